This is an optimization exercise on Yosys and OpenROAD, whose aim is small area, not a production implementation. RTL that was checked went through simulation tests only; none was proved equivalent to the original. The runs stand in the order in which they began. Some may have run side by side, so a run need not build on the results above it, and the first need not be the original design. Not every run is shown, and edits may drop behaviour that the tests do not exercise. For runs 1 to 3, 6, 15 and 25, only the layout was checked, not whether the RTL still works. No driver is modelled on the clock port, so clocking that relies on it looks cheaper here than on a real chip. Power and IR drop assume default switching activity.

[design/flow/run.sh]
#!/bin/bash
# synth_recipe.tcl (not shown) runs the flow's synth.tcl, then flattens the netlist and writes it again
# the make line also repeats each setting of config.mk as NAME=value (left out here)
make -C /OpenROAD-flow-scripts/flow DESIGN_CONFIG=/design/flow/config.mk WORK_HOME=/design/flow/orfs CLKGATE_MAP_FILE= SYNTH_SCRIPT=/design/flow/synth_recipe.tcl finish
[design/flow/config.mk]
export PLATFORM = sky130hd
export DESIGN_NAME = sync_shfifo
export DESIGN_NICKNAME = sync_shfifo
export VERILOG_FILES = /design/flow/design.v
export SDC_FILE = /design/flow/constraint.sdc
export NUM_CORES = 4
export LEC_CHECK = 0
export CAP_MARGIN = 20
export CORE_MARGIN = 2
export CORE_UTILIZATION = 40
export SLEW_MARGIN = 20
[design/flow/constraint.sdc]
create_clock -name core_clock -period 7.0 [get_ports {clk}]
set_input_delay 1.4000 -clock core_clock [delete_from_list [all_inputs] [get_ports {clk}]]
set_output_delay 1.4000 -clock core_clock [all_outputs]
set_load 0.01 [all_outputs]
[design/flow/design.v]
module sync_shfifo #(
    parameter FIFO_WIDTH = 32,
    parameter FIFO_ADDR  = 5,
    parameter FIFO_DEPTH = 1 << FIFO_ADDR,
    parameter FIFO_AE_THRESHOLD = 1,
    parameter FIFO_AF_THRESHOLD = FIFO_DEPTH -1) 
(
    input                           clk,
    input                           rst_n,
    input                           fifo_wen,
    input      [FIFO_WIDTH-1 :0]    fifo_wdat,
    input                           fifo_ren,
    output     [FIFO_WIDTH-1 :0]    fifo_rdat,
    output                          fifo_empty,
    output                          fifo_full,
    output                          fifo_aempty,
    output                          fifo_afull,
    output reg [FIFO_ADDR :0]       fifo_wcnt,
    output reg [FIFO_ADDR :0]       fifo_rcnt,
    output reg                      fifo_wr_full_err,
    output reg                      fifo_rd_empty_err
);
reg  [FIFO_WIDTH-1 :0]   fifo_data[FIFO_DEPTH-1 :0];
reg  [FIFO_ADDR-1 :0]    fifo_wr_ptr;
reg  [FIFO_ADDR-1 :0]    fifo_rd_ptr;
always @(posedge clk or negedge rst_n)
begin
    if(~rst_n) begin
        fifo_wr_ptr <= 'b0;
    end
    else if(fifo_wen & ~fifo_full) begin
        fifo_wr_ptr <= fifo_wr_ptr + 'b1;
    end
    else;
end
always @(posedge clk or negedge rst_n)
begin
    if(~rst_n) begin
        for(integer i = 0; i <= FIFO_DEPTH-1; i=i+1) begin
            fifo_data[i] <= 'b0;
        end
    end
    else if(fifo_wen & ~fifo_full) begin
        fifo_data[fifo_wr_ptr] <= fifo_wdat;
    end
    else;
end
always @(posedge clk or negedge rst_n)
begin
    if(~rst_n) begin
        fifo_rd_ptr <= 'b0;
    end
    else if(fifo_ren & ~fifo_empty) begin
        fifo_rd_ptr <= fifo_rd_ptr + 'b1;
    end
    else;
end
assign fifo_rdat = fifo_data[fifo_rd_ptr];
always@(posedge clk or negedge rst_n)
begin
    if(~rst_n) begin
        fifo_rcnt <= 'b0;
    end
    else if((fifo_wen & ~fifo_full) & ~(fifo_ren & ~fifo_empty)) begin
        fifo_rcnt <= fifo_rcnt + 'b1;
    end
    else if((fifo_ren & ~fifo_empty) & ~(fifo_wen & ~fifo_full)) begin
        fifo_rcnt <= fifo_rcnt - 'b1;
    end
    else;
end
always @(posedge clk or negedge rst_n)
begin
    if(~rst_n) begin
        fifo_wcnt <= FIFO_DEPTH;
    end
    else if((fifo_wen & ~fifo_full) & ~(fifo_ren & ~fifo_empty)) begin
        fifo_wcnt <= fifo_wcnt - 'b1;
    end
    else if((fifo_ren & ~fifo_empty) & ~(fifo_wen & ~fifo_full)) begin
        fifo_wcnt <= fifo_wcnt + 'b1;
    end
    else;
end
assign fifo_full = fifo_rcnt == FIFO_DEPTH;
assign fifo_empty = fifo_rcnt == 'b0;
assign fifo_aempty = fifo_rcnt <= FIFO_AE_THRESHOLD;
assign fifo_afull = fifo_rcnt >= FIFO_AF_THRESHOLD;
always @(posedge clk or negedge rst_n) begin
    if(~rst_n) begin
        fifo_wr_full_err <= 'b0;
    end
    else if(fifo_full & fifo_wen) begin
        fifo_wr_full_err <= 'b1;
    end
    else;
end
always @(posedge clk or negedge rst_n) begin
    if(~rst_n) begin
        fifo_rd_empty_err <= 'b0;
    end
    else if(fifo_empty & fifo_ren) begin
        fifo_rd_empty_err <= 'b1;
    end
    else;
end
endmodule
==> impl_metrics.yaml, run 1 <==
status:
  status: "no timing/DRC/antenna violations"
clock_network:
  postCtsResizedCells: 0
  cts_hold_buf: 0
  clockRootBuffer: "clkbuf_16"
  cts_setup_buffers: 0
  clock-sinks: 1048
  clock_path_buffers: 3
  htreeDepth: 3
  cts_buffers: 114
  clk_pin_slew_worst_paths_ns: 0.07
  cts_tree: "built"
  insertion_delay_ns: 0.73
sta:
  fin_crit_ns: 6.698
  drv_slew: 0
  hold_ws_ns: 0.4611
  max_freq_mhz: 149.3
  finalHoldViolCount: 0
  setup_violations: 0
  fin_skew_ns: 0.02311
  max_slew_margin: 0.1891
  tns_ns: 0
  rsz0062_at_grt: "no"
  period_share: 0.9569
  worstMarginPinSlew_ns: 1.211
final_layout:
  syn2layout_area_growth_pct: 13.85
  final_util: 0.4574
  finalNetCount: 3542
  final_cell_area_mm2: 0.05386
  drive_gt1_frac: 0.4022
  layout_common_cells: "1044 x dfrtp_1, 1031 x mux2_2, 190 x a22oi_1, 114 x clkbuf_16, 114 x buf_4"
  nFillCells: 10413
  final_common_cell: "dfrtp_1"
setup_path:
  crit_start: "fifo_rd_ptr[4]"
  r2r-start: "fifo_rcnt[0]"
  crit_path_end_kind: "output port"
  worstPathArrival_ns: 5.30
  cp_slowest_stage_delay_ns: 0.99
  crit_path_start_kind: "flip-flop"
  path_class: "reg2out"
  crit_buf_inv: 3
  slowest_stage: "dfrtp_4"
  crit_family: "buffers and inverters"
  worstPathCellList: "clkinv_1 -> ha_2 -> buf_4 -> a22oi_1 -> o21ai_0 -> nor4_1 -> a21oi_1 -> clkdlybuf4s50_1"
  worst_ep_required_time_ns: 5.60
  worstPathMaxFanout: 45
logic_synthesis:
  synth-edff-count: 0
  yosysSeqAreaShare: 0.5543
  ys.flop_type: "dfrtp_1"
  synth_warnings: 2
  synthCells: 3499
  synth_nets: 3553
  async_flop_share: 1.000
  syn_avg_cell_area_um2: 13.52
  synth_cell_types: 71
  ys_ff_latch: 1048
  syn-cell-area_mm2: 0.04731
place:
  dpl_cell_area_mm2: 0.05007
  place.gp.congestion: 0.8877
  hpwl_um: 106900
  port_buffers: 85
power:
  intPower_mw: 16.35
  vdd_drop_max_v: 0.0002457
  pwr-share-seq: 0.400
  p_clk_frac: 0.246
  p_per_area_mw_per_mm2: 472.9
  power.leakage_nw: 24.17
  p_sw_mw: 9.121
  swShare: 0.3581
  p_comb_frac: 0.354
global_routing:
  first_global_vias: 32284
  globalRouteOverflowTotal: 0
  grt_pass1_wl_um: 250200
  antenna_found_initial: 3
  grt_max_degree: 176
  grt_usage: 0.2891
routing:
  post_drt_wl_per_cell_um: 34.44
  drt_wl_total_um: 176300
  drt-initial-drc-count: 3721
  postRouteAntennaNets: 0
  dr.pass1.iters: 6
  vias_per_cell: 6.324
  drc: 0
  vias: 32374
flow_run:
  maxCapViolations: 0
min_path:
  hold_path.class: "reg2reg"
  hp-start: "fifo_rd_empty_err"
floorplan:
  die_w_um: 347.9
  core_mm2: 0.1178
  placementRows: 126
  die-area_mm2: 0.1210
  start_util: 0.4018
  ios: 86
  fp.dieH_um: 347.9
[Yosys cell counts, types with 28 or more instances]
cell type / count / area share
clkbuf_1: 174 / 0.014
mux2i_1: 110 / 0.023
nand2_1: 99 / 0.0079
a222oi_1: 28 / 0.0059
o21ai_0: 35 / 0.0037
o22ai_1: 32 / 0.0042
mux2_2: 1031 / 0.25
dfrtp_1: 1047 / 0.55
a22oi_1: 190 / 0.030
nor2_1: 75 / 0.0060
mux2_1: 37 / 0.0088
buf_2: 134 / 0.014
nand3_1: 38 / 0.0040
a21oi_1: 30 / 0.0032
[kinds of logic after synthesis]
logic type / count (synthesis) / synth area share
flops: 1048 / 0.5543
mux: 1183 / 0.2798
compound gates: 518 / 0.08378
fa+ha+maj: 18 / 0.004760
simple gates: 362 / 0.04059
buf+inv: 352 / 0.03337
xor+xnor: 18 / 0.003332
[routing by layer]
metal	vias to the layer above	GRT usage	routed length (um)	part of all wire
met1	17270	0.3970	73650	0.42
met2	1643	0.4377	77970	0.44
met5	-	0	35	0.00020
li1	13035	-	-	-
met3	420	0.06428	15830	0.090
met4	6	0.1298	8804	0.050
[flip-flops by register name, indices dropped and copies added, names as in the netlist]
name and cells:
fifo_wr_ptr 5, fifo_rd_ptr 5, fifo_wcnt 6, fifo_data 1024, fifo_wr_full_err 1, fifo_rd_empty_err 1, fifo_rcnt 6
[worst paths after layout]
path | end | slack (ns) | depth (start not counted)
setup / recovery | fifo_rdat[15] | 0.30 | 8
max in group asynchronous | fifo_data[25][27] | 4.84 | 2
setup reg to reg | fifo_data[21][29] | 2.92 | 7
hold reg to reg | fifo_rd_empty_err | 0.46 | 1
hold / removal | fifo_rd_empty_err | 0.46 | 1
min in group asynchronous | fifo_data[24][28] | 0.71 | 1
[power by group through the flow]
stage	combinational [mW]	sequential [mW]	clock [mW]
floorplan	5.44	9.62	0
global placement	8.74	10.2	0
detailed placement	8.88	10.2	0
CTS	8.91	10.2	6.32
global route	9.36	10.5	6.57
finish	9.01	10.2	6.26
[stage by stage]
stage | power (mW) | cells | setup slack (ns)
final | 25.47 | 5119 | 0.3017
after global routing | 26.42 | 5116 | 0.3127
after CTS | 25.38 | 5115 | 0.4047
after detailed placement | 19.13 | 4907 | 1.176
after global placement | 18.93 | 4907 | 1.185
after floorplan | 15.06 | 3499 | 2.658
[final cells by class]
type / instances / area (um2) / share of cell area
multi-input combinational: 2099 / 19930 / 0.3701
antenna: 3 / 7.507 / 0.0001394
inverter: 14 / 52.55 / 0.0009756
timing repair buffer: 211 / 1852 / 0.03438
tap: 1536 / 1922 / 0.03568
sequential: 1048 / 26240 / 0.4871
clock buffer: 160 / 3246 / 0.06026
clock inverter: 48 / 614.3 / 0.01141
==> run 2: changes to the inputs <==
==> design/flow/design.v (replaced) <==
module sync_shfifo #(
    parameter FIFO_WIDTH = 32,
    parameter FIFO_ADDR  = 5,
    parameter FIFO_DEPTH = 1 << FIFO_ADDR,
    parameter FIFO_AE_THRESHOLD = 1,
    parameter FIFO_AF_THRESHOLD = FIFO_DEPTH -1)
(
    input                           clk,
    input                           rst_n,
    input                           fifo_wen,
    input      [FIFO_WIDTH-1 :0]    fifo_wdat,
    input                           fifo_ren,
    output     [FIFO_WIDTH-1 :0]    fifo_rdat,
    output                          fifo_empty,
    output                          fifo_full,
    output                          fifo_aempty,
    output                          fifo_afull,
    output     [FIFO_ADDR :0]       fifo_wcnt,
    output reg [FIFO_ADDR :0]       fifo_rcnt,
    output reg                      fifo_wr_full_err,
    output reg                      fifo_rd_empty_err
);
reg  [FIFO_WIDTH-1 :0]   fifo_data[FIFO_DEPTH-1 :0];
reg  [FIFO_ADDR-1 :0]    fifo_wr_ptr;
reg  [FIFO_ADDR-1 :0]    fifo_rd_ptr;
wire wr_acc = fifo_wen & ~fifo_full;
wire rd_acc = fifo_ren & ~fifo_empty;
always @(posedge clk or negedge rst_n)
begin
    if(~rst_n)
        fifo_wr_ptr <= 'b0;
    else if(wr_acc)
        fifo_wr_ptr <= fifo_wr_ptr + 'b1;
end
always @(posedge clk)
begin
    if(wr_acc)
        fifo_data[fifo_wr_ptr] <= fifo_wdat;
end
always @(posedge clk or negedge rst_n)
begin
    if(~rst_n)
        fifo_rd_ptr <= 'b0;
    else if(rd_acc)
        fifo_rd_ptr <= fifo_rd_ptr + 'b1;
end
wire [FIFO_DEPTH-1 :0]   rd_sel_n;
genvar gk, gb;
generate
    for (gk = 0; gk < FIFO_DEPTH; gk = gk + 1) begin : g_sel
        assign rd_sel_n[gk] = fifo_rd_ptr != gk;
    end
    for (gb = 0; gb < FIFO_WIDTH; gb = gb + 1) begin : g_rd
        wire [FIFO_DEPTH-1 :0] col;
        for (gk = 0; gk < FIFO_DEPTH; gk = gk + 1) begin : g_col
            assign col[gk] = fifo_data[gk][gb];
        end
        sync_shfifo_rdbit #(.N(FIFO_DEPTH)) u_rd (.d(col), .sel_n(rd_sel_n), .q(fifo_rdat[gb]));
    end
endgenerate
always @(posedge clk or negedge rst_n)
begin
    if(~rst_n)
        fifo_rcnt <= 'b0;
    else if(wr_acc & ~rd_acc)
        fifo_rcnt <= fifo_rcnt + 'b1;
    else if(rd_acc & ~wr_acc)
        fifo_rcnt <= fifo_rcnt - 'b1;
end
assign fifo_wcnt   = FIFO_DEPTH - fifo_rcnt;
assign fifo_full   = fifo_rcnt[FIFO_ADDR];
assign fifo_empty  = fifo_rcnt == 'b0;
assign fifo_aempty = fifo_rcnt <= FIFO_AE_THRESHOLD;
assign fifo_afull  = fifo_rcnt >= FIFO_AF_THRESHOLD;
always @(posedge clk or negedge rst_n) begin
    if(~rst_n)
        fifo_wr_full_err <= 'b0;
    else if(fifo_full & fifo_wen)
        fifo_wr_full_err <= 'b1;
end
always @(posedge clk or negedge rst_n) begin
    if(~rst_n)
        fifo_rd_empty_err <= 'b0;
    else if(fifo_empty & fifo_ren)
        fifo_rd_empty_err <= 'b1;
end
endmodule
module sync_shfifo_rdbit #(parameter N = 32) (
    input  [N-1:0] d,
    input  [N-1:0] sel_n,
    output         q
);
assign q = &(d | sel_n);
endmodule
==> design/flow/config.mk (replaced) <==
export PLATFORM = sky130hd
export DESIGN_NAME = sync_shfifo
export DESIGN_NICKNAME = sync_shfifo
export VERILOG_FILES = /design/flow/design.v
export SDC_FILE = /design/flow/constraint.sdc
export NUM_CORES = 4
export LEC_CHECK = 0
export CAP_MARGIN = 0
export CORE_MARGIN = 2
export CORE_UTILIZATION = 60
export CTS_BUF_LIST = sky130_fd_sc_hd__clkbuf_4 sky130_fd_sc_hd__clkbuf_8
export SLEW_MARGIN = 0
export SYNTH_HIERARCHICAL = 1
==> run 2 against run 1 <==
Net effect:
- count of clock-buffer cells in the layout increased by 66
- non-clock buffer count decreased by 68
- via count decreased by 33%
- largest cell class unchanged
- cell count decreased by 36%
==> impl_metrics.yaml, run 2 <==
sta:
  finalHoldViolCount: 0
  drv_slew: 0
  tns_ns: 0
  setup_violations: 0
  worstMarginPinSlew_ns: 1.325
  max_slew_margin: 0.1139
  period_share: 0.8674
  rsz0062_at_grt: "no"
  fin_skew_ns: 0.03335
  worst_slack_ns: 0.9281
  hold_ws_ns: 0.4517
  max_freq_mhz: 164.7
  fin_crit_ns: 6.072
setup_path:
  crit_path_start_kind: "flip-flop"
  path_class: "reg2out"
  crit_path_end_kind: "output port"
  worstPathArrival_ns: 4.67
  worstPathMaxFanout: 23
  worst_ep_required_time_ns: 5.60
final_layout:
  reg_top3: "fifo_data (1024), fifo_rcnt (6)"
  finalNetCount: 2429
  final_common_cell: "edfxtp_1"
  regMostFlops: "fifo_data"
  layout_common_cells: "1024 x edfxtp_1, 512 x o22ai_1, 295 x nor2_1, 168 x clkbuf_8, 85 x clkdlybuf4s50_1"
  drive_gt1_frac: 0.1474
  syn2layout_area_growth_pct: 15.07
  largest_reg_flops: 1024
  fin_cells: 3291
logic_synthesis:
  synth_top_area_frac: 0.8311
  ys.flop_type: "edfxtp_1"
  syn_avg_cell_area_um2: 17.73
  yosysSeqAreaShare: 0.8432
  synth-edff-count: 1024
  synth_top_area_cell: "edfxtp_1"
  synth_commonest_cells: "1024 x edfxtp_1, 512 x o22ai_1, 327 x nor2_1"
  synthCells: 2087
  synth_nets: 2138
  syn-cell-area_mm2: 0.03700
  async_flop_share: 0.01727
  post-synth-top-count-cell: "edfxtp_1"
  ys_ff_latch: 1042
  synth_warnings: 7
  synth_cell_types: 40
  yosys-top-cells-area: "edfxtp_1 83%, o22ai_1 8.7%, nor2_1 3.3%, dfrtp_1 1.2%, nand4_1 1.2%"
clock_network:
  cts_setup_buffers: 0
  clockRootBuffer: "clkbuf_8"
  clock_path_buffers: 3
  clk_pin_slew_worst_paths_ns: 0.06
  htreeDepth: 4
  insertion_delay_ns: 0.81
  cts_tree: "built"
  cts_hold_buf: 0
  cts_buffers: 161
  postCtsResizedCells: 0
  clock-sinks: 1042
global_routing:
  grt_max_degree: 33
  first_global_vias: 21253
  globalRouteOverflowTotal: 0
  grt_usage: 0.3159
  antenna_found_initial: 3
  grt_pass1_wl_um: 141100
flow_run:
  maxCapViolations: 0
routing:
  drt_wl_total_um: 99090
  dr.pass1.iters: 5
  post_drt_wl_per_cell_um: 30.11
  vias: 21590
  drc: 0
  vias_per_cell: 6.560
  postRouteAntennaNets: 0
  drt-initial-drc-count: 2647
floorplan:
  die-area_mm2: 0.06367
  placementRows: 91
  ios: 86
  core_mm2: 0.06137
  fp.dieH_um: 252.3
  start_util: 0.6029
  die_w_um: 252.3
power:
  power.leakage_nw: 13.49
  vdd_drop_max_v: 0.0002864
  total_power_mw: 15.68
  p_per_area_mw_per_mm2: 368.3
place:
  place.gp.congestion: 0.7953
  port_buffers: 85
  hpwl_um: 53380
  place_ws_ns: 1.852
  dp_cells: 3005
status:
  status: "no timing/DRC/antenna violations"
min_path:
  hold_path.class: "reg2reg"
[run 2: cell count changes after synthesis, moves of 75 or more]
cell      delta
mux2_2    -1031
dfrtp_1   -1029
edfxtp_1  +1024
o22ai_1    +480
nor2_1     +252
a22oi_1    -190
clkbuf_1   -167
buf_2      -131
mux2i_1    -108
nand2_1     -75
[run 2: layout make-up]
cell class	instances	area, um2
well taps	790	988.4
fillers	4076	18790
diodes	4	10.01
repair buffers	143	1286
clock inverters	56	300.3
flip-flops and latches	1042	31200
multi-input cells	1020	6008
inverters	10	37.54
clock buffers	226	2748
[run 2: stage by stage]
stage,util,cell area [um2]
after CTS,0.6936,42570
after detailed placement,0.6440,39520
after global routing,0.6937,42570
final,0.6938,42580
after global placement,0.6440,39520
after floorplan,-,37000
[run 2: kinds of logic (layout without fill, tap and decap cells)]
family,after synthesis,after routing,synth area share
AOI/OAI and AO/OA,526,526,0.08941
adders and majority gates,15,15,0.005072
xor gates and xnor gates,16,16,0.003788
buffers and inverters,25,435,0.003246
other,0,4,0
DFF,1042,1042,0.8432
muxes,3,3,0.0008454
and+or+nand+nor,460,460,0.05441
[run 2: where the power goes]
| group | internal (mW) | switching [mW] | total, mW | leakage [nW] |
|---|---|---|---|---|
| Combinational | 1.27 | 2.26 | 3.53 | 2.45 |
| Sequential | 7.17 | 0.171 | 7.34 | 9.43 |
| Clock | 2.56 | 2.25 | 4.81 | 1.61 |
| Total | 11.0 | 4.68 | 15.7 | 13.5 |
[run 2: worst paths after layout]
kind                                endpoint  cells past startpoint  slack (ns)        startpoint
max                            fifo_rdat[15]                     10        0.93    fifo_rd_ptr[0]
min                         fifo_wr_full_err                      1        0.45  fifo_wr_full_err
max reg2reg                fifo_data[13][22]                      4        3.38      fifo_rcnt[5]
min reg2reg                 fifo_wr_full_err                      1        0.45  fifo_wr_full_err
max in group asynchronous     fifo_wr_ptr[2]                      1        5.22             rst_n
min in group asynchronous       fifo_rcnt[0]                      1        1.15             rst_n
[run 2: critical path: stages (launching register included)]
cell             delay, ns
dfrtp_1               0.41
ha_1                  0.31
and3_1                0.24
ha_1                  0.19
inv_1                 0.90
buf_4                 0.39
o22ai_1               0.12
nor2_1                0.15
nand4_1               0.28
nor2_1                0.29
clkdlybuf4s50_1       0.58
[run 2: metal layers]
metal,vias to the layer above,GRT usage,wire length (um)
met5,-,0,23
met4,4,0.1041,2503
met3,189,0.08177,10440
met2,1185,0.4886,46490
met1,10963,0.4462,39630
li1,9249,-,-
==> run 3: changes to the inputs <==
==> design/flow/config.mk (replaced) <==
export PLATFORM = sky130hd
export DESIGN_NAME = sync_shfifo
export DESIGN_NICKNAME = sync_shfifo
export VERILOG_FILES = /design/flow/design.v
export SDC_FILE = /design/flow/constraint.sdc
export NUM_CORES = 4
export LEC_CHECK = 0
export CAP_MARGIN = 20
export CORE_MARGIN = 2
export CORE_UTILIZATION = 40
export SLEW_MARGIN = 20
export SYNTH_HIERARCHICAL = 1
==> run 3 against run 2 <==
Net effect:
- critical path depth is 3 lower
- total power increased by 4.0%
- design area increased by 1.8%
- routed wire length increased by 7.3%
- global-route usage is 9.3 points lower
- count of clock-buffer cells in the layout fell by 105
- non-clock buffer count grew 14
- core utilization down 22 points
- clock skew about the same
- cell count grew 9.6%
- combinational power is 3% higher
- register-to-register slack improved by 0.04 ns
- critical endpoint is now fifo_rdat[16]
- highest routed layer is now met4
==> impl_metrics.yaml, run 3 <==
setup_path:
  reg2reg_slack_ns: 3.42
  crit_path_start_kind: "flip-flop"
  rr_endpoint: "fifo_data[8][24]"
  path_class: "reg2out"
  slowest_stage: "dfrtp_1"
  cp_slowest_stage_delay_ns: 0.96
  worst_ep_required_time_ns: 5.60
  worstPathMaxFanout: 21
  crit_path_end_kind: "output port"
  crit_top_cell: "nor2_1"
  worstPathArrival_ns: 4.55
  worstPathCellList: "nor2b_1 -> nand2_2 -> o22ai_1 -> nor2_1 -> nand4_1 -> nor2_1 -> clkdlybuf4s50_1"
  reg2reg_depth: 4
  r2r-start: "fifo_rcnt[5]"
final_layout:
  finalNetCount: 2384
  fin_cells: 3606
  layout_common_cells: "1024 x edfxtp_1, 512 x o22ai_1, 295 x nor2_1, 103 x clkbuf_16, 69 x nand4_1"
  drive_gt1_frac: 0.1306
  final_common_cell: "edfxtp_1"
  syn2layout_area_growth_pct: 17.16
  regMostFlops: "fifo_data"
  reg_top3: "fifo_data (1024), fifo_rcnt (6)"
  largest_reg_flops: 1024
floorplan:
  die-area_mm2: 0.09495
  core_mm2: 0.09166
  die_w_um: 308.1
  start_util: 0.4037
  fp.dieH_um: 308.1
  ios: 86
  placementRows: 111
logic_synthesis:
  synthCells: 2087
  yosys-top-cells-area: "edfxtp_1 83%, o22ai_1 8.7%, nor2_1 3.3%, dfrtp_1 1.2%, nand4_1 1.2%"
  ys_ff_latch: 1042
  synth_top_area_frac: 0.8311
  synth-edff-count: 1024
  synth_top_area_cell: "edfxtp_1"
  ys.flop_type: "edfxtp_1"
  syn-cell-area_mm2: 0.03700
  synth-simple-area-share: 0.05441
  async_flop_share: 0.01727
  synth-compound-area-share: 0.08941
  synth_commonest_cells: "1024 x edfxtp_1, 512 x o22ai_1, 327 x nor2_1"
  synth_cell_types: 40
  synth_top_family_by_area: "compound AO/OA/AOI/OAI gates"
  yosysSeqAreaShare: 0.8432
  synth_mux_area_frac: 0.0008454
  synthXorXnorAreaFrac: 0.003787
  syn_avg_cell_area_um2: 17.73
  synthAdderAreaFrac: 0.005072
  synth_nets: 2138
  synth_warnings: 7
  post-synth-top-count-cell: "edfxtp_1"
power:
  total_power_mw: 16.31
  p_comb_frac: 0.222
  p_sw_mw: 4.829
  power.leakage_nw: 13.57
  p_per_area_mw_per_mm2: 376.3
  pwr-share-seq: 0.450
  intPower_mw: 11.48
  vdd_drop_max_v: 0.0002456
  p_clk_frac: 0.328
  swShare: 0.2961
global_routing:
  grt_usage: 0.2231
  first_global_vias: 21638
  grt_pass1_wl_um: 151600
  antenna_found_initial: 1
  grt_max_degree: 33
  globalRouteOverflowTotal: 0
place:
  place_ws_ns: 1.857
  dp_cells: 3415
  place.gp.congestion: 0.8512
  hpwl_um: 62880
  port_buffers: 85
clock_network:
  cts_setup_buffers: 0
  postCtsResizedCells: 0
  cts_buffers: 102
  clk_pin_slew_worst_paths_ns: 0.06
  cts_tree: "built"
  clock-sinks: 1042
  clockRootBuffer: "clkbuf_16"
  insertion_delay_ns: 0.68
  cts_hold_buf: 0
  htreeDepth: 3
  clock_path_buffers: 3
sta:
  worst_slack_ns: 1.048
  max_slew_margin: 0.2389
  fin_crit_ns: 5.952
  hold_ws_ns: 0.4579
  drv_slew: 0
  worstMarginPinSlew_ns: 1.139
  tns_ns: 0
  period_share: 0.8502
  max_freq_mhz: 168.0
  finalHoldViolCount: 0
  fin_skew_ns: 0.03307
  rsz0062_at_grt: "no"
  setup_violations: 0
routing:
  vias: 21663
  drt_wl_total_um: 106300
  postRouteAntennaNets: 0
  dr.pass1.iters: 6
  post_drt_wl_per_cell_um: 29.48
  vias_per_cell: 6.007
  drt-initial-drc-count: 2516
  drc: 0
status:
  status: "no timing/DRC/antenna violations"
flow_run:
  maxCapViolations: 0
min_path:
  whs_path_depth: 1
  hold_path_end: "fifo_wr_full_err"
  hold_path.class: "reg2reg"
  hp-start: "fifo_wr_full_err"
[run 3: cell counts after synthesis]
No cell type changed its count.
[run 3: critical path: cells and delay by family, from the launching register on]
family / cells / cell delay (ns)
and+or+nand+nor: 5 / 2.04
DFF: 1 / 0.96
buffers and inverters: 1 / 0.61
AOI/OAI and AO/OA: 1 / 0.23
[run 3: kinds of logic (layout without fill, tap and decap cells)]
group | after synthesis | count (layout)
other | 0 | 1
DFF | 1042 | 1042
adders and majority gates | 15 | 15
buffers and inverters | 25 | 357
and+or+nand+nor | 460 | 460
AOI/OAI and AO/OA | 526 | 526
muxes | 3 | 3
xor gates and xnor gates | 16 | 16
[run 3: layout make-up]
cell class / instances / area, um2
clock inverters: 69 / 619.3
multi-input cells: 1020 / 6036
flip-flops and latches: 1042 / 31200
diodes: 1 / 2.502
clock buffers: 121 / 2645
repair buffers: 157 / 1326
inverters: 10 / 37.54
well taps: 1186 / 1484
fillers: 7748 / 48310
[run 3: how the worst max path moves through the flow]
stage                         from                to  slack (ns)  cells past startpoint
finish              fifo_rd_ptr[4]     fifo_rdat[16]        1.05                      7
global route        fifo_rd_ptr[4]     fifo_rdat[28]        0.92                      8
CTS                 fifo_rd_ptr[4]      fifo_rdat[9]        1.13                      8
detailed placement  fifo_rd_ptr[4]      fifo_rdat[1]        1.86                      8
global placement    fifo_rd_ptr[4]      fifo_rdat[9]        1.98                      8
floorplan                 fifo_wen  fifo_data[31][0]        3.30                      4
[run 3: power groups by stage]
| stage | clock network (mW) | registers (mW) | logic [mW] |
|---|---|---|---|
| 3_5_place_dp | 0 | 7.47 | 3.63 |
| 5_1_grt | 5.64 | 7.36 | 3.85 |
| 4_1_cts | 5.41 | 7.34 | 3.64 |
| 2_1_floorplan | 0 | 7.40 | 1.60 |
| 3_3_place_gp | 0 | 7.46 | 3.58 |
| 6_report | 5.35 | 7.34 | 3.62 |
[run 3: per-stage QoR]
stage | utilization | area [um2]
after floorplan | - | 37000
after global placement | 0.4374 | 40100
after detailed placement | 0.4384 | 40190
after CTS | 0.4741 | 43450
after global routing | 0.4729 | 43350
final | 0.4729 | 43350
[run 3: per-layer routing]
| layer | wire length [um] | share of wire | global-route usage | up-vias |
|---|---|---|---|---|
| met4 | 3395 | 0.032 | 0.07533 | 0 |
| met3 | 9953 | 0.094 | 0.04508 | 222 |
| met5 | 0 | 0 | 0 | - |
| li1 | - | - | - | 9164 |
| met1 | 42230 | 0.40 | 0.3014 | 11137 |
| met2 | 50720 | 0.48 | 0.3618 | 1140 |
==> run 4: changes to the inputs <==
--- a/design/flow/design.v
+++ b/design/flow/design.v
@@ -44,18 +44,18 @@
     else if(rd_acc)
         fifo_rd_ptr <= fifo_rd_ptr + 'b1;
 end
-wire [FIFO_DEPTH-1 :0]   rd_sel_n;
+wire [FIFO_DEPTH-1 :0]   rd_sel;
 genvar gk, gb;
 generate
     for (gk = 0; gk < FIFO_DEPTH; gk = gk + 1) begin : g_sel
-        assign rd_sel_n[gk] = fifo_rd_ptr != gk;
+        assign rd_sel[gk] = fifo_rd_ptr == gk;
     end
     for (gb = 0; gb < FIFO_WIDTH; gb = gb + 1) begin : g_rd
         wire [FIFO_DEPTH-1 :0] col;
         for (gk = 0; gk < FIFO_DEPTH; gk = gk + 1) begin : g_col
             assign col[gk] = fifo_data[gk][gb];
         end
-        sync_shfifo_rdbit #(.N(FIFO_DEPTH)) u_rd (.d(col), .sel_n(rd_sel_n), .q(fifo_rdat[gb]));
+        sync_shfifo_rdbit u_rd (.d(col), .sel(rd_sel), .q(fifo_rdat[gb]));
     end
 endgenerate
 always @(posedge clk or negedge rst_n)
@@ -85,10 +85,31 @@
         fifo_rd_empty_err <= 'b1;
 end
 endmodule
-module sync_shfifo_rdbit #(parameter N = 32) (
-    input  [N-1:0] d,
-    input  [N-1:0] sel_n,
-    output         q
+module sync_shfifo_rdbit (
+    input  [31:0] d,
+    input  [31:0] sel,
+    output        q
 );
-assign q = &(d | sel_n);
+wire [10:0] g;
+wire [2:0]  h;
+genvar i;
+generate
+    for (i = 0; i < 10; i = i + 1) begin : g_aoi
+        sync_shfifo_aoi222 u_aoi (.d(d[3*i+2:3*i]), .s(sel[3*i+2:3*i]), .y(g[i]));
+    end
+endgenerate
+sync_shfifo_aoi222 u_aoi10 (.d({d[31:30], d[30]}), .s({sel[31:30], sel[30]}), .y(g[10]));
+sync_shfifo_nand4  u_nd0 (.a(g[3:0]),  .y(h[0]));
+sync_shfifo_nand4  u_nd1 (.a(g[7:4]),  .y(h[1]));
+sync_shfifo_nand3  u_nd2 (.a(g[10:8]), .y(h[2]));
+assign q = |h;
 endmodule
+module sync_shfifo_aoi222 (input [2:0] d, input [2:0] s, output y);
+assign y = ~|(d & s);
+endmodule
+module sync_shfifo_nand4 (input [3:0] a, output y);
+assign y = ~&a;
+endmodule
+module sync_shfifo_nand3 (input [2:0] a, output y);
+assign y = ~&a;
+endmodule
==> design/flow/config.mk (replaced) <==
export PLATFORM = sky130hd
export DESIGN_NAME = sync_shfifo
export DESIGN_NICKNAME = sync_shfifo
export VERILOG_FILES = /design/flow/design.v
export SDC_FILE = /design/flow/constraint.sdc
export NUM_CORES = 4
export LEC_CHECK = 0
export CAP_MARGIN = 10
export CORE_MARGIN = 2
export CORE_UTILIZATION = 55
export CTS_BUF_LIST = sky130_fd_sc_hd__clkbuf_16
export CTS_CLUSTER_DIAMETER = 100
export CTS_CLUSTER_SIZE = 30
export SLEW_MARGIN = 10
export SYNTH_HIERARCHICAL = 1
==> run 4 against run 3 <==
Net effect:
- worst hold slack better by 0.013 ns
- critical endpoint is now fifo_rdat[26]
- critical path type unchanged
- highest routed layer is now met5
- routed wire length down 2.3%
- global-route usage rose by 8.3 points
- non-clock buffer count down 13
- sequential cell count stayed put
==> impl_metrics.yaml, run 4 <==
clock_network:
  cts_buffers: 40
  clk_pin_slew_worst_paths_ns: 0.12
  clockRootBuffer: "clkbuf_16"
  postCtsResizedCells: 0
  htreeDepth: 2
  clock-sinks: 1042
  cts_hold_buf: 0
  cts_setup_buffers: 0
  clock_path_buffers: 3
  insertion_delay_ns: 0.63
  cts_tree: "built"
routing:
  postRouteAntennaNets: 0
  drc: 0
  post_drt_wl_per_cell_um: 37.68
  vias_per_cell: 7.304
  dr.pass1.iters: 12
  drt-initial-drc-count: 4405
  vias: 20138
  drt_wl_total_um: 103900
power:
  swShare: 0.3002
  p_comb_frac: 0.255
  pwr-share-seq: 0.531
  p_sw_mw: 4.146
  p_per_area_mw_per_mm2: 341.1
  intPower_mw: 9.664
  power.leakage_nw: 12.32
  vdd_drop_max_v: 0.0002647
  p_clk_frac: 0.214
final_layout:
  reg_top3: "fifo_data (1024), fifo_rcnt (6)"
  drive_gt1_frac: 0.09456
  finalNetCount: 1928
  layout_common_cells: "1024 x edfxtp_1, 352 x a222oi_1, 83 x clkdlybuf4s50_1, 66 x nand4_1, 62 x nor2_4"
  final_util: 0.6157
  syn2layout_area_growth_pct: 10.88
  regMostFlops: "fifo_data"
  final_common_cell: "edfxtp_1"
  antenna-diode-count: 0
  largest_reg_flops: 1024
  nFillCells: 4564
logic_synthesis:
  synth_commonest_cells: "1024 x edfxtp_1, 352 x a222oi_1, 73 x nor2_1"
  synth_nets: 1754
  synth_cell_types: 31
  yosys-top-cells-area: "edfxtp_1 84%, a222oi_1 9.7%, dfrtp_1 1.2%, nand4_1 1.1%, nor2_1 0.75%"
  synth_warnings: 7
  synthCells: 1703
  synth_top_area_cell: "edfxtp_1"
  ys_ff_latch: 1042
  yosysSeqAreaShare: 0.8546
  synth-edff-count: 1024
  synth_top_area_frac: 0.8422
  post-synth-top-count-cell: "edfxtp_1"
  syn-cell-area_mm2: 0.03651
  syn_avg_cell_area_um2: 21.44
  ys.flop_type: "edfxtp_1"
  async_flop_share: 0.01727
setup_path:
  worst_ep_required_time_ns: 5.60
  path_class: "reg2out"
  worstPathArrival_ns: 4.21
  worstPathMaxFanout: 17
  reg2reg_depth: 4
  crit_path_end_kind: "output port"
  crit_path_start_kind: "flip-flop"
floorplan:
  core_mm2: 0.06575
  fp.dieH_um: 261.6
  ios: 86
  placementRows: 94
  start_util: 0.5553
  die-area_mm2: 0.06846
  die_w_um: 261.6
global_routing:
  first_global_vias: 19337
  antenna_found_initial: 4
  globalRouteOverflowTotal: 0
  grt_usage: 0.3057
  grt_pass1_wl_um: 145300
  grt_max_degree: 37
flow_run:
  maxCapViolations: 0
sta:
  max_slew_margin: 0.07852
  fin_crit_ns: 5.608
  rsz0062_at_grt: "no"
  finalHoldViolCount: 0
  tns_ns: 0
  max_freq_mhz: 178.3
  fin_skew_ns: 0.02198
  setup_violations: 0
  period_share: 0.8011
  worstMarginPinSlew_ns: 1.379
  drv_slew: 0
min_path:
  hold_path.class: "reg2reg"
  whs_path_depth: 1
place:
  hpwl_um: 59950
  place.gp.congestion: 0.8048
  port_buffers: 85
status:
  status: "no timing/DRC/antenna violations"
## run 4: cell count changes in the layout (fill, tap and decap cells not counted), sizes merged, moves of 6 or more
cell / before / now
o22ai: 512 / 1
a222oi: 0 / 352
nor2: 327 / 73
clkbuf: 121 / 42
clkinv: 52 / 1
buf: 103 / 61
or3: 2 / 34
clkdlybuf4s50: 54 / 83
nand3: 18 / 35
inv: 14 / 22
bufinv: 9 / 2
nor2b: 7 / 1
## run 4: critical path: stages, from the launching register on
cell             delay [ns]
dfrtp_1                0.45
nand2b_1               0.56
nor2_4                 0.89
buf_4                  0.44
a222oi_1               0.17
nand3_1                0.19
or3_1                  0.27
clkdlybuf4s50_1        0.60
## run 4: power groups by stage
stage               clock network (mW)  registers, mW  logic [mW]
floorplan                            0           7.42        1.49
global placement                     0           7.46        3.51
detailed placement                   0           7.47        3.51
CTS                               2.99           7.33        3.53
global route                      3.17           7.36        3.70
finish                            2.95           7.33        3.52
## run 4: area by class of cell
type	count	area, um2	area share
Clock buffer	42	1051	0.02596
Clock inverter	16	125.1	0.003091
Inverter	9	33.78	0.0008345
Multi-Input combinational cell	640	5680	0.1403
Sequential cell	1042	31200	0.7707
Tap cell	864	1081	0.02671
Timing Repair Buffer	144	1309	0.03233
## run 4: worst paths after layout
kind / startpoint / end / slack (ns)
hold / removal: fifo_wr_full_err / fifo_wr_full_err / 0.47
hold reg to reg: fifo_wr_full_err / fifo_wr_full_err / 0.47
max in group asynchronous: rst_n / fifo_wr_ptr[4] / 5.02
setup / recovery: fifo_rd_ptr[2] / fifo_rdat[26] / 1.39
setup reg to reg: fifo_rcnt[5] / fifo_data[8][8] / 3.43
min in group asynchronous: rst_n / fifo_rd_ptr[4] / 1.35
## run 4: logic make-up (layout without fill, tap and decap cells)
family          after synthesis  in the layout  share of synthesized area
mux                           2              2                  0.0006853
simple gates                244            244                    0.03437
fa+ha+maj                    15             15                   0.005141
flops                      1042           1042                     0.8546
compound gates              363            363                    0.09867
buf+inv                      21            211                   0.002707
xor+xnor                     16             16                   0.003839
## run 4: routing by layer
metal	wire length, um	track usage	up-vias	share of wire
met5	13	0	-	0.00013
met4	3043	0.08081	2	0.029
met3	11610	0.05093	163	0.11
met2	49660	0.4908	1357	0.48
met1	39560	0.4425	10450	0.38
li1	-	-	8166	-
## run 4: Yosys stat by module (local to each module, per instance)
module | cell area, um2 | flops+latches
sync_shfifo | 32220 | 1042
sync_shfifo_aoi222 | 10.01 | 0
sync_shfifo_nand4 | 6.256 | 0
sync_shfifo_rdbit | 6.256 | 0
sync_shfifo_nand3 | 5.005 | 0
## run 4: through the flow
step                worst slack [ns]  area (um2)  std cells  hold slack (ns)  power, mW
floorplan                      2.303       36510       1703           0.4882      8.917
global placement               2.075       39270       2697           0.4476      10.97
detailed placement             1.999       39270       2697           0.4472      10.98
CTS                            1.392       40450       2755           0.4753      13.86
global route                   1.292       40480       2757           0.4997      14.23
finish                         1.392       40480       2757           0.4707      13.81
==> run 5: changes to the inputs <==
--- a/design/flow/config.mk
+++ b/design/flow/config.mk
@@ -8,8 +8,8 @@
 export CAP_MARGIN = 10
 export CORE_MARGIN = 2
 export CORE_UTILIZATION = 55
-export CTS_BUF_LIST = sky130_fd_sc_hd__clkbuf_16
-export CTS_CLUSTER_DIAMETER = 100
-export CTS_CLUSTER_SIZE = 30
+export CTS_BUF_LIST = sky130_fd_sc_hd__clkbuf_8
+export CTS_CLUSTER_DIAMETER = 60
+export CTS_CLUSTER_SIZE = 16
 export SLEW_MARGIN = 10
 export SYNTH_HIERARCHICAL = 1
==> run 5 against run 4 <==
Net effect:
- still clean on timing, DRC and antenna
- critical path depth unchanged
- synthesized area unchanged
- cell count up 1.3%
- core utilization about the same
- routed wire length up 1.1%
- first-iteration DRC count down 1.4%
- critical endpoint unchanged
- highest routed layer is now met4
==> impl_metrics.yaml, run 5 <==
status:
  status: "no timing/DRC/antenna violations"
setup_path:
  reg2reg_depth: 4
  worstPathArrival_ns: 4.28
  path_class: "reg2out"
  crit_path_end: "fifo_rdat[26]"
  rr_endpoint: "fifo_data[8][26]"
  r2r-start: "fifo_rcnt[5]"
  crit_path_end_kind: "output port"
  worstPathMaxFanout: 17
  reg2reg_slack_ns: 3.49
  crit_start: "fifo_rd_ptr[2]"
  crit_path_start_kind: "flip-flop"
  worst_ep_required_time_ns: 5.60
flow_run:
  maxCapViolations: 0
floorplan:
  die_w_um: 261.6
  start_util: 0.5553
  core_mm2: 0.06575
  placementRows: 94
  ios: 86
  fp.dieH_um: 261.6
  die-area_mm2: 0.06846
place:
  dpl_cell_area_mm2: 0.03927
  dp_cells: 2697
  port_buffers: 85
  place.gp.congestion: 0.8048
  hpwl_um: 59950
final_layout:
  regMostFlops: "fifo_data"
  layout_common_cells: "1024 x edfxtp_1, 352 x a222oi_1, 82 x clkdlybuf4s50_1, 77 x clkbuf_8, 66 x nand4_1"
  reg_top3: "fifo_data (1024), fifo_rcnt (6)"
  final_common_cell: "edfxtp_1"
  syn2layout_area_growth_pct: 10.79
  finalNetCount: 1964
  final_cell_area_mm2: 0.04045
  final_util: 0.6152
  drive_gt1_frac: 0.1131
  largest_reg_flops: 1024
  fin_cells: 2792
logic_synthesis:
  synth_top_area_cell: "edfxtp_1"
  post-synth-top-count-cell: "edfxtp_1"
  synth-edff-count: 1024
  synth_cell_types: 31
  ys_ff_latch: 1042
  synth_warnings: 7
  syn_avg_cell_area_um2: 21.44
  yosys-top-cells-area: "edfxtp_1 84%, a222oi_1 9.7%, dfrtp_1 1.2%, nand4_1 1.1%, nor2_1 0.75%"
  ys.flop_type: "edfxtp_1"
  synth_top_area_frac: 0.8422
  syn-cell-area_mm2: 0.03651
  async_flop_share: 0.01727
  synthCells: 1703
  synth_nets: 1754
  synth_commonest_cells: "1024 x edfxtp_1, 352 x a222oi_1, 73 x nor2_1"
  yosysSeqAreaShare: 0.8546
sta:
  max_freq_mhz: 175.9
  drv_slew: 0
  setup_violations: 0
  max_slew_margin: 0.07705
  fin_crit_ns: 5.685
  tns_ns: 0
  finalHoldViolCount: 0
  fin_skew_ns: 0.04108
  worstMarginPinSlew_ns: 1.381
  rsz0062_at_grt: "no"
  period_share: 0.8121
power:
  p_per_area_mw_per_mm2: 339.6
  swShare: 0.3084
  p_comb_frac: 0.257
  intPower_mw: 9.499
  p_sw_mw: 4.236
  power.leakage_nw: 12.31
  pwr-share-seq: 0.534
  vdd_drop_max_v: 0.0002896
  p_clk_frac: 0.209
global_routing:
  grt_pass1_wl_um: 146800
  grt_max_degree: 37
  grt_usage: 0.3103
  first_global_vias: 19663
  globalRouteOverflowTotal: 0
  antenna_found_initial: 5
routing:
  post_drt_wl_per_cell_um: 37.63
  dr.pass1.iters: 15
  drt-initial-drc-count: 4345
  drt_wl_total_um: 105100
  vias: 20213
  vias_per_cell: 7.240
  postRouteAntennaNets: 0
  drc: 0
clock_network:
  clockRootBuffer: "clkbuf_8"
  insertion_delay_ns: 0.71
  cts_setup_buffers: 0
  clock-sinks: 1042
  postCtsResizedCells: 0
  cts_hold_buf: 0
  htreeDepth: 3
  cts_tree: "built"
  cts_buffers: 76
  clock_path_buffers: 3
  clk_pin_slew_worst_paths_ns: 0.08
min_path:
  hold_path.class: "reg2reg"
==> run 5: how the worst min path moves through the flow <==
stage / slack (ns) / startpoint / endpoint / cells past startpoint
after floorplan: 0.49 / fifo_rd_ptr[3] / fifo_rd_ptr[3] / 1
after global placement: 0.45 / fifo_wr_full_err / fifo_wr_full_err / 1
after detailed placement: 0.45 / fifo_rd_empty_err / fifo_rd_empty_err / 1
after CTS: 0.47 / fifo_wr_full_err / fifo_wr_full_err / 1
after global routing: 0.49 / fifo_wr_full_err / fifo_wr_full_err / 1
final: 0.46 / fifo_wr_full_err / fifo_wr_full_err / 1
==> run 5: stage by stage <==
step	hold slack [ns]	setup WS (ns)	power, mW
after global routing	0.4897	1.260	14.17
after CTS	0.4703	1.340	13.77
after floorplan	0.4882	2.303	8.917
after global placement	0.4476	2.075	10.97
final	0.4623	1.315	13.74
after detailed placement	0.4472	1.999	10.98
==> run 5: critical path: stages (launching register included) <==
cell and delay, ns:
dfrtp_1 0.44, nand2b_1 0.58, nor2_4 0.90, buf_4 0.45
a222oi_1 0.17, nand3_1 0.19, or3_1 0.27, clkdlybuf4s50_1 0.60
==> run 5: modules after synthesis (local to each module, per instance) <==
module              times used  cells inside  area [um2]
sync_shfifo                  1          1223       32220
sync_shfifo_aoi222         352             1       10.01
sync_shfifo_nand3           32             1       5.005
sync_shfifo_rdbit           32             1       6.256
sync_shfifo_nand4           64             1       6.256
==> run 5: routing by layer <==
metal	wire, um	track usage
met5	0	0
met4	2988	0.09422
met3	11850	0.05517
met2	50110	0.4938
met1	40110	0.4455
==> run 5: kinds of logic after synthesis <==
kind of cell / share of synthesized area
AO/OA/AOI/OAI: 0.09867
XOR/XNOR: 0.003839
adder cells (fa/ha/maj): 0.005141
buffers and inverters: 0.002707
flip-flops: 0.8546
multiplexers: 0.0006853
AND/OR/NAND/NOR: 0.03437
==> run 5: final cells by class <==
cell class / count / area, um2
multi-input combinational: 640 / 5680
inverter: 9 / 33.78
antenna: 1 / 2.502
fill: 4568 / 25300
tap: 864 / 1081
timing repair buffer: 144 / 1304
clock buffer: 77 / 1060
clock inverter: 15 / 86.33
sequential: 1042 / 31200
==> run 5: power by group through the flow <==
stage,clock (mW),combinational [mW],sequential (mW)
2_1_floorplan,0,1.49,7.42
4_1_cts,2.90,3.53,7.33
6_report,2.87,3.53,7.33
3_5_place_dp,0,3.51,7.47
3_3_place_gp,0,3.51,7.46
5_1_grt,3.11,3.70,7.36
==> run 6: changes to the inputs <==
--- a/design/flow/design.v
+++ b/design/flow/design.v
@@ -21,35 +21,36 @@
     output reg                      fifo_rd_empty_err
 );
 reg  [FIFO_WIDTH-1 :0]   fifo_data[FIFO_DEPTH-1 :0];
-reg  [FIFO_ADDR-1 :0]    fifo_wr_ptr;
 reg  [FIFO_ADDR-1 :0]    fifo_rd_ptr;
+wire [FIFO_ADDR-1 :0]    fifo_wr_ptr = fifo_rd_ptr + fifo_rcnt[FIFO_ADDR-1:0];
 wire wr_acc = fifo_wen & ~fifo_full;
 wire rd_acc = fifo_ren & ~fifo_empty;
-always @(posedge clk or negedge rst_n)
-begin
-    if(~rst_n)
-        fifo_wr_ptr <= 'b0;
-    else if(wr_acc)
-        fifo_wr_ptr <= fifo_wr_ptr + 'b1;
-end
+wire [3:0]              wr_lo, rd_lo;
+wire [7:0]              wr_hi, rd_hi;
+wire [FIFO_DEPTH-1 :0]  wr_en, rd_sel;
+genvar gk, gb;
+generate
+    for (gk = 0; gk < 4; gk = gk + 1) begin : g_lo
+        assign wr_lo[gk] = wr_acc & (fifo_wr_ptr[1:0] == gk);
+        assign rd_lo[gk] = fifo_rd_ptr[1:0] == gk;
+    end
+    for (gk = 0; gk < 8; gk = gk + 1) begin : g_hi
+        assign wr_hi[gk] = fifo_wr_ptr[4:2] == gk;
+        assign rd_hi[gk] = fifo_rd_ptr[4:2] == gk;
+    end
+    for (gk = 0; gk < FIFO_DEPTH; gk = gk + 1) begin : g_dec
+        sync_shfifo_and2 u_wr (.a(wr_hi[gk/4]), .b(wr_lo[gk%4]), .y(wr_en[gk]));
+        sync_shfifo_and2 u_rd (.a(rd_hi[gk/4]), .b(rd_lo[gk%4]), .y(rd_sel[gk]));
+    end
+endgenerate
+integer i;
 always @(posedge clk)
 begin
-    if(wr_acc)
-        fifo_data[fifo_wr_ptr] <= fifo_wdat;
+    for (i = 0; i < FIFO_DEPTH; i = i + 1)
+        if (wr_en[i])
+            fifo_data[i] <= fifo_wdat;
 end
-always @(posedge clk or negedge rst_n)
-begin
-    if(~rst_n)
-        fifo_rd_ptr <= 'b0;
-    else if(rd_acc)
-        fifo_rd_ptr <= fifo_rd_ptr + 'b1;
-end
-wire [FIFO_DEPTH-1 :0]   rd_sel;
-genvar gk, gb;
 generate
-    for (gk = 0; gk < FIFO_DEPTH; gk = gk + 1) begin : g_sel
-        assign rd_sel[gk] = fifo_rd_ptr == gk;
-    end
     for (gb = 0; gb < FIFO_WIDTH; gb = gb + 1) begin : g_rd
         wire [FIFO_DEPTH-1 :0] col;
         for (gk = 0; gk < FIFO_DEPTH; gk = gk + 1) begin : g_col
@@ -58,6 +59,13 @@
         sync_shfifo_rdbit u_rd (.d(col), .sel(rd_sel), .q(fifo_rdat[gb]));
     end
 endgenerate
+always @(posedge clk or negedge rst_n)
+begin
+    if(~rst_n)
+        fifo_rd_ptr <= 'b0;
+    else if(rd_acc)
+        fifo_rd_ptr <= fifo_rd_ptr + 'b1;
+end
 always @(posedge clk or negedge rst_n)
 begin
     if(~rst_n)
@@ -84,6 +92,9 @@
     else if(fifo_empty & fifo_ren)
         fifo_rd_empty_err <= 'b1;
 end
+endmodule
+module sync_shfifo_and2 (input a, input b, output y);
+assign y = a & b;
 endmodule
 module sync_shfifo_rdbit (
     input  [31:0] d,
==> design/flow/flow/run.sh (new file) <==
#!/bin/bash
# Standard ORFS layout (standard.sh, standard synthesis unchanged) with
# two changes to how the layout is made:
#  - port buffers are sky130_fd_sc_hd__buf_2 instead of the default pick;
#  - power recovery after global routing downsizes cells off the critical path.
set -uo pipefail
export BUFFER_PORTS_ARGS="-buffer_cell sky130_fd_sc_hd__buf_2"
export RECOVER_POWER=100
bash standard.sh > standard.log 2>&1
rc=$?
# keep every tool's log beside this run
mkdir -p orfs_logs
cp -r orfs/logs/. orfs_logs/ 2>/dev/null || true
exit $rc
==> design/flow/standard.sh (new file) <==
#!/bin/bash
# synth_recipe.tcl (not shown) runs the flow's synth.tcl, then flattens the netlist and writes it again
# the make line also repeats each setting of config.mk as NAME=value (left out here)
make -C /OpenROAD-flow-scripts/flow DESIGN_CONFIG=/design/flow/config.mk WORK_HOME=/design/flow/orfs CLKGATE_MAP_FILE= SYNTH_SCRIPT=/design/flow/synth_recipe.tcl "${@:-finish}"
removed: design/flow/run.sh
==> run 6 against run 5 <==
Net effect:
- total power rose by 5.4%
- highest routed layer is now met5
- now fails the layout checks on capacitance limit, slew limit
- global-route usage fell by 0.37 points
- clock skew fell by 0.010 ns
- register-to-register slack got worse by 2.3 ns
- routed wire length rose by 2.0%
- non-clock buffer count fell by 8
- cell count rose by 0.61%
- setup slack got worse by 0.17 ns
==> impl_metrics.yaml, run 6 <==
setup_path:
  worst_ep_required_time_ns: 7.29
  reg2reg_slack_ns: 1.14
  reg2reg_depth: 8
  worstPathArrival_ns: 6.15
  crit_path_end_kind: "flip-flop"
  crit_path_start_kind: "flip-flop"
  path_class: "reg2reg"
  worstPathMaxFanout: 18
final_layout:
  seqCellArea_mm2: 0.03107
  multi_input_area_mm2: 0.005554
  syn2layout_area_growth_pct: 7.951
  layout_common_cells: "1024 x edfxtp_1, 352 x a222oi_1, 113 x clkbuf_1, 79 x clkbuf_8, 68 x nand4_1"
  reg_top3: "fifo_data (1024), fifo_rcnt (6), fifo_rd_ptr (5)"
  drive_gt1_frac: 0.08436
  finalNetCount: 1963
  largest_reg_flops: 1024
  regMostFlops: "fifo_data"
  final_common_cell: "edfxtp_1"
  nFillCells: 4821
logic_synthesis:
  synth_commonest_cells: "1024 x edfxtp_1, 352 x a222oi_1, 68 x nand4_1"
  ys_ff_latch: 1037
  yosys-top-cells-area: "edfxtp_1 84%, a222oi_1 9.6%, nand4_1 1.2%, and2_1 1.1%, dfrtp_1 0.89%"
  async_flop_share: 0.01254
  synth_top_area_frac: 0.8383
  synthCells: 1713
  synth_warnings: 8
  syn_avg_cell_area_um2: 21.41
  yosysSeqAreaShare: 0.8472
  post-synth-top-count-cell: "edfxtp_1"
  synth_nets: 1762
  synth_cell_types: 40
  syn-cell-area_mm2: 0.03668
  synth_top_area_cell: "edfxtp_1"
  synth-edff-count: 1024
  ys.flop_type: "edfxtp_1"
sta:
  fin_crit_ns: 5.860
  max_slew_margin: -1.165
  setup_violations: 0
  finalHoldViolCount: 0
  worst_slack_ns: 1.140
  fin_skew_ns: 0.03061
  max_freq_mhz: 170.7
  rsz0062_at_grt: "no"
  period_share: 0.8371
  tns_ns: 0
  worstMarginPinSlew_ns: 3.248
  drv_slew: 1049
place:
  place.gp.congestion: 0.8180
  hpwl_um: 58080
  port_buffers: 85
  place_ws_ns: 2.654
global_routing:
  antenna_found_initial: 3
  first_global_vias: 20031
  grt_usage: 0.3066
  grt_max_degree: 35
  grt_pass1_wl_um: 148500
  globalRouteOverflowTotal: 0
clock_network:
  clock-sinks: 1037
  clk_pin_slew_worst_paths_ns: 0.09
  cts_tree: "built"
  clockRootBuffer: "clkbuf_8"
  cts_hold_buf: 0
  htreeDepth: 3
  postCtsResizedCells: 0
  insertion_delay_ns: 0.71
  cts_buffers: 77
  clock_path_buffers: 3
  cts_setup_buffers: 0
routing:
  drc: 0
  postRouteAntennaNets: 0
  drt_wl_total_um: 107100
  dr.pass1.iters: 14
  drt-initial-drc-count: 4097
  post_drt_wl_per_cell_um: 38.14
  vias_per_cell: 7.356
  vias: 20663
min_path:
  whs_path_depth: 1
  hold_path.class: "reg2reg"
power:
  p_per_area_mw_per_mm2: 365.8
  vdd_drop_max_v: 0.0002002
  power.leakage_nw: 12.10
floorplan:
  start_util: 0.5569
  die_w_um: 262.2
  core_mm2: 0.06586
  ios: 86
  fp.dieH_um: 262.2
  placementRows: 94
  die-area_mm2: 0.06877
status:
  violations: "capacitance limit, slew limit"
  status: "finished with violations"
flow_run:
  maxCapViolations: 42
## run 6: final timing paths
path | start | endpoint
worst max-delay path | fifo_rcnt[0] | fifo_data[28][1]
worst min-delay path | fifo_wr_full_err | fifo_wr_full_err
worst max register to register | fifo_rcnt[0] | fifo_data[28][1]
worst min register to register | fifo_wr_full_err | fifo_wr_full_err
max in group asynchronous | rst_n | fifo_rd_ptr[0]
min in group asynchronous | rst_n | fifo_rd_ptr[3]
## run 6: cell families (layout without fill, tap and decap cells)
group,count (synthesis),count (layout),synth area share
buf+inv,20,251,0.002695
mux,1,1,0.0002729
flops,1037,1037,0.8472
other cells,0,1,0
compound gates,370,370,0.09943
xor+xnor,18,18,0.004298
fa+ha+maj,13,13,0.004639
simple gates,254,254,0.04148
## run 6: where the power goes
part | internal [mW] | total, mW | switching [mW]
clock | 1.09 | 2.96 | 1.87
sequential | 7.60 | 7.85 | 0.254
combinational | 0.988 | 3.67 | 2.68
## run 6: layout make-up
type,count,share of cell area
Antenna cell,1,0.00006320
Clock buffer,79,0.02746
Tap cell,864,0.02730
Inverter,6,0.0005688
Multi-Input combinational cell,656,0.1403
Clock inverter,30,0.004740
Sequential cell,1037,0.7848
Timing Repair Buffer,136,0.01482
## run 6: modules after synthesis, one instance, submodules excluded
module	area [um2]	flops+latches
sync_shfifo	32000	1037
sync_shfifo_and2	6.256	0
sync_shfifo_aoi222	10.01	0
sync_shfifo_nand3	5.005	0
sync_shfifo_nand4	6.256	0
sync_shfifo_rdbit	6.256	0
## run 6: layer usage
| layer | track usage | vias up | part of all wire |
|---|---|---|---|
| met1 | 0.4214 | 10642 | 0.36 |
| li1 | - | 8288 | - |
| met4 | 0.1189 | 2 | 0.038 |
| met5 | 0 | - | 0.00010 |
| met3 | 0.06392 | 210 | 0.12 |
| met2 | 0.4873 | 1521 | 0.47 |
## run 6: per-stage QoR
stage,cell area [um2],power [mW],hold slack [ns],instances,utilization
floorplan,36680,9.751,0.4932,1713,-
CTS,39850,14.55,0.4666,2808,0.6050
global placement,38570,11.64,0.4371,2699,0.5857
detailed placement,38570,11.68,0.4415,2699,0.5857
finish,39600,14.48,0.4709,2809,0.6012
global route,39600,14.93,0.4766,2809,0.6012
## run 6: worst max-delay path, stage by stage, from the launching register on
cell,delay (ns)
dfrtp_1,0.59
ha_1,0.35
fa_1,0.55
a21o_1,0.24
a21oi_1,0.26
xnor2_1,0.21
a211oi_1,0.36
and2_0,1.35
clkbuf_1,1.47
==> run 7: changes to the inputs <==
--- a/design/flow/design.v
+++ b/design/flow/design.v
@@ -101,7 +101,7 @@
     input  [31:0] sel,
     output        q
 );
-wire [10:0] g;
+wire [9:0]  g;
 wire [2:0]  h;
 genvar i;
 generate
@@ -109,10 +109,9 @@
         sync_shfifo_aoi222 u_aoi (.d(d[3*i+2:3*i]), .s(sel[3*i+2:3*i]), .y(g[i]));
     end
 endgenerate
-sync_shfifo_aoi222 u_aoi10 (.d({d[31:30], d[30]}), .s({sel[31:30], sel[30]}), .y(g[10]));
 sync_shfifo_nand4  u_nd0 (.a(g[3:0]),  .y(h[0]));
 sync_shfifo_nand4  u_nd1 (.a(g[7:4]),  .y(h[1]));
-sync_shfifo_nand3  u_nd2 (.a(g[10:8]), .y(h[2]));
+sync_shfifo_aoi22_nand3 u_nd2 (.g(g[9:8]), .d(d[31:30]), .s(sel[31:30]), .y(h[2]));
 assign q = |h;
 endmodule
 module sync_shfifo_aoi222 (input [2:0] d, input [2:0] s, output y);
@@ -121,6 +120,6 @@
 module sync_shfifo_nand4 (input [3:0] a, output y);
 assign y = ~&a;
 endmodule
-module sync_shfifo_nand3 (input [2:0] a, output y);
-assign y = ~&a;
+module sync_shfifo_aoi22_nand3 (input [1:0] g, input [1:0] d, input [1:0] s, output y);
+assign y = ~(g[0] & g[1] & ~|(d & s));
 endmodule
==> design/flow/flow/run.sh (replaced) <==
#!/bin/bash
# Standard ORFS layout (standard.sh, standard synthesis unchanged) with:
#  - port buffers sky130_fd_sc_hd__buf_1;
#  - power recovery after global routing (downsizes cells off the critical
#    path), followed by a repair_design pass to restore slew/cap limits.
set -uo pipefail
export BUFFER_PORTS_ARGS="-buffer_cell sky130_fd_sc_hd__buf_1"
export RECOVER_POWER=100
export POST_GLOBAL_ROUTE_TCL=$PWD/flow/post_grt.tcl
bash standard.sh > standard.log 2>&1
rc=$?
mkdir -p orfs_logs
cp -r orfs/logs/. orfs_logs/ 2>/dev/null || true
exit $rc
==> design/flow/flow/post_grt.tcl (new file) <==
# after power recovery: fix any slew/cap violation it introduced
global_route -start_incremental
repair_design -verbose -cap_margin $::env(CAP_MARGIN) -slew_margin $::env(SLEW_MARGIN)
detailed_placement
global_route -end_incremental
estimate_parasitics -global_routing
report_check_types -max_slew -max_capacitance -violators
==> run 7 against run 6 <==
Net effect:
- the run now finishes clean
- count of clock-buffer cells in the layout shrank 3
- routed wire length shrank 2.8%
- non-clock buffer count grew 22
- total power shrank 1.2%
- setup slack gained 0.66 ns
- clock power shrank 5%
- sequential share of layout area shrank 0.67 points
- worst hold slack lost 0.0049 ns
- highest routed layer unchanged
==> impl_metrics.yaml, run 7 <==
status:
  status: "no timing/DRC/antenna violations"
routing:
  met1Wirelength_um: 39690
  drt_wl_total_um: 104100
  met3_length_um: 13170
  drt-initial-drc-count: 4057
  postRouteAntennaNets: 0
  dr.pass1.iters: 10
  wl_met2_um: 47150
  post_drt_wl_per_cell_um: 37.04
  vias_per_cell: 7.332
  vias: 20611
  highest_layer: "met5"
  drc: 0
final_layout:
  final_common_cell: "edfxtp_1"
  drive_gt1_frac: 0.1125
  final_util: 0.6064
  fin_cells: 2811
  regMostFlops: "fifo_data"
  syn2layout_area_growth_pct: 9.121
  largest_reg_flops: 1024
  nFillCells: 4732
  layout_common_cells: "1024 x edfxtp_1, 320 x a222oi_1, 76 x clkbuf_8, 68 x nand4_1, 66 x buf_1"
  finalNetCount: 1983
  reg_top3: "fifo_data (1024), fifo_rcnt (6), fifo_rd_ptr (5)"
  final_cell_area_mm2: 0.03994
logic_synthesis:
  async_flop_share: 0.01254
  synth_mux_area_frac: 0.0002735
  synth-edff-count: 1024
  synthXorXnorAreaFrac: 0.004307
  post-synth-top-count-cell: "edfxtp_1"
  synth_commonest_cells: "1024 x edfxtp_1, 320 x a222oi_1, 68 x nand4_1"
  ys.flop_type: "edfxtp_1"
  synth_top_area_frac: 0.8401
  synth_nets: 1762
  yosysSeqAreaShare: 0.8490
  synth_cell_types: 41
  syn_avg_cell_area_um2: 21.37
  syn-cell-area_mm2: 0.03660
  synthCells: 1713
  synth-simple-area-share: 0.04157
  synthAdderAreaFrac: 0.004649
  ys_ff_latch: 1037
  yosys-top-cells-area: "edfxtp_1 84%, a222oi_1 8.8%, nand4_1 1.2%, and2_1 1.1%, dfrtp_1 0.89%"
  synth_top_family_by_area: "compound AO/OA/AOI/OAI gates"
  synth-compound-area-share: 0.09746
  synth_top_area_cell: "edfxtp_1"
  synth_warnings: 8
setup_path:
  slowest_stage: "and2_1"
  worstPathCellList: "inv_1 -> ha_1 -> and2_1 -> buf_4 -> a222oi_1 -> nand4_1 -> or3_1 -> buf_1"
  crit_family: "simple AND/OR/NAND/NOR gates"
  cp_slowest_stage_delay_ns: 0.53
  worstPathMaxFanout: 17
  path_class: "reg2out"
  cp.depth: 8
  crit_path_end_kind: "output port"
  crit_path_start_kind: "flip-flop"
  worstPathArrival_ns: 3.80
  worst_ep_required_time_ns: 5.60
  reg2reg_depth: 8
  crit_buf_inv: 3
sta:
  max_slew_margin: 0.1331
  fin_skew_ns: 0.02462
  period_share: 0.7429
  drv_slew: 0
  max_freq_mhz: 192.3
  finalHoldViolCount: 0
  setup_violations: 0
  worstMarginPinSlew_ns: 1.300
  tns_ns: 0
  fin_crit_ns: 5.200
clock_network:
  cts_setup_buffers: 0
  clockRootBuffer: "clkbuf_8"
  postCtsResizedCells: 0
  clock_path_buffers: 3
  cts_buffers: 75
  clk_pin_slew_worst_paths_ns: 0.10
  cts_hold_buf: 0
  htreeDepth: 3
  insertion_delay_ns: 0.69
  clock-sinks: 1037
  cts_tree: "built"
global_routing:
  first_global_vias: 20080
  grt_max_degree: 33
  globalRouteOverflowTotal: 0
  antenna_found_initial: 8
  grt_usage: 0.3057
  grt_pass1_wl_um: 144800
floorplan:
  start_util: 0.5557
  die_w_um: 262.0
  fp.dieH_um: 262.0
  core_mm2: 0.06586
  placementRows: 94
  ios: 86
  die-area_mm2: 0.06863
power:
  p_per_area_mw_per_mm2: 358.1
  intPower_mw: 9.598
  p_comb_frac: 0.260
  p_clk_frac: 0.197
  power.leakage_nw: 12.32
  pwr-share-seq: 0.543
  vdd_drop_max_v: 0.0003492
  swShare: 0.3290
  p_sw_mw: 4.706
place:
  dpl_cell_area_mm2: 0.03836
  hpwl_um: 53350
  dp_cells: 2696
  place.gp.congestion: 0.8093
  port_buffers: 85
flow_run:
  maxCapViolations: 0
min_path:
  whs_path_depth: 1
  hold_path.class: "reg2reg"
==> run 7: changes by cell type in the layout (fill, tap and decap cells not counted), sizes merged <==
cell	before	now
bufinv	1	0
a22oi	0	32
buf	23	110
inv	28	17
clkinvlp	2	1
a222oi	352	320
clkbuf	192	124
clkinv	5	1
==> run 7: metal layers <==
layer  vias to the layer above  GRT usage
li1                       8246          -
met1                     10683     0.4409
met2                      1461     0.4540
met3                       213    0.07108
met4                         8     0.1315
met5                         -          0
==> run 7: logic make-up (layout without fill, tap and decap cells) <==
logic type / count (synthesis) / in the layout
xor+xnor: 18 / 18
buf+inv: 20 / 253
mux: 1 / 1
fa+ha+maj: 13 / 13
simple gates: 254 / 254
other cells: 0 / 1
compound gates: 370 / 370
flops: 1037 / 1037
==> run 7: final timing paths <==
| check | startpoint | endpoint | slack (ns) |
|---|---|---|---|
| max reg2reg | fifo_rcnt[0] | fifo_data[29][8] | 2.66 |
| max | fifo_rd_ptr[0] | fifo_rdat[22] | 1.80 |
| max in group asynchronous | rst_n | fifo_rcnt[3] | 5.74 |
| min in group asynchronous | rst_n | fifo_rd_ptr[1] | 0.77 |
| min reg2reg | fifo_rd_empty_err | fifo_rd_empty_err | 0.47 |
| min | fifo_rd_empty_err | fifo_rd_empty_err | 0.47 |
==> run 7: layout make-up <==
cell class	count	area (um2)	share of cell area
Tap cell	864	1081	0.02707
Clock buffer	76	1046	0.02619
Sequential cell	1037	31070	0.7781
Clock inverter	13	67.56	0.001692
Antenna cell	1	2.502	0.00006266
Inverter	6	22.52	0.0005639
Multi-Input combinational cell	656	5479	0.1372
Timing Repair Buffer	158	1165	0.02917
==> run 7: power groups by stage <==
stage               clock, mW  sequential [mW]  combinational, mW
finish                   2.82             7.77               3.72
detailed placement          0             7.92               3.59
floorplan                   0             7.82               1.90
CTS                      2.87             7.78               3.60
global placement            0             7.89               3.55
==> run 7: stage by stage <==
stage / worst slack (ns) / hold WS [ns] / power [mW]
final: 1.800 / 0.4660 / 14.30
after CTS: 1.786 / 0.4692 / 14.24
after detailed placement: 2.556 / 0.4476 / 11.51
after global placement: 2.675 / 0.4375 / 11.44
after floorplan: 3.493 / 0.4932 / 9.728
==> run 7: modules after synthesis (local to each module, per instance) <==
module | flops+latches | copies in the design
sync_shfifo_rdbit | 0 | 32
sync_shfifo_nand4 | 0 | 64
sync_shfifo_and2 | 0 | 64
sync_shfifo_aoi22_nand3 | 0 | 32
sync_shfifo | 1037 | 1
sync_shfifo_aoi222 | 0 | 320
==> run 8: changes to the inputs <==
==> design/flow/flow/run.sh (replaced) <==
#!/bin/bash
# Standard ORFS layout (standard.sh, standard synthesis unchanged);
# the only change: port buffers are sky130_fd_sc_hd__buf_1 (repair_design
# then sizes up or buffers the ones with large loads).
set -uo pipefail
export BUFFER_PORTS_ARGS="-buffer_cell sky130_fd_sc_hd__buf_1"
bash standard.sh > standard.log 2>&1
rc=$?
mkdir -p orfs_logs
cp -r orfs/logs/. orfs_logs/ 2>/dev/null || true
exit $rc
removed: design/flow/flow/post_grt.tcl
==> run 8 against run 7 <==
Net effect:
- synthesized area is the same
- via count shrank 0.96%
- critical path depth shrank 1
- clock power is essentially flat
- worst hold slack gained 0.0015 ns
- cell count shrank 0.89%
- die area is the same
- total power shrank 0.60%
- global-route usage is the same
- sequential cell count is the same
- critical path type unchanged
==> impl_metrics.yaml, run 8 <==
power:
  power.leakage_nw: 12.12
  total_power_mw: 14.22
  p_per_area_mw_per_mm2: 360.0
  vdd_drop_max_v: 0.0003501
setup_path:
  slowest_stage: "and2_1"
  crit_path_end: "fifo_rdat[19]"
  worstPathCellList: "nor3b_1 -> and2_1 -> buf_4 -> a222oi_1 -> nand4_1 -> or3_1 -> buf_1"
  rr_endpoint: "fifo_data[28][21]"
  crit_start: "fifo_rd_ptr[2]"
  crit_path_start_kind: "flip-flop"
  crit_path_end_kind: "output port"
  r2r-start: "fifo_rcnt[0]"
  path_class: "reg2out"
  reg2reg_slack_ns: 3.01
  cp_slowest_stage_delay_ns: 0.92
  worstPathArrival_ns: 3.83
  worst_ep_required_time_ns: 5.60
  worstPathMaxFanout: 17
  reg2reg_depth: 8
logic_synthesis:
  synth_nets: 1762
  syn-cell-area_mm2: 0.03660
  yosysSeqAreaShare: 0.8490
  syn_avg_cell_area_um2: 21.37
  ys_ff_latch: 1037
  synth-edff-count: 1024
  synth_top_area_cell: "edfxtp_1"
  async_flop_share: 0.01254
  post-synth-top-count-cell: "edfxtp_1"
  yosys-top-cells-area: "edfxtp_1 84%, a222oi_1 8.8%, nand4_1 1.2%, and2_1 1.1%, dfrtp_1 0.89%"
  ys.flop_type: "edfxtp_1"
  synth_cell_types: 41
  synth_warnings: 8
  synth_top_area_frac: 0.8401
  synth_commonest_cells: "1024 x edfxtp_1, 320 x a222oi_1, 68 x nand4_1"
  synthCells: 1713
floorplan:
  start_util: 0.5557
  core_mm2: 0.06586
  fp.dieH_um: 262.0
  ios: 86
  placementRows: 94
  die_w_um: 262.0
  die-area_mm2: 0.06863
clock_network:
  clock-sinks: 1037
  clockRootBuffer: "clkbuf_8"
  postCtsResizedCells: 0
  htreeDepth: 3
  cts_hold_buf: 0
  cts_setup_buffers: 0
  insertion_delay_ns: 0.69
  clock_path_buffers: 3
  cts_tree: "built"
  cts_buffers: 75
  clk_pin_slew_worst_paths_ns: 0.10
routing:
  drt_wl_total_um: 104100
  vias_per_cell: 7.327
  drt-initial-drc-count: 4252
  postRouteAntennaNets: 0
  post_drt_wl_per_cell_um: 37.37
  vias: 20414
  drc: 0
  dr.pass1.iters: 13
final_layout:
  fin_cells: 2786
  final_common_cell: "edfxtp_1"
  final_util: 0.5996
  syn2layout_area_growth_pct: 7.900
  regMostFlops: "fifo_data"
  finalNetCount: 1958
  drive_gt1_frac: 0.1067
  reg_top3: "fifo_data (1024), fifo_rcnt (6), fifo_rd_ptr (5)"
  layout_common_cells: "1024 x edfxtp_1, 320 x a222oi_1, 76 x clkbuf_8, 72 x buf_1, 68 x nand4_1"
  largest_reg_flops: 1024
  final_cell_area_mm2: 0.03949
sta:
  setup_violations: 0
  max_freq_mhz: 191.2
  fin_crit_ns: 5.230
  tns_ns: 0
  fin_skew_ns: 0.02982
  drv_slew: 0
  max_slew_margin: 0.1264
  rsz0062_at_grt: "no"
  period_share: 0.7472
  worstMarginPinSlew_ns: 1.310
  finalHoldViolCount: 0
global_routing:
  antenna_found_initial: 8
  grt_usage: 0.3057
  first_global_vias: 20080
  grt_max_degree: 33
  grt_pass1_wl_um: 144800
  globalRouteOverflowTotal: 0
place:
  place.gp.congestion: 0.8093
  dp_cells: 2696
  dpl_cell_area_mm2: 0.03836
  port_buffers: 85
  hpwl_um: 53350
min_path:
  hp-start: "fifo_rd_empty_err"
  hold_path.class: "reg2reg"
flow_run:
  maxCapViolations: 0
status:
  status: "no timing/DRC/antenna violations"
==> run 8: where the power goes <==
group	switching (mW)	internal, mW
Combinational	2.64	0.987
Clock	1.82	0.995
Sequential	0.229	7.55
==> run 8: area by class of cell <==
type / count / area, um2
Antenna cell: 1 / 2.502
Clock buffer: 76 / 1046
Clock inverter: 13 / 67.56
Fill cell: 4761 / 26370
Inverter: 6 / 22.52
Multi-Input combinational cell: 656 / 5502
Sequential cell: 1037 / 31070
Tap cell: 864 / 1081
Timing Repair Buffer: 133 / 695.7
==> run 8: Yosys stat by module (local to each module, per instance) <==
module / copies in the design / cells inside / area (um2)
sync_shfifo_nand4: 64 / 1 / 6.256
sync_shfifo_rdbit: 32 / 1 / 6.256
sync_shfifo_aoi22_nand3: 32 / 2 / 12.51
sync_shfifo_aoi222: 320 / 1 / 10.01
sync_shfifo_and2: 64 / 1 / 6.256
sync_shfifo: 1 / 1169 / 32000
==> run 8: kinds of logic (layout without fill, tap and decap cells) <==
family                     count (synthesis)  after routing  share of synthesized area
AOI/OAI and AO/OA                        370            370                    0.09746
xor gates and xnor gates                  18             18                   0.004308
adders and majority gates                 13             13                   0.004649
muxes                                      1              1                  0.0002735
other                                      0              1                          0
buffers and inverters                     20            228                   0.002701
and+or+nand+nor                          254            254                    0.04157
DFF                                     1037           1037                     0.8490
==> run 8: critical path, delay by kind of cell, from the launching register on <==
family / cells / cell delay, ns
buffers and inverters: 2 / 0.66
AO/OA/AOI/OAI: 1 / 0.19
AND/OR/NAND/NOR: 4 / 1.70
flip-flops: 1 / 0.57
==> run 8: per-stage QoR <==
stage | hold slack (ns) | setup WS (ns)
after floorplan | 0.4932 | 3.493
after global placement | 0.4375 | 2.675
after detailed placement | 0.4476 | 2.556
after CTS | 0.4692 | 1.786
after global routing | 0.4847 | 1.660
final | 0.4675 | 1.770
==> run 8: how the worst min path moves through the flow <==
| stage | slack [ns] | cells past startpoint | end |
|---|---|---|---|
| 6_report | 0.47 | 1 | fifo_rd_empty_err |
| 5_1_grt | 0.48 | 1 | fifo_rd_empty_err |
| 4_1_cts | 0.47 | 1 | fifo_rd_empty_err |
| 3_5_place_dp | 0.45 | 1 | fifo_rd_empty_err |
| 3_3_place_gp | 0.44 | 1 | fifo_rd_empty_err |
| 2_1_floorplan | 0.49 | 1 | fifo_rd_empty_err |
==> run 8: layer usage <==
metal  track usage  part of all wire  vias to the layer above
met4        0.1315             0.043                        8
met1        0.4409              0.38                    10539
li1              -                 -                     8189
met2        0.4540              0.45                     1446
met3       0.07108              0.13                      232
met5             0           0.00044                        -
==> run 9: changes to the inputs <==
==> design/flow/config.mk (replaced) <==
export PLATFORM = sky130hd
export DESIGN_NAME = sync_shfifo
export DESIGN_NICKNAME = sync_shfifo
export VERILOG_FILES = /design/flow/design.v
export SDC_FILE = /design/flow/constraint.sdc
export NUM_CORES = 4
export LEC_CHECK = 0
export CAP_MARGIN = 10
export CORE_MARGIN = 2
export CORE_UTILIZATION = 65
export CTS_BUF_LIST = sky130_fd_sc_hd__clkbuf_4
export CTS_CLUSTER_DIAMETER = 40
export CTS_CLUSTER_SIZE = 10
export SLEW_MARGIN = 10
export SYNTH_HIERARCHICAL = 1
==> run 9 against run 8 <==
Net effect:
- still clean
- register-to-register slack gained 0.04 ns
- critical path depth increased by 1
- first-iteration DRC count shrank 3.2%
- sequential share of layout area fell by 0.88 points
- clock power grew 22%
- via count grew 2.1%
- total power increased by 4.3%
- sequential power about the same
- combinational power hardly changed
- largest power group unchanged
==> impl_metrics.yaml, run 9 <==
status:
  status: "no timing/DRC/antenna violations"
floorplan:
  placementRows: 86
  die-area_mm2: 0.05822
  die_w_um: 241.3
  fp.dieH_um: 241.3
  ios: 86
  start_util: 0.6605
  core_mm2: 0.05542
logic_synthesis:
  async_flop_share: 0.01254
  synth_cell_types: 41
  yosysSeqAreaShare: 0.8490
  yosys-top-cells-area: "edfxtp_1 84%, a222oi_1 8.8%, nand4_1 1.2%, and2_1 1.1%, dfrtp_1 0.89%"
  syn_avg_cell_area_um2: 21.37
  ys.flop_type: "edfxtp_1"
  synth_top_area_cell: "edfxtp_1"
  synth_commonest_cells: "1024 x edfxtp_1, 320 x a222oi_1, 68 x nand4_1"
  post-synth-top-count-cell: "edfxtp_1"
  synth_nets: 1762
  synth_top_area_frac: 0.8401
  ys_ff_latch: 1037
  synth-edff-count: 1024
  syn-cell-area_mm2: 0.03660
  synth_warnings: 8
  synthCells: 1713
place:
  hpwl_um: 54770
  place_ws_ns: 2.624
  dpl_cell_area_mm2: 0.03821
  place.gp.congestion: 0.8228
  port_buffers: 85
  dp_cells: 2581
routing:
  drt_wl_total_um: 102900
  drt-initial-drc-count: 4115
  post_drt_wl_per_cell_um: 36.77
  wl_met2_um: 48100
  dr.pass1.iters: 11
  postRouteAntennaNets: 0
  met3_length_um: 13580
  vias_per_cell: 7.449
  highest_layer: "met5"
  drc: 0
  met1Wirelength_um: 36100
  vias: 20850
clock_network:
  cts_buffers: 134
  htreeDepth: 4
  clk_pin_slew_worst_paths_ns: 0.11
  insertion_delay_ns: 1.05
  cts_hold_buf: 0
  clockRootBuffer: "clkbuf_4"
  cts_setup_buffers: 0
  clock_path_buffers: 3
  postCtsResizedCells: 0
  clock-sinks: 1037
  cts_tree: "built"
sta:
  max_freq_mhz: 181.7
  tns_ns: 0
  worstMarginPinSlew_ns: 1.322
  fin_skew_ns: 0.03531
  finalHoldViolCount: 0
  worst_slack_ns: 1.497
  hold_ws_ns: 0.4024
  setup_violations: 0
  drv_slew: 0
  rsz0062_at_grt: "no"
  fin_crit_ns: 5.503
  period_share: 0.7862
  max_slew_margin: 0.1186
setup_path:
  crit_path_end_kind: "output port"
  crit_family: "simple AND/OR/NAND/NOR gates"
  reg2reg_depth: 8
  crit_path_start_kind: "flip-flop"
  worstPathCellList: "inv_1 -> ha_1 -> and2_1 -> buf_4 -> a222oi_1 -> nand4_1 -> or3_1 -> buf_1"
  slowest_stage: "dfrtp_1"
  reg2reg_slack_ns: 3.05
  cp.depth: 8
  cp_slowest_stage_delay_ns: 0.47
  worstPathArrival_ns: 4.10
  worst_ep_required_time_ns: 5.60
  crit_buf_inv: 3
  worstPathMaxFanout: 19
  path_class: "reg2out"
power:
  vdd_drop_max_v: 0.0002276
  p_sw_mw: 4.823
  power.leakage_nw: 12.53
  p_per_area_mw_per_mm2: 371.4
  total_power_mw: 14.83
  swShare: 0.3252
  intPower_mw: 10.01
  p_comb_frac: 0.244
  pwr-share-seq: 0.524
  p_clk_frac: 0.231
min_path:
  hold_path.class: "in2async"
final_layout:
  syn2layout_area_growth_pct: 9.128
  layout_common_cells: "1024 x edfxtp_1, 320 x a222oi_1, 162 x clkbuf_4, 68 x nand4_1, 65 x buf_1"
  largest_reg_flops: 1024
  final_cell_area_mm2: 0.03994
  nFillCells: 3452
  final_util: 0.7208
  drive_gt1_frac: 0.1569
  fin_cells: 2799
  regMostFlops: "fifo_data"
  finalNetCount: 2018
  reg_top3: "fifo_data (1024), fifo_rcnt (6), fifo_rd_ptr (5)"
  final_common_cell: "edfxtp_1"
global_routing:
  globalRouteOverflowTotal: 0
  grt_usage: 0.3634
  antenna_found_initial: 7
  grt_max_degree: 33
  first_global_vias: 20359
  grt_pass1_wl_um: 143900
flow_run:
  maxCapViolations: 0
==> run 9: cell type report <==
| type | count | area [um2] | share of cell area |
|---|---|---|---|
| diodes | 12 | 30.03 | 0.0007518 |
| multi-input cells | 656 | 5492 | 0.1375 |
| repair buffers | 134 | 711.9 | 0.01782 |
| well taps | 748 | 935.9 | 0.02343 |
| inverters | 6 | 22.52 | 0.0005639 |
| clock buffers | 162 | 1216 | 0.03045 |
| flip-flops and latches | 1037 | 31070 | 0.7780 |
| clock inverters | 44 | 457.9 | 0.01147 |
==> run 9: Yosys stat by module (local to each module, per instance) <==
module	copies in the design	flip-flops and latches	cells	cell area (um2)
sync_shfifo_aoi222	320	0	1	10.01
sync_shfifo	1	1037	1169	32000
sync_shfifo_aoi22_nand3	32	0	2	12.51
sync_shfifo_and2	64	0	1	6.256
sync_shfifo_rdbit	32	0	1	6.256
sync_shfifo_nand4	64	0	1	6.256
==> run 9: worst reg2reg max path: stages (launching register included) <==
cell and delay [ns]:
dfrtp_1 0.55, ha_1 0.32, fa_1 0.53, a21o_1 0.24, a21oi_2 0.18, xnor2_1 0.17
a211oi_1 0.40, and2_2 0.56, buf_4 0.60
==> run 9: kinds of logic (layout without fill, tap and decap cells) <==
kind of cell / after synthesis / after routing / share of synthesized area
buffers and inverters: 20 / 346 / 0.002701
AOI/OAI and AO/OA: 370 / 370 / 0.09746
other: 0 / 12 / 0
adders and majority gates: 13 / 13 / 0.004649
muxes: 1 / 1 / 0.0002735
and+or+nand+nor: 254 / 254 / 0.04157
xor gates and xnor gates: 18 / 18 / 0.004308
DFF: 1037 / 1037 / 0.8490
==> run 9: path summary, 6_finish.rpt <==
check	start	to
setup reg to reg	fifo_rcnt[0]	fifo_data[30][23]
hold / removal	rst_n	fifo_rd_empty_err
max in group asynchronous	rst_n	fifo_rcnt[0]
hold reg to reg	fifo_wr_full_err	fifo_wr_full_err
min in group core_clock	fifo_wr_full_err	fifo_wr_full_err
setup / recovery	fifo_rd_ptr[1]	fifo_rdat[20]
==> run 9: routing by layer <==
| metal | vias to the layer above | track usage |
|---|---|---|
| met5 | - | 0 |
| met1 | 10551 | 0.4856 |
| met4 | 4 | 0.1887 |
| met2 | 1591 | 0.5563 |
| li1 | 8438 | - |
| met3 | 266 | 0.1019 |
==> run 9: power groups by stage <==
stage	sequential, mW	combinational [mW]	clock (mW)
after floorplan	7.82	1.90	0
after CTS	7.78	3.56	3.47
final	7.78	3.62	3.43
after detailed placement	7.92	3.55	0
after global placement	7.89	3.50	0
after global routing	7.83	3.77	3.72
==> run 10: changes to the inputs <==
--- a/design/flow/config.mk
+++ b/design/flow/config.mk
@@ -8,8 +8,8 @@
 export CAP_MARGIN = 10
 export CORE_MARGIN = 2
 export CORE_UTILIZATION = 65
-export CTS_BUF_LIST = sky130_fd_sc_hd__clkbuf_4
-export CTS_CLUSTER_DIAMETER = 40
-export CTS_CLUSTER_SIZE = 10
+export CTS_BUF_LIST = sky130_fd_sc_hd__clkbuf_16
+export CTS_CLUSTER_DIAMETER = 60
+export CTS_CLUSTER_SIZE = 32
 export SLEW_MARGIN = 10
 export SYNTH_HIERARCHICAL = 1
==> run 10 against run 9 <==
Net effect:
- still clean
- first-iteration DRC count down 2.7%
- via count is 2.2% lower
- worst hold slack improved by 0.067 ns
- total power hardly changed
- clock skew increased by 0.012 ns
- global-route usage decreased by 0.95 points
- critical endpoint is now fifo_rdat[5]
- highest routed layer unchanged
==> impl_metrics.yaml, run 10 <==
clock_network:
  clock_path_buffers: 3
  cts_tree: "built"
  clk_pin_slew_worst_paths_ns: 0.10
  clock-sinks: 1037
  htreeDepth: 2
  cts_setup_buffers: 0
  cts_buffers: 48
  postCtsResizedCells: 0
  clockRootBuffer: "clkbuf_16"
  cts_hold_buf: 0
  insertion_delay_ns: 0.66
logic_synthesis:
  ys_ff_latch: 1037
  synth_top_area_cell: "edfxtp_1"
  synthCells: 1713
  synth_nets: 1762
  synth_warnings: 8
  syn_avg_cell_area_um2: 21.37
  ys.flop_type: "edfxtp_1"
  async_flop_share: 0.01254
  syn-cell-area_mm2: 0.03660
  synth_top_area_frac: 0.8401
  synth-edff-count: 1024
  yosysSeqAreaShare: 0.8490
  yosys-top-cells-area: "edfxtp_1 84%, a222oi_1 8.8%, nand4_1 1.2%, and2_1 1.1%, dfrtp_1 0.89%"
  synth_commonest_cells: "1024 x edfxtp_1, 320 x a222oi_1, 68 x nand4_1"
  synth_cell_types: 41
  post-synth-top-count-cell: "edfxtp_1"
floorplan:
  placementRows: 86
  start_util: 0.6605
  core_mm2: 0.05542
  ios: 86
  die-area_mm2: 0.05822
  fp.dieH_um: 241.3
  die_w_um: 241.3
power:
  p_per_area_mw_per_mm2: 371.7
  vdd_drop_max_v: 0.0003389
  power.leakage_nw: 12.36
global_routing:
  globalRouteOverflowTotal: 0
  antenna_found_initial: 4
  grt_pass1_wl_um: 141000
  grt_usage: 0.3539
  first_global_vias: 19420
  grt_max_degree: 33
setup_path:
  rr_endpoint: "fifo_data[30][8]"
  crit_path_end_kind: "output port"
  slowest_stage: "and2_1"
  reg2reg_depth: 8
  worstPathCellList: "inv_1 -> ha_1 -> and2_1 -> buf_4 -> a222oi_1 -> nand4_1 -> or3_1 -> buf_1"
  worstPathMaxFanout: 18
  cp_slowest_stage_delay_ns: 0.50
  worstPathArrival_ns: 3.69
  r2r-start: "fifo_rcnt[0]"
  worst_ep_required_time_ns: 5.60
  reg2reg_slack_ns: 3.02
  path_class: "reg2out"
  crit_path_start_kind: "flip-flop"
min_path:
  hold_path.class: "reg2reg"
  hp-start: "fifo_wr_full_err"
  whs_path_depth: 1
  hold_path_end: "fifo_wr_full_err"
routing:
  dr.pass1.iters: 10
  drc: 0
  drt_wl_total_um: 101200
  post_drt_wl_per_cell_um: 37.86
  vias: 20396
  drt-initial-drc-count: 4003
  vias_per_cell: 7.633
  postRouteAntennaNets: 0
sta:
  period_share: 0.7268
  drv_slew: 0
  worst_slack_ns: 1.913
  max_slew_margin: 0.1350
  finalHoldViolCount: 0
  rsz0062_at_grt: "no"
  setup_violations: 0
  fin_crit_ns: 5.087
  fin_skew_ns: 0.04691
  worstMarginPinSlew_ns: 1.297
  max_freq_mhz: 196.6
  tns_ns: 0
final_layout:
  final_common_cell: "edfxtp_1"
  drive_gt1_frac: 0.1068
  syn2layout_area_growth_pct: 9.076
  fin_cells: 2672
  finalNetCount: 1932
  regMostFlops: "fifo_data"
  reg_top3: "fifo_data (1024), fifo_rcnt (6), fifo_rd_ptr (5)"
  largest_reg_flops: 1024
  layout_common_cells: "1024 x edfxtp_1, 320 x a222oi_1, 68 x nand4_1, 66 x buf_1, 52 x and2_2"
  final_util: 0.7204
  final_cell_area_mm2: 0.03992
place:
  place.gp.congestion: 0.8228
  hpwl_um: 54770
  dpl_cell_area_mm2: 0.03821
  dp_cells: 2581
  place_ws_ns: 2.624
  port_buffers: 85
status:
  status: "no timing/DRC/antenna violations"
flow_run:
  maxCapViolations: 0
run 10: cell counts after synthesis:
Identical to the previous run, type by type.
run 10: how the worst max path moves through the flow:
stage | slack [ns] | endpoint | startpoint
2_1_floorplan | 3.49 | fifo_rdat[0] | fifo_rd_ptr[3]
3_3_place_gp | 2.69 | fifo_rdat[5] | fifo_rd_ptr[1]
3_5_place_dp | 2.62 | fifo_rdat[20] | fifo_rd_ptr[1]
4_1_cts | 1.94 | fifo_rdat[20] | fifo_rd_ptr[1]
5_1_grt | 1.78 | fifo_rdat[20] | fifo_rd_ptr[1]
6_report | 1.91 | fifo_rdat[5] | fifo_rd_ptr[1]
run 10: kinds of logic after synthesis:
kind of cell               Yosys count  synth area share
adders and majority gates           13          0.004649
DFF                               1037            0.8490
buffers and inverters               20          0.002701
and+or+nand+nor                    254           0.04157
xor gates and xnor gates            18          0.004308
muxes                                1         0.0002735
AOI/OAI and AO/OA                  370           0.09746
run 10: power by group:
| group | leakage, nW | internal [mW] | switching, mW |
|---|---|---|---|
| sequential | 9.37 | 7.55 | 0.229 |
| clock | 0.822 | 1.42 | 2.03 |
| combinational | 2.17 | 0.990 | 2.62 |
run 10: Yosys stat by module (local to each module, per instance):
| module | cell area [um2] | cells |
|---|---|---|
| sync_shfifo | 32000 | 1169 |
| sync_shfifo_and2 | 6.256 | 1 |
| sync_shfifo_aoi222 | 10.01 | 1 |
| sync_shfifo_rdbit | 6.256 | 1 |
| sync_shfifo_aoi22_nand3 | 12.51 | 2 |
| sync_shfifo_nand4 | 6.256 | 1 |
run 10: area by class of cell:
cell class | instances | area, um2
Antenna cell | 5 | 12.51
Clock buffer | 50 | 1251
Clock inverter | 36 | 422.9
Fill cell | 3356 | 15490
Inverter | 6 | 22.52
Multi-Input combinational cell | 656 | 5492
Sequential cell | 1037 | 31070
Tap cell | 748 | 935.9
Timing Repair Buffer | 134 | 710.7
run 10: per-stage QoR:
step                      hold WS, ns  power [mW]
after floorplan                0.4932       9.728
after global placement         0.4385       11.39
after detailed placement       0.4516       11.47
after CTS                      0.4747       14.82
after global routing           0.4993       15.28
final                          0.4694       14.84
run 10: metal layers:
metal	GRT usage	vias to the layer above	share of wire
li1	-	8204	-
met1	0.4843	10496	0.35
met2	0.5523	1459	0.47
met3	0.08352	235	0.13
met4	0.1618	2	0.049
met5	0	-	0.00012
run 10: worst max-delay path: cells and delay by family (launching register included):
kind	cells	cell delay, ns
AOI/OAI and AO/OA	1	0.36
adders and majority gates	1	0.26
buffers and inverters	3	0.67
DFF	1	0.47
and+or+nand+nor	3	1.30
==> run 11: changes to the inputs <==
--- a/design/flow/config.mk
+++ b/design/flow/config.mk
@@ -7,9 +7,10 @@
 export LEC_CHECK = 0
 export CAP_MARGIN = 10
 export CORE_MARGIN = 2
-export CORE_UTILIZATION = 65
-export CTS_BUF_LIST = sky130_fd_sc_hd__clkbuf_16
+export CORE_UTILIZATION = 55
+export CTS_BUF_LIST = sky130_fd_sc_hd__clkbuf_8
 export CTS_CLUSTER_DIAMETER = 60
-export CTS_CLUSTER_SIZE = 32
+export CTS_CLUSTER_SIZE = 16
+export GPL_TIMING_DRIVEN = 0
 export SLEW_MARGIN = 10
 export SYNTH_HIERARCHICAL = 1
==> run 11 against run 10 <==
Net effect:
- still clean
- maximum frequency up 2.2%
- cell count is 5.4% higher
- clock power shrank 19%
- sequential share of layout area is 1.5 points lower
- die area is 18% higher
- critical path depth is the same
- non-clock buffer count is 33 higher
- sequential power down 0.8%
- core utilization decreased by 10 points
- worst hold slack lost 0.0048 ns
- total power is 2.9% lower
- via count decreased by 0.98%
- critical path type unchanged
- largest cell class unchanged
- largest power group unchanged
==> impl_metrics.yaml, run 11 <==
routing:
  drc: 0
  dr.pass1.iters: 10
  post_drt_wl_per_cell_um: 35.47
  drt_wl_total_um: 99840
  vias_per_cell: 7.175
  drt-initial-drc-count: 3571
  postRouteAntennaNets: 0
  vias: 20197
setup_path:
  cp_slowest_stage_delay_ns: 0.45
  crit_path_start_kind: "flip-flop"
  r2r-start: "fifo_rcnt[0]"
  crit_buf_inv: 3
  path_class: "reg2out"
  slowest_stage: "or3_1"
  reg2reg_depth: 9
  worst_ep_required_time_ns: 5.60
  crit_family: "simple AND/OR/NAND/NOR gates"
  crit_path_end_kind: "output port"
  worstPathCellList: "clkbuf_1 -> and3b_1 -> and2_2 -> buf_16 -> a222oi_1 -> nand3_1 -> or3_1 -> buf_1"
  cp.depth: 8
  rr_endpoint: "fifo_data[30][16]"
  worstPathMaxFanout: 17
  crit_start: "fifo_rd_ptr[2]"
  reg2reg_slack_ns: 3.27
  worstPathArrival_ns: 3.58
final_layout:
  nFillCells: 4668
  final_common_cell: "edfxtp_1"
  reg_top3: "fifo_data (1024), fifo_rcnt (6), fifo_rd_ptr (5)"
  regMostFlops: "fifo_data"
  drive_gt1_frac: 0.1241
  syn2layout_area_growth_pct: 11.22
  seqCellArea_mm2: 0.03107
  largest_reg_flops: 1024
  layout_common_cells: "1024 x edfxtp_1, 320 x a222oi_1, 77 x clkbuf_8, 68 x nand4_1, 68 x buf_1"
  multi_input_area_mm2: 0.005507
  finalNetCount: 1992
  final_cell_area_mm2: 0.04071
sta:
  tns_ns: 0
  max_slew_margin: 0.1741
  fin_crit_ns: 4.977
  drv_slew: 0
  finalHoldViolCount: 0
  period_share: 0.7109
  rsz0062_at_grt: "no"
  max_freq_mhz: 200.9
  worstMarginPinSlew_ns: 1.239
  fin_skew_ns: 0.02678
  setup_violations: 0
clock_network:
  cts_hold_buf: 0
  cts_buffers: 75
  clock-sinks: 1037
  cts_tree: "built"
  clockRootBuffer: "clkbuf_8"
  clock_path_buffers: 3
  cts_setup_buffers: 0
  clk_pin_slew_worst_paths_ns: 0.10
  insertion_delay_ns: 0.69
  htreeDepth: 3
  postCtsResizedCells: 0
logic_synthesis:
  synth_cell_types: 41
  ys_ff_latch: 1037
  synthCells: 1713
  yosys-top-cells-area: "edfxtp_1 84%, a222oi_1 8.8%, nand4_1 1.2%, and2_1 1.1%, dfrtp_1 0.89%"
  synth_commonest_cells: "1024 x edfxtp_1, 320 x a222oi_1, 68 x nand4_1"
  synth_top_area_cell: "edfxtp_1"
  syn_avg_cell_area_um2: 21.37
  async_flop_share: 0.01254
  synth_warnings: 8
  syn-cell-area_mm2: 0.03660
  synth-edff-count: 1024
  ys.flop_type: "edfxtp_1"
  yosysSeqAreaShare: 0.8490
  synth_top_area_frac: 0.8401
  post-synth-top-count-cell: "edfxtp_1"
  synth_nets: 1762
global_routing:
  first_global_vias: 19984
  grt_max_degree: 33
  grt_pass1_wl_um: 139700
  grt_usage: 0.2929
  globalRouteOverflowTotal: 0
  antenna_found_initial: 4
min_path:
  hold_path.class: "reg2reg"
  hold_path_end: "fifo_wr_full_err"
  whs_path_depth: 1
  hp-start: "fifo_wr_full_err"
power:
  total_power_mw: 14.41
  power.leakage_nw: 12.53
  vdd_drop_max_v: 0.0002655
  p_per_area_mw_per_mm2: 354.1
floorplan:
  die-area_mm2: 0.06863
  fp.dieH_um: 262.0
  start_util: 0.5557
  core_mm2: 0.06586
  ios: 86
  die_w_um: 262.0
  placementRows: 94
place:
  dpl_cell_area_mm2: 0.03954
  hpwl_um: 63100
  place.gp.congestion: 0.7675
  port_buffers: 85
flow_run:
  maxCapViolations: 0
status:
  status: "no timing/DRC/antenna violations"
-- run 11: power breakdown --
part	switching [mW]	internal, mW
clock	1.78	0.999
sequential	0.177	7.54
combinational	2.69	1.23
-- run 11: stage by stage --
step | hold slack (ns) | worst slack, ns | utilization | instances
floorplan | 0.4932 | 3.493 | - | 1713
global placement | 0.4409 | 1.827 | 0.5770 | 2662
detailed placement | 0.4461 | 2.789 | 0.6004 | 2727
CTS | 0.4706 | 1.995 | 0.6172 | 2811
global route | 0.4849 | 1.844 | 0.6180 | 2815
finish | 0.4645 | 2.023 | 0.6180 | 2815
-- run 11: cells by family (layout without fill, tap and decap cells) --
| kind of cell | count (synthesis) | after routing | share of synthesized area |
|---|---|---|---|
| flops | 1037 | 1037 | 0.8490 |
| compound gates | 370 | 370 | 0.09746 |
| simple gates | 254 | 254 | 0.04157 |
| buf+inv | 20 | 257 | 0.002701 |
| xor+xnor | 18 | 18 | 0.004308 |
| fa+ha+maj | 13 | 13 | 0.004649 |
| mux | 1 | 1 | 0.0002735 |
| other cells | 0 | 1 | 0 |
-- run 11: worst max-delay path by stage --
| stage | to | slack, ns |
|---|---|---|
| floorplan | fifo_rdat[0] | 3.49 |
| global placement | fifo_rdat[28] | 1.83 |
| detailed placement | fifo_rdat[1] | 2.79 |
| CTS | fifo_rdat[1] | 1.99 |
| global route | fifo_rdat[1] | 1.84 |
| finish | fifo_rdat[18] | 2.02 |
-- run 11: layout make-up --
class                           count  area share
Inverter                            6   0.0005533
Sequential cell                  1037      0.7634
Timing Repair Buffer              153     0.04509
Buffer                             14    0.001875
Multi-Input combinational cell    656      0.1353
Tap cell                          864     0.02656
Antenna cell                        1  0.00006147
Clock buffer                       77     0.02603
Clock inverter                      7    0.001168
-- run 11: modules after synthesis, one instance, submodules excluded --
module / copies in the design / cells / flops+latches
sync_shfifo_nand4: 64 / 1 / 0
sync_shfifo_and2: 64 / 1 / 0
sync_shfifo: 1 / 1169 / 1037
sync_shfifo_aoi22_nand3: 32 / 2 / 0
sync_shfifo_aoi222: 320 / 1 / 0
sync_shfifo_rdbit: 32 / 1 / 0
-- run 11: worst register-to-register path, stage by stage (launching register included) --
cell      delay [ns]
dfrtp_1         0.55
ha_1            0.32
fa_1            0.35
buf_2           0.18
a21o_1          0.20
a21oi_2         0.18
xnor2_1         0.16
a211oi_1        0.47
and2_2          0.69
buf_12          0.27
-- run 11: routing by layer --
layer | track usage | part of all wire | vias up
met1 | 0.4145 | 0.38 | 10488
met4 | 0.09887 | 0.031 | 6
li1 | - | - | 8261
met5 | 0 | 0.00039 | -
met3 | 0.04861 | 0.11 | 201
met2 | 0.4704 | 0.48 | 1241
==> run 12: changes to the inputs <==
--- a/design/flow/config.mk
+++ b/design/flow/config.mk
@@ -7,10 +7,9 @@
 export LEC_CHECK = 0
 export CAP_MARGIN = 10
 export CORE_MARGIN = 2
-export CORE_UTILIZATION = 55
+export CORE_UTILIZATION = 70
 export CTS_BUF_LIST = sky130_fd_sc_hd__clkbuf_8
 export CTS_CLUSTER_DIAMETER = 60
 export CTS_CLUSTER_SIZE = 16
-export GPL_TIMING_DRIVEN = 0
 export SLEW_MARGIN = 10
 export SYNTH_HIERARCHICAL = 1
==> run 12 against run 11 <==
Net effect:
- sequential share of layout area increased by 2.5 points
- via count increased by 2.6%
- clock skew decreased by 0.0042 ns
- total power decreased by 1.1%
- synthesized area unchanged
- worst hold slack improved by 0.0066 ns
- largest power group unchanged
- highest routed layer unchanged
==> impl_metrics.yaml, run 12 <==
status:
  status: "no timing/DRC/antenna violations"
routing:
  drt-initial-drc-count: 4476
  postRouteAntennaNets: 0
  drc: 0
  vias: 20729
  post_drt_wl_per_cell_um: 38.03
  vias_per_cell: 7.924
  dr.pass1.iters: 10
  drt_wl_total_um: 99480
final_layout:
  finalNetCount: 1966
  layout_common_cells: "1024 x edfxtp_1, 320 x a222oi_1, 79 x clkbuf_8, 68 x nand4_1, 68 x buf_1"
  multi_input_area_mm2: 0.005473
  largest_reg_flops: 1024
  drive_gt1_frac: 0.1024
  regMostFlops: "fifo_data"
  seqCellArea_mm2: 0.03107
  reg_top3: "fifo_data (1024), fifo_rcnt (6), fifo_rd_ptr (5)"
  final_common_cell: "edfxtp_1"
  nFillCells: 2859
  syn2layout_area_growth_pct: 7.651
sta:
  fin_crit_ns: 5.127
  max_freq_mhz: 195.1
  max_slew_margin: 0.1441
  period_share: 0.7324
  fin_skew_ns: 0.02257
  worst_slack_ns: 1.873
  worstMarginPinSlew_ns: 1.284
  drv_slew: 0
  tns_ns: 0
  setup_violations: 0
  finalHoldViolCount: 0
  rsz0062_at_grt: "no"
logic_synthesis:
  yosysSeqAreaShare: 0.8490
  yosys-top-cells-area: "edfxtp_1 84%, a222oi_1 8.8%, nand4_1 1.2%, and2_1 1.1%, dfrtp_1 0.89%"
  synth_nets: 1762
  synth_top_area_frac: 0.8401
  synth_cell_types: 41
  ys_ff_latch: 1037
  synth_top_area_cell: "edfxtp_1"
  synth_warnings: 8
  ys.flop_type: "edfxtp_1"
  synthCells: 1713
  synth_commonest_cells: "1024 x edfxtp_1, 320 x a222oi_1, 68 x nand4_1"
  post-synth-top-count-cell: "edfxtp_1"
  syn_avg_cell_area_um2: 21.37
  async_flop_share: 0.01254
  synth-edff-count: 1024
  syn-cell-area_mm2: 0.03660
setup_path:
  crit_path_end: "fifo_rdat[9]"
  path_class: "reg2out"
  crit_start: "fifo_rd_ptr[1]"
  rr_endpoint: "fifo_data[19][4]"
  slowest_stage: "and2_1"
  reg2reg_slack_ns: 3.32
  worst_ep_required_time_ns: 5.60
  crit_path_start_kind: "flip-flop"
  crit_path_end_kind: "output port"
  worstPathCellList: "inv_1 -> ha_1 -> and2_1 -> buf_4 -> a222oi_1 -> nand4_1 -> or3_1 -> buf_1"
  worstPathMaxFanout: 20
  cp_slowest_stage_delay_ns: 0.50
  worstPathArrival_ns: 3.73
  crit_buf_inv: 3
  crit_family: "simple AND/OR/NAND/NOR gates"
  reg2reg_depth: 8
  r2r-start: "fifo_rcnt[0]"
  cp.depth: 8
floorplan:
  ios: 86
  die_w_um: 232.7
  fp.dieH_um: 232.7
  die-area_mm2: 0.05413
  placementRows: 83
  core_mm2: 0.05151
  start_util: 0.7106
place:
  port_buffers: 85
  place.gp.congestion: 0.8003
  hpwl_um: 51350
  place_ws_ns: 2.689
global_routing:
  first_global_vias: 20359
  antenna_found_initial: 4
  globalRouteOverflowTotal: 0
  grt_max_degree: 33
  grt_pass1_wl_um: 140100
  grt_usage: 0.3763
clock_network:
  cts_buffers: 75
  postCtsResizedCells: 0
  clock-sinks: 1037
  cts_hold_buf: 0
  clock_path_buffers: 3
  insertion_delay_ns: 0.69
  clockRootBuffer: "clkbuf_8"
  clk_pin_slew_worst_paths_ns: 0.10
  cts_tree: "built"
  htreeDepth: 3
  cts_setup_buffers: 0
power:
  p_per_area_mw_per_mm2: 361.7
  power.leakage_nw: 12.22
  vdd_drop_max_v: 0.0004002
flow_run:
  maxCapViolations: 0
min_path:
  hold_path.class: "reg2reg"
## run 12: cell counts after synthesis
No cell type changed its count.
## run 12: logic make-up (layout without fill, tap and decap cells)
logic type,count (synthesis),count (layout),share of synthesized area
AND/OR/NAND/NOR,254,254,0.04157
flip-flops,1037,1037,0.8490
multiplexers,1,1,0.0002735
other,0,2,0
buffers and inverters,20,241,0.002701
adder cells (fa/ha/maj),13,13,0.004649
AO/OA/AOI/OAI,370,370,0.09746
XOR/XNOR,18,18,0.004308
## run 12: Yosys stat by module (local to each module, per instance)
module,flip-flops and latches,times used
sync_shfifo_nand4,0,64
sync_shfifo_rdbit,0,32
sync_shfifo_and2,0,64
sync_shfifo_aoi22_nand3,0,32
sync_shfifo,1037,1
sync_shfifo_aoi222,0,320
## run 12: worst min path at each step
stage          cells past startpoint         startpoint           endpoint  slack, ns
2_1_floorplan                      1  fifo_rd_empty_err  fifo_rd_empty_err       0.49
3_3_place_gp                       1   fifo_wr_full_err   fifo_wr_full_err       0.44
3_5_place_dp                       1  fifo_rd_empty_err  fifo_rd_empty_err       0.45
4_1_cts                            1   fifo_wr_full_err   fifo_wr_full_err       0.47
5_1_grt                            1  fifo_rd_empty_err  fifo_rd_empty_err       0.49
6_report                           1   fifo_wr_full_err   fifo_wr_full_err       0.47
## run 12: layer usage
layer,vias to the layer above,part of all wire,GRT usage
met3,274,0.15,0.1013
met2,1913,0.47,0.5830
li1,8216,-,-
met1,10322,0.33,0.5090
met4,4,0.047,0.1756
met5,-,0.00023,0
## run 12: layout make-up
| class | count | share of cell area |
|---|---|---|
| flip-flops and latches | 1037 | 0.7887 |
| multi-input cells | 656 | 0.1389 |
| clock buffers | 79 | 0.02760 |
| well taps | 680 | 0.02159 |
| repair buffers | 141 | 0.01950 |
| clock inverters | 15 | 0.003017 |
| inverters | 6 | 0.0005716 |
| diodes | 2 | 0.0001270 |
## run 12: power breakdown
group | total (mW) | switching, mW | internal, mW | leakage [nW]
clock | 2.88 | 1.78 | 1.10 | 0.658
combinational | 3.58 | 2.58 | 0.999 | 2.20
sequential | 7.79 | 0.245 | 7.55 | 9.37
## run 12: through the flow
step / cell area [um2] / total power, mW / util / hold slack (ns) / instances
after detailed placement: 38150 / 11.39 / 0.7407 / 0.4468 / 2519
after floorplan: 36600 / 9.728 / - / 0.4932 / 1713
final: 39400 / 14.25 / 0.7649 / 0.4712 / 2616
after CTS: 39360 / 14.17 / 0.7641 / 0.4696 / 2613
after global routing: 39400 / 14.66 / 0.7649 / 0.4862 / 2616
after global placement: 38150 / 11.31 / 0.7407 / 0.4422 / 2519
## run 12: worst register-to-register path, cell delays in order, from the launching register on
cell,delay (ns)
dfrtp_1,0.53
ha_1,0.31
fa_1,0.54
or4_1,0.44
o21ai_0,0.09
a211oi_1,0.08
nor2_1,0.20
and2_2,0.68
buf_4,0.46
==> run 13: changes to the inputs <==
--- a/design/flow/design.v
+++ b/design/flow/design.v
@@ -21,35 +21,32 @@
     output reg                      fifo_rd_empty_err
 );
 reg  [FIFO_WIDTH-1 :0]   fifo_data[FIFO_DEPTH-1 :0];
-reg  [FIFO_ADDR-1 :0]    fifo_rd_ptr;
-wire [FIFO_ADDR-1 :0]    fifo_wr_ptr = fifo_rd_ptr + fifo_rcnt[FIFO_ADDR-1:0];
 wire wr_acc = fifo_wen & ~fifo_full;
 wire rd_acc = fifo_ren & ~fifo_empty;
-wire [3:0]              wr_lo, rd_lo;
-wire [7:0]              wr_hi, rd_hi;
-wire [FIFO_DEPTH-1 :0]  wr_en, rd_sel;
+integer i;
+always @(posedge clk)
+begin
+    if (wr_acc) begin
+        fifo_data[0] <= fifo_wdat;
+        for (i = 1; i < FIFO_DEPTH; i = i + 1)
+            fifo_data[i] <= fifo_data[i-1];
+    end
+end
+wire [3:0]              rd_lo;
+wire [8:0]              rd_hi;
+wire [FIFO_DEPTH-1 :0]  rd_sel;
 genvar gk, gb;
 generate
     for (gk = 0; gk < 4; gk = gk + 1) begin : g_lo
-        assign wr_lo[gk] = wr_acc & (fifo_wr_ptr[1:0] == gk);
-        assign rd_lo[gk] = fifo_rd_ptr[1:0] == gk;
+        assign rd_lo[gk] = fifo_rcnt[1:0] == gk;
     end
-    for (gk = 0; gk < 8; gk = gk + 1) begin : g_hi
-        assign wr_hi[gk] = fifo_wr_ptr[4:2] == gk;
-        assign rd_hi[gk] = fifo_rd_ptr[4:2] == gk;
+    for (gk = 0; gk < 9; gk = gk + 1) begin : g_hi
+        assign rd_hi[gk] = fifo_rcnt[FIFO_ADDR:2] == gk;
     end
     for (gk = 0; gk < FIFO_DEPTH; gk = gk + 1) begin : g_dec
-        sync_shfifo_and2 u_wr (.a(wr_hi[gk/4]), .b(wr_lo[gk%4]), .y(wr_en[gk]));
-        sync_shfifo_and2 u_rd (.a(rd_hi[gk/4]), .b(rd_lo[gk%4]), .y(rd_sel[gk]));
+        sync_shfifo_and2 u_rd (.a(rd_hi[(gk+1)/4]), .b(rd_lo[(gk+1)%4]), .y(rd_sel[gk]));
     end
 endgenerate
-integer i;
-always @(posedge clk)
-begin
-    for (i = 0; i < FIFO_DEPTH; i = i + 1)
-        if (wr_en[i])
-            fifo_data[i] <= fifo_wdat;
-end
 generate
     for (gb = 0; gb < FIFO_WIDTH; gb = gb + 1) begin : g_rd
         wire [FIFO_DEPTH-1 :0] col;
@@ -59,13 +56,6 @@
         sync_shfifo_rdbit u_rd (.d(col), .sel(rd_sel), .q(fifo_rdat[gb]));
     end
 endgenerate
-always @(posedge clk or negedge rst_n)
-begin
-    if(~rst_n)
-        fifo_rd_ptr <= 'b0;
-    else if(rd_acc)
-        fifo_rd_ptr <= fifo_rd_ptr + 'b1;
-end
 always @(posedge clk or negedge rst_n)
 begin
     if(~rst_n)
--- a/design/flow/config.mk
+++ b/design/flow/config.mk
@@ -7,7 +7,7 @@
 export LEC_CHECK = 0
 export CAP_MARGIN = 10
 export CORE_MARGIN = 2
-export CORE_UTILIZATION = 70
+export CORE_UTILIZATION = 55
 export CTS_BUF_LIST = sky130_fd_sc_hd__clkbuf_8
 export CTS_CLUSTER_DIAMETER = 60
 export CTS_CLUSTER_SIZE = 16
==> run 13 against run 12 <==
Net effect:
- count of clock-buffer cells in the layout down 2
- cell count increased by 2.3%
- non-clock buffer count decreased by 8
- largest power group unchanged
- largest cell class unchanged
- synthesized cell count decreased by 6.2%
- critical endpoint is now fifo_rdat[10]
- clock skew grew 0.0073 ns
- still clean
==> impl_metrics.yaml, run 13 <==
logic_synthesis:
  synthCells: 1607
  post-synth-top-count-cell: "edfxtp_1"
  syn_avg_cell_area_um2: 22.27
  synth_top_area_cell: "edfxtp_1"
  yosysSeqAreaShare: 0.8646
  ys.flop_type: "edfxtp_1"
  syn-cell-area_mm2: 0.03580
  async_flop_share: 0.007752
  synth_nets: 1649
  ys_ff_latch: 1032
  synth_top_area_frac: 0.8590
  yosys-top-cells-area: "edfxtp_1 86%, a222oi_1 8.9%, nand4_1 1.2%, a22oi_1 0.67%, and2_1 0.59%"
  synth-edff-count: 1024
  synth_warnings: 8
  synth_cell_types: 32
  synth_commonest_cells: "1024 x edfxtp_1, 320 x a222oi_1, 66 x nand4_1"
final_layout:
  nFillCells: 4581
  finalNetCount: 1852
  layout_common_cells: "1024 x edfxtp_1, 320 x a222oi_1, 85 x buf_1, 77 x clkbuf_8, 66 x nand4_1"
  largest_reg_flops: 1024
  final_util: 0.6018
  drive_gt1_frac: 0.07752
  final_common_cell: "edfxtp_1"
  regMostFlops: "fifo_data"
  final_cell_area_mm2: 0.03873
  syn2layout_area_growth_pct: 8.190
  reg_top3: "fifo_data (1024), fifo_rcnt (6)"
sta:
  max_freq_mhz: 183.4
  finalHoldViolCount: 0
  setup_violations: 0
  rsz0062_at_grt: "no"
  fin_crit_ns: 5.453
  period_share: 0.7790
  max_slew_margin: 0.2143
  fin_skew_ns: 0.02983
  tns_ns: 0
  worstMarginPinSlew_ns: 1.179
  drv_slew: 0
flow_run:
  maxCapViolations: 0
routing:
  post_drt_wl_per_cell_um: 31.92
  vias_per_cell: 7.078
  drt-initial-drc-count: 4130
  vias: 18934
  dr.pass1.iters: 8
  postRouteAntennaNets: 0
  drc: 0
  drt_wl_total_um: 85400
setup_path:
  worstPathMaxFanout: 22
  rr_endpoint: "fifo_data[10][4]"
  reg2reg_depth: 3
  worstPathArrival_ns: 4.05
  r2r-start: "fifo_rcnt[5]"
  worst_ep_required_time_ns: 5.60
  crit_path_start_kind: "flip-flop"
  crit_start: "fifo_rcnt[2]"
  path_class: "reg2out"
  crit_path_end_kind: "output port"
  reg2reg_slack_ns: 3.77
min_path:
  hold_path_end: "fifo_data[2][31]"
  whs_path_depth: 0
  hold_path.class: "reg2reg"
  hp-start: "fifo_data[1][31]"
floorplan:
  core_mm2: 0.06435
  ios: 86
  placementRows: 93
  fp.dieH_um: 259.1
  die_w_um: 259.1
  start_util: 0.5563
  die-area_mm2: 0.06714
clock_network:
  insertion_delay_ns: 0.70
  cts_tree: "built"
  clk_pin_slew_worst_paths_ns: 0.10
  clockRootBuffer: "clkbuf_8"
  clock_path_buffers: 3
  cts_setup_buffers: 0
  cts_hold_buf: 0
  cts_buffers: 75
  htreeDepth: 3
  postCtsResizedCells: 0
  clock-sinks: 1032
status:
  status: "no timing/DRC/antenna violations"
global_routing:
  antenna_found_initial: 1
  grt_usage: 0.2533
  first_global_vias: 18185
  grt_max_degree: 212
  grt_pass1_wl_um: 123800
  globalRouteOverflowTotal: 0
place:
  hpwl_um: 46120
  dpl_cell_area_mm2: 0.03759
  port_buffers: 85
  place.gp.congestion: 0.7848
power:
  vdd_drop_max_v: 0.0002579
  power.leakage_nw: 12.22
  total_power_mw: 14.88
  p_per_area_mw_per_mm2: 384.1
[run 13: cell count changes in the layout (fill, tap and decap cells not counted), sizes merged, moves of 7 or more]
cell | before | now
and2 | 64 | 34
buf | 124 | 133
nor3b | 7 | 0
clkbuf | 96 | 77
nor2 | 14 | 5
inv | 16 | 5
[run 13: final cells by class]
| cell class | instances | area [um2] | area share |
|---|---|---|---|
| Timing Repair Buffer | 133 | 742.0 | 0.01916 |
| Clock buffer | 77 | 1060 | 0.02737 |
| Inverter | 2 | 7.507 | 0.0001938 |
| Tap cell | 855 | 1070 | 0.02762 |
| Sequential cell | 1032 | 30950 | 0.7992 |
| Multi-Input combinational cell | 566 | 4818 | 0.1244 |
| Clock inverter | 9 | 77.57 | 0.002003 |
| Antenna cell | 1 | 2.502 | 0.00006462 |
[run 13: critical path, cell delays in order (launching register included)]
cell	delay, ns
dfrtp_1	0.58
nand2b_1	0.25
nor3_1	0.38
and2_1	0.68
buf_4	0.58
a222oi_1	0.16
nand4_1	0.25
or3_1	0.16
buf_1	0.27
[run 13: stage by stage]
stage,instances,hold WS (ns),worst slack [ns]
2_1_floorplan,1607,0.4260,-11.79
3_3_place_gp,2588,0.4289,2.458
3_5_place_dp,2588,0.4320,2.318
4_1_cts,2674,0.4443,1.548
5_1_grt,2675,0.4622,1.399
6_report,2675,0.4382,1.547
[run 13: logic make-up after synthesis]
logic type               count (synthesis)  share of synthesized area
multiplexers                             1                  0.0002796
adder cells (fa/ha/maj)                  6                   0.002097
buffers and inverters                    9                   0.001188
AO/OA/AOI/OAI                          360                    0.09808
XOR/XNOR                                10                   0.002447
flip-flops                            1032                     0.8646
AND/OR/NAND/NOR                        189                    0.03128
[run 13: how the worst max path moves through the flow]
stage	end
floorplan	fifo_rcnt[5]
global placement	fifo_rdat[10]
detailed placement	fifo_rdat[10]
CTS	fifo_rdat[10]
global route	fifo_rdat[10]
finish	fifo_rdat[10]
[run 13: modules after synthesis, one instance, submodules excluded]
module	cells inside	flip-flops and latches	cell area, um2	times used
sync_shfifo_aoi22_nand3	2	0	12.51	32
sync_shfifo_and2	1	0	6.256	32
sync_shfifo_rdbit	1	0	6.256	32
sync_shfifo	1095	1032	31390	1
sync_shfifo_aoi222	1	0	10.01	320
sync_shfifo_nand4	1	0	6.256	64
[run 13: power breakdown]
| group | total [mW] | internal [mW] | switching [mW] |
|---|---|---|---|
| sequential | 9.48 | 8.75 | 0.736 |
| combinational | 2.53 | 0.679 | 1.85 |
| clock | 2.86 | 1.04 | 1.82 |
| total | 14.9 | 10.5 | 4.41 |
[run 13: routing by layer]
| metal | global-route usage | wire [um] | vias to the layer above |
|---|---|---|---|
| li1 | - | - | 7851 |
| met1 | 0.3775 | 34150 | 9769 |
| met2 | 0.3784 | 39280 | 1181 |
| met3 | 0.06444 | 9917 | 133 |
| met4 | 0.06535 | 2052 | 0 |
| met5 | 0 | 0 | - |
==> run 14: changes to the inputs <==
--- a/design/flow/config.mk
+++ b/design/flow/config.mk
@@ -9,7 +9,7 @@
 export CORE_MARGIN = 2
 export CORE_UTILIZATION = 55
 export CTS_BUF_LIST = sky130_fd_sc_hd__clkbuf_8
-export CTS_CLUSTER_DIAMETER = 60
-export CTS_CLUSTER_SIZE = 16
+export CTS_CLUSTER_DIAMETER = 50
+export CTS_CLUSTER_SIZE = 18
 export SLEW_MARGIN = 10
 export SYNTH_HIERARCHICAL = 1
==> run 14 against run 13 <==
Net effect:
- register-to-register slack improved by 0.04 ns
- design area grew 2.5%
- via count is 1.3% higher
- sequential share of layout area is 2.0 points lower
- cell count up 3.0%
- synthesized area stayed put
- largest power group unchanged
==> impl_metrics.yaml, run 14 <==
power:
  p_comb_frac: 0.158
  intPower_mw: 11.14
  p_sw_mw: 4.783
  p_per_area_mw_per_mm2: 401.1
  vdd_drop_max_v: 0.0003087
  pwr-share-seq: 0.596
  power.leakage_nw: 12.69
  p_clk_frac: 0.246
  total_power_mw: 15.92
  swShare: 0.3004
global_routing:
  grt_pass1_wl_um: 125200
  globalRouteOverflowTotal: 0
  grt_max_degree: 212
  first_global_vias: 18470
  antenna_found_initial: 1
  grt_usage: 0.2549
floorplan:
  fp.dieH_um: 259.1
  core_mm2: 0.06435
  start_util: 0.5563
  placementRows: 93
  die_w_um: 259.1
  ios: 86
  die-area_mm2: 0.06714
setup_path:
  reg2reg_depth: 3
  r2r-start: "fifo_rcnt[5]"
  worst_ep_required_time_ns: 5.60
  reg2reg_slack_ns: 3.81
  worstPathMaxFanout: 16
  crit_path_start_kind: "flip-flop"
  crit_path_end_kind: "output port"
  path_class: "reg2out"
  rr_endpoint: "fifo_data[15][4]"
  worstPathArrival_ns: 4.06
clock_network:
  cts_buffers: 91
  cts_hold_buf: 0
  clock_path_buffers: 3
  cts_setup_buffers: 0
  htreeDepth: 3
  cts_tree: "built"
  postCtsResizedCells: 0
  clock-sinks: 1032
  insertion_delay_ns: 0.73
  clk_pin_slew_worst_paths_ns: 0.11
  clockRootBuffer: "clkbuf_8"
sta:
  period_share: 0.7800
  rsz0062_at_grt: "no"
  tns_ns: 0
  fin_crit_ns: 5.460
  finalHoldViolCount: 0
  setup_violations: 0
  drv_slew: 0
  max_slew_margin: 0.2398
  worstMarginPinSlew_ns: 1.140
  fin_skew_ns: 0.03357
  max_freq_mhz: 183.1
final_layout:
  layout_common_cells: "1024 x edfxtp_1, 320 x a222oi_1, 95 x clkbuf_8, 85 x buf_1, 66 x nand4_1"
  seqCellArea_mm2: 0.03095
  multi_input_area_mm2: 0.004818
  drive_gt1_frac: 0.1121
  regMostFlops: "fifo_data"
  finalNetCount: 1868
  fin_cells: 2756
  reg_top3: "fifo_data (1024), fifo_rcnt (6)"
  final_common_cell: "edfxtp_1"
  largest_reg_flops: 1024
  nFillCells: 4546
  syn2layout_area_growth_pct: 10.90
logic_synthesis:
  post-synth-top-count-cell: "edfxtp_1"
  syn-cell-area_mm2: 0.03580
  synth-edff-count: 1024
  synth_top_area_cell: "edfxtp_1"
  yosys-top-cells-area: "edfxtp_1 86%, a222oi_1 8.9%, nand4_1 1.2%, a22oi_1 0.67%, and2_1 0.59%"
  syn_avg_cell_area_um2: 22.27
  yosysSeqAreaShare: 0.8646
  synth_nets: 1649
  async_flop_share: 0.007752
  synthCells: 1607
  synth_commonest_cells: "1024 x edfxtp_1, 320 x a222oi_1, 66 x nand4_1"
  ys.flop_type: "edfxtp_1"
  synth_cell_types: 32
  ys_ff_latch: 1032
  synth_top_area_frac: 0.8590
  synth_warnings: 8
place:
  place.gp.congestion: 0.7848
  port_buffers: 85
  hpwl_um: 46120
  dp_cells: 2588
routing:
  vias_per_cell: 6.962
  drt_wl_total_um: 85690
  dr.pass1.iters: 10
  post_drt_wl_per_cell_um: 31.09
  drt-initial-drc-count: 4059
  drc: 0
  postRouteAntennaNets: 0
  vias: 19187
flow_run:
  maxCapViolations: 0
min_path:
  hp-start: "fifo_data[19][12]"
  hold_path.class: "reg2reg"
  hold_path_end: "fifo_data[20][12]"
  whs_path_depth: 0
status:
  status: "no timing/DRC/antenna violations"
run 14: cell count changes in the layout (fill, tap and decap cells not counted), sizes merged:
cell      previous run  this run
clkinv               2        25
inv                  5        29
bufinv               1         9
clkbuf              77        95
clkinvlp             3        11
run 14: logic make-up after synthesis:
logic type / Yosys count / share of synthesized area
AOI/OAI and AO/OA: 360 / 0.09808
DFF: 1032 / 0.8646
buffers and inverters: 9 / 0.001188
muxes: 1 / 0.0002796
xor gates and xnor gates: 10 / 0.002447
and+or+nand+nor: 189 / 0.03128
adders and majority gates: 6 / 0.002097
run 14: final cells by class:
| class | count | area share |
|---|---|---|
| diodes | 1 | 0.00006304 |
| clock buffers | 95 | 0.03294 |
| clock inverters | 72 | 0.02014 |
| inverters | 2 | 0.0001891 |
| multi-input cells | 566 | 0.1214 |
| flip-flops and latches | 1032 | 0.7797 |
| well taps | 855 | 0.02695 |
| repair buffers | 133 | 0.01869 |
run 14: power groups by stage:
stage          clock network, mW  registers (mW)  logic (mW)
2_1_floorplan                  0            10.0        1.47
3_3_place_gp                   0            9.53        2.50
3_5_place_dp                   0            9.59        2.55
4_1_cts                     4.02            9.48        2.54
5_1_grt                     4.24            9.64        2.71
6_report                    3.92            9.49        2.52
run 14: layer usage:
metal / global-route usage / share of wire / vias to the layer above / routed length, um
li1: - / - / 7963 / -
met2: 0.3850 / 0.47 / 1135 / 40160
met3: 0.05165 / 0.11 / 112 / 9038
met1: 0.3882 / 0.41 / 9977 / 34930
met5: 0 / 0 / - / 0
met4: 0.05909 / 0.018 / 0 / 1565
run 14: metrics by stage:
stage               worst slack [ns]    util  hold WS [ns]  area [um2]
global route                   1.412  0.6169        0.4499       39700
detailed placement             2.318  0.5841        0.4320       37590
global placement               2.458  0.5841        0.4289       37590
CTS                            1.537  0.6169        0.4360       39690
floorplan                     -11.79       -        0.4260       35810
finish                         1.540  0.6169        0.4371       39700
run 14: Yosys stat by module (local to each module, per instance):
module | area (um2) | copies in the design | flops+latches | cells inside
sync_shfifo_aoi222 | 10.01 | 320 | 0 | 1
sync_shfifo_nand4 | 6.256 | 64 | 0 | 1
sync_shfifo_aoi22_nand3 | 12.51 | 32 | 0 | 2
sync_shfifo_and2 | 6.256 | 32 | 0 | 1
sync_shfifo_rdbit | 6.256 | 32 | 0 | 1
sync_shfifo | 31390 | 1 | 1032 | 1095
run 14: worst max path at each step:
stage	startpoint	to	slack, ns	depth (start not counted)
final	fifo_rcnt[2]	fifo_rdat[23]	1.54	8
after global routing	fifo_rcnt[2]	fifo_rdat[10]	1.41	8
after CTS	fifo_rcnt[2]	fifo_rdat[10]	1.54	8
after detailed placement	fifo_rcnt[2]	fifo_rdat[10]	2.32	8
after global placement	fifo_rcnt[2]	fifo_rdat[10]	2.46	8
after floorplan	fifo_wen	fifo_rcnt[5]	-11.79	6
run 14: worst max-delay path: stages (launching register included):
cell,delay [ns]
dfrtp_1,0.57
nor4_1,0.66
and2_1,0.84
buf_4,0.38
buf_4,0.27
a222oi_1,0.14
nand4_1,0.18
or3_1,0.13
buf_1,0.17
==> run 15: changes to the inputs <==
--- a/design/flow/design.v
+++ b/design/flow/design.v
@@ -23,19 +23,26 @@
 reg  [FIFO_WIDTH-1 :0]   fifo_data[FIFO_DEPTH-1 :0];
 wire wr_acc = fifo_wen & ~fifo_full;
 wire rd_acc = fifo_ren & ~fifo_empty;
+wire                    wr_ok = ~fifo_full;
+wire [FIFO_WIDTH-1 :0]  wr_col;
 integer i;
-always @(posedge clk)
-begin
-    if (wr_acc) begin
-        fifo_data[0] <= fifo_wdat;
-        for (i = 1; i < FIFO_DEPTH; i = i + 1)
-            fifo_data[i] <= fifo_data[i-1];
+genvar gk, gb;
+generate
+    for (gb = 0; gb < FIFO_WIDTH; gb = gb + 1) begin : g_wr
+        sync_shfifo_and2 u_we (.a(fifo_wen), .b(wr_ok), .y(wr_col[gb]));
+        always @(posedge clk)
+        begin
+            if (wr_col[gb]) begin
+                fifo_data[0][gb] <= fifo_wdat[gb];
+                for (i = 1; i < FIFO_DEPTH; i = i + 1)
+                    fifo_data[i][gb] <= fifo_data[i-1][gb];
+            end
+        end
     end
-end
+endgenerate
 wire [3:0]              rd_lo;
 wire [8:0]              rd_hi;
 wire [FIFO_DEPTH-1 :0]  rd_sel;
-genvar gk, gb;
 generate
     for (gk = 0; gk < 4; gk = gk + 1) begin : g_lo
         assign rd_lo[gk] = fifo_rcnt[1:0] == gk;
--- a/design/flow/config.mk
+++ b/design/flow/config.mk
@@ -9,7 +9,7 @@
 export CORE_MARGIN = 2
 export CORE_UTILIZATION = 55
 export CTS_BUF_LIST = sky130_fd_sc_hd__clkbuf_8
-export CTS_CLUSTER_DIAMETER = 50
-export CTS_CLUSTER_SIZE = 18
+export CTS_CLUSTER_DIAMETER = 60
+export CTS_CLUSTER_SIZE = 16
 export SLEW_MARGIN = 10
 export SYNTH_HIERARCHICAL = 1
==> run 15 against run 14 <==
Net effect:
- worst hold slack barely moved
- still clean
- register-to-register slack improved by 0.33 ns
- maximum frequency rose by 4.9%
- clock skew fell by 0.0084 ns
- critical endpoint is now fifo_rdat[21]
- combinational power fell by 9.5%
- first-iteration DRC count rose by 3.5%
- count of clock-buffer cells in the layout fell by 18
- sequential share of layout area rose by 1.3 points
- routed wire length rose by 1.5%
- clock power fell by 25%
- global-route usage rose by 0.072 points
==> impl_metrics.yaml, run 15 <==
status:
  status: "no timing/DRC/antenna violations"
clock_network:
  clockRootBuffer: "clkbuf_8"
  clock_path_buffers: 3
  cts_setup_buffers: 0
  cts_buffers: 76
  clk_pin_slew_worst_paths_ns: 0.10
  htreeDepth: 3
  cts_tree: "built"
  postCtsResizedCells: 0
  cts_hold_buf: 0
  clock-sinks: 1032
  insertion_delay_ns: 0.70
routing:
  post_drt_wl_per_cell_um: 31.82
  vias: 19563
  postRouteAntennaNets: 0
  vias_per_cell: 7.161
  drt-initial-drc-count: 4201
  dr.pass1.iters: 14
  drc: 0
  drt_wl_total_um: 86940
setup_path:
  worst_ep_required_time_ns: 5.60
  cp_slowest_stage_delay_ns: 1.08
  crit_path_start_kind: "flip-flop"
  worstPathArrival_ns: 3.80
  worstPathCellList: "nand2_1 -> nor3_1 -> and2_2 -> a222oi_1 -> nand4_1 -> or3_1 -> buf_1"
  crit_family: "simple AND/OR/NAND/NOR gates"
  slowest_stage: "and2_2"
  worstPathMaxFanout: 32
  crit_buf_inv: 1
  path_class: "reg2out"
  crit_path_end_kind: "output port"
logic_synthesis:
  async_flop_share: 0.007752
  synth_cell_types: 34
  syn_avg_cell_area_um2: 21.91
  synth_top_area_cell: "edfxtp_1"
  synth_top_area_frac: 0.8540
  ys.flop_type: "edfxtp_1"
  synthCells: 1643
  yosys-top-cells-area: "edfxtp_1 85%, a222oi_1 8.9%, nand4_1 1.1%, and2_1 1.1%, a22oi_1 0.67%"
  yosysSeqAreaShare: 0.8596
  ys_ff_latch: 1032
  syn-cell-area_mm2: 0.03600
  synth_commonest_cells: "1024 x edfxtp_1, 320 x a222oi_1, 66 x nand4_1"
  synth_nets: 1685
  post-synth-top-count-cell: "edfxtp_1"
  synth-edff-count: 1024
  synth_warnings: 8
sta:
  period_share: 0.7432
  hold_ws_ns: 0.4369
  setup_violations: 0
  finalHoldViolCount: 0
  fin_crit_ns: 5.203
  drv_slew: 0
  max_slew_margin: 0.1129
  tns_ns: 0
  rsz0062_at_grt: "no"
  fin_skew_ns: 0.02516
  worstMarginPinSlew_ns: 1.331
  max_freq_mhz: 192.2
global_routing:
  globalRouteOverflowTotal: 0
  grt_usage: 0.2556
  antenna_found_initial: 3
  grt_pass1_wl_um: 125900
  first_global_vias: 18874
  grt_max_degree: 37
flow_run:
  maxCapViolations: 0
final_layout:
  largest_reg_flops: 1024
  regMostFlops: "fifo_data"
  drive_gt1_frac: 0.09701
  syn2layout_area_growth_pct: 8.444
  reg_top3: "fifo_data (1024), fifo_rcnt (6)"
  final_common_cell: "edfxtp_1"
  fin_cells: 2732
  final_util: 0.6046
  layout_common_cells: "1024 x edfxtp_1, 320 x a222oi_1, 85 x buf_1, 77 x clkbuf_8, 66 x nand4_1"
  finalNetCount: 1896
min_path:
  hold_path.class: "reg2reg"
floorplan:
  start_util: 0.5575
  core_mm2: 0.06458
  fp.dieH_um: 259.9
  die_w_um: 259.9
  die-area_mm2: 0.06752
  placementRows: 93
  ios: 86
place:
  dp_cells: 2631
  place.gp.congestion: 0.7975
  hpwl_um: 45640
  port_buffers: 85
power:
  vdd_drop_max_v: 0.0002140
  total_power_mw: 14.41
  p_per_area_mw_per_mm2: 369.0
  power.leakage_nw: 12.28
run 15: cell count changes after synthesis, moves of 2 or more:
cell and delta:
buf_2 +2, nand2_1 +2, nor2_1 +2, and2_1 +30, nand2b_1 -2
run 15: area by class of cell:
cell class                 instances  area, um2
antenna                            1      2.502
clock buffer                      77       1060
clock inverter                    23      177.7
fill                            4627      25540
inverter                           3      11.26
multi-input combinational        600       5035
sequential                      1032      30950
tap                              855       1070
timing repair buffer             141      739.5
run 15: kinds of logic after synthesis:
kind of cell,after synthesis,share of synthesized area
flops,1032,0.8596
compound gates,360,0.09706
simple gates,223,0.03687
buf+inv,11,0.001668
xor+xnor,10,0.002432
fa+ha+maj,6,0.002085
mux,1,0.0002780
run 15: power breakdown:
part	switching, mW	internal [mW]
logic	1.65	0.627
clock network	1.85	1.09
registers	0.650	8.53
run 15: routing by layer:
metal / vias to the layer above / GRT usage / wire length, um
met5: - / 0 / 13
met4: 2 / 0.06897 / 2055
met3: 136 / 0.05741 / 11290
met2: 1331 / 0.3668 / 38610
met1: 10103 / 0.3988 / 34960
li1: 7991 / - / -
run 15: worst reg2reg max path, stage by stage (launching register included):
cell	delay, ns
dfrtp_1	0.52
inv_1	0.17
ha_1	0.39
nand2_1	0.20
nor3_1	0.27
nand2b_1	0.18
ha_1	0.32
nand4_1	0.15
or2_2	0.33
a21oi_2	0.13
xnor2_1	0.07
run 15: final timing paths:
kind | start | to | cells past startpoint | slack [ns]
worst max-delay path | fifo_rcnt[2] | fifo_rdat[21] | 7 | 1.80
worst min-delay path | fifo_data[22][18] | fifo_data[23][18] | 0 | 0.44
worst max register to register | fifo_rcnt[0] | fifo_rcnt[5] | 10 | 4.14
worst min register to register | fifo_data[22][18] | fifo_data[23][18] | 0 | 0.44
max in group asynchronous | rst_n | fifo_rcnt[4] | 1 | 6.05
min in group asynchronous | rst_n | fifo_rd_empty_err | 1 | 0.63
run 15: per-module statistics from Yosys (local to each module, per instance):
module / cell area (um2) / flops+latches
sync_shfifo: 31400 / 1032
sync_shfifo_aoi222: 10.01 / 0
sync_shfifo_rdbit: 6.256 / 0
sync_shfifo_and2: 6.256 / 0
sync_shfifo_nand4: 6.256 / 0
sync_shfifo_aoi22_nand3: 12.51 / 0
run 15: through the flow:
step                      cell area, um2  setup WS (ns)
after floorplan                    36000          2.836
after global placement             37810          2.655
after detailed placement           37810          2.590
after CTS                          39040          1.792
after global routing               39040          1.578
final                              39040          1.797
==> run 16: changes to the inputs <==
--- a/design/flow/design.v
+++ b/design/flow/design.v
@@ -23,26 +23,19 @@
 reg  [FIFO_WIDTH-1 :0]   fifo_data[FIFO_DEPTH-1 :0];
 wire wr_acc = fifo_wen & ~fifo_full;
 wire rd_acc = fifo_ren & ~fifo_empty;
-wire                    wr_ok = ~fifo_full;
-wire [FIFO_WIDTH-1 :0]  wr_col;
 integer i;
-genvar gk, gb;
-generate
-    for (gb = 0; gb < FIFO_WIDTH; gb = gb + 1) begin : g_wr
-        sync_shfifo_and2 u_we (.a(fifo_wen), .b(wr_ok), .y(wr_col[gb]));
-        always @(posedge clk)
-        begin
-            if (wr_col[gb]) begin
-                fifo_data[0][gb] <= fifo_wdat[gb];
-                for (i = 1; i < FIFO_DEPTH; i = i + 1)
-                    fifo_data[i][gb] <= fifo_data[i-1][gb];
-            end
-        end
+always @(posedge clk)
+begin
+    if (wr_acc) begin
+        fifo_data[0] <= fifo_wdat;
+        for (i = 1; i < FIFO_DEPTH; i = i + 1)
+            fifo_data[i] <= fifo_data[i-1];
     end
-endgenerate
+end
 wire [3:0]              rd_lo;
 wire [8:0]              rd_hi;
 wire [FIFO_DEPTH-1 :0]  rd_sel;
+genvar gk, gb;
 generate
     for (gk = 0; gk < 4; gk = gk + 1) begin : g_lo
         assign rd_lo[gk] = fifo_rcnt[1:0] == gk;
--- a/design/flow/config.mk
+++ b/design/flow/config.mk
@@ -9,7 +9,7 @@
 export CORE_MARGIN = 2
 export CORE_UTILIZATION = 55
 export CTS_BUF_LIST = sky130_fd_sc_hd__clkbuf_8
-export CTS_CLUSTER_DIAMETER = 60
+export CTS_CLUSTER_DIAMETER = 80
 export CTS_CLUSTER_SIZE = 16
 export SLEW_MARGIN = 10
 export SYNTH_HIERARCHICAL = 1
==> run 16 against run 15 <==
Net effect:
- sequential power grew 3.3%
- cell count down 2.2%
- combinational power is 11% higher
- total power increased by 2.8%
- register-to-register slack lost 0.32 ns
- global-route usage is 0.28 points lower
- critical path type unchanged
==> impl_metrics.yaml, run 16 <==
clock_network:
  postCtsResizedCells: 0
  cts_setup_buffers: 0
  clk_pin_slew_worst_paths_ns: 0.10
  clock-sinks: 1032
  clockRootBuffer: "clkbuf_8"
  clock_path_buffers: 3
  htreeDepth: 3
  cts_buffers: 74
  cts_hold_buf: 0
  insertion_delay_ns: 0.69
  cts_tree: "built"
logic_synthesis:
  synth_top_area_cell: "edfxtp_1"
  post-synth-top-count-cell: "edfxtp_1"
  synth_top_area_frac: 0.8590
  synth_nets: 1649
  synth_cell_types: 32
  syn-cell-area_mm2: 0.03580
  syn_avg_cell_area_um2: 22.27
  synthCells: 1607
  async_flop_share: 0.007752
  synth-edff-count: 1024
  yosysSeqAreaShare: 0.8646
  ys.flop_type: "edfxtp_1"
  yosys-top-cells-area: "edfxtp_1 86%, a222oi_1 8.9%, nand4_1 1.2%, a22oi_1 0.67%, and2_1 0.59%"
  ys_ff_latch: 1032
  synth_warnings: 8
  synth_commonest_cells: "1024 x edfxtp_1, 320 x a222oi_1, 66 x nand4_1"
final_layout:
  regMostFlops: "fifo_data"
  layout_common_cells: "1024 x edfxtp_1, 320 x a222oi_1, 85 x buf_1, 77 x clkbuf_8, 66 x nand4_1"
  final_common_cell: "edfxtp_1"
  largest_reg_flops: 1024
  syn2layout_area_growth_pct: 8.057
  finalNetCount: 1851
  drive_gt1_frac: 0.07603
  reg_top3: "fifo_data (1024), fifo_rcnt (6)"
routing:
  vias_per_cell: 7.070
  dr.pass1.iters: 8
  drt-initial-drc-count: 4009
  drt_wl_total_um: 85230
  postRouteAntennaNets: 0
  post_drt_wl_per_cell_um: 31.91
  drc: 0
  vias: 18883
power:
  power.leakage_nw: 12.20
  p_per_area_mw_per_mm2: 383.0
  vdd_drop_max_v: 0.0002576
floorplan:
  ios: 86
  placementRows: 93
  start_util: 0.5563
  fp.dieH_um: 259.1
  die_w_um: 259.1
  core_mm2: 0.06435
  die-area_mm2: 0.06714
setup_path:
  crit_start: "fifo_rcnt[2]"
  crit_buf_inv: 3
  crit_family: "simple AND/OR/NAND/NOR gates"
  crit_path_start_kind: "flip-flop"
  worstPathArrival_ns: 4.00
  worstPathMaxFanout: 16
  worst_ep_required_time_ns: 5.60
  crit_path_end_kind: "output port"
  worstPathCellList: "nor4_1 -> and2_1 -> buf_4 -> buf_4 -> a222oi_1 -> nand4_1 -> or3_1 -> buf_1"
  cp_slowest_stage_delay_ns: 0.83
  crit_top_cell: "buf_4"
  path_class: "reg2out"
  slowest_stage: "and2_1"
  r2r-start: "fifo_rcnt[5]"
sta:
  rsz0062_at_grt: "no"
  hold_ws_ns: 0.4437
  finalHoldViolCount: 0
  worstMarginPinSlew_ns: 1.126
  period_share: 0.7713
  setup_violations: 0
  fin_crit_ns: 5.399
  max_freq_mhz: 185.2
  fin_skew_ns: 0.02493
  max_slew_margin: 0.2494
  drv_slew: 0
  tns_ns: 0
min_path:
  hold_path.class: "reg2reg"
  hp-start: "fifo_data[19][19]"
global_routing:
  grt_max_degree: 212
  grt_pass1_wl_um: 123800
  antenna_found_initial: 1
  first_global_vias: 18179
  grt_usage: 0.2527
  globalRouteOverflowTotal: 0
place:
  place.gp.congestion: 0.7848
  port_buffers: 85
  hpwl_um: 46120
flow_run:
  maxCapViolations: 0
status:
  status: "no timing/DRC/antenna violations"
run 16: cell types whose count changed after synthesis, sizes merged, moves of 2 or more:
cell	delta
nand2	-2
buf	-2
nand2b	+2
nor2	-2
and2	-30
run 16: metrics by stage:
stage	worst slack [ns]	cells	cell area [um2]	total power, mW	utilization
detailed placement	2.318	2588	37590	12.14	0.5841
global placement	2.458	2588	37590	12.03	0.5841
global route	1.403	2671	38680	15.44	0.6011
finish	1.601	2671	38680	14.82	0.6011
CTS	1.555	2670	38680	14.91	0.6011
floorplan	-11.79	1607	35810	11.48	-
run 16: final cells by class:
class,count,area (um2)
Clock inverter,5,30.03
Inverter,2,7.507
Tap cell,855,1070
Clock buffer,77,1060
Antenna cell,1,2.502
Fill cell,4583,25670
Sequential cell,1032,30950
Timing Repair Buffer,133,742.0
Multi-Input combinational cell,566,4818
run 16: cells by family (layout without fill, tap and decap cells):
| group | after synthesis | count (layout) | share of synthesized area |
|---|---|---|---|
| mux | 1 | 1 | 0.0002796 |
| flops | 1032 | 1032 | 0.8646 |
| xor+xnor | 10 | 10 | 0.002447 |
| simple gates | 189 | 189 | 0.03128 |
| compound gates | 360 | 360 | 0.09808 |
| other cells | 0 | 1 | 0 |
| buf+inv | 9 | 217 | 0.001188 |
| fa+ha+maj | 6 | 6 | 0.002097 |
run 16: Yosys stat by module (local to each module, per instance):
module	cells inside	copies in the design	area, um2	flops+latches
sync_shfifo	1095	1	31390	1032
sync_shfifo_and2	1	32	6.256	0
sync_shfifo_aoi222	1	320	10.01	0
sync_shfifo_aoi22_nand3	2	32	12.51	0
sync_shfifo_nand4	1	64	6.256	0
sync_shfifo_rdbit	1	32	6.256	0
run 16: metal layers:
layer  global-route usage  vias to the layer above  wire length, um  part of all wire
met2               0.3790                     1119            39600              0.46
met1               0.3789                     9796            34080              0.40
li1                     -                     7843                -                 -
met3              0.06132                      125             9695              0.11
met4              0.06182                        0             1862             0.022
met5                    0                        -                0                 0
run 16: where the power goes:
group,switching [mW],leakage [nW],internal (mW)
logic,1.85,1.87,0.679
registers,0.737,9.77,8.75
clock network,1.81,0.561,0.995
run 16: path summary, 6_finish.rpt:
kind | depth (start not counted) | slack [ns] | to
worst min-delay path | 0 | 0.44 | fifo_data[20][19]
max in group asynchronous | 1 | 6.05 | fifo_rcnt[5]
min in group asynchronous | 1 | 0.63 | fifo_rd_empty_err
worst max register to register | 3 | 3.82 | fifo_data[16][4]
worst max-delay path | 8 | 1.60 | fifo_rdat[20]
worst min register to register | 0 | 0.44 | fifo_data[20][19]
==> run 17: changes to the inputs <==
==> design/flow/flow/run.sh (replaced) <==
#!/bin/bash
# Standard ORFS layout (standard.sh, standard synthesis unchanged) with
# two changes to how the layout is made:
#  - port buffers are sky130_fd_sc_hd__buf_1 (repair_design then sizes up or
#    buffers the ones with large loads);
#  - clock tree synthesis without dummy loads (same clustering and buffer as
#    config.mk's CTS settings).
set -uo pipefail
export BUFFER_PORTS_ARGS="-buffer_cell sky130_fd_sc_hd__buf_1"
export CTS_ARGS="-sink_clustering_enable -repair_clock_nets -sink_clustering_size 16 -sink_clustering_max_diameter 60 -buf_list sky130_fd_sc_hd__clkbuf_8 -dont_use_dummy_load"
bash standard.sh > standard.log 2>&1
rc=$?
mkdir -p orfs_logs
cp -r orfs/logs/. orfs_logs/ 2>/dev/null || true
exit $rc
--- a/design/flow/config.mk
+++ b/design/flow/config.mk
@@ -9,7 +9,7 @@
 export CORE_MARGIN = 2
 export CORE_UTILIZATION = 55
 export CTS_BUF_LIST = sky130_fd_sc_hd__clkbuf_8
-export CTS_CLUSTER_DIAMETER = 80
+export CTS_CLUSTER_DIAMETER = 60
 export CTS_CLUSTER_SIZE = 16
 export SLEW_MARGIN = 10
 export SYNTH_HIERARCHICAL = 1
==> run 17 against run 16 <==
Net effect:
- critical endpoint is now fifo_rdat[10]
- worst hold slack lost 0.015 ns
- design area shrank 0.15%
- still clean
- sequential cell count is the same
- highest routed layer unchanged
- synthesized area is the same
- first-iteration DRC count grew 6.0%
- total power shrank 0.34%
==> impl_metrics.yaml, run 17 <==
routing:
  post_drt_wl_per_cell_um: 32.03
  drc: 0
  drt-initial-drc-count: 4249
  postRouteAntennaNets: 0
  vias: 18876
  drt_wl_total_um: 85330
  dr.pass1.iters: 8
  vias_per_cell: 7.086
place:
  place.gp.congestion: 0.7848
  hpwl_um: 46120
  place_ws_ns: 2.318
  port_buffers: 85
logic_synthesis:
  async_flop_share: 0.007752
  syn_avg_cell_area_um2: 22.27
  ys_ff_latch: 1032
  synth-edff-count: 1024
  synth_top_area_cell: "edfxtp_1"
  syn-cell-area_mm2: 0.03580
  ys.flop_type: "edfxtp_1"
  yosys-top-cells-area: "edfxtp_1 86%, a222oi_1 8.9%, nand4_1 1.2%, a22oi_1 0.67%, and2_1 0.59%"
  synth_commonest_cells: "1024 x edfxtp_1, 320 x a222oi_1, 66 x nand4_1"
  synth_nets: 1649
  yosysSeqAreaShare: 0.8646
  synth_cell_types: 32
  synth_top_area_frac: 0.8590
  synthCells: 1607
  post-synth-top-count-cell: "edfxtp_1"
  synth_warnings: 8
final_layout:
  drive_gt1_frac: 0.07356
  finalNetCount: 1852
  syn2layout_area_growth_pct: 7.896
  largest_reg_flops: 1024
  seqCellArea_mm2: 0.03095
  nFillCells: 4586
  reg_top3: "fifo_data (1024), fifo_rcnt (6)"
  final_util: 0.6002
  regMostFlops: "fifo_data"
  multi_input_area_mm2: 0.004818
  layout_common_cells: "1024 x edfxtp_1, 320 x a222oi_1, 85 x buf_1, 75 x clkbuf_8, 66 x nand4_1"
  final_common_cell: "edfxtp_1"
setup_path:
  r2r-start: "fifo_rcnt[5]"
  worst_ep_required_time_ns: 5.60
  rr_endpoint: "fifo_data[10][4]"
  crit_start: "fifo_rcnt[2]"
  worstPathMaxFanout: 22
  crit_path_start_kind: "flip-flop"
  reg2reg_slack_ns: 3.84
  worstPathArrival_ns: 4.00
  slowest_stage: "and2_1"
  worstPathCellList: "nand2b_1 -> nor3_1 -> and2_1 -> buf_4 -> a222oi_1 -> nand4_1 -> or3_1 -> buf_1"
  crit_path_end_kind: "output port"
  reg2reg_depth: 3
  path_class: "reg2out"
  crit_path_end: "fifo_rdat[10]"
  cp_slowest_stage_delay_ns: 0.69
floorplan:
  fp.dieH_um: 259.1
  die_w_um: 259.1
  start_util: 0.5563
  core_mm2: 0.06435
  die-area_mm2: 0.06714
  ios: 86
  placementRows: 93
clock_network:
  cts_buffers: 75
  cts_tree: "built"
  insertion_delay_ns: 0.71
  cts_hold_buf: 0
  clock-sinks: 1032
  postCtsResizedCells: 0
  cts_setup_buffers: 0
  clockRootBuffer: "clkbuf_8"
  clock_path_buffers: 3
  htreeDepth: 3
  clk_pin_slew_worst_paths_ns: 0.09
global_routing:
  antenna_found_initial: 1
  globalRouteOverflowTotal: 0
  grt_usage: 0.2531
  grt_pass1_wl_um: 123700
  grt_max_degree: 212
  first_global_vias: 18162
power:
  total_power_mw: 14.77
  vdd_drop_max_v: 0.0002574
  swShare: 0.2961
  p_sw_mw: 4.372
  p_clk_frac: 0.187
  p_per_area_mw_per_mm2: 382.3
  power.leakage_nw: 12.17
  intPower_mw: 10.39
  p_comb_frac: 0.171
  pwr-share-seq: 0.642
flow_run:
  maxCapViolations: 0
sta:
  period_share: 0.7714
  worst_slack_ns: 1.600
  hold_ws_ns: 0.4285
  max_freq_mhz: 185.2
  max_slew_margin: 0.2292
  tns_ns: 0
  fin_crit_ns: 5.400
  setup_violations: 0
  finalHoldViolCount: 0
  worstMarginPinSlew_ns: 1.156
  drv_slew: 0
  fin_skew_ns: 0.04774
  rsz0062_at_grt: "no"
status:
  status: "no timing/DRC/antenna violations"
min_path:
  hold_path.class: "reg2reg"
-- run 17: cell counts after synthesis --
Identical to the previous run, type by type.
-- run 17: Yosys stat by module, one instance, submodules excluded --
module	flip-flops and latches	area, um2	copies in the design
sync_shfifo_and2	0	6.256	32
sync_shfifo_aoi222	0	10.01	320
sync_shfifo_aoi22_nand3	0	12.51	32
sync_shfifo	1032	31390	1
sync_shfifo_rdbit	0	6.256	32
sync_shfifo_nand4	0	6.256	64
-- run 17: worst min-delay path by stage --
stage,to,depth (start not counted),from
2_1_floorplan,fifo_data[10][0],0,fifo_data[9][0]
3_3_place_gp,fifo_data[3][1],0,fifo_data[2][1]
3_5_place_dp,fifo_data[28][19],0,fifo_data[27][19]
4_1_cts,fifo_data[21][5],0,fifo_data[20][5]
5_1_grt,fifo_data[20][19],0,fifo_data[19][19]
6_report,fifo_data[21][5],0,fifo_data[20][5]
-- run 17: cell type report --
type / count / area share
flip-flops and latches: 1032 / 0.8013
multi-input cells: 566 / 0.1248
well taps: 855 / 0.02770
clock buffers: 75 / 0.02673
repair buffers: 133 / 0.01921
inverters: 2 / 0.0001944
diodes: 1 / 0.00006479
-- run 17: power groups by stage --
| stage | Clock, mW | Combinational, mW | Sequential (mW) |
|---|---|---|---|
| after floorplan | 0 | 1.47 | 10.0 |
| after global placement | 0 | 2.50 | 9.53 |
| after detailed placement | 0 | 2.55 | 9.59 |
| after CTS | 2.84 | 2.54 | 9.48 |
| after global routing | 3.04 | 2.71 | 9.64 |
| final | 2.75 | 2.53 | 9.49 |
-- run 17: routing by layer --
layer | wire length (um) | vias up | GRT usage
li1 | - | 7838 | -
met4 | 1896 | 0 | 0.06535
met1 | 34050 | 9775 | 0.3775
met3 | 9921 | 121 | 0.06366
met5 | 0 | - | 0
met2 | 39470 | 1142 | 0.3783
-- run 17: metrics by stage --
step / cell area [um2] / cells
CTS: 38620 / 2663
finish: 38620 / 2664
global placement: 37590 / 2588
global route: 38620 / 2664
floorplan: 35810 / 1607
detailed placement: 37590 / 2588
-- run 17: cell families (layout without fill, tap and decap cells) --
kind of cell               after synthesis  count (layout)  synth area share
and+or+nand+nor                        189             189           0.03128
adders and majority gates                6               6          0.002097
xor gates and xnor gates                10              10          0.002447
DFF                                   1032            1032            0.8646
AOI/OAI and AO/OA                      360             360           0.09808
muxes                                    1               1         0.0002796
other                                    0               1                 0
buffers and inverters                    9             210          0.001188
-- run 17: critical path: cells and delay by family (launching register included) --
kind,cells,cell delay [ns]
DFF,1,0.58
and+or+nand+nor,5,1.72
buffers and inverters,2,0.84
AOI/OAI and AO/OA,1,0.16
==> run 18: changes to the inputs <==
--- a/design/flow/flow/run.sh
+++ b/design/flow/flow/run.sh
@@ -7,7 +7,7 @@
 #    config.mk's CTS settings).
 set -uo pipefail
 export BUFFER_PORTS_ARGS="-buffer_cell sky130_fd_sc_hd__buf_1"
-export CTS_ARGS="-sink_clustering_enable -repair_clock_nets -sink_clustering_size 16 -sink_clustering_max_diameter 60 -buf_list sky130_fd_sc_hd__clkbuf_8 -dont_use_dummy_load"
+export CTS_ARGS="-sink_clustering_enable -repair_clock_nets -sink_clustering_size 18 -sink_clustering_max_diameter 100 -buf_list sky130_fd_sc_hd__clkbuf_8 -dont_use_dummy_load"
 bash standard.sh > standard.log 2>&1
 rc=$?
 mkdir -p orfs_logs
==> run 18 against run 17 <==
Net effect:
- still clean
- first-iteration DRC count fell by 5.4%
- core utilization decreased by 0.17 points
- critical path depth unchanged
- maximum frequency is 0.25% lower
- routed wire length down 0.11%
- sequential power barely moved
- synthesized area unchanged
- critical path type unchanged
==> impl_metrics.yaml, run 18 <==
global_routing:
  met1_usage: 0.3809
  grt_max_degree: 212
  grt_usage: 0.2524
  globalRouteOverflowTotal: 0
  grt_use_met2: 0.3795
  met3_usage: 0.05438
  antenna_found_initial: 1
  first_global_vias: 18084
  busiest_layer: "met1"
  grt_pass1_wl_um: 123400
routing:
  dr.pass1.iters: 10
  drt-initial-drc-count: 4020
  drc: 0
  post_drt_wl_per_cell_um: 32.09
  postRouteAntennaNets: 0
  vias_per_cell: 7.060
  vias: 18752
  drt_wl_total_um: 85240
logic_synthesis:
  synthCells: 1607
  synthXorXnorAreaFrac: 0.002447
  ys_ff_latch: 1032
  syn_avg_cell_area_um2: 22.27
  synth-compound-area-share: 0.09808
  yosysSeqAreaShare: 0.8646
  synth_top_area_frac: 0.8590
  synth_warnings: 8
  synth_nets: 1649
  synth_mux_area_frac: 0.0002796
  ys.flop_type: "edfxtp_1"
  synth-simple-area-share: 0.03128
  synthAdderAreaFrac: 0.002097
  syn-cell-area_mm2: 0.03580
  async_flop_share: 0.007752
  synth_cell_types: 32
  post-synth-top-count-cell: "edfxtp_1"
  synth_top_area_cell: "edfxtp_1"
  yosys-top-cells-area: "edfxtp_1 86%, a222oi_1 8.9%, nand4_1 1.2%, a22oi_1 0.67%, and2_1 0.59%"
  synth_commonest_cells: "1024 x edfxtp_1, 320 x a222oi_1, 66 x nand4_1"
  synth-edff-count: 1024
  synth_top_family_by_area: "compound AO/OA/AOI/OAI gates"
sta:
  tns_ns: 0
  fin_crit_ns: 5.413
  worst_slack_ns: 1.587
  period_share: 0.7733
  setup_violations: 0
  fin_skew_ns: 0.05414
  max_freq_mhz: 184.7
  finalHoldViolCount: 0
  rsz0062_at_grt: "no"
  max_slew_margin: 0.2495
  worstMarginPinSlew_ns: 1.126
  drv_slew: 0
power:
  power.leakage_nw: 12.12
  total_power_mw: 14.64
  vdd_drop_max_v: 0.0003202
  p_per_area_mw_per_mm2: 380.2
floorplan:
  core_mm2: 0.06435
  die_w_um: 259.1
  start_util: 0.5563
  placementRows: 93
  fp.dieH_um: 259.1
  die-area_mm2: 0.06714
  ios: 86
min_path:
  hold_path_end: "fifo_data[4][5]"
  hp-start: "fifo_data[3][5]"
  hold_path.class: "reg2reg"
  whs_path_depth: 0
setup_path:
  crit_path_start_kind: "flip-flop"
  reg2reg_slack_ns: 3.83
  crit_path_end_kind: "output port"
  worst_ep_required_time_ns: 5.60
  worstPathMaxFanout: 16
  reg2reg_depth: 3
  rr_endpoint: "fifo_data[4][4]"
  path_class: "reg2out"
  r2r-start: "fifo_rcnt[5]"
  worstPathArrival_ns: 4.01
final_layout:
  layout_common_cells: "1024 x edfxtp_1, 320 x a222oi_1, 85 x buf_1, 67 x clkbuf_8, 66 x nand4_1"
  seqCellArea_mm2: 0.03095
  final_util: 0.5985
  syn2layout_area_growth_pct: 7.588
  multi_input_area_mm2: 0.004818
  largest_reg_flops: 1024
  drive_gt1_frac: 0.06944
  final_cell_area_mm2: 0.03851
  reg_top3: "fifo_data (1024), fifo_rcnt (6)"
  final_common_cell: "edfxtp_1"
  regMostFlops: "fifo_data"
  nFillCells: 4585
  finalNetCount: 1844
clock_network:
  clk_pin_slew_worst_paths_ns: 0.12
  postCtsResizedCells: 0
  cts_hold_buf: 0
  insertion_delay_ns: 0.68
  clock-sinks: 1032
  clock_path_buffers: 3
  cts_buffers: 67
  cts_setup_buffers: 0
  cts_tree: "built"
  htreeDepth: 3
  clockRootBuffer: "clkbuf_8"
place:
  hpwl_um: 46120
  port_buffers: 85
  place_ws_ns: 2.318
  dpl_cell_area_mm2: 0.03759
  place.gp.congestion: 0.7848
flow_run:
  maxCapViolations: 0
status:
  status: "no timing/DRC/antenna violations"
-- run 18: critical path: stages (launching register included) --
cell,delay (ns)
dfrtp_1,0.58
nor4_1,0.64
and2_1,0.84
buf_4,0.38
buf_4,0.27
a222oi_1,0.13
nand4_1,0.19
or3_1,0.14
buf_1,0.15
-- run 18: Yosys stat by module (local to each module, per instance) --
module	cells	flops+latches	copies in the design	area, um2
sync_shfifo_and2	1	0	32	6.256
sync_shfifo_rdbit	1	0	32	6.256
sync_shfifo_aoi22_nand3	2	0	32	12.51
sync_shfifo_aoi222	1	0	320	10.01
sync_shfifo_nand4	1	0	64	6.256
sync_shfifo	1095	1032	1	31390
-- run 18: worst max-delay path by stage --
stage / slack [ns] / from / cells past startpoint / endpoint
after global placement: 2.46 / fifo_rcnt[2] / 8 / fifo_rdat[10]
final: 1.59 / fifo_rcnt[2] / 8 / fifo_rdat[20]
after CTS: 1.55 / fifo_rcnt[2] / 8 / fifo_rdat[10]
after detailed placement: 2.32 / fifo_rcnt[2] / 8 / fifo_rdat[10]
after floorplan: -11.79 / fifo_wen / 6 / fifo_rcnt[5]
after global routing: 1.41 / fifo_rcnt[2] / 8 / fifo_rdat[10]
-- run 18: final cells by class --
cell class / count / area share
multi-input combinational: 566 / 0.1251
sequential: 1032 / 0.8036
tap: 855 / 0.02778
antenna: 1 / 0.00006498
clock buffer: 67 / 0.02394
inverter: 2 / 0.0001949
timing repair buffer: 133 / 0.01927
-- run 18: cell families (layout without fill, tap and decap cells) --
group | Yosys count | count (layout)
mux | 1 | 1
simple gates | 189 | 189
compound gates | 360 | 360
xor+xnor | 10 | 10
other cells | 0 | 1
flops | 1032 | 1032
fa+ha+maj | 6 | 6
buf+inv | 9 | 202
-- run 18: routing by layer --
metal | vias up | routed length (um)
met5 | - | 0
met4 | 0 | 1696
met3 | 114 | 9517
met2 | 1071 | 39500
met1 | 9745 | 34520
li1 | 7822 | -
-- run 18: power breakdown --
part	internal (mW)	switching, mW	total, mW	leakage [nW]
logic	0.679	1.85	2.53	1.87
registers	8.75	0.736	9.48	9.77
clock network	0.869	1.76	2.62	0.482
-- run 18: metrics by stage --
stage	instances	hold slack (ns)
CTS	2655	0.4199
global placement	2588	0.4289
detailed placement	2588	0.4320
finish	2656	0.4204
floorplan	1607	0.4260
global route	2656	0.4213
==> run 19: changes to the inputs <==
==> design/flow/flow/run.sh (replaced) <==
#!/bin/bash
# Standard ORFS layout (standard.sh, standard synthesis unchanged) with
# these changes to how the layout is made:
#  - port buffers are sky130_fd_sc_hd__buf_1 (repair_design then sizes up or
#    buffers the ones with large loads);
#  - clock tree synthesis without dummy loads (same clustering and buffer as
#    config.mk's CTS settings);
#  - after CTS, an area-recovery pass (flow/downsize.tcl) downsizes
#    combinational cells while slew, capacitance and timing stay met.
set -uo pipefail
export BUFFER_PORTS_ARGS="-buffer_cell sky130_fd_sc_hd__buf_1"
export CTS_ARGS="-sink_clustering_enable -repair_clock_nets -sink_clustering_size 16 -sink_clustering_max_diameter 60 -buf_list sky130_fd_sc_hd__clkbuf_8 -dont_use_dummy_load"
export POST_CTS_TCL=$PWD/flow/post_cts.tcl
bash standard.sh > standard.log 2>&1
rc=$?
mkdir -p orfs_logs
cp -r orfs/logs/. orfs_logs/ 2>/dev/null || true
exit $rc
==> design/flow/flow/downsize.tcl (new file) <==
# Area recovery: try each upsized combinational cell at smaller drive
# strengths of the same function; keep a change only if no max-slew (with
# a 10% margin) or max-capacitance violation appears and setup/hold slack
# stay comfortable. Clock-tree cells and registers are left alone.
proc my_downsize {} {
  set_max_transition 1.35 [current_design]
  set lib_cells {}
  foreach lc [get_lib_cells sky130_fd_sc_hd__*] {
    dict set lib_cells [get_name $lc] 1
  }
  set dont_use [expr {[info exists ::env(DONT_USE_CELLS)] ? $::env(DONT_USE_CELLS) : {}}]
  set base_slew [sta::max_slew_violation_count]
  set base_cap [sta::max_capacitance_violation_count]
  set base_setup [sta::worst_slack_cmd max]
  puts "downsize: start slew_viol=$base_slew cap_viol=$base_cap setup_ws=$base_setup"
  set saved 0.0
  set n 0
  foreach inst [get_cells *] {
    set ref [get_property $inst ref_name]
    if {![regexp {^(sky130_fd_sc_hd__[a-z0-9]+)_([0-9]+)$} $ref -> base drive]} { continue }
    if {[regexp {df|dl|edf|sdf|clkbuf|clkinv|clkdly|tap|fill|decap|conb|probe} $base]} { continue }
    set orig $ref
    set best $ref
    foreach d {0 1 2 4 6 8 12} {
      if {$d >= $drive} break
      set cand ${base}_$d
      if {![dict exists $lib_cells $cand] || [lsearch $dont_use $cand] >= 0} continue
      replace_cell $inst [get_lib_cells $cand]
      set ok 1
      if {[sta::max_slew_violation_count] > $base_slew} { set ok 0 }
      if {$ok && [sta::max_capacitance_violation_count] > $base_cap} { set ok 0 }
      if {$ok && [sta::worst_slack_cmd max] < 0.5e-9} { set ok 0 }
      if {$ok && [sta::worst_slack_cmd min] < 0.05e-9} { set ok 0 }
      if {$ok} { set best $cand; break }
      replace_cell $inst [get_lib_cells $orig]
    }
    if {$best ne $orig} {
      replace_cell $inst [get_lib_cells $best]
      set a0 [get_property [get_lib_cells $orig] area]
      set a1 [get_property [get_lib_cells $best] area]
      set saved [expr {$saved + $a0 - $a1}]
      incr n
    }
  }
  puts "downsize: $n cells resized, area saved [format %.1f $saved] um2"
  set_max_transition 1.5 [current_design]
}
==> design/flow/flow/post_cts.tcl (new file) <==
# after clock tree synthesis and its timing repair: area recovery by
# downsizing combinational cells that have slack and slew to spare
source [file join [file dirname [info script]] downsize.tcl]
set_propagated_clock [all_clocks]
estimate_parasitics -placement
my_downsize
estimate_parasitics -placement
detailed_placement
check_placement -verbose
==> run 19 against run 18 <==
Net effect:
- largest power group unchanged
- clock skew is 0.0031 ns higher
- critical path type unchanged
- sequential power hardly changed
- via count is 0.71% higher
==> impl_metrics.yaml, run 19 <==
final_layout:
  drive_gt1_frac: 0.06633
  syn2layout_area_growth_pct: 7.512
  regMostFlops: "fifo_data"
  final_common_cell: "edfxtp_1"
  layout_common_cells: "1024 x edfxtp_1, 320 x a222oi_1, 90 x buf_1, 76 x clkbuf_8, 66 x nand4_1"
  largest_reg_flops: 1024
  final_util: 0.5981
  finalNetCount: 1853
  reg_top3: "fifo_data (1024), fifo_rcnt (6)"
sta:
  max_freq_mhz: 151.8
  finalHoldViolCount: 0
  rsz0062_at_grt: "no"
  fin_crit_ns: 6.589
  fin_skew_ns: 0.05719
  max_slew_margin: 0.04564
  worstMarginPinSlew_ns: 1.431
  drv_slew: 0
  setup_violations: 0
  period_share: 0.9413
  tns_ns: 0
  hold_ws_ns: 0.4268
power:
  power.leakage_nw: 12.12
  vdd_drop_max_v: 0.0002547
  intPower_mw: 10.37
  p_sw_mw: 4.370
  p_clk_frac: 0.187
  pwr-share-seq: 0.644
  total_power_mw: 14.74
  p_comb_frac: 0.169
  swShare: 0.2964
  p_per_area_mw_per_mm2: 383.1
floorplan:
  die-area_mm2: 0.06714
  start_util: 0.5563
  placementRows: 93
  ios: 86
  fp.dieH_um: 259.1
  core_mm2: 0.06435
  die_w_um: 259.1
global_routing:
  grt_usage: 0.2530
  grt_max_degree: 212
  globalRouteOverflowTotal: 0
  grt_pass1_wl_um: 123700
  first_global_vias: 18158
  antenna_found_initial: 1
logic_synthesis:
  synth_commonest_cells: "1024 x edfxtp_1, 320 x a222oi_1, 66 x nand4_1"
  synth-edff-count: 1024
  async_flop_share: 0.007752
  synthCells: 1607
  synth_warnings: 8
  post-synth-top-count-cell: "edfxtp_1"
  yosys-top-cells-area: "edfxtp_1 86%, a222oi_1 8.9%, nand4_1 1.2%, a22oi_1 0.67%, and2_1 0.59%"
  syn_avg_cell_area_um2: 22.27
  syn-cell-area_mm2: 0.03580
  synth_top_area_cell: "edfxtp_1"
  yosysSeqAreaShare: 0.8646
  synth_nets: 1649
  synth_top_area_frac: 0.8590
  ys_ff_latch: 1032
  ys.flop_type: "edfxtp_1"
  synth_cell_types: 32
setup_path:
  crit_path_start_kind: "flip-flop"
  slowest_stage: "and2_0"
  path_class: "reg2out"
  crit_family: "simple AND/OR/NAND/NOR gates"
  rr_endpoint: "fifo_data[8][26]"
  crit_top_cell: "buf_1"
  worstPathArrival_ns: 5.19
  worstPathMaxFanout: 16
  r2r-start: "fifo_rcnt[5]"
  reg2reg_depth: 3
  worstPathCellList: "nor4_1 -> and2_0 -> buf_1 -> buf_1 -> a222oi_1 -> nand4_1 -> or3_1 -> buf_1"
  crit_buf_inv: 3
  crit_path_end_kind: "output port"
  cp_slowest_stage_delay_ns: 1.17
  reg2reg_slack_ns: 3.17
  worst_ep_required_time_ns: 5.60
clock_network:
  insertion_delay_ns: 0.71
  cts_tree: "built"
  clk_pin_slew_worst_paths_ns: 0.10
  clock-sinks: 1032
min_path:
  hold_path.class: "reg2reg"
  hold_path_end: "fifo_data[2][31]"
  whs_path_depth: 0
  hp-start: "fifo_data[1][31]"
place:
  hpwl_um: 46120
  place.gp.congestion: 0.7848
  port_buffers: 85
routing:
  postRouteAntennaNets: 0
  drc: 0
  vias: 18886
  post_drt_wl_per_cell_um: 31.95
  drt_wl_total_um: 85180
  vias_per_cell: 7.084
  dr.pass1.iters: 9
  drt-initial-drc-count: 4099
flow_run:
  maxCapViolations: 0
status:
  status: "no timing/DRC/antenna violations"
[run 19: metrics by stage]
step                setup slack, ns  area [um2]  std cells
detailed placement            2.318       37590       2588
floorplan                    -11.79       35810       1607
global placement              2.458       37590       2588
global route                 0.3175       38480       2665
finish                       0.4111       38480       2666
[run 19: worst max-delay path by stage]
| stage | end | slack, ns | startpoint | cells after the start |
|---|---|---|---|---|
| floorplan | fifo_rcnt[5] | -11.79 | fifo_wen | 6 |
| global placement | fifo_rdat[10] | 2.46 | fifo_rcnt[2] | 8 |
| detailed placement | fifo_rdat[10] | 2.32 | fifo_rcnt[2] | 8 |
| global route | fifo_rdat[23] | 0.32 | fifo_rcnt[2] | 8 |
| finish | fifo_rdat[20] | 0.41 | fifo_rcnt[2] | 8 |
[run 19: power groups by stage]
stage | clock network (mW) | registers (mW) | logic, mW
global placement | 0 | 9.53 | 2.50
global route | 3.04 | 9.65 | 2.68
detailed placement | 0 | 9.59 | 2.55
floorplan | 0 | 10.0 | 1.47
finish | 2.76 | 9.49 | 2.50
[run 19: logic make-up after synthesis]
| logic type | count (synthesis) | synth area share |
|---|---|---|
| AOI/OAI and AO/OA | 360 | 0.09808 |
| xor gates and xnor gates | 10 | 0.002447 |
| adders and majority gates | 6 | 0.002097 |
| buffers and inverters | 9 | 0.001188 |
| DFF | 1032 | 0.8646 |
| muxes | 1 | 0.0002796 |
| and+or+nand+nor | 189 | 0.03128 |
[run 19: metal layers]
metal  global-route usage  routed length (um)
met5                    0                   0
met4              0.06583                2189
met3              0.06073                9646
met2               0.3787               39200
met1               0.3787               34140
[run 19: cell type report]
cell class	instances	area [um2]
clock buffers	75	1032
multi-input cells	566	4796
well taps	855	1070
inverters	2	7.507
repair buffers	134	624.3
fillers	4617	25860
flip-flops and latches	1032	30950
diodes	2	5.005
[run 19: worst register-to-register path, delay by kind of cell, from the launching register on]
| family | cells | cell delay [ns] |
|---|---|---|
| buffers and inverters | 2 | 1.97 |
| flip-flops | 1 | 0.56 |
| AND/OR/NAND/NOR | 1 | 0.77 |
[run 19: Yosys stat by module (local to each module, per instance)]
| module | cells inside | copies in the design |
|---|---|---|
| sync_shfifo | 1095 | 1 |
| sync_shfifo_aoi22_nand3 | 2 | 32 |
| sync_shfifo_and2 | 1 | 32 |
| sync_shfifo_aoi222 | 1 | 320 |
| sync_shfifo_nand4 | 1 | 64 |
| sync_shfifo_rdbit | 1 | 32 |
==> run 20: changes to the inputs <==
--- a/design/flow/flow/run.sh
+++ b/design/flow/flow/run.sh
@@ -9,7 +9,7 @@
 #    combinational cells while slew, capacitance and timing stay met.
 set -uo pipefail
 export BUFFER_PORTS_ARGS="-buffer_cell sky130_fd_sc_hd__buf_1"
-export CTS_ARGS="-sink_clustering_enable -repair_clock_nets -sink_clustering_size 16 -sink_clustering_max_diameter 60 -buf_list sky130_fd_sc_hd__clkbuf_8 -dont_use_dummy_load"
+export CTS_ARGS="-sink_clustering_enable -repair_clock_nets -sink_clustering_size 18 -sink_clustering_max_diameter 100 -buf_list sky130_fd_sc_hd__clkbuf_8 -dont_use_dummy_load"
 export POST_CTS_TCL=$PWD/flow/post_cts.tcl
 bash standard.sh > standard.log 2>&1
 rc=$?
==> run 20 against run 19 <==
Net effect:
- still clean
- core utilization decreased by 0.18 points
- setup slack improved by 0.0066 ns
- sequential share of layout area increased by 0.24 points
- worst hold slack got worse by 0.0059 ns
- via count decreased by 0.16%
- critical path type unchanged
- largest cell class unchanged
- highest routed layer unchanged
==> impl_metrics.yaml, run 20 <==
status:
  status: "no timing/DRC/antenna violations"
setup_path:
  cp.depth: 8
  worst_ep_required_time_ns: 5.60
  path_class: "reg2out"
  crit_family: "simple AND/OR/NAND/NOR gates"
  worstPathMaxFanout: 16
  crit_path_start_kind: "flip-flop"
  reg2reg_depth: 3
  crit_buf_inv: 3
  worstPathArrival_ns: 5.18
  crit_path_end_kind: "output port"
  crit_top_cell: "buf_1"
  r2r-start: "fifo_rcnt[5]"
  slowest_stage: "and2_0"
  crit_start: "fifo_rcnt[2]"
  worstPathCellList: "nor4_1 -> and2_0 -> buf_1 -> buf_1 -> a222oi_1 -> nand4_1 -> or3_1 -> buf_1"
  cp_slowest_stage_delay_ns: 1.10
final_layout:
  reg_top3: "fifo_data (1024), fifo_rcnt (6)"
  largest_reg_flops: 1024
  regMostFlops: "fifo_data"
  final_common_cell: "edfxtp_1"
  finalNetCount: 1845
  layout_common_cells: "1024 x edfxtp_1, 320 x a222oi_1, 90 x buf_1, 68 x clkbuf_8, 66 x nand4_1"
  drive_gt1_frac: 0.06219
  syn2layout_area_growth_pct: 7.197
  nFillCells: 4616
  final_util: 0.5963
sta:
  max_slew_margin: 0.1043
  drv_slew: 0
  fin_crit_ns: 6.582
  finalHoldViolCount: 0
  rsz0062_at_grt: "no"
  setup_violations: 0
  worstMarginPinSlew_ns: 1.343
  tns_ns: 0
  max_freq_mhz: 151.9
  period_share: 0.9403
  fin_skew_ns: 0.05312
power:
  p_clk_frac: 0.180
  p_per_area_mw_per_mm2: 380.7
  vdd_drop_max_v: 0.0003158
  p_comb_frac: 0.171
  power.leakage_nw: 12.06
  swShare: 0.2967
  p_sw_mw: 4.335
  pwr-share-seq: 0.650
  intPower_mw: 10.27
clock_network:
  clock-sinks: 1032
  insertion_delay_ns: 0.68
  cts_tree: "built"
  clk_pin_slew_worst_paths_ns: 0.12
global_routing:
  grt_max_degree: 212
  first_global_vias: 18079
  grt_usage: 0.2522
  grt_pass1_wl_um: 123300
  antenna_found_initial: 1
  globalRouteOverflowTotal: 0
logic_synthesis:
  ys.flop_type: "edfxtp_1"
  ys_ff_latch: 1032
  yosys-top-cells-area: "edfxtp_1 86%, a222oi_1 8.9%, nand4_1 1.2%, a22oi_1 0.67%, and2_1 0.59%"
  synth_nets: 1649
  synth-edff-count: 1024
  syn_avg_cell_area_um2: 22.27
  syn-cell-area_mm2: 0.03580
  synth_top_area_cell: "edfxtp_1"
  synth_warnings: 8
  post-synth-top-count-cell: "edfxtp_1"
  synthCells: 1607
  yosysSeqAreaShare: 0.8646
  synth_cell_types: 32
  synth_top_area_frac: 0.8590
  async_flop_share: 0.007752
  synth_commonest_cells: "1024 x edfxtp_1, 320 x a222oi_1, 66 x nand4_1"
routing:
  vias: 18856
  dr.pass1.iters: 10
  drc: 0
  post_drt_wl_per_cell_um: 32.07
  postRouteAntennaNets: 0
  vias_per_cell: 7.097
  drt_wl_total_um: 85220
  drt-initial-drc-count: 4142
floorplan:
  die_w_um: 259.1
  die-area_mm2: 0.06714
  ios: 86
  placementRows: 93
  start_util: 0.5563
  fp.dieH_um: 259.1
  core_mm2: 0.06435
place:
  hpwl_um: 46120
  place.gp.congestion: 0.7848
  port_buffers: 85
flow_run:
  maxCapViolations: 0
min_path:
  whs_path_depth: 0
  hold_path.class: "reg2reg"
  hp-start: "fifo_data[3][5]"
## run 20: cell counts after synthesis
No cell type changed its count.
## run 20: logic make-up (layout without fill, tap and decap cells)
logic type,after synthesis,count (layout),share of synthesized area
adders and majority gates,6,6,0.002097
xor gates and xnor gates,10,10,0.002447
and+or+nand+nor,189,189,0.03128
DFF,1032,1032,0.8646
AOI/OAI and AO/OA,360,360,0.09808
buffers and inverters,9,203,0.001188
other,0,1,0
muxes,1,1,0.0002796
## run 20: cell type report
class,instances,area [um2],share of cell area
antenna,1,2.502,0.00006521
clock buffer,67,922.1,0.02403
inverter,2,7.507,0.0001956
multi-input combinational,566,4796,0.1250
sequential,1032,30950,0.8066
tap,855,1070,0.02788
timing repair buffer,134,624.3,0.01627
## run 20: path summary, 6_finish.rpt
kind	endpoint	slack, ns
max in group asynchronous	fifo_wr_full_err	6.06
min in group asynchronous	fifo_rd_empty_err	0.63
min reg2reg	fifo_data[4][5]	0.42
min	fifo_data[4][5]	0.42
max	fifo_rdat[20]	0.42
max reg2reg	fifo_data[2][12]	3.09
## run 20: through the flow
step	setup slack [ns]	area [um2]	power (mW)	hold slack [ns]	instances
2_1_floorplan	-11.79	35810	11.48	0.4260	1607
3_3_place_gp	2.458	37590	12.03	0.4289	2588
3_5_place_dp	2.318	37590	12.14	0.4320	2588
5_1_grt	0.2861	38370	15.24	0.4213	2657
6_report	0.4177	38370	14.61	0.4210	2657
## run 20: worst register-to-register path: stages (launching register included)
cell	delay, ns
dfrtp_1	0.57
nor2b_4	0.78
buf_4	0.94
clkbuf_8	0.99
## run 20: per-module statistics from Yosys (local to each module, per instance)
module / copies in the design / cells
sync_shfifo_aoi222: 320 / 1
sync_shfifo_rdbit: 32 / 1
sync_shfifo: 1 / 1095
sync_shfifo_aoi22_nand3: 32 / 2
sync_shfifo_nand4: 64 / 1
sync_shfifo_and2: 32 / 1
## run 20: routing by layer
metal | vias up | wire length (um) | GRT usage
met2 | 1169 | 39560 | 0.3801
li1 | 7828 | - | -
met4 | 0 | 1669 | 0.06551
met1 | 9752 | 34160 | 0.3817
met3 | 107 | 9835 | 0.05145
met5 | - | 0 | 0
## run 20: power groups by stage
stage / logic [mW] / registers, mW / clock network (mW)
after floorplan: 1.47 / 10.0 / 0
final: 2.50 / 9.49 / 2.62
after detailed placement: 2.55 / 9.59 / 0
after global routing: 2.68 / 9.65 / 2.91
after global placement: 2.50 / 9.53 / 0
==> run 21: changes to the inputs <==
--- a/design/flow/flow/run.sh
+++ b/design/flow/flow/run.sh
@@ -9,7 +9,7 @@
 #    combinational cells while slew, capacitance and timing stay met.
 set -uo pipefail
 export BUFFER_PORTS_ARGS="-buffer_cell sky130_fd_sc_hd__buf_1"
-export CTS_ARGS="-sink_clustering_enable -repair_clock_nets -sink_clustering_size 18 -sink_clustering_max_diameter 100 -buf_list sky130_fd_sc_hd__clkbuf_8 -dont_use_dummy_load"
+export CTS_ARGS="-sink_clustering_enable -repair_clock_nets -sink_clustering_size 17 -sink_clustering_max_diameter 80 -buf_list sky130_fd_sc_hd__clkbuf_8 -dont_use_dummy_load"
 export POST_CTS_TCL=$PWD/flow/post_cts.tcl
 bash standard.sh > standard.log 2>&1
 rc=$?
==> run 21 against run 20 <==
Net effect:
- clock skew decreased by 0.022 ns
- sequential cell count unchanged
- critical path depth unchanged
- global-route usage about the same
- maximum frequency increased by 0.16%
- register-to-register slack improved by 0.08 ns
==> impl_metrics.yaml, run 21 <==
status:
  status: "no timing/DRC/antenna violations"
logic_synthesis:
  synth_warnings: 8
  synth_nets: 1649
  yosys-top-cells-area: "edfxtp_1 86%, a222oi_1 8.9%, nand4_1 1.2%, a22oi_1 0.67%, and2_1 0.59%"
  ys_ff_latch: 1032
  ys.flop_type: "edfxtp_1"
  syn_avg_cell_area_um2: 22.27
  syn-cell-area_mm2: 0.03580
  yosysSeqAreaShare: 0.8646
  synth_top_area_cell: "edfxtp_1"
  synth-edff-count: 1024
  synth_commonest_cells: "1024 x edfxtp_1, 320 x a222oi_1, 66 x nand4_1"
  synth_cell_types: 32
  async_flop_share: 0.007752
  synth_top_area_frac: 0.8590
  synthCells: 1607
  post-synth-top-count-cell: "edfxtp_1"
setup_path:
  rr_endpoint: "fifo_data[24][7]"
  path_class: "reg2out"
  reg2reg_slack_ns: 3.17
  worst_ep_required_time_ns: 5.60
  crit_path_end_kind: "output port"
  cp.depth: 8
  slowest_stage: "and2_0"
  crit_top_cell: "buf_1"
  worstPathMaxFanout: 16
  crit_path_start_kind: "flip-flop"
  worstPathArrival_ns: 5.17
  crit_family: "simple AND/OR/NAND/NOR gates"
  worstPathCellList: "nor4_1 -> and2_0 -> buf_1 -> buf_1 -> a222oi_1 -> nand4_1 -> or3_1 -> buf_1"
  cp_slowest_stage_delay_ns: 1.12
  r2r-start: "fifo_rcnt[5]"
  crit_buf_inv: 3
  reg2reg_depth: 3
  crit_start: "fifo_rcnt[2]"
routing:
  vias: 18933
  postRouteAntennaNets: 0
  drt_wl_total_um: 85240
  vias_per_cell: 7.115
  drc: 0
  post_drt_wl_per_cell_um: 32.03
  drt-initial-drc-count: 3961
  dr.pass1.iters: 10
place:
  place.gp.congestion: 0.7848
  port_buffers: 85
  place_ws_ns: 2.318
  hpwl_um: 46120
  dpl_cell_area_mm2: 0.03759
clock_network:
  clk_pin_slew_worst_paths_ns: 0.10
  insertion_delay_ns: 0.69
  clock-sinks: 1032
  cts_tree: "built"
floorplan:
  placementRows: 93
  die-area_mm2: 0.06714
  fp.dieH_um: 259.1
  start_util: 0.5563
  ios: 86
  die_w_um: 259.1
  core_mm2: 0.06435
sta:
  tns_ns: 0
  setup_violations: 0
  rsz0062_at_grt: "no"
  max_slew_margin: 0.08770
  max_freq_mhz: 152.2
  period_share: 0.9388
  drv_slew: 0
  worst_slack_ns: 0.4283
  finalHoldViolCount: 0
  fin_crit_ns: 6.572
  fin_skew_ns: 0.03098
  worstMarginPinSlew_ns: 1.368
global_routing:
  busiest_layer: "met2"
  antenna_found_initial: 1
  grt_max_degree: 212
  met3_usage: 0.05643
  met1_usage: 0.3760
  grt_usage: 0.2519
  grt_use_met2: 0.3785
  globalRouteOverflowTotal: 0
  grt_pass1_wl_um: 123300
  first_global_vias: 18237
min_path:
  hold_path_end: "fifo_data[15][21]"
  hold_path.class: "reg2reg"
  hp-start: "fifo_data[14][21]"
  whs_path_depth: 0
final_layout:
  nFillCells: 4620
  final_util: 0.5970
  final_common_cell: "edfxtp_1"
  final_cell_area_mm2: 0.03842
  seqCellArea_mm2: 0.03095
  drive_gt1_frac: 0.06375
  reg_top3: "fifo_data (1024), fifo_rcnt (6)"
  finalNetCount: 1848
  layout_common_cells: "1024 x edfxtp_1, 320 x a222oi_1, 90 x buf_1, 71 x clkbuf_8, 66 x nand4_1"
  syn2layout_area_growth_pct: 7.319
  largest_reg_flops: 1024
  regMostFlops: "fifo_data"
  multi_input_area_mm2: 0.004796
power:
  vdd_drop_max_v: 0.0003320
  power.leakage_nw: 12.08
  total_power_mw: 14.66
  p_per_area_mw_per_mm2: 381.6
flow_run:
  maxCapViolations: 0
-- run 21: routing by layer --
| layer | wire length [um] | vias up |
|---|---|---|
| li1 | - | 7833 |
| met1 | 34240 | 9846 |
| met2 | 39220 | 1127 |
| met3 | 9731 | 127 |
| met4 | 2050 | 0 |
| met5 | 0 | - |
-- run 21: metrics by stage --
step,instances,hold WS (ns)
3_3_place_gp,2588,0.4289
3_5_place_dp,2588,0.4320
2_1_floorplan,1607,0.4260
5_1_grt,2661,0.4640
6_report,2661,0.4345
-- run 21: cell type report --
cell class              instances  area share
flip-flops and latches       1032      0.8057
multi-input cells             566      0.1248
well taps                     855     0.02785
clock buffers                  70     0.02508
repair buffers                134     0.01625
inverters                       2   0.0001954
diodes                          2   0.0001303
-- run 21: kinds of logic after synthesis --
group,share of synthesized area
adders and majority gates,0.002097
xor gates and xnor gates,0.002447
muxes,0.0002796
and+or+nand+nor,0.03128
AOI/OAI and AO/OA,0.09808
DFF,0.8646
buffers and inverters,0.001188
-- run 21: modules after synthesis, one instance, submodules excluded --
module | copies in the design | flops+latches | cell area (um2) | cells inside
sync_shfifo_aoi22_nand3 | 32 | 0 | 12.51 | 2
sync_shfifo_aoi222 | 320 | 0 | 10.01 | 1
sync_shfifo_rdbit | 32 | 0 | 6.256 | 1
sync_shfifo | 1 | 1032 | 31390 | 1095
sync_shfifo_and2 | 32 | 0 | 6.256 | 1
sync_shfifo_nand4 | 64 | 0 | 6.256 | 1
-- run 21: how the worst max path moves through the flow --
stage	end	slack, ns
after floorplan	fifo_rcnt[5]	-11.79
after global placement	fifo_rdat[10]	2.46
after detailed placement	fifo_rdat[10]	2.32
after global routing	fifo_rdat[23]	0.33
final	fifo_rdat[20]	0.43
-- run 21: worst register-to-register path, delay by kind of cell (launching register included) --
| kind | cells | cell delay (ns) |
|---|---|---|
| buffers and inverters | 2 | 1.97 |
| DFF | 1 | 0.56 |
| and+or+nand+nor | 1 | 0.78 |
-- run 21: power by group --
part,total (mW),switching [mW],internal (mW)
clock,2.67,1.76,0.905
combinational,2.50,1.85,0.651
sequential,9.49,0.736,8.76
==> run 22: changes to the inputs <==
--- a/design/flow/flow/downsize.tcl
+++ b/design/flow/flow/downsize.tcl
@@ -25,6 +25,7 @@
       if {$d >= $drive} break
       set cand ${base}_$d
       if {![dict exists $lib_cells $cand] || [lsearch $dont_use $cand] >= 0} continue
+      if {[get_property [get_lib_cells $cand] area] >= [get_property [get_lib_cells $orig] area]} continue
       replace_cell $inst [get_lib_cells $cand]
       set ok 1
       if {[sta::max_slew_violation_count] > $base_slew} { set ok 0 }
--- a/design/flow/config.mk
+++ b/design/flow/config.mk
@@ -8,8 +8,5 @@
 export CAP_MARGIN = 10
 export CORE_MARGIN = 2
 export CORE_UTILIZATION = 55
-export CTS_BUF_LIST = sky130_fd_sc_hd__clkbuf_8
-export CTS_CLUSTER_DIAMETER = 60
-export CTS_CLUSTER_SIZE = 16
 export SLEW_MARGIN = 10
 export SYNTH_HIERARCHICAL = 1
==> run 22 against run 21 <==
Net effect:
- critical path depth stayed put
- synthesized cell count stayed put
- still clean
- via count hardly changed
- maximum frequency is 4.8% higher
- critical path type unchanged
- largest cell class unchanged
- cell count stayed put
- design area stayed put
- core utilization stayed put
- worst hold slack better by 0.0032 ns
==> impl_metrics.yaml, run 22 <==
status:
  status: "no timing/DRC/antenna violations"
sta:
  fin_crit_ns: 6.274
  fin_skew_ns: 0.02800
  max_slew_margin: 0.1408
  max_freq_mhz: 159.4
  finalHoldViolCount: 0
  tns_ns: 0
  drv_slew: 0
  period_share: 0.8962
  setup_violations: 0
  worstMarginPinSlew_ns: 1.288
  rsz0062_at_grt: "no"
final_layout:
  reg_top3: "fifo_data (1024), fifo_rcnt (6)"
  largest_reg_flops: 1024
  finalNetCount: 1848
  final_util: 0.5970
  drive_gt1_frac: 0.06375
  final_common_cell: "edfxtp_1"
  layout_common_cells: "1024 x edfxtp_1, 320 x a222oi_1, 90 x buf_1, 71 x clkbuf_8, 66 x nand4_1"
  syn2layout_area_growth_pct: 7.319
  final_cell_area_mm2: 0.03842
  regMostFlops: "fifo_data"
logic_synthesis:
  synth-edff-count: 1024
  synth_top_area_frac: 0.8590
  ys_ff_latch: 1032
  syn_avg_cell_area_um2: 22.27
  synth_commonest_cells: "1024 x edfxtp_1, 320 x a222oi_1, 66 x nand4_1"
  syn-cell-area_mm2: 0.03580
  async_flop_share: 0.007752
  synth_nets: 1649
  synth_top_area_cell: "edfxtp_1"
  post-synth-top-count-cell: "edfxtp_1"
  yosys-top-cells-area: "edfxtp_1 86%, a222oi_1 8.9%, nand4_1 1.2%, a22oi_1 0.67%, and2_1 0.59%"
  synthCells: 1607
  yosysSeqAreaShare: 0.8646
  synth_cell_types: 32
  synth_warnings: 8
  ys.flop_type: "edfxtp_1"
routing:
  post_drt_wl_per_cell_um: 32.01
  vias_per_cell: 7.111
  drt-initial-drc-count: 3935
  postRouteAntennaNets: 0
  dr.pass1.iters: 10
  drt_wl_total_um: 85170
  vias: 18923
  drc: 0
global_routing:
  grt_usage: 0.2519
  grt_max_degree: 212
  antenna_found_initial: 1
  grt_pass1_wl_um: 123300
  first_global_vias: 18237
  globalRouteOverflowTotal: 0
min_path:
  hp-start: "fifo_data[14][21]"
  whs_path_depth: 0
  hold_path.class: "reg2reg"
  hold_path_end: "fifo_data[15][21]"
floorplan:
  placementRows: 93
  fp.dieH_um: 259.1
  core_mm2: 0.06435
  start_util: 0.5563
  die_w_um: 259.1
  ios: 86
  die-area_mm2: 0.06714
place:
  place.gp.congestion: 0.7848
  hpwl_um: 46120
  port_buffers: 85
  dpl_cell_area_mm2: 0.03759
setup_path:
  worstPathMaxFanout: 16
  path_class: "reg2out"
  reg2reg_slack_ns: 3.16
  crit_path_end_kind: "output port"
  worstPathArrival_ns: 4.87
  worst_ep_required_time_ns: 5.60
  reg2reg_depth: 3
  crit_path_start_kind: "flip-flop"
  rr_endpoint: "fifo_data[24][7]"
  r2r-start: "fifo_rcnt[5]"
clock_network:
  cts_tree: "built"
  insertion_delay_ns: 0.68
  clock-sinks: 1032
  clk_pin_slew_worst_paths_ns: 0.11
power:
  power.leakage_nw: 12.11
  vdd_drop_max_v: 0.0003301
  total_power_mw: 14.65
  p_per_area_mw_per_mm2: 381.4
flow_run:
  maxCapViolations: 0
## run 22: power breakdown
part	total [mW]	internal (mW)	switching, mW
combinational	2.49	0.652	1.84
clock	2.67	0.906	1.76
sequential	9.49	8.76	0.735
## run 22: final cells by class
cell class	instances	area, um2
sequential	1032	30950
fill	4620	25930
multi-input combinational	566	4796
tap	855	1070
clock buffer	70	963.4
timing repair buffer	134	624.3
inverter	2	7.507
antenna	2	5.005
## run 22: cells by family after synthesis
logic type,after synthesis,synth area share
adders and majority gates,6,0.002097
xor gates and xnor gates,10,0.002447
muxes,1,0.0002796
and+or+nand+nor,189,0.03128
buffers and inverters,9,0.001188
AOI/OAI and AO/OA,360,0.09808
DFF,1032,0.8646
## run 22: worst max path at each step
stage | cells past startpoint | startpoint | slack, ns | endpoint
2_1_floorplan | 6 | fifo_wen | -11.79 | fifo_rcnt[5]
3_3_place_gp | 8 | fifo_rcnt[2] | 2.46 | fifo_rdat[10]
3_5_place_dp | 8 | fifo_rcnt[2] | 2.32 | fifo_rdat[10]
5_1_grt | 8 | fifo_rcnt[2] | 0.62 | fifo_rdat[23]
6_report | 8 | fifo_rcnt[2] | 0.73 | fifo_rdat[20]
## run 22: modules after synthesis (local to each module, per instance)
module	times used	cells	flip-flops and latches	area, um2
sync_shfifo_nand4	64	1	0	6.256
sync_shfifo_and2	32	1	0	6.256
sync_shfifo	1	1095	1032	31390
sync_shfifo_aoi222	320	1	0	10.01
sync_shfifo_rdbit	32	1	0	6.256
sync_shfifo_aoi22_nand3	32	2	0	12.51
## run 22: through the flow
| step | worst slack (ns) | cells | hold WS (ns) |
|---|---|---|---|
| final | 0.7263 | 2661 | 0.4378 |
| after global routing | 0.6217 | 2661 | 0.4640 |
| after global placement | 2.458 | 2588 | 0.4289 |
| after floorplan | -11.79 | 1607 | 0.4260 |
| after detailed placement | 2.318 | 2588 | 0.4320 |
## run 22: critical path, stage by stage (launching register included)
cell and delay [ns]:
dfrtp_1 0.57, nor4_1 0.65, and2_1 0.85, buf_1 0.70, buf_1 0.70, a222oi_1 0.22
nand4_1 0.23, or3_1 0.14, buf_1 0.15
## run 22: routing by layer
metal,up-vias,GRT usage,share of wire
met3,125,0.05643,0.11
li1,7831,-,-
met4,0,0.07129,0.022
met5,-,0,0
met1,9829,0.3760,0.40
met2,1138,0.3785,0.46
==> run 23: changes to the inputs <==
--- a/design/flow/config.mk
+++ b/design/flow/config.mk
@@ -7,6 +7,6 @@
 export LEC_CHECK = 0
 export CAP_MARGIN = 10
 export CORE_MARGIN = 2
-export CORE_UTILIZATION = 55
+export CORE_UTILIZATION = 48
 export SLEW_MARGIN = 10
 export SYNTH_HIERARCHICAL = 1
==> run 23 against run 22 <==
Net effect:
- largest power group unchanged
- still clean
- clock skew up 0.044 ns
- synthesized cell count unchanged
- global-route usage down 3.8 points
- count of clock-buffer cells in the layout up 1
- core utilization down 7.8 points
- design area up 0.17%
- combinational power up 2%
- worst hold slack worse by 0.033 ns
- sequential power about the same
- routed wire length down 1.7%
- total power up 0.42%
- non-clock buffer count down 17
==> impl_metrics.yaml, run 23 <==
sta:
  period_share: 0.8512
  worstMarginPinSlew_ns: 1.286
  setup_violations: 0
  rsz0062_at_grt: "no"
  max_freq_mhz: 167.8
  tns_ns: 0
  drv_slew: 0
  fin_skew_ns: 0.07200
  finalHoldViolCount: 0
  max_slew_margin: 0.1425
  fin_crit_ns: 5.959
global_routing:
  grt_usage: 0.2137
  antenna_found_initial: 2
  first_global_vias: 18354
  globalRouteOverflowTotal: 0
  grt_max_degree: 232
  grt_pass1_wl_um: 123300
setup_path:
  path_class: "reg2out"
  reg2reg_slack_ns: 3.76
  crit_path_end_kind: "output port"
  r2r-start: "fifo_rcnt[5]"
  crit_top_cell: "buf_1"
  rr_endpoint: "fifo_data[29][28]"
  reg2reg_depth: 3
  worst_ep_required_time_ns: 5.60
  slowest_stage: "buf_1"
  cp_slowest_stage_delay_ns: 0.98
  crit_path_start_kind: "flip-flop"
  worstPathArrival_ns: 4.56
  crit_family: "simple AND/OR/NAND/NOR gates"
  worstPathCellList: "inv_1 -> ha_1 -> and2_1 -> buf_1 -> a222oi_1 -> nand3_1 -> or3_1 -> buf_1"
  crit_buf_inv: 3
  worstPathMaxFanout: 17
final_layout:
  reg_top3: "fifo_data (1024), fifo_rcnt (6)"
  syn2layout_area_growth_pct: 7.501
  regMostFlops: "fifo_data"
  largest_reg_flops: 1024
  finalNetCount: 1832
  layout_common_cells: "1024 x edfxtp_1, 320 x a222oi_1, 94 x buf_1, 71 x clkbuf_8, 66 x nand4_1"
  final_common_cell: "edfxtp_1"
  final_cell_area_mm2: 0.03848
  drive_gt1_frac: 0.05705
logic_synthesis:
  ys_ff_latch: 1032
  syn_avg_cell_area_um2: 22.27
  post-synth-top-count-cell: "edfxtp_1"
  synth_commonest_cells: "1024 x edfxtp_1, 320 x a222oi_1, 66 x nand4_1"
  synth_nets: 1649
  synth_cell_types: 32
  ys.flop_type: "edfxtp_1"
  yosysSeqAreaShare: 0.8646
  async_flop_share: 0.007752
  synth-edff-count: 1024
  synthCells: 1607
  syn-cell-area_mm2: 0.03580
  yosys-top-cells-area: "edfxtp_1 86%, a222oi_1 8.9%, nand4_1 1.2%, a22oi_1 0.67%, and2_1 0.59%"
  synth_top_area_frac: 0.8590
  synth_warnings: 8
  synth_top_area_cell: "edfxtp_1"
floorplan:
  fp.dieH_um: 277.1
  start_util: 0.4824
  die-area_mm2: 0.07677
  die_w_um: 277.1
  placementRows: 100
  core_mm2: 0.07420
  ios: 86
status:
  status: "no timing/DRC/antenna violations"
place:
  dpl_cell_area_mm2: 0.03761
  place.gp.congestion: 0.7565
  hpwl_um: 45110
  port_buffers: 85
min_path:
  hp-start: "fifo_data[21][23]"
  whs_path_depth: 0
  hold_path_end: "fifo_data[22][23]"
  hold_path.class: "reg2reg"
routing:
  drt_wl_total_um: 83690
  drc: 0
  drt-initial-drc-count: 3976
  postRouteAntennaNets: 0
  post_drt_wl_per_cell_um: 30.34
  vias_per_cell: 6.848
  dr.pass1.iters: 12
  vias: 18886
clock_network:
  clock-sinks: 1032
  clk_pin_slew_worst_paths_ns: 0.11
  insertion_delay_ns: 0.68
  cts_tree: "built"
power:
  intPower_mw: 10.32
  pwr-share-seq: 0.645
  swShare: 0.2983
  p_sw_mw: 4.389
  power.leakage_nw: 12.01
  p_clk_frac: 0.183
  p_comb_frac: 0.173
  vdd_drop_max_v: 0.0002393
  p_per_area_mw_per_mm2: 382.3
flow_run:
  maxCapViolations: 0
-- run 23: changes by cell type in the layout (fill, tap and decap cells not counted), sizes merged --
| cell | previous run | this run |
|---|---|---|
| clkbuf | 72 | 71 |
| diode | 2 | 1 |
| buf | 132 | 117 |
-- run 23: power by group through the flow --
stage	logic, mW	clock network (mW)	registers, mW
floorplan	1.47	0	10.0
global placement	2.55	0	9.51
detailed placement	2.58	0	9.60
global route	2.70	3.00	9.65
finish	2.54	2.69	9.48
-- run 23: metrics by stage --
step | instances | hold slack [ns] | utilization | power [mW] | setup slack [ns]
global placement | 2686 | 0.4299 | 0.5069 | 12.06 | 2.266
floorplan | 1607 | 0.4260 | - | 11.48 | -11.79
global route | 2758 | 0.4217 | 0.5186 | 15.35 | 0.8626
finish | 2758 | 0.4046 | 0.5186 | 14.71 | 1.041
detailed placement | 2686 | 0.4320 | 0.5069 | 12.18 | 2.256
-- run 23: how the worst max path moves through the flow --
stage,start,to,slack (ns),cells past startpoint
after floorplan,fifo_wen,fifo_rcnt[5],-11.79,6
after global placement,fifo_rcnt[2],fifo_rdat[16],2.27,7
after detailed placement,fifo_rcnt[2],fifo_rdat[16],2.26,7
after global routing,fifo_rcnt[0],fifo_rdat[23],0.86,8
final,fifo_rcnt[0],fifo_rdat[23],1.04,8
-- run 23: layout make-up --
| class | count | area, um2 |
|---|---|---|
| Inverter | 2 | 7.507 |
| Fill cell | 5797 | 35720 |
| Tap cell | 969 | 1212 |
| Clock buffer | 71 | 977.2 |
| Sequential cell | 1032 | 30950 |
| Timing Repair Buffer | 117 | 533.0 |
| Antenna cell | 1 | 2.502 |
| Multi-Input combinational cell | 566 | 4798 |
-- run 23: kinds of logic after synthesis --
logic type,synth area share
flip-flops,0.8646
AND/OR/NAND/NOR,0.03128
XOR/XNOR,0.002447
AO/OA/AOI/OAI,0.09808
buffers and inverters,0.001188
multiplexers,0.0002796
adder cells (fa/ha/maj),0.002097
-- run 23: per-module statistics from Yosys, one instance, submodules excluded --
module | cell area, um2 | cells inside | copies in the design
sync_shfifo | 31390 | 1095 | 1
sync_shfifo_aoi22_nand3 | 12.51 | 2 | 32
sync_shfifo_aoi222 | 10.01 | 1 | 320
sync_shfifo_and2 | 6.256 | 1 | 32
sync_shfifo_nand4 | 6.256 | 1 | 64
sync_shfifo_rdbit | 6.256 | 1 | 32
-- run 23: metal layers --
layer	vias to the layer above	part of all wire	track usage
li1	7792	-	-
met4	2	0.020	0.05853
met1	9911	0.41	0.3172
met3	97	0.091	0.03130
met5	-	0.00014	0
met2	1084	0.48	0.3343
==> run 24: changes to the inputs <==
--- a/design/flow/flow/run.sh
+++ b/design/flow/flow/run.sh
@@ -9,7 +9,7 @@
 #    combinational cells while slew, capacitance and timing stay met.
 set -uo pipefail
 export BUFFER_PORTS_ARGS="-buffer_cell sky130_fd_sc_hd__buf_1"
-export CTS_ARGS="-sink_clustering_enable -repair_clock_nets -sink_clustering_size 17 -sink_clustering_max_diameter 80 -buf_list sky130_fd_sc_hd__clkbuf_8 -dont_use_dummy_load"
+export CTS_ARGS="-sink_clustering_enable -repair_clock_nets -sink_clustering_size 34 -sink_clustering_max_diameter 120 -buf_list sky130_fd_sc_hd__clkbuf_16 -dont_use_dummy_load"
 export POST_CTS_TCL=$PWD/flow/post_cts.tcl
 bash standard.sh > standard.log 2>&1
 rc=$?
--- a/design/flow/config.mk
+++ b/design/flow/config.mk
@@ -7,6 +7,6 @@
 export LEC_CHECK = 0
 export CAP_MARGIN = 10
 export CORE_MARGIN = 2
-export CORE_UTILIZATION = 48
+export CORE_UTILIZATION = 55
 export SLEW_MARGIN = 10
 export SYNTH_HIERARCHICAL = 1
==> run 24 against run 23 <==
Net effect:
- total power shrank 0.74%
- setup slack lost 0.21 ns
- worst hold slack better by 0.025 ns
- die area fell by 13%
- first-iteration DRC count rose by 2.5%
- core utilization increased by 7.7 points
- clock power shrank 2%
- count of clock-buffer cells in the layout is 35 lower
- highest routed layer is now met4
- sequential power barely moved
- largest power group unchanged
==> impl_metrics.yaml, run 24 <==
logic_synthesis:
  synth_top_area_frac: 0.8590
  syn_avg_cell_area_um2: 22.27
  ys_ff_latch: 1032
  synth-edff-count: 1024
  synth_nets: 1649
  syn-cell-area_mm2: 0.03580
  yosys-top-cells-area: "edfxtp_1 86%, a222oi_1 8.9%, nand4_1 1.2%, a22oi_1 0.67%, and2_1 0.59%"
  yosysSeqAreaShare: 0.8646
  synth_cell_types: 32
  post-synth-top-count-cell: "edfxtp_1"
  synth_commonest_cells: "1024 x edfxtp_1, 320 x a222oi_1, 66 x nand4_1"
  synth_warnings: 8
  async_flop_share: 0.007752
  ys.flop_type: "edfxtp_1"
  synthCells: 1607
  synth_top_area_cell: "edfxtp_1"
sta:
  max_slew_margin: 0.1229
  finalHoldViolCount: 0
  worstMarginPinSlew_ns: 1.315
  drv_slew: 0
  period_share: 0.8818
  setup_violations: 0
  fin_crit_ns: 6.172
  rsz0062_at_grt: "no"
  tns_ns: 0
  max_freq_mhz: 162.0
  fin_skew_ns: 0.04938
floorplan:
  die-area_mm2: 0.06714
  fp.dieH_um: 259.1
  placementRows: 93
  die_w_um: 259.1
  ios: 86
  core_mm2: 0.06435
  start_util: 0.5563
final_layout:
  antenna-diode-count: 0
  nFillCells: 4603
  drive_gt1_frac: 0.04576
  final_util: 0.5959
  regMostFlops: "fifo_data"
  largest_reg_flops: 1024
  multi_input_area_mm2: 0.004796
  syn2layout_area_growth_pct: 7.131
  final_cell_area_mm2: 0.03835
  layout_common_cells: "1024 x edfxtp_1, 320 x a222oi_1, 90 x buf_1, 66 x nand4_1, 37 x buf_2"
  final_common_cell: "edfxtp_1"
  finalNetCount: 1814
  reg_top3: "fifo_data (1024), fifo_rcnt (6)"
  seqCellArea_mm2: 0.03095
setup_path:
  worstPathArrival_ns: 4.77
  crit_path_start_kind: "flip-flop"
  crit_family: "simple AND/OR/NAND/NOR gates"
  path_class: "reg2out"
  worstPathMaxFanout: 16
  worstPathCellList: "nor4_1 -> and2_1 -> buf_1 -> buf_1 -> a222oi_1 -> nand4_1 -> or3_1 -> buf_1"
  cp_slowest_stage_delay_ns: 0.84
  worst_ep_required_time_ns: 5.60
  crit_top_cell: "buf_1"
  crit_buf_inv: 3
  slowest_stage: "and2_1"
  crit_path_end_kind: "output port"
routing:
  vias_per_cell: 7.133
  met3_length_um: 9450
  dr.pass1.iters: 8
  met1Wirelength_um: 33750
  drt-initial-drc-count: 4074
  highest_layer: "met4"
  drt_wl_total_um: 83960
  wl_met2_um: 39040
  postRouteAntennaNets: 0
  vias: 18723
  drc: 0
  post_drt_wl_per_cell_um: 31.99
power:
  vdd_drop_max_v: 0.0002548
  total_power_mw: 14.60
  p_per_area_mw_per_mm2: 380.8
  power.leakage_nw: 12.05
place:
  hpwl_um: 46120
  port_buffers: 85
  place.gp.congestion: 0.7848
  dpl_cell_area_mm2: 0.03759
global_routing:
  first_global_vias: 17883
  antenna_found_initial: 0
  globalRouteOverflowTotal: 0
  grt_usage: 0.2482
  grt_pass1_wl_um: 121900
  grt_max_degree: 212
flow_run:
  maxCapViolations: 0
status:
  status: "no timing/DRC/antenna violations"
clock_network:
  insertion_delay_ns: 0.61
  clock-sinks: 1032
  cts_tree: "built"
  clk_pin_slew_worst_paths_ns: 0.12
min_path:
  hold_path.class: "reg2reg"
run 24: cell types whose count changed in the layout (fill, tap and decap cells not counted), sizes merged:
cell,change
clkbuf,-33
buf,+15
diode,-1
run 24: power by group:
| group | switching (mW) | total (mW) | internal (mW) | leakage [nW] |
|---|---|---|---|---|
| logic | 1.84 | 2.49 | 0.652 | 1.84 |
| registers | 0.735 | 9.49 | 8.75 | 9.77 |
| clock network | 1.69 | 2.63 | 0.943 | 0.444 |
run 24: stage by stage:
| stage | hold WS [ns] | setup slack (ns) | std cells |
|---|---|---|---|
| after global routing | 0.4431 | 0.7031 | 2625 |
| after floorplan | 0.4260 | -11.79 | 1607 |
| after global placement | 0.4289 | 2.458 | 2588 |
| final | 0.4296 | 0.8276 | 2625 |
| after detailed placement | 0.4320 | 2.318 | 2588 |
run 24: cells by family (layout without fill, tap and decap cells):
| kind of cell | count (synthesis) | count (layout) | synth area share |
|---|---|---|---|
| AOI/OAI and AO/OA | 360 | 360 | 0.09808 |
| xor gates and xnor gates | 10 | 10 | 0.002447 |
| adders and majority gates | 6 | 6 | 0.002097 |
| buffers and inverters | 9 | 172 | 0.001188 |
| DFF | 1032 | 1032 | 0.8646 |
| muxes | 1 | 1 | 0.0002796 |
| and+or+nand+nor | 189 | 189 | 0.03128 |
run 24: cell type report:
type | instances | area share
Clock buffer | 36 | 0.02349
Sequential cell | 1032 | 0.8071
Tap cell | 855 | 0.02790
Multi-Input combinational cell | 566 | 0.1251
Inverter | 2 | 0.0001958
Timing Repair Buffer | 134 | 0.01628
run 24: final timing paths:
| check | from | endpoint | slack [ns] | depth (start not counted) |
|---|---|---|---|---|
| min in group asynchronous | rst_n | fifo_rcnt[1] | 0.74 | 1 |
| setup / recovery | fifo_rcnt[2] | fifo_rdat[20] | 0.83 | 8 |
| hold reg to reg | fifo_data[14][5] | fifo_data[15][5] | 0.43 | 0 |
| hold / removal | fifo_data[14][5] | fifo_data[15][5] | 0.43 | 0 |
| max in group asynchronous | rst_n | fifo_rcnt[4] | 5.95 | 1 |
| setup reg to reg | fifo_rcnt[5] | fifo_data[2][12] | 3.18 | 3 |
run 24: per-module statistics from Yosys (local to each module, per instance):
module                   times used  flops+latches
sync_shfifo                       1           1032
sync_shfifo_aoi222              320              0
sync_shfifo_nand4                64              0
sync_shfifo_and2                 32              0
sync_shfifo_aoi22_nand3          32              0
sync_shfifo_rdbit                32              0
run 24: per-layer routing:
| metal | vias up | global-route usage |
|---|---|---|
| met1 | 9759 | 0.3752 |
| met4 | 0 | 0.05829 |
| li1 | 7780 | - |
| met2 | 1084 | 0.3789 |
| met3 | 100 | 0.04843 |
| met5 | - | 0 |
==> run 25: changes to the inputs <==
--- a/design/flow/design.v
+++ b/design/flow/design.v
@@ -32,19 +32,20 @@
             fifo_data[i] <= fifo_data[i-1];
     end
 end
-wire [3:0]              rd_lo;
-wire [8:0]              rd_hi;
+wire [3:0]              rd_p0, rd_p1;
+wire [2:0]              rd_p2;
 wire [FIFO_DEPTH-1 :0]  rd_sel;
 genvar gk, gb;
 generate
-    for (gk = 0; gk < 4; gk = gk + 1) begin : g_lo
-        assign rd_lo[gk] = fifo_rcnt[1:0] == gk;
+    for (gk = 0; gk < 4; gk = gk + 1) begin : g_p01
+        assign rd_p0[gk] = fifo_rcnt[1:0] == gk;
+        assign rd_p1[gk] = fifo_rcnt[3:2] == gk;
     end
-    for (gk = 0; gk < 9; gk = gk + 1) begin : g_hi
-        assign rd_hi[gk] = fifo_rcnt[FIFO_ADDR:2] == gk;
+    for (gk = 0; gk < 3; gk = gk + 1) begin : g_p2
+        assign rd_p2[gk] = fifo_rcnt[5:4] == gk;
     end
     for (gk = 0; gk < FIFO_DEPTH; gk = gk + 1) begin : g_dec
-        sync_shfifo_and2 u_rd (.a(rd_hi[(gk+1)/4]), .b(rd_lo[(gk+1)%4]), .y(rd_sel[gk]));
+        sync_shfifo_and3 u_rd (.a(rd_p2[(gk+1)/16]), .b(rd_p1[((gk+1)/4)%4]), .c(rd_p0[(gk+1)%4]), .y(rd_sel[gk]));
     end
 endgenerate
 generate
@@ -83,8 +84,8 @@
         fifo_rd_empty_err <= 'b1;
 end
 endmodule
-module sync_shfifo_and2 (input a, input b, output y);
-assign y = a & b;
+module sync_shfifo_and3 (input a, input b, input c, output y);
+assign y = a & b & c;
 endmodule
 module sync_shfifo_rdbit (
     input  [31:0] d,
--- a/design/flow/flow/run.sh
+++ b/design/flow/flow/run.sh
@@ -9,7 +9,7 @@
 #    combinational cells while slew, capacitance and timing stay met.
 set -uo pipefail
 export BUFFER_PORTS_ARGS="-buffer_cell sky130_fd_sc_hd__buf_1"
-export CTS_ARGS="-sink_clustering_enable -repair_clock_nets -sink_clustering_size 34 -sink_clustering_max_diameter 120 -buf_list sky130_fd_sc_hd__clkbuf_16 -dont_use_dummy_load"
+export CTS_ARGS="-sink_clustering_enable -repair_clock_nets -sink_clustering_size 17 -sink_clustering_max_diameter 80 -buf_list sky130_fd_sc_hd__clkbuf_8 -dont_use_dummy_load"
 export POST_CTS_TCL=$PWD/flow/post_cts.tcl
 bash standard.sh > standard.log 2>&1
 rc=$?
--- a/design/flow/config.mk
+++ b/design/flow/config.mk
@@ -7,6 +7,6 @@
 export LEC_CHECK = 0
 export CAP_MARGIN = 10
 export CORE_MARGIN = 2
-export CORE_UTILIZATION = 55
+export CORE_UTILIZATION = 48
 export SLEW_MARGIN = 10
 export SYNTH_HIERARCHICAL = 1
==> run 25 against run 24 <==
Net effect:
- first-iteration DRC count down 11%
- register-to-register slack got worse by 0.56 ns
- maximum frequency rose by 1.8%
- combinational power grew 4%
- clock skew up 0.037 ns
- synthesized cell count shrank 0.37%
- via count about the same
- still clean on timing, DRC and antenna
- synthesized area about the same
- sequential power shrank 0.5%
- highest routed layer is now met5
- routed wire length down 0.88%
- largest cell class unchanged
- setup slack better by 0.11 ns
==> impl_metrics.yaml, run 25 <==
sta:
  fin_crit_ns: 6.061
  hold_ws_ns: 0.4006
  period_share: 0.8658
  max_freq_mhz: 165.0
  worst_slack_ns: 0.9392
  setup_violations: 0
  rsz0062_at_grt: "no"
  fin_skew_ns: 0.08620
  worstMarginPinSlew_ns: 1.317
  tns_ns: 0
  finalHoldViolCount: 0
  max_slew_margin: 0.1223
  drv_slew: 0
power:
  vdd_drop_max_v: 0.0001994
  power.leakage_nw: 12.21
  p_per_area_mw_per_mm2: 382.2
logic_synthesis:
  ys.flop_type: "edfxtp_1"
  ys_ff_latch: 1032
  syn-cell-area_mm2: 0.03578
  async_flop_share: 0.007752
  synthAdderAreaFrac: 0.002098
  synth_top_family_by_area: "compound AO/OA/AOI/OAI gates"
  post-synth-top-count-cell: "edfxtp_1"
  yosysSeqAreaShare: 0.8651
  synthCells: 1601
  synth_top_area_frac: 0.8595
  synth_warnings: 8
  syn_avg_cell_area_um2: 22.35
  synth_nets: 1643
  synth_cell_types: 34
  synth_mux_area_frac: 0.0002798
  synth-compound-area-share: 0.09764
  yosys-top-cells-area: "edfxtp_1 86%, a222oi_1 9.0%, nand4_1 1.1%, a22oi_1 0.67%, and3_1 0.58%"
  synth-edff-count: 1024
  synth-simple-area-share: 0.03092
  synth_commonest_cells: "1024 x edfxtp_1, 320 x a222oi_1, 64 x nand4_1"
  synth_top_area_cell: "edfxtp_1"
  synthXorXnorAreaFrac: 0.002448
setup_path:
  worst_ep_required_time_ns: 5.60
  path_class: "reg2out"
  rr_endpoint: "fifo_data[18][21]"
  r2r-start: "fifo_rcnt[5]"
  cp_slowest_stage_delay_ns: 1.00
  worstPathMaxFanout: 17
  crit_top_cell: "buf_1"
  worstPathArrival_ns: 4.66
  reg2reg_depth: 4
  reg2reg_slack_ns: 2.62
  crit_buf_inv: 2
  worstPathCellList: "nor2b_1 -> and3_1 -> buf_1 -> a222oi_1 -> nand3_1 -> or3_1 -> buf_1"
  crit_family: "simple AND/OR/NAND/NOR gates"
  slowest_stage: "and3_1"
  crit_path_end_kind: "output port"
  crit_path_start_kind: "flip-flop"
routing:
  drt_wl_total_um: 83220
  drt-initial-drc-count: 3638
  postRouteAntennaNets: 0
  vias: 18737
  post_drt_wl_per_cell_um: 29.99
  vias_per_cell: 6.752
  dr.pass1.iters: 10
  drc: 0
floorplan:
  ios: 86
  die_w_um: 277.0
  fp.dieH_um: 277.0
  die-area_mm2: 0.07673
  core_mm2: 0.07407
  placementRows: 100
  start_util: 0.4830
place:
  hpwl_um: 47200
  dp_cells: 2701
  port_buffers: 85
  place.gp.congestion: 0.7760
  place_ws_ns: 2.232
  dpl_cell_area_mm2: 0.03781
min_path:
  hold_path_end: "fifo_data[14][13]"
  hp-start: "fifo_data[13][13]"
  hold_path.class: "reg2reg"
  whs_path_depth: 0
final_layout:
  layout_common_cells: "1024 x edfxtp_1, 320 x a222oi_1, 106 x buf_1, 71 x clkbuf_8, 64 x nand4_1"
  final_cell_area_mm2: 0.03853
  fin_cells: 2775
  reg_top3: "fifo_data (1024), fifo_rcnt (6)"
  nFillCells: 5838
  syn2layout_area_growth_pct: 7.683
  finalNetCount: 1848
  regMostFlops: "fifo_data"
  drive_gt1_frac: 0.06042
  largest_reg_flops: 1024
  final_common_cell: "edfxtp_1"
clock_network:
  cts_tree: "built"
  clk_pin_slew_worst_paths_ns: 0.10
  insertion_delay_ns: 0.67
  clock-sinks: 1032
global_routing:
  first_global_vias: 18392
  grt_usage: 0.2128
  grt_pass1_wl_um: 121800
  globalRouteOverflowTotal: 0
  antenna_found_initial: 3
  grt_max_degree: 187
flow_run:
  maxCapViolations: 0
status:
  status: "no timing/DRC/antenna violations"
## run 25: cell types whose count changed after synthesis, moves of 3 or more
cell	change
nor3_1	-4
nor2b_1	+3
and2_1	-34
and3_1	+33
nand2b_1	-3
## run 25: metal layers
metal  track usage  wire [um]  vias to the layer above
met3       0.04564       8394                      111
met4       0.06814       2022                        4
met1        0.2986      33110                     9745
li1              -          -                     7838
met2        0.3351      39630                     1039
met5      0.006879         74                        -
## run 25: kinds of logic after synthesis
| logic type | Yosys count |
|---|---|
| flip-flops | 1032 |
| AO/OA/AOI/OAI | 360 |
| AND/OR/NAND/NOR | 183 |
| XOR/XNOR | 10 |
| buffers and inverters | 9 |
| adder cells (fa/ha/maj) | 6 |
| multiplexers | 1 |
## run 25: area by class of cell
cell class                 count  area [um2]  area share
antenna                        2       5.005   0.0001299
clock buffer                  71       977.2     0.02536
inverter                       2       7.507   0.0001949
multi-input combinational    560        4751      0.1233
sequential                  1032       30950      0.8034
tap                          969        1212     0.03147
timing repair buffer         139       623.1     0.01617
## run 25: worst max path at each step
| stage | to | startpoint | cells past startpoint | slack (ns) |
|---|---|---|---|---|
| after floorplan | fifo_rcnt[5] | fifo_wen | 7 | -11.67 |
| after global placement | fifo_rdat[5] | fifo_rcnt[5] | 7 | 2.27 |
| after detailed placement | fifo_rdat[5] | fifo_rcnt[5] | 7 | 2.23 |
| after global routing | fifo_rdat[3] | fifo_rcnt[4] | 7 | 0.71 |
| final | fifo_rdat[6] | fifo_rcnt[4] | 7 | 0.94 |
## run 25: where the power goes
group          total, mW  switching, mW  internal [mW]
Combinational       2.60           1.93          0.674
Sequential          9.44          0.715           8.72
Clock               2.69           1.77          0.918
## run 25: modules after synthesis, one instance, submodules excluded
module,copies in the design,cells inside,flops+latches
sync_shfifo_and3,32,1,0
sync_shfifo_aoi22_nand3,32,2,0
sync_shfifo_aoi222,320,1,0
sync_shfifo_nand4,64,1,0
sync_shfifo_rdbit,32,1,0
sync_shfifo,1,1089,1032
## run 25: stage by stage
stage | total power, mW | utilization
2_1_floorplan | 11.46 | -
3_5_place_dp | 12.24 | 0.5104
6_report | 14.73 | 0.5201
3_3_place_gp | 12.11 | 0.5098
5_1_grt | 15.38 | 0.5201

-- port drivers added, routing unchanged --
The results above use ideal ports. As a check the final layouts listed here were re-extracted and re-timed, cells and wires unchanged.
Step 1, drivers: a clkbuf_16 drives clk and a buf_2 each remaining input, both assumed.
Step 2, shift: input delay + t, output delay - t, t = (earliest + latest rising clock arrival at the registers) / 2. This alone moves slack from input paths to output paths.
Slacks: ideal / step 1 / step 2; pairs: ideal / step 1.
| run | shift t [ns] | slack for setup (ns) | latest minus earliest clock arrival (ns) | worst register clock-pin slew, ns | worst data-port slew with drivers (ns) |
|---|---|---|---|---|---|
| run 1 | 0.784 | 0.302 / 0.233 / 1.017 | 0.029 / 0.029 | 0.07 / 0.07 | 0.10 |
| run 2 | 0.855 | 0.928 / 0.866 / 1.721 | 0.037 / 0.036 | 0.06 / 0.06 | 0.08 |
| run 3 | 0.724 | 1.048 / 0.986 / 1.710 | 0.033 / 0.033 | 0.07 / 0.07 | 0.09 |
| run 4 | 0.681 | 1.392 / 1.327 / 2.009 | 0.027 / 0.027 | 0.12 / 0.12 | 0.10 |
| run 5 | 0.748 | 1.315 / 1.256 / 2.004 | 0.041 / 0.042 | 0.11 / 0.11 | 0.10 |
| run 6 | 0.757 | 1.140 / 1.140 / 0.966 | 0.032 / 0.032 | 0.11 / 0.11 | 0.15 |
| run 7 | 0.740 | 1.800 / 1.740 / 2.360 | 0.039 / 0.039 | 0.10 / 0.10 | 0.13 |
| run 8 | 0.738 | 1.770 / 1.710 / 2.448 | 0.038 / 0.038 | 0.10 / 0.10 | 0.13 |
| run 9 | 1.081 | 1.497 / 1.437 / 2.518 | 0.048 / 0.048 | 0.12 / 0.12 | 0.12 |
| run 10 | 0.694 | 1.913 / 1.853 / 2.546 | 0.047 / 0.047 | 0.12 / 0.12 | 0.13 |
| run 11 | 0.744 | 2.023 / 1.962 / 2.706 | 0.035 / 0.036 | 0.10 / 0.10 | 0.13 |
| run 12 | 0.742 | 1.873 / 1.815 / 2.558 | 0.029 / 0.029 | 0.10 / 0.10 | 0.13 |
| run 13 | 0.748 | 1.547 / 1.486 / 2.234 | 0.032 / 0.033 | 0.11 / 0.11 | 0.06 |
| run 14 | 0.762 | 1.540 / 1.485 / 2.247 | 0.049 / 0.049 | 0.11 / 0.11 | 0.06 |
| run 15 | 0.748 | 1.797 / 1.735 / 2.484 | 0.037 / 0.037 | 0.10 / 0.10 | 0.11 |
| run 16 | 0.742 | 1.601 / 1.537 / 2.279 | 0.028 / 0.028 | 0.10 / 0.10 | 0.06 |
| run 17 | 0.746 | 1.600 / 1.538 / 2.284 | 0.047 / 0.047 | 0.11 / 0.11 | 0.06 |
| run 18 | 0.709 | 1.587 / 1.530 / 2.239 | 0.058 / 0.057 | 0.12 / 0.12 | 0.06 |
| run 19 | 0.746 | 0.411 / 0.350 / 1.096 | 0.057 / 0.058 | 0.10 / 0.10 | 0.06 |
| run 20 | 0.711 | 0.418 / 0.362 / 1.072 | 0.056 / 0.055 | 0.12 / 0.12 | 0.06 |
| run 21 | 0.730 | 0.428 / 0.371 / 1.101 | 0.034 / 0.034 | 0.11 / 0.11 | 0.06 |
| run 22 | 0.725 | 0.726 / 0.669 / 1.394 | 0.031 / 0.030 | 0.11 / 0.11 | 0.06 |
| run 23 | 0.706 | 1.041 / 0.982 / 1.688 | 0.085 / 0.084 | 0.11 / 0.11 | 0.06 |
| run 24 | 0.647 | 0.828 / 0.764 / 1.411 | 0.059 / 0.059 | 0.12 / 0.12 | 0.06 |
| run 25 | 0.702 | 0.939 / 0.874 / 1.575 | 0.095 / 0.095 | 0.11 / 0.11 | 0.06 |
The setup slack of run 6, which loses most, moves by 0.000 ns with the drivers and by -0.174 ns with both steps.
